What follows belongs to an exercise in optimizing a design on an open flow for a short achievable clock period and few clock cycles; a production flow would make more cautious choices.
Only simulation tests tie the RTL to the original design; equivalence was not proved.
The runs stand in the order in which they began. Some may have run side by side, so a run need not build on the results above it, and the first need not be the original design.
Not every run is shown, and edits may drop behaviour that the tests do not exercise.
Power and IR drop assume default switching activity.

<file path="design.v">
module ALU(
    input [31:0] rs1,
    input [31:0] rs2,
    input [3:0]  ALUControl,
    output logic [31:0] rd
);
localparam ADD  = 4'b0000;
localparam SUB  = 4'b1000;
localparam SLL  = 4'b0001;
localparam SLT  = 4'b0010;
localparam SLTU = 4'b0011;
localparam XOR  = 4'b0100;
localparam SRL  = 4'b0101;
localparam SRA  = 4'b1101;
localparam OR   = 4'b0110;
localparam AND  = 4'b0111;
always_comb begin
    unique case (ALUControl) 
        ADD: begin
            rd = rs1 + rs2;
        end
        SUB: begin
            rd = rs1 - rs2;
        end
        SLL: begin
            rd = $unsigned(rs1) << rs2[4:0];
        end
        SLT: begin
            rd = $signed(rs1) < $signed(rs2) ? 1 : 0;
        end
        SLTU: begin
            rd = $unsigned(rs1) < $unsigned(rs2) ? 1 : 0;
        end
        XOR: begin
            rd = rs1 ^ rs2;
        end
        SRL: begin
            rd = $unsigned(rs1) >> rs2[4:0];
        end
        SRA: begin
            rd = $signed(rs1) >>> rs2[4:0];
        end
        OR: begin
            rd = rs1 | rs2;
        end
        AND: begin
            rd = rs1 & rs2;
        end
        default: begin
            rd = 32'b0;
        end
    endcase
end
endmodule
module ALU_Control_Unit(
    input [1:0] ALUOp,
    input [6:0] funct7,
    input [2:0] funct3,
    output logic [3:0] ALUControl
);
localparam ADD  = 4'b0000;
localparam SUB  = 4'b1000;
localparam SLL  = 4'b0001;
localparam SLT  = 4'b0010;
localparam SLTU = 4'b0011;
localparam XOR  = 4'b0100;
localparam SRL  = 4'b0101;
localparam SRA  = 4'b1101;
localparam OR   = 4'b0110;
localparam AND  = 4'b0111;
always_comb begin
    unique case (ALUOp) 
        2'b00: begin
            ALUControl = ADD;
        end
        2'b01: begin
            ALUControl = SUB;
        end
        2'b10: begin
            ALUControl = {funct7[5], funct3};
        end
        2'b11: begin
            if (funct3 == 3'b101) begin         
                ALUControl = {funct7[5], funct3};
            end
            else begin
                ALUControl = {1'b0, funct3};
            end
        end
        default: begin
            ALUControl = ADD;
        end
    endcase
end
endmodule
module Control_Unit(
    input  logic [6:0]  opcode,
    output logic [1:0]  ALUOp,       
    output logic [1:0]  ALUSrcA,     
    output logic        ALUSrcB,            
    output logic        Branch,
    output logic        Jal,
    output logic        Jalr,
    output logic        MemWrite,
    output logic        MemRead,
    output logic [1:0]  ResultSrc,    
    output logic        RegWrite,
    output logic        FALUEnable          
);
always_comb begin
    ALUOp = 2'b00;
    ALUSrcA = 2'b00;
    ALUSrcB = 1'b0;
    Branch = 1'b0;
    Jal = 1'b0;
    Jalr = 1'b0;
    MemWrite = 1'b0;
    MemRead = 1'b0;
    ResultSrc = 2'b00;
    RegWrite = 1'b0;
    FALUEnable = 1'b0;
    case (opcode)
        7'b0110011: begin
            ALUOp = 2'b10;
            RegWrite = 1'b1;
        end
        7'b0000011: begin
            ALUSrcB = 1'b1;
            MemRead = 1'b1;
            ResultSrc = 2'b01;
            RegWrite = 1'b1;
        end
        7'b0010011: begin
            ALUOp = 2'b11;
            ALUSrcB = 1'b1;
            RegWrite = 1'b1;
        end
        7'b1100111: begin
            ALUSrcB = 1'b1;
            Jalr = 1'b1;
            ResultSrc = 2'b10;
            RegWrite = 1'b1;
        end
        7'b0100011: begin
            ALUSrcB = 1'b1;
            MemWrite = 1'b1;
        end
        7'b1100011: begin
            ALUOp = 2'b01;
            Branch = 1'b1;
        end
        7'b0010111: begin
            ALUSrcA = 2'b01;
            ALUSrcB = 1'b1;
            RegWrite = 1'b1;
        end
        7'b0110111: begin
            ALUSrcA = 2'b10;
            ALUSrcB = 1'b1;
            RegWrite = 1'b1;
        end
        7'b1101111: begin
            Jal = 1'b1;
            ResultSrc = 2'b10;
            RegWrite = 1'b1;
        end
    endcase
end
endmodule
module EX_MEM_Reg(
    input clk,
    input rst,
    input [31:0] EX_pc4,
    input [31:0] EX_alu_result,
    input [31:0] EX_rs2_data,
    input [4:0]  EX_rd,
    input [2:0]  EX_funct3,
    input        EX_MemWrite,
    input        EX_MemRead,
    input        EX_RegWrite,
    input [1:0]  EX_ResultSrc,
    output logic [31:0] MEM_pc4,
    output logic [31:0] MEM_alu_result,
    output logic [31:0] MEM_rs2_data,
    output logic [4:0]  MEM_rd,
    output logic [2:0]  MEM_funct3,
    output logic        MEM_MemWrite,
    output logic        MEM_MemRead,
    output logic        MEM_RegWrite,
    output logic [1:0]  MEM_ResultSrc
);
always_ff @(posedge clk or posedge rst) begin
    if (rst) begin
        MEM_pc4         <= 32'b0;
        MEM_alu_result  <= 32'b0;
        MEM_rs2_data    <= 32'b0;
        MEM_rd          <= 5'b0;
        MEM_funct3      <= 3'b0;
        MEM_MemWrite    <= 1'b0;
        MEM_MemRead     <= 1'b0;
        MEM_RegWrite    <= 1'b0;
        MEM_ResultSrc   <= 2'b0;
    end
    else begin
        MEM_pc4         <= EX_pc4;
        MEM_alu_result  <= EX_alu_result;
        MEM_rs2_data    <= EX_rs2_data;
        MEM_rd          <= EX_rd;
        MEM_funct3      <= EX_funct3;
        MEM_MemWrite    <= EX_MemWrite;
        MEM_MemRead     <= EX_MemRead;
        MEM_RegWrite    <= EX_RegWrite;
        MEM_ResultSrc   <= EX_ResultSrc;
    end
end
endmodule
module Forwarding_Unit(
    input [4:0] EX_rs1,
    input [4:0] EX_rs2,
    input [4:0] MEM_rd,
    input       MEM_RegWrite,
    input [4:0] WB_rd,
    input       WB_RegWrite,
    output logic [1:0] ForwardA,
    output logic [1:0] ForwardB
);
always_comb begin
    ForwardA = 2'b00;
    if (MEM_RegWrite && (MEM_rd != 5'b0) && (MEM_rd == EX_rs1)) begin
        ForwardA = 2'b01;
    end
    else if (WB_RegWrite && (WB_rd != 5'b0) && (WB_rd == EX_rs1)) begin
        ForwardA = 2'b10;
    end 
end
always_comb begin
    ForwardB = 2'b00;
    if (MEM_RegWrite && (MEM_rd != 5'b0) && (MEM_rd == EX_rs2)) begin
        ForwardB = 2'b01;
    end
    else if (WB_RegWrite && (WB_rd != 5'b0) && (WB_rd == EX_rs2)) begin
        ForwardB = 2'b10;
    end 
end
endmodule
module Hazard_Detection_Unit(
    input [4:0] ID_rs1,
    input [4:0] ID_rs2,
    input [4:0] EX_rd,
    input       EX_MemRead,
    input ID_Branch,
    input ID_take_branch,
    input ID_Jal,
    input ID_Jalr,
    input ID_Branch_Stall,
    output logic Stall,
    output logic IF_ID_flush,
    output logic ID_EX_flush
);
logic load_use_hazard;
always_comb begin
    load_use_hazard = 1'b0;
    if (EX_MemRead) begin
        if ((EX_rd == ID_rs1) || (EX_rd == ID_rs2)) begin
            if (EX_rd != 5'b0) begin
                load_use_hazard = 1'b1;
            end
        end
    end
end
logic control_hazard;
logic branch_hazard;     
logic jump_hazard;       
always_comb begin
    branch_hazard = 1'b0;
    jump_hazard = 1'b0;
    if (ID_Branch && ID_take_branch) begin
        branch_hazard = 1'b1;
    end
    if (ID_Jal || ID_Jalr) begin
        jump_hazard = 1'b1;
    end
    control_hazard = (branch_hazard || jump_hazard) && !Stall;
end
assign Stall = ID_Branch_Stall || load_use_hazard;
always_comb begin
    IF_ID_flush = 1'b0;
    if (control_hazard) begin
        IF_ID_flush = 1'b1;
    end
end
always_comb begin
    ID_EX_flush = 1'b0;
    if (Stall) begin
        ID_EX_flush = 1'b1;
    end
    if (branch_hazard && control_hazard) begin
        ID_EX_flush = 1'b1;
    end
end
endmodule
module ID_EX_Reg(
    input clk,
    input rst,
    input flush,
    input [31:0] ID_PC,
    input [31:0] ID_pc4,
    input [31:0] ID_rs1_data,
    input [31:0] ID_rs2_data,
    input [31:0] ID_imm,
    input [4:0] ID_rs1,
    input [4:0] ID_rs2,
    input [4:0] ID_rd,
    input [2:0] ID_funct3,
    input [3:0] ID_ALUControl,
    input [1:0] ID_ALUSrcA,
    input       ID_ALUSrcB,
    input       ID_MemWrite,
    input       ID_MemRead,
    input       ID_RegWrite,
    input [1:0] ID_ResultSrc,
    output logic [31:0] EX_PC,
    output logic [31:0] EX_pc4,
    output logic [31:0] EX_rs1_data,
    output logic [31:0] EX_rs2_data,
    output logic [31:0] EX_imm,
    output logic [4:0] EX_rs1,
    output logic [4:0] EX_rs2,
    output logic [4:0] EX_rd,
    output logic [2:0] EX_funct3,
    output logic [3:0] EX_ALUControl,
    output logic [1:0] EX_ALUSrcA,
    output logic       EX_ALUSrcB,
    output logic       EX_MemWrite,
    output logic       EX_MemRead,
    output logic       EX_RegWrite,
    output logic [1:0] EX_ResultSrc
);
always_ff @(posedge clk or posedge rst) begin
    if (rst) begin
        EX_PC       <= 32'b0;
        EX_pc4      <= 32'b0;
        EX_rs1_data <= 32'b0;
        EX_rs2_data <= 32'b0;
        EX_imm      <= 32'b0;
        EX_rs1      <= 5'b0;
        EX_rs2      <= 5'b0;
        EX_rd       <= 5'b0;
        EX_funct3   <= 3'b0;
        EX_ALUControl <= 4'b0;
        EX_ALUSrcA  <= 2'b0;
        EX_ALUSrcB  <= 1'b0;
        EX_MemWrite <= 1'b0;
        EX_MemRead  <= 1'b0;
        EX_RegWrite <= 1'b0;
        EX_ResultSrc <= 2'b0;
    end
    else if (flush) begin
        EX_PC       <= 32'b0;
        EX_pc4      <= 32'b0;
        EX_rs1_data <= 32'b0;
        EX_rs2_data <= 32'b0;
        EX_imm      <= 32'b0;
        EX_rs1      <= 5'b0;
        EX_rs2      <= 5'b0;
        EX_rd       <= 5'b0;
        EX_funct3   <= 3'b0;
        EX_ALUControl <= 4'b0;
        EX_ALUSrcA  <= 2'b0;
        EX_ALUSrcB  <= 1'b0;
        EX_MemWrite <= 1'b0;
        EX_MemRead  <= 1'b0;
        EX_RegWrite <= 1'b0;
        EX_ResultSrc <= 2'b0;
    end
    else begin
        EX_PC       <= ID_PC;
        EX_pc4      <= ID_pc4;
        EX_rs1_data <= ID_rs1_data;
        EX_rs2_data <= ID_rs2_data;
        EX_imm      <= ID_imm;
        EX_rs1      <= ID_rs1;
        EX_rs2      <= ID_rs2;
        EX_rd       <= ID_rd;
        EX_funct3   <= ID_funct3;
        EX_ALUControl <= ID_ALUControl;
        EX_ALUSrcA  <= ID_ALUSrcA;
        EX_ALUSrcB  <= ID_ALUSrcB;
        EX_MemWrite <= ID_MemWrite;
        EX_MemRead  <= ID_MemRead;
        EX_RegWrite <= ID_RegWrite;
        EX_ResultSrc <= ID_ResultSrc;
    end
end
endmodule
module ID_Forwarding_Unit(
    input [4:0] ID_rs1,
    input [4:0] ID_rs2,
    input       ID_Branch,       
    input       ID_Jalr,
    input [4:0] EX_rd,
    input       EX_RegWrite,
    input       EX_MemRead,
    input [4:0] MEM_rd,
    input       MEM_RegWrite,
    input       MEM_MemRead,
    input [4:0] WB_rd,
    input       WB_RegWrite,
    output logic [1:0] ID_ForwardA,
    output logic [1:0] ID_ForwardB,
    output logic ID_Branch_Stall
);
logic need_forwarding;
assign need_forwarding = ID_Branch || ID_Jalr;
always_comb begin
    ID_ForwardA = 2'b00;
    if (need_forwarding) begin
        if (MEM_RegWrite && (MEM_rd != 5'b0) && (MEM_rd == ID_rs1)) begin
            ID_ForwardA = 2'b01;
        end
        else if (WB_RegWrite && (WB_rd != 5'b0) && (WB_rd == ID_rs1)) begin
            ID_ForwardA = 2'b10;
        end
    end
end
always_comb begin
    ID_ForwardB = 2'b00;
    if (need_forwarding) begin
        if (MEM_RegWrite && (MEM_rd != 5'b0) && (MEM_rd == ID_rs2)) begin
            ID_ForwardB = 2'b01;
        end
        else if (WB_RegWrite && (WB_rd != 5'b0) && (WB_rd == ID_rs2)) begin
            ID_ForwardB = 2'b10;
        end
    end
end
always_comb begin
    ID_Branch_Stall = 1'b0;
    if (need_forwarding) begin
        if (EX_RegWrite && (EX_rd != 5'b0)) begin
            if ((EX_rd == ID_rs1) || (EX_rd == ID_rs2)) begin
                ID_Branch_Stall = 1'b1;
            end
        end
        if (MEM_MemRead && MEM_RegWrite && (MEM_rd != 5'b0)) begin
            if ((MEM_rd == ID_rs1) || (MEM_rd == ID_rs2)) begin
                ID_Branch_Stall = 1'b1;
            end
        end
    end
end
endmodule
module IF_ID_Reg(
    input clk,
    input rst,
    input stall,
    input flush,
    input [31:0] IF_PC,
    input [31:0] IF_pc4,
    input [31:0] IF_instr,
    output logic [31:0] ID_PC,
    output logic [31:0] ID_pc4,
    output logic [31:0] ID_instr
);
always_ff @(posedge clk or posedge rst) begin
    if (rst) begin
        ID_PC       <= 32'b0;
        ID_pc4      <= 32'b0;
        ID_instr    <= 32'h00000013;  
    end
    else if (flush) begin
        ID_PC       <= 32'b0;
        ID_pc4      <= 32'b0;
        ID_instr    <= 32'h00000013;
    end
    else if (!stall) begin
        ID_PC       <= IF_PC;
        ID_pc4      <= IF_pc4;
        ID_instr    <= IF_instr;
    end
end
endmodule
module MEM_WB_Reg(
    input clk,
    input rst,
    input [31:0] MEM_pc4,
    input [31:0] MEM_alu_result,
    input [31:0] MEM_load_data,
    input [4:0]  MEM_rd,
    input        MEM_RegWrite,
    input [1:0]  MEM_ResultSrc,
    output logic [31:0] WB_pc4,
    output logic [31:0] WB_alu_result,
    output logic [31:0] WB_load_data,
    output logic [4:0]  WB_rd,
    output logic        WB_RegWrite,
    output logic [1:0]  WB_ResultSrc
);
always_ff @(posedge clk or posedge rst) begin
    if (rst) begin
        WB_pc4          <= 32'b0;
        WB_alu_result   <= 32'b0;
        WB_load_data    <= 32'b0;
        WB_rd           <= 5'b0;
        WB_RegWrite     <= 1'b0;
        WB_ResultSrc    <= 2'b0;
    end
    else begin
        WB_pc4          <= MEM_pc4;
        WB_alu_result   <= MEM_alu_result;
        WB_load_data    <= MEM_load_data;
        WB_rd           <= MEM_rd;
        WB_RegWrite     <= MEM_RegWrite;
        WB_ResultSrc    <= MEM_ResultSrc;
    end
end
endmodule
module branch_decision(
    input       Branch,
    input [2:0] funct3,
    input       eq,
    input       lt,
    input       ltu,
    output logic take_branch
);
localparam BEQ  = 3'b000;
localparam BNE  = 3'b001;
localparam BLT  = 3'b100;
localparam BGE  = 3'b101;
localparam BLTU = 3'b110;
localparam BGEU = 3'b111;
always_comb begin
    if (!Branch) begin
        take_branch = 1'b0;
    end
    else begin
        case (funct3)
            BEQ: begin
                take_branch = eq;
            end
            BNE: begin
                take_branch = ~eq;
            end
            BLT: begin
                take_branch = lt;
            end
            BGE: begin
                take_branch = ~lt;
            end
            BLTU: begin
                take_branch = ltu;
            end
            BGEU: begin
                take_branch = ~ltu;
            end
            default: begin
                take_branch = 1'b0;
            end
        endcase
    end
end
endmodule
module comparator(
    input [31:0] rs1,
    input [31:0] rs2,
    output logic eq,
    output logic lt,
    output logic ltu
);
assign eq = (rs1 == rs2);
assign lt = ($signed(rs1) < $signed(rs2));
assign ltu = (rs1 < rs2);
endmodule
module imm_gen(
    input  logic [31:0] instr,
    output logic [31:0] imm
);
logic [6:0] opcode;
assign opcode = instr[6:0];
always_comb begin
    case(opcode) 
        7'b0000011, 7'b0010011, 7'b1100111: begin
            imm = {{20{instr[31]}}, instr[31:20]};
        end
        7'b0100011: begin
            imm = {{20{instr[31]}}, instr[31:25], instr[11:7]};
        end
        7'b1100011: begin
            imm = {{19{instr[31]}}, instr[31], instr[7], instr[30:25], instr[11:8], 1'b0};
        end
        7'b0010111, 7'b0110111: begin
            imm = {instr[31:12], 12'b0};
        end
        7'b1101111: begin
            imm = {{11{instr[31]}}, instr[31], instr[19:12], instr[20], instr[30:21], 1'b0};
        end
        default: begin
            imm = 32'b0;
        end
    endcase
end
endmodule
module load_data(
    input        MemRead,
    input [31:0] dm_rdata,
    input [2:0]  funct3,
    input [31:0] alu_result,
    output logic [31:0] load_data_final
);
localparam LW  = 3'b010;
localparam LB  = 3'b000;
localparam LH  = 3'b001;
localparam LBU = 3'b100;
localparam LHU = 3'b101;
always_comb begin
    load_data_final = 32'b0;
    if (MemRead) begin
        load_data_final = dm_rdata;
        case (funct3)
            LW: begin
                load_data_final = dm_rdata;
            end
            LB: begin
                case (alu_result[1:0]) 
                    2'b00: load_data_final = {{24{dm_rdata[7]}}, dm_rdata[7:0]};
                    2'b01: load_data_final = {{24{dm_rdata[15]}}, dm_rdata[15:8]};
                    2'b10: load_data_final = {{24{dm_rdata[23]}}, dm_rdata[23:16]};
                    2'b11: load_data_final = {{24{dm_rdata[31]}}, dm_rdata[31:24]};
                endcase
            end
            LH: begin
                case (alu_result[1])
                    1'b0: load_data_final = {{16{dm_rdata[15]}}, dm_rdata[15:0]};
                    1'b1: load_data_final = {{16{dm_rdata[31]}}, dm_rdata[31:16]};
                endcase
            end
            LBU: begin
                case (alu_result[1:0])
                    2'b00: load_data_final = {24'b0, dm_rdata[7:0]};
                    2'b01: load_data_final = {24'b0, dm_rdata[15:8]};
                    2'b10: load_data_final = {24'b0, dm_rdata[23:16]};
                    2'b11: load_data_final = {24'b0, dm_rdata[31:24]};
                endcase
            end 
            LHU: begin
                case(alu_result[1])
                    1'b0: load_data_final = {16'b0, dm_rdata[15:0]};
                    1'b1: load_data_final = {16'b0, dm_rdata[31:16]};
                endcase
            end
        endcase
    end
end
endmodule
module pc_mux(
    input [1:0]  PCSel,
    input [31:0] pc4,
    input [31:0] pc_imm,
    input [31:0] ALU_Result,
    output logic [31:0] pc_next
);
always_comb begin
    case (PCSel)
        2'b00: begin
            pc_next = pc4;
        end
        2'b01: begin
            pc_next = pc_imm;
        end
        2'b10: begin
            pc_next = {ALU_Result[31:1], 1'b0};
        end
        default: begin
            pc_next = pc4;
        end
    endcase
end
endmodule
module pc_select(
    input Branch,
    input take_branch,
    input Jal,
    input Jalr,
    output logic [1:0] PCSel
);
always_comb begin
    if (Jalr) begin
        PCSel = 2'b10;
    end
    else if (Jal) begin
        PCSel = 2'b01;
    end
    else if (Branch && take_branch) begin
        PCSel = 2'b01;
    end
    else begin
        PCSel = 2'b00;
    end
end
endmodule
module regfile(
    input logic clk,
    input  logic [4:0]  rs1_addr,
    input  logic [4:0]  rs2_addr,
    output logic [31:0] rs1_data,
    output logic [31:0] rs2_data,
    input  logic        we,
    input  logic [4:0]  rd_addr,
    input  logic [31:0] rd_data
);
logic [31:0] regs [31:0];
assign rs1_data = (rs1_addr == 5'b0) ? 32'b0 :
                  (we && (rd_addr == rs1_addr)) ? rd_data : regs[rs1_addr];
assign rs2_data = (rs2_addr == 5'b0) ? 32'b0 :
                  (we && (rd_addr == rs2_addr)) ? rd_data : regs[rs2_addr];
always_ff @(posedge clk) begin
    if (we && (rd_addr != 5'b0)) begin
        regs[rd_addr] <= rd_data;
    end
end
endmodule
module store_data(
    input [2:0]  funct3,
    input        MemWrite,
    input [31:0] rs2_data,
    input [31:0] alu_result,
    output logic [3:0]  dm_web,
    output logic [31:0] dm_wdata
);
localparam SW = 3'b010;
localparam SB = 3'b000;
localparam SH = 3'b001;
always_comb begin
    dm_wdata = 32'b0;
    dm_web = 4'b1111;
    if (MemWrite) begin
        case(funct3)
            SB: begin
                dm_wdata = {4{rs2_data[7:0]}};
                case (alu_result[1:0]) 
                    2'b00: dm_web = 4'b1110;
                    2'b01: dm_web = 4'b1101;
                    2'b10: dm_web = 4'b1011;
                    2'b11: dm_web = 4'b0111;
                endcase
            end
            SH: begin
                dm_wdata = {2{rs2_data[15:0]}};
                case (alu_result[1:0]) 
                    2'b00: dm_web = 4'b1100;
                    2'b10: dm_web = 4'b0011;
                    default: dm_web = 4'b1111;
                endcase
            end
            SW: begin
                dm_wdata = rs2_data;
                dm_web = 4'b0;
            end
            default: begin
                dm_wdata = rs2_data;
                dm_web = 4'b1111;
            end
        endcase
    end
end
endmodule
module CPU(
    input logic clk,
    input logic rst,
    output logic [31:0] im_addr,
    input  logic [31:0] im_rdata,     
    output logic [31:0] dm_addr,
    output logic [31:0] dm_wdata,    
    output logic [3:0]  dm_web,       
    input  logic [31:0] dm_rdata      
);
logic [31:0] IF_PC;
logic [31:0] IF_pc4;
logic [31:0] IF_PC_next;
logic [31:0] IF_instr;
logic [31:0] ID_PC;
logic [31:0] ID_pc4;
logic [31:0] ID_instr;
logic IF_ID_stall;
logic IF_ID_flush;
logic [6:0] ID_opcode;
logic [4:0] ID_rd;
logic [2:0] ID_funct3;
logic [4:0] ID_rs1;
logic [4:0] ID_rs2;
logic [6:0] ID_funct7;
logic [31:0] ID_rs1_data;
logic [31:0] ID_rs2_data;
logic [31:0] ID_imm;
logic [1:0] ID_ALUOp;
logic [1:0] ID_ALUSrcA;
logic ID_ALUSrcB;
logic ID_Branch;
logic ID_Jal;
logic ID_Jalr;
logic ID_MemWrite;
logic ID_MemRead;
logic ID_RegWrite;
logic [1:0] ID_ResultSrc;
logic [3:0] ID_ALUControl;
logic [31:0] ID_pc_imm;
logic [31:0] ID_jalr_target;
logic ID_eq;
logic ID_lt;
logic ID_ltu;
logic ID_take_branch;
logic [1:0] ID_PCSel;
logic [1:0] ID_ForwardA;
logic [1:0] ID_ForwardB;
logic [31:0] ID_forward_rs1;
logic [31:0] ID_forward_rs2;
logic ID_Branch_Stall;
logic ID_EX_flush;
logic [31:0] EX_PC;
logic [31:0] EX_pc4;
logic [31:0] EX_rs1_data;
logic [31:0] EX_rs2_data;
logic [31:0] EX_imm;
logic [4:0] EX_rs1;
logic [4:0] EX_rs2;
logic [4:0] EX_rd;
logic [2:0] EX_funct3;
logic [3:0] EX_ALUControl;
logic [1:0] EX_ALUSrcA;
logic EX_ALUSrcB;
logic EX_MemWrite;
logic EX_MemRead;
logic EX_RegWrite;
logic [1:0] EX_ResultSrc;
logic [31:0] EX_alu_in1;
logic [31:0] EX_alu_in2;
logic [31:0] EX_alu_result;
logic [1:0] ForwardA;
logic [1:0] ForwardB;
logic [31:0] EX_forward_rs1;
logic [31:0] EX_forward_rs2;
logic [31:0] MEM_pc4;
logic [31:0] MEM_alu_result;
logic [31:0] MEM_rs2_data;
logic [4:0] MEM_rd;
logic [2:0] MEM_funct3;
logic MEM_MemWrite;
logic MEM_MemRead;
logic MEM_RegWrite;
logic [1:0] MEM_ResultSrc;
logic [31:0] MEM_load_data;
logic [31:0] MEM_fwd_data;
logic [31:0] WB_pc4;
logic [31:0] WB_alu_result;
logic [31:0] WB_load_data;
logic [4:0] WB_rd;
logic WB_RegWrite;
logic [1:0] WB_ResultSrc;
logic [31:0] WB_write_data;
assign im_addr = IF_PC;
assign IF_instr = im_rdata;
assign IF_pc4 = IF_PC + 32'd4;
pc_mux u_pc_mux(
    .PCSel(ID_PCSel),
    .pc4(IF_pc4),
    .pc_imm(ID_pc_imm),
    .ALU_Result(ID_jalr_target),
    .pc_next(IF_PC_next)
);
always_ff @(posedge clk or posedge rst) begin
    if (rst) begin
        IF_PC <= 32'b0;
    end
    else if (!IF_ID_stall) begin
        IF_PC <= IF_PC_next;
    end
end
Hazard_Detection_Unit u_hazard_detection(
    .ID_rs1(ID_rs1),
    .ID_rs2(ID_rs2),
    .EX_rd(EX_rd),
    .EX_MemRead(EX_MemRead),
    .ID_Branch(ID_Branch),
    .ID_take_branch(ID_take_branch),
    .ID_Jal(ID_Jal),
    .ID_Jalr(ID_Jalr),
    .ID_Branch_Stall(ID_Branch_Stall),
    .Stall(IF_ID_stall),
    .IF_ID_flush(IF_ID_flush),
    .ID_EX_flush(ID_EX_flush)
);
IF_ID_Reg u_IF_ID_Reg(
    .clk(clk),
    .rst(rst),
    .stall(IF_ID_stall),
    .flush(IF_ID_flush),
    .IF_PC(IF_PC),
    .IF_pc4(IF_pc4),
    .IF_instr(IF_instr),
    .ID_PC(ID_PC),
    .ID_pc4(ID_pc4),
    .ID_instr(ID_instr)
);
assign ID_opcode = ID_instr[6:0];
assign ID_rd = ID_instr[11:7];
assign ID_funct3 = ID_instr[14:12];
assign ID_rs1 = ID_instr[19:15];
assign ID_rs2 = ID_instr[24:20];
assign ID_funct7 = ID_instr[31:25];
regfile u_regfile(
    .clk(clk),
    .rs1_addr(ID_rs1),
    .rs2_addr(ID_rs2),
    .rs1_data(ID_rs1_data),
    .rs2_data(ID_rs2_data),
    .we(WB_RegWrite),
    .rd_addr(WB_rd),
    .rd_data(WB_write_data)
);
imm_gen u_imm(
    .instr(ID_instr),
    .imm(ID_imm)
);
assign ID_pc_imm = ID_PC + ID_imm;
assign ID_jalr_target = ID_forward_rs1 + ID_imm;
ID_Forwarding_Unit u_id_forwarding(
    .ID_rs1(ID_rs1),
    .ID_rs2(ID_rs2),
    .ID_Branch(ID_Branch),
    .ID_Jalr(ID_Jalr),
    .EX_rd(EX_rd),
    .EX_RegWrite(EX_RegWrite),
    .EX_MemRead(EX_MemRead),
    .MEM_rd(MEM_rd),
    .MEM_RegWrite(MEM_RegWrite),
    .MEM_MemRead(MEM_MemRead),
    .WB_rd(WB_rd),
    .WB_RegWrite(WB_RegWrite),
    .ID_ForwardA(ID_ForwardA),
    .ID_ForwardB(ID_ForwardB),
    .ID_Branch_Stall(ID_Branch_Stall)
);
always_comb begin
    case (ID_ForwardA)
        2'b00: ID_forward_rs1 = ID_rs1_data;
        2'b01: ID_forward_rs1 = MEM_fwd_data;
        2'b10: ID_forward_rs1 = WB_write_data;
        default: ID_forward_rs1 = ID_rs1_data;
    endcase
end
always_comb begin
    case (ID_ForwardB)
        2'b00: ID_forward_rs2 = ID_rs2_data;
        2'b01: ID_forward_rs2 = MEM_fwd_data;
        2'b10: ID_forward_rs2 = WB_write_data;
        default: ID_forward_rs2 = ID_rs2_data;
    endcase
end
Control_Unit u_ctrl(
    .opcode(ID_opcode),
    .ALUOp(ID_ALUOp),
    .ALUSrcA(ID_ALUSrcA),
    .ALUSrcB(ID_ALUSrcB),
    .Branch(ID_Branch),
    .Jal(ID_Jal),
    .Jalr(ID_Jalr),
    .MemWrite(ID_MemWrite),
    .MemRead(ID_MemRead),
    .ResultSrc(ID_ResultSrc),
    .RegWrite(ID_RegWrite),
    .FALUEnable()
);
ALU_Control_Unit u_aluctrl(
    .ALUOp(ID_ALUOp),
    .funct7(ID_funct7),
    .funct3(ID_funct3),
    .ALUControl(ID_ALUControl)
);
comparator u_com(
    .rs1(ID_forward_rs1),
    .rs2(ID_forward_rs2),
    .eq(ID_eq),
    .lt(ID_lt),
    .ltu(ID_ltu)
);
branch_decision u_br_dec(
    .Branch(ID_Branch),
    .funct3(ID_funct3),
    .eq(ID_eq),
    .lt(ID_lt),
    .ltu(ID_ltu),
    .take_branch(ID_take_branch)
);
pc_select u_pc_sel(
    .Branch(ID_Branch),
    .take_branch(ID_take_branch),
    .Jal(ID_Jal),
    .Jalr(ID_Jalr),
    .PCSel(ID_PCSel)
);
ID_EX_Reg u_ID_EX_Reg(
    .clk(clk),
    .rst(rst),
    .flush(ID_EX_flush),
    .ID_PC(ID_PC),
    .ID_pc4(ID_pc4),
    .ID_rs1_data(ID_rs1_data),
    .ID_rs2_data(ID_rs2_data),
    .ID_imm(ID_imm),
    .ID_rs1(ID_rs1),
    .ID_rs2(ID_rs2),
    .ID_rd(ID_rd),
    .ID_funct3(ID_funct3),
    .ID_ALUControl(ID_ALUControl),
    .ID_ALUSrcA(ID_ALUSrcA),
    .ID_ALUSrcB(ID_ALUSrcB),
    .ID_MemWrite(ID_MemWrite),
    .ID_MemRead(ID_MemRead),
    .ID_RegWrite(ID_RegWrite),
    .ID_ResultSrc(ID_ResultSrc),
    .EX_PC(EX_PC),
    .EX_pc4(EX_pc4),
    .EX_rs1_data(EX_rs1_data),
    .EX_rs2_data(EX_rs2_data),
    .EX_imm(EX_imm),
    .EX_rs1(EX_rs1),
    .EX_rs2(EX_rs2),
    .EX_rd(EX_rd),
    .EX_funct3(EX_funct3),
    .EX_ALUControl(EX_ALUControl),
    .EX_ALUSrcA(EX_ALUSrcA),
    .EX_ALUSrcB(EX_ALUSrcB),
    .EX_MemWrite(EX_MemWrite),
    .EX_MemRead(EX_MemRead),
    .EX_RegWrite(EX_RegWrite),
    .EX_ResultSrc(EX_ResultSrc)
);
Forwarding_Unit u_forwarding(
    .EX_rs1(EX_rs1),
    .EX_rs2(EX_rs2),
    .MEM_rd(MEM_rd),
    .MEM_RegWrite(MEM_RegWrite),
    .WB_rd(WB_rd),
    .WB_RegWrite(WB_RegWrite),
    .ForwardA(ForwardA),
    .ForwardB(ForwardB)
);
always_comb begin
    case (ForwardA)
        2'b00: EX_forward_rs1 = EX_rs1_data;
        2'b01: EX_forward_rs1 = MEM_fwd_data;
        2'b10: EX_forward_rs1 = WB_write_data;
        default: EX_forward_rs1 = EX_rs1_data;
    endcase
end
always_comb begin
    case (ForwardB)
        2'b00: EX_forward_rs2 = EX_rs2_data;
        2'b01: EX_forward_rs2 = MEM_fwd_data;
        2'b10: EX_forward_rs2 = WB_write_data;
        default: EX_forward_rs2 = EX_rs2_data;
    endcase
end
always_comb begin
    case (EX_ALUSrcA) 
        2'b00: EX_alu_in1 = EX_forward_rs1;
        2'b01: EX_alu_in1 = EX_PC;
        2'b10: EX_alu_in1 = 32'b0;
        default: EX_alu_in1 = EX_forward_rs1;
    endcase
end
assign EX_alu_in2 = (EX_ALUSrcB) ? EX_imm : EX_forward_rs2;
ALU u_alu(
    .rs1(EX_alu_in1),
    .rs2(EX_alu_in2),
    .ALUControl(EX_ALUControl),
    .rd(EX_alu_result)
);
EX_MEM_Reg u_EX_MEM_Reg(
    .clk(clk),
    .rst(rst),
    .EX_pc4(EX_pc4),
    .EX_alu_result(EX_alu_result),
    .EX_rs2_data(EX_forward_rs2),
    .EX_rd(EX_rd),
    .EX_funct3(EX_funct3),
    .EX_MemWrite(EX_MemWrite),
    .EX_MemRead(EX_MemRead),
    .EX_RegWrite(EX_RegWrite),
    .EX_ResultSrc(EX_ResultSrc),
    .MEM_pc4(MEM_pc4),
    .MEM_alu_result(MEM_alu_result),
    .MEM_rs2_data(MEM_rs2_data),
    .MEM_rd(MEM_rd),
    .MEM_funct3(MEM_funct3),
    .MEM_MemWrite(MEM_MemWrite),
    .MEM_MemRead(MEM_MemRead),
    .MEM_RegWrite(MEM_RegWrite),
    .MEM_ResultSrc(MEM_ResultSrc)
);
assign dm_addr = MEM_alu_result;
assign MEM_fwd_data = (MEM_ResultSrc == 2'b10) ? MEM_pc4 : MEM_alu_result;
store_data u_store_data(
    .funct3(MEM_funct3),
    .MemWrite(MEM_MemWrite),
    .rs2_data(MEM_rs2_data),
    .alu_result(MEM_alu_result),
    .dm_web(dm_web),
    .dm_wdata(dm_wdata)
);
load_data u_load_data(
    .MemRead(MEM_MemRead),
    .dm_rdata(dm_rdata),
    .funct3(MEM_funct3),
    .alu_result(MEM_alu_result),
    .load_data_final(MEM_load_data)
);
MEM_WB_Reg u_MEM_WB_Reg(
    .clk(clk),
    .rst(rst),
    .MEM_pc4(MEM_pc4),
    .MEM_alu_result(MEM_alu_result),
    .MEM_load_data(MEM_load_data),
    .MEM_rd(MEM_rd),
    .MEM_RegWrite(MEM_RegWrite),
    .MEM_ResultSrc(MEM_ResultSrc),
    .WB_pc4(WB_pc4),
    .WB_alu_result(WB_alu_result),
    .WB_load_data(WB_load_data),
    .WB_rd(WB_rd),
    .WB_RegWrite(WB_RegWrite),
    .WB_ResultSrc(WB_ResultSrc)
);
always_comb begin
    case (WB_ResultSrc)
        2'b00: WB_write_data = WB_alu_result;
        2'b01: WB_write_data = WB_load_data;
        2'b10: WB_write_data = WB_pc4;
        default: WB_write_data = 32'b0;
    endcase
end
endmodule
</file>
<file path="run.sh">
#!/bin/bash
# synth_recipe.tcl (not shown) runs the flow's synth.tcl, then flattens the netlist and writes it again
# the make line also repeats each setting of config.mk as NAME=value (left out here)
make -C /OpenROAD-flow-scripts/flow DESIGN_CONFIG=/design/flow/config.mk WORK_HOME=/design/flow/orfs CLKGATE_MAP_FILE= SYNTH_SCRIPT=/design/flow/synth_recipe.tcl finish
</file>
<file path="config.mk">
export PLATFORM = sky130hd
export DESIGN_NAME = CPU
export DESIGN_NICKNAME = CPU
export VERILOG_FILES = /design/flow/design.v
export SDC_FILE = /design/flow/constraint.sdc
export NUM_CORES = 4
export LEC_CHECK = 0
export CAP_MARGIN = 20
export CORE_MARGIN = 2
export CORE_UTILIZATION = 40
export PLACE_DENSITY = 0.6
export SLEW_MARGIN = 20
</file>
<file path="constraint.sdc">
create_clock -name core_clock -period 8.5 [get_ports {clk}]
set_input_delay 1.7000 -clock core_clock [delete_from_list [all_inputs] [get_ports {clk}]]
set_output_delay 1.7000 -clock core_clock [all_outputs]
set_load 0.01 [all_outputs]
</file>
==> out/qor.csv, run 1 <==
metric,value,unit
Hold Crit Class,reg -> reg,
WL final,324000,um
CP arrival,8.39,ns
initial antenna violation count,21,
Startpoint Class,flip-flop,
CTS Hold Bufs,0,
Worst Tran Pin Value,1.18,ns
hold_ws,0.346,ns
first-pass GRT wire length,454000,um
Critical Path RT,9.12,ns
Final Skew,0.0450,ns
Synth Instances,6318,
Yosys reg bits,1549,
clock buffer count from CTS,169,
DR vias/cell,6.53,
ys flop type,edfxtp_1,
Slew headroom,20.4,%
Clock transition at path regs,0.06,ns
die width,460,um
outcome,"complete, no violations",
Vias,60800,
CTS Root Cell,clkbuf_16,
syn avg cell area,13.2,um2
vias in the first global route,59400,
TritonRoute pass-1 iters,6,
full die area,0.211,mm2
I/O Pins,166,
sequential area share after synthesis,52.8,%
antenna-violating nets left,0,
Starting Density,40.2,%
DR WL/cell,34.8,um
dpl hpwl,220000,um
DRC,0,
H-Tree Depth,4,
total gr overflow,0,
unrepaired setup endpoints after global routing,no,
share of layout cells above drive strength 1,20.5,%
worst setup margin,0.728,ns
pre-CTS setup slack,1.20,ns
die height,460,um
r2r setup slk,0.73,ns
post_cts resized,0,
largest net degree at the start of global routing,140,
core area,0.207,mm2
final hold vios,0,
Slew Limit Fails,0,
Worst IR Drop VDD,0.000225,V
Mapped Area,0.0831,mm2
max_cap viols,0,
Finish-stage setup viols,0,
Yosys cell types,97,
Critical Path Fanout Max,20,
Starting DRT DRC Count,8002,
CP Capture Type,flip-flop,
asr flop ratio synth,33.9,%
cell row count,167,
number of I/O port buffers,165,
Setup CP Type,reg -> reg,
Layout area overhead,14.3,%
fin crit share,91.4,%
Clock Sinks,1549,
pwr dens,256,mW/mm2
Max Clk Rate,129,MHz
CTS tree,done,
Worst-Skew Late Latency,0.86,ns
Final Critical Period,7.77,ns
Post-synth EDFFs,1024,
GPL Wtd Cong,1.01,
Final nets,6729,
setup bufs post-CTS,0,
Leak,35.3,nW
Synth warnings,18,
worst-case clock buffer depth,3,
gr usage total,30.3,%
cells by family after synthesis:
kind of cell / synth area share (%)
compound gates: 11.1
xor+xnor: 1.64
fa+ha+maj: 3.02
buf+inv: 3.15
flops: 52.8
mux: 20.4
other cells: 0.00451
simple gates: 7.86
routing by layer:
metal,wire (um),GRT usage [%],vias up
met5,118,0,-
met4,17600,14.4,20
met3,35200,7.91,797
met2,143000,45.3,3743
met1,128000,41.1,31400
li1,-,-,24900
synthesized netlist by cell type (131+ instances only):
library cell | count | area (um2)
edfxtp_1 | 1024 | 30700
mux4_2 | 559 | 12600
dfrtp_1 | 522 | 13100
nand2_1 | 518 | 1940
nor2_1 | 365 | 1370
clkbuf_1 | 343 | 1290
mux2i_1 | 323 | 3230
o21ai_0 | 261 | 1310
a21oi_1 | 255 | 1280
ha_1 | 194 | 2430
inv_1 | 146 | 548
nor3_1 | 146 | 731
and3_1 | 131 | 820
cell type report:
| type | instances | area (um2) |
|---|---|---|
| flip-flops and latches | 1549 | 43900 |
| multi-input cells | 4158 | 37300 |
| clock inverters | 111 | 1370 |
| diodes | 6 | 15.0 |
| clock buffers | 203 | 4470 |
| repair buffers | 436 | 3950 |
| well taps | 2704 | 3380 |
| inverters | 151 | 574 |
| fillers | 18300 | 112000 |
where the power goes:
| part | leakage [nW] | switching (mW) | internal [mW] | total, mW |
|---|---|---|---|---|
| clock network | 2.81 | 3.26 | 4.49 | 7.75 |
| logic | 16.8 | 4.12 | 2.09 | 6.21 |
| registers | 15.7 | 0.939 | 9.46 | 10.4 |
registers in the layout, summed over array words and instances, names as in the netlist, 30 cells and up:
name	count
u_IF_ID_Reg.ID_pc4	30
u_MEM_WB_Reg.WB_load_data	32
u_EX_MEM_Reg.MEM_pc4	32
u_ID_EX_Reg.EX_imm	32
u_ID_EX_Reg.EX_rs1_data	32
u_IF_ID_Reg.ID_instr	32
u_EX_MEM_Reg.MEM_alu_result	32
u_MEM_WB_Reg.WB_pc4	32
u_ID_EX_Reg.EX_PC	32
u_EX_MEM_Reg.MEM_rs2_data	32
u_ID_EX_Reg.EX_pc4	30
u_regfile.regs	1024
u_MEM_WB_Reg.WB_alu_result	32
u_IF_ID_Reg.ID_PC	32
IF_PC	32
u_ID_EX_Reg.EX_rs2_data	32
metrics by stage:
step | area [um2] | total power, mW | utilization [%] | instances | TNS, ns
2_1_floorplan | 83200 | 13.4 | - | 6349 | -173.16
3_3_place_gp | 89200 | 16.5 | 43.1 | 8998 | 0
3_5_place_dp | 89200 | 16.5 | 43.1 | 8998 | 0
4_1_cts | 95000 | 24.2 | 45.9 | 9312 | 0
5_1_grt | 95000 | 25.0 | 45.9 | 9313 | 0
6_report | 95000 | 24.4 | 45.9 | 9318 | 0
cell usage in the layout (no fill, tap or decap), types with 67 or more instances in the layout:
cell type	count
clkdlybuf4s50_1	165
a21oi_1	255
and3_1	130
o211ai_1	102
mux4_2	559
clkbuf_16	171
a221oi_1	102
ha_1	193
mux2i_1	323
mux2_2	94
o31ai_1	77
o21ai_0	261
edfxtp_1	1024
nor2_1	333
nand2_1	515
buf_4	250
xnor2_1	93
nor3_1	146
dfrtp_1	510
o22ai_1	76
nand3_1	67
a21o_1	90
inv_1	144
final timing paths:
path                                        startpoint                              end  depth (start not counted)
worst max register to register   u_MEM_WB_Reg.WB_rd[3]  u_EX_MEM_Reg.MEM_alu_result[30]                         20
max in group asynchronous                          rst         u_IF_ID_Reg.ID_instr[18]                          4
min in group asynchronous                          rst          u_MEM_WB_Reg.WB_pc4[25]                          2
worst max-delay path             u_MEM_WB_Reg.WB_rd[3]  u_EX_MEM_Reg.MEM_alu_result[30]                         20
worst min-delay path            u_ID_EX_Reg.EX_pc4[31]         u_EX_MEM_Reg.MEM_pc4[31]                          0
worst min register to register  u_ID_EX_Reg.EX_pc4[31]         u_EX_MEM_Reg.MEM_pc4[31]                          0
worst max-delay path, stage by stage, from the launching register on:
cell and delay [ns]:
dfrtp_1 0.55, or3_4 0.51, o31ai_4 0.38, or4_1 0.87, nor3_1 0.11, o41ai_1 0.65, buf_4 0.33, ha_1 0.23
inv_1 0.07, fa_1 0.48, o21bai_1 0.16, a21oi_1 0.13, o21ai_0 0.44, a21oi_1 0.26, o21ai_0 0.43, a31oi_1 0.26
o31ai_1 0.57, a221oi_1 0.30, o21ai_0 0.33, mux2i_1 0.23, o2111ai_1 0.24
Testbench counts, summed over its fixed seeds: cycles 127,668.
==> run 2, diff against run 1 <==
==> design.v (replaced) <==
module CPU(
    input  logic        clk,
    input  logic        rst,
    output logic [31:0] im_addr,
    input  logic [31:0] im_rdata,
    output logic [31:0] dm_addr,
    output logic [31:0] dm_wdata,
    output logic [3:0]  dm_web,
    input  logic [31:0] dm_rdata
);
localparam int BI   = 5;             
localparam int BN   = 1 << BI;       
localparam int TL   = BI + 2;        
logic [31:0] pc;
logic [31:0] pc_next;
logic [31:0] if_pc4;
logic        if_hit;
logic [31:1] if_tgt;
logic [BN-1:0]   btb_v;
logic [31:TL]    btb_tag [BN];
logic [31:1]     btb_tgt [BN];
logic        id_valid;
logic [31:0] id_pc;
logic [31:0] id_instr;
logic        id_ptk;
logic [31:1] id_ptgt;
logic [6:0]  id_op;
logic [4:0]  id_rd, id_rs1, id_rs2;
logic [2:0]  id_f3;
logic        id_f7b5;
logic        id_lui, id_auipc, id_jal, id_jalr, id_br, id_load, id_store, id_opimm, id_oprr;
logic        id_ctrl;
logic        id_use1, id_use2;
logic        id_regwrite;
logic [31:0] id_imm;
logic [31:0] id_pc4;
logic [31:0] id_btgt;
logic [31:0] id_rs1v, id_rs2v;
logic        id_ret, id_call;
logic        stall;
logic        id_redir;
logic [31:0] id_rtgt;
logic        id_new_ptk;
logic [31:1] id_new_ptgt;
logic        id_new_match;
logic [31:0] ras [4];
logic [1:0]  ras_sp;
logic [2:0]  ras_cnt;
logic        ex_valid;
logic [31:0] ex_pc;
logic [31:0] ex_pc4;
logic [31:0] ex_btgt;
logic [31:0] ex_a, ex_b, ex_s;
logic        ex_fa_m, ex_fa_w, ex_fb_m, ex_fb_w, ex_fs_m, ex_fs_w;
logic [4:0]  ex_rd;
logic [2:0]  ex_f3;
logic        ex_jal, ex_jalr, ex_br, ex_load, ex_store, ex_regwrite;
logic        ex_ptk, ex_match;
logic [31:1] ex_ptgt;
logic        ex_r_sum, ex_r_slt, ex_r_sltu, ex_r_xor, ex_r_or, ex_r_and, ex_r_sll, ex_r_srl, ex_r_pc4;
logic        ex_sub, ex_sra;
logic [31:0] a, b, s;
logic [31:0] sum;
logic [31:0] ex_result;
logic        cond, ex_taken;
logic        ex_redir;
logic [31:0] ex_tgt;
logic [3:0]  ex_web;
logic [31:0] ex_wdata;
logic [31:0] mem_result;
logic [4:0]  mem_rd;
logic        mem_regwrite;
logic        mem_load;
logic [2:0]  mem_f3;
logic [3:0]  mem_web;
logic [31:0] mem_wdata;
logic        mem_bwe;
logic [31:0] mem_bpc;
logic [31:1] mem_btgt;
logic [31:0] mem_ld;
logic [31:0] mem_wbdata;
logic [31:0] wb_data;
logic [4:0]  wb_rd;
logic        wb_we;
logic [31:0] regs [32];
assign im_addr = pc;
assign if_pc4  = pc + 32'd4;
always_comb begin
    if_hit = btb_v[pc[TL-1:2]] && (btb_tag[pc[TL-1:2]] == pc[31:TL]);
    if_tgt = btb_tgt[pc[TL-1:2]];
end
always_comb begin
    if (ex_redir)       pc_next = ex_tgt;
    else if (stall)     pc_next = pc;
    else if (id_redir)  pc_next = id_rtgt;
    else if (if_hit)    pc_next = {if_tgt, 1'b0};
    else                pc_next = if_pc4;
end
always_ff @(posedge clk or posedge rst) begin
    if (rst) pc <= 32'b0;
    else     pc <= pc_next;
end
always_ff @(posedge clk or posedge rst) begin
    if (rst) btb_v <= '0;
    else if (mem_bwe) btb_v[mem_bpc[TL-1:2]] <= 1'b1;
end
always_ff @(posedge clk) begin
    if (mem_bwe) begin
        btb_tag[mem_bpc[TL-1:2]] <= mem_bpc[31:TL];
        btb_tgt[mem_bpc[TL-1:2]] <= mem_btgt;
    end
end
always_ff @(posedge clk or posedge rst) begin
    if (rst)                              id_valid <= 1'b0;
    else if (ex_redir || (id_redir && !stall)) id_valid <= 1'b0;
    else if (!stall)                      id_valid <= 1'b1;
end
always_ff @(posedge clk) begin
    if (!stall) begin
        id_pc    <= pc;
        id_instr <= im_rdata;
        id_ptk   <= if_hit;
        id_ptgt  <= if_tgt;
    end
end
assign id_op   = id_instr[6:0];
assign id_rd   = id_instr[11:7];
assign id_f3   = id_instr[14:12];
assign id_rs1  = id_instr[19:15];
assign id_rs2  = id_instr[24:20];
assign id_f7b5 = id_instr[30];
assign id_lui   = (id_op == 7'b0110111);
assign id_auipc = (id_op == 7'b0010111);
assign id_jal   = (id_op == 7'b1101111);
assign id_jalr  = (id_op == 7'b1100111);
assign id_br    = (id_op == 7'b1100011);
assign id_load  = (id_op == 7'b0000011);
assign id_store = (id_op == 7'b0100011);
assign id_opimm = (id_op == 7'b0010011);
assign id_oprr  = (id_op == 7'b0110011);
assign id_ctrl  = id_jal || id_jalr || id_br;
assign id_use1 = id_jalr || id_br || id_load || id_store || id_opimm || id_oprr;
assign id_use2 = id_br || id_store || id_oprr;
assign id_regwrite = (id_lui || id_auipc || id_jal || id_jalr || id_load || id_opimm || id_oprr)
                     && (id_rd != 5'b0);
always_comb begin
    case (1'b1)
        id_store:          id_imm = {{20{id_instr[31]}}, id_instr[31:25], id_instr[11:7]};
        id_br:             id_imm = {{19{id_instr[31]}}, id_instr[31], id_instr[7], id_instr[30:25], id_instr[11:8], 1'b0};
        id_lui, id_auipc:  id_imm = {id_instr[31:12], 12'b0};
        id_jal:            id_imm = {{11{id_instr[31]}}, id_instr[31], id_instr[19:12], id_instr[20], id_instr[30:21], 1'b0};
        default:           id_imm = {{20{id_instr[31]}}, id_instr[31:20]};
    endcase
end
assign id_pc4  = id_pc + 32'd4;
assign id_btgt = id_pc + id_imm;
assign id_rs1v = (id_rs1 == 5'b0) ? 32'b0 : (wb_we && (wb_rd == id_rs1)) ? wb_data : regs[id_rs1];
assign id_rs2v = (id_rs2 == 5'b0) ? 32'b0 : (wb_we && (wb_rd == id_rs2)) ? wb_data : regs[id_rs2];
always_ff @(posedge clk) begin
    if (wb_we) regs[wb_rd] <= wb_data;
end
assign stall = id_valid && ex_valid && ex_load && (ex_rd != 5'b0) &&
               ((id_use1 && (ex_rd == id_rs1)) || (id_use2 && (ex_rd == id_rs2)));
assign id_call = (id_jal || id_jalr) && (id_rd == 5'd1 || id_rd == 5'd5);
assign id_ret  = id_jalr && (id_rs1 == 5'd1 || id_rs1 == 5'd5) && !(id_rd == 5'd1 || id_rd == 5'd5);
always_comb begin
    id_redir     = 1'b0;
    id_rtgt      = id_btgt;
    id_new_ptk   = id_ptk;
    id_new_ptgt  = id_ptgt;
    id_new_match = (id_ptgt == id_btgt[31:1]);
    if (id_valid) begin
        if (!id_ctrl && id_ptk) begin
            id_redir   = 1'b1;
            id_rtgt    = id_pc4;
            id_new_ptk = 1'b0;
        end
        else if ((id_jal || (id_br && id_instr[31])) && !id_ptk) begin
            id_redir     = 1'b1;
            id_rtgt      = id_btgt;
            id_new_ptk   = 1'b1;
            id_new_match = 1'b1;
        end
        else if (id_ret && (ras_cnt != 3'd0) && (!id_ptk || (id_ptgt != ras[ras_sp][31:1]))) begin
            id_redir    = 1'b1;
            id_rtgt     = {ras[ras_sp][31:1], 1'b0};
            id_new_ptk  = 1'b1;
            id_new_ptgt = ras[ras_sp][31:1];
        end
    end
end
logic id_adv;
assign id_adv = id_valid && !stall && !ex_redir;
always_ff @(posedge clk or posedge rst) begin
    if (rst) begin
        ras_sp  <= 2'd0;
        ras_cnt <= 3'd0;
    end
    else if (id_adv) begin
        if (id_call && !id_ret) begin
            ras_sp  <= ras_sp + 2'd1;
            ras_cnt <= (ras_cnt == 3'd4) ? 3'd4 : ras_cnt + 3'd1;
        end
        else if (id_ret && !id_call) begin
            ras_sp  <= ras_sp - 2'd1;
            ras_cnt <= (ras_cnt == 3'd0) ? 3'd0 : ras_cnt - 3'd1;
        end
    end
end
always_ff @(posedge clk) begin
    if (id_adv && id_call) begin
        if (id_ret) ras[ras_sp] <= id_pc4;
        else        ras[ras_sp + 2'd1] <= id_pc4;
    end
end
logic fwd1_m, fwd1_w, fwd2_m, fwd2_w;
assign fwd1_m = ex_valid && ex_regwrite && (ex_rd == id_rs1);
assign fwd1_w = mem_regwrite && (mem_rd == id_rs1);
assign fwd2_m = ex_valid && ex_regwrite && (ex_rd == id_rs2);
assign fwd2_w = mem_regwrite && (mem_rd == id_rs2);
always_ff @(posedge clk or posedge rst) begin
    if (rst)                    ex_valid <= 1'b0;
    else if (ex_redir || stall) ex_valid <= 1'b0;
    else                        ex_valid <= id_valid;
end
always_ff @(posedge clk) begin
    ex_pc   <= id_pc;
    ex_pc4  <= id_pc4;
    ex_btgt <= id_btgt;
    ex_a    <= (id_lui) ? 32'b0 : (id_auipc || id_jal) ? id_pc : id_rs1v;
    ex_b    <= id_oprr ? id_rs2v : id_imm;
    ex_s    <= id_rs2v;
    ex_fa_m <= id_use1 && fwd1_m;
    ex_fa_w <= id_use1 && !fwd1_m && fwd1_w;
    ex_fb_m <= id_oprr && fwd2_m;
    ex_fb_w <= id_oprr && !fwd2_m && fwd2_w;
    ex_fs_m <= id_use2 && fwd2_m;
    ex_fs_w <= id_use2 && !fwd2_m && fwd2_w;
    ex_rd   <= id_rd;
    ex_f3   <= id_f3;
    ex_jal  <= id_jal;
    ex_jalr <= id_jalr;
    ex_br   <= id_br;
    ex_load <= id_load;
    ex_store <= id_store;
    ex_regwrite <= id_regwrite;
    ex_ptk   <= id_new_ptk;
    ex_ptgt  <= id_new_ptgt;
    ex_match <= id_new_match;
    ex_r_sum  <= (id_oprr && (id_f3 == 3'b000)) || (id_opimm && id_f3 == 3'b000) ||
                 id_lui || id_auipc || id_load || id_store || id_jalr || id_br;
    ex_sub    <= id_oprr && (id_f3 == 3'b000) && id_f7b5;
    ex_r_slt  <= (id_oprr || id_opimm) && (id_f3 == 3'b010) && !(id_oprr && id_f7b5);
    ex_r_sltu <= (id_oprr || id_opimm) && (id_f3 == 3'b011) && !(id_oprr && id_f7b5);
    ex_r_xor  <= (id_oprr || id_opimm) && (id_f3 == 3'b100) && !(id_oprr && id_f7b5);
    ex_r_or   <= (id_oprr || id_opimm) && (id_f3 == 3'b110) && !(id_oprr && id_f7b5);
    ex_r_and  <= (id_oprr || id_opimm) && (id_f3 == 3'b111) && !(id_oprr && id_f7b5);
    ex_r_sll  <= (id_oprr || id_opimm) && (id_f3 == 3'b001) && !(id_oprr && id_f7b5);
    ex_r_srl  <= (id_oprr || id_opimm) && (id_f3 == 3'b101);
    ex_sra    <= id_f7b5;
    ex_r_pc4  <= id_jal || id_jalr;
end
assign a = ex_fa_m ? mem_result : ex_fa_w ? wb_data : ex_a;
assign b = ex_fb_m ? mem_result : ex_fb_w ? wb_data : ex_b;
assign s = ex_fs_m ? mem_result : ex_fs_w ? wb_data : ex_s;
assign sum = ex_sub ? (a - b) : (a + b);
always_comb begin
    ex_result = 32'b0;
    if (ex_r_sum)  ex_result = ex_result | sum;
    if (ex_r_slt)  ex_result = ex_result | {31'b0, $signed(a) < $signed(b)};
    if (ex_r_sltu) ex_result = ex_result | {31'b0, a < b};
    if (ex_r_xor)  ex_result = ex_result | (a ^ b);
    if (ex_r_or)   ex_result = ex_result | (a | b);
    if (ex_r_and)  ex_result = ex_result | (a & b);
    if (ex_r_sll)  ex_result = ex_result | (a << b[4:0]);
    if (ex_r_srl)  ex_result = ex_result | 32'($signed({ex_sra & a[31], a}) >>> b[4:0]);
    if (ex_r_pc4)  ex_result = ex_pc4;
end
always_comb begin
    case (ex_f3)
        3'b000:  cond = (a == s);
        3'b001:  cond = (a != s);
        3'b100:  cond = ($signed(a) < $signed(s));
        3'b101:  cond = !($signed(a) < $signed(s));
        3'b110:  cond = (a < s);
        3'b111:  cond = !(a < s);
        default: cond = 1'b0;
    endcase
end
assign ex_taken = ex_jal || (ex_br && cond);
always_comb begin
    ex_redir = 1'b0;
    if (ex_valid) begin
        if (ex_jal || ex_br)
            ex_redir = (ex_taken != ex_ptk) || (ex_taken && !ex_match);
        else if (ex_jalr)
            ex_redir = !ex_ptk || (ex_ptgt != sum[31:1]);
    end
end
always_comb begin
    if (ex_jalr)       ex_tgt = {sum[31:1], 1'b0};
    else if (ex_taken) ex_tgt = ex_btgt;
    else               ex_tgt = ex_pc4;
end
always_comb begin
    ex_web   = 4'b1111;
    ex_wdata = s;
    case (ex_f3)
        3'b000: begin
            ex_wdata = {4{s[7:0]}};
            case (sum[1:0])
                2'b00: ex_web = 4'b1110;
                2'b01: ex_web = 4'b1101;
                2'b10: ex_web = 4'b1011;
                2'b11: ex_web = 4'b0111;
            endcase
        end
        3'b001: begin
            ex_wdata = {2{s[15:0]}};
            case (sum[1:0])
                2'b00: ex_web = 4'b1100;
                2'b10: ex_web = 4'b0011;
                default: ex_web = 4'b1111;
            endcase
        end
        3'b010: ex_web = 4'b0000;
        default: ex_web = 4'b1111;
    endcase
end
always_ff @(posedge clk or posedge rst) begin
    if (rst) begin
        mem_regwrite <= 1'b0;
        mem_web      <= 4'b1111;
        mem_bwe      <= 1'b0;
    end
    else begin
        mem_regwrite <= ex_valid && ex_regwrite;
        mem_web      <= (ex_valid && ex_store) ? ex_web : 4'b1111;
        mem_bwe      <= ex_valid && (ex_taken || ex_jalr);
    end
end
always_ff @(posedge clk) begin
    mem_result <= ex_result;
    mem_rd     <= ex_rd;
    mem_load   <= ex_load;
    mem_f3     <= ex_f3;
    mem_wdata  <= ex_wdata;
    mem_bpc    <= ex_pc;
    mem_btgt   <= ex_tgt[31:1];
end
assign dm_addr  = mem_result;
assign dm_wdata = mem_wdata;
assign dm_web   = mem_web;
always_comb begin
    case (mem_f3)
        3'b000: case (mem_result[1:0])
                    2'b00: mem_ld = {{24{dm_rdata[7]}},  dm_rdata[7:0]};
                    2'b01: mem_ld = {{24{dm_rdata[15]}}, dm_rdata[15:8]};
                    2'b10: mem_ld = {{24{dm_rdata[23]}}, dm_rdata[23:16]};
                    2'b11: mem_ld = {{24{dm_rdata[31]}}, dm_rdata[31:24]};
                endcase
        3'b001: mem_ld = mem_result[1] ? {{16{dm_rdata[31]}}, dm_rdata[31:16]}
                                       : {{16{dm_rdata[15]}}, dm_rdata[15:0]};
        3'b100: case (mem_result[1:0])
                    2'b00: mem_ld = {24'b0, dm_rdata[7:0]};
                    2'b01: mem_ld = {24'b0, dm_rdata[15:8]};
                    2'b10: mem_ld = {24'b0, dm_rdata[23:16]};
                    2'b11: mem_ld = {24'b0, dm_rdata[31:24]};
                endcase
        3'b101: mem_ld = mem_result[1] ? {16'b0, dm_rdata[31:16]} : {16'b0, dm_rdata[15:0]};
        default: mem_ld = dm_rdata;
    endcase
end
assign mem_wbdata = mem_load ? mem_ld : mem_result;
always_ff @(posedge clk or posedge rst) begin
    if (rst) wb_we <= 1'b0;
    else     wb_we <= mem_regwrite;
end
always_ff @(posedge clk) begin
    wb_data <= mem_wbdata;
    wb_rd   <= mem_rd;
end
endmodule
--- a/config.mk
+++ b/config.mk
@@ -5,8 +5,10 @@
 export SDC_FILE = /design/flow/constraint.sdc
 export NUM_CORES = 4
 export LEC_CHECK = 0
+export ABC_CLOCK_PERIOD_IN_PS = 3000
 export CAP_MARGIN = 20
 export CORE_MARGIN = 2
 export CORE_UTILIZATION = 40
 export PLACE_DENSITY = 0.6
+export SETUP_SLACK_MARGIN = 5
 export SLEW_MARGIN = 20
==> run 2 against run 1 <==
  * Routed wire length increased by 80%
  * Fmax is 45% higher
  * Global-route usage fell by 1.7 points
==> out/qor.csv, run 2 <==
metric,value,unit
hold_ws,0.328,ns
initial antenna violation count,46,
fin crit share,63.1,%
clock buffer count from CTS,368,
cell row count,229,
Yosys top cell area share,58.1,%
Synth Instances,9300,
Final Critical Period,5.36,ns
max_cap viols,0,
final core utilization,48.6,%
WL met2,270000,um
FF-to-FF path depth,21,
Final Skew,0.105,ns
Critical Path Fanout Max,17,
Final nets,10300,
largest reg by FF count,regs,
Critical Path RT,9.12,ns
Layout area overhead,20.6,%
die height,630,um
worst-case clock buffer depth,4,
gr usage total,28.6,%
Starting Density,40.3,%
Startpoint Class,flip-flop,
largest net degree at the start of global routing,85,
core area,0.390,mm2
DR vias/cell,6.38,
antenna-violating nets left,0,
full die area,0.397,mm2
vias in the first global route,96100,
"top cells by count, synth","3036 x edfxtp_1, 1172 x mux4_2, 547 x nand2_1",
Yosys cell types,108,
asr flop ratio synth,2.20,%
number of I/O port buffers,165,
first-pass GRT wire length,793000,um
Worst Tran Pin Value,1.20,ns
Worst IR Drop VDD,0.000259,V
Slew Limit Fails,0,
I/O Pins,166,
Synth warnings,1,
final instance area,0.189,mm2
syn avg cell area,16.9,um2
CTS Root Cell,clkbuf_16,
most frequent cells in the layout,"3036 x edfxtp_1, 1172 x mux4_2, 517 x nand2_1, 517 x buf_4, 439 x nor2_1",
met3 routed wirelength,58600,um
TritonRoute pass-1 iters,6,
Finish-stage setup viols,0,
dpl hpwl,355000,um
CTS tree,done,
metal1 wirelength,221000,um
DRC,0,
total gr overflow,0,
CP arrival,5.98,ns
Setup CP Type,reg -> reg,
worst setup margin,3.14,ns
Synth area leader,edfxtp_1,
pre-CTS setup slack,1.70,ns
outcome,"complete, no violations",
non-filler instance count after layout,15600,
pwr dens,292,mW/mm2
sequential area share after synthesis,64.9,%
Slew headroom,19.7,%
Starting DRT DRC Count,14200,
"commonest non-fill, non-tap cell in the layout",edfxtp_1,
most common cell in the synthesized netlist,edfxtp_1,
Clock transition at path regs,0.06,ns
setup_tns,0,ns
cell count of the worst hold path,0,
CP Capture Type,flip-flop,
WL final,583000,um
Tot Pwr,55.3,mW
Vias,99500,
main area contributors after synthesis,"edfxtp_1 58%, mux4_2 17%, dfxtp_1 5.6%",
DR WL/cell,37.4,um
share of layout cells above drive strength 1,33.5,%
Leak,63.5,nW
ys flop type,edfxtp_1,
Clock Sinks,3549,
unrepaired setup endpoints after global routing,yes,
max reg flops,1024,
Max Clk Rate,186,MHz
Mapped Area,0.157,mm2
Filler cells,32500,
top routing layer used,met5,
die width,630,um
Yosys reg bits,3549,
placed inst area,0.166,mm2
Post-Place Cells,14400,
GPL Wtd Cong,0.990,
final hold vios,0,
Hold Crit Class,reg -> reg,
Worst-Skew Late Latency,1.00,ns
H-Tree Depth,5,
Post-synth EDFFs,3036,
[run 2: cell types whose count changed after synthesis, moves of 71 or more]
cell      previous run  this run
mux4_2             559      1172
xnor2_1             93       170
a221oi_1           102        27
mux2i_1            323       394
dfxtp_1              0       435
and3_1             131        29
dfrtp_1            522        74
edfxtp_1          1024      3036
o31ai_1             92        21
buf_1               60       132
nor2_1             365       525
a21oi_1            255       361
[run 2: report_power, final]
group	leakage [nW]	internal (mW)	switching, mW	total (mW)
Sequential	32.7	21.0	2.03	23.0
Combinational	25.0	6.83	9.21	16.0
Clock	5.88	9.29	6.99	16.3
Total	63.5	37.1	18.2	55.3
[run 2: final timing paths]
kind	start	slack, ns	endpoint
setup / recovery	ex_fa_w	3.14	ras[0][27]
hold / removal	ex_pc[20]	0.33	mem_bpc[20]
setup reg to reg	ex_fa_w	3.14	ras[0][27]
hold reg to reg	ex_pc[20]	0.33	mem_bpc[20]
max in group asynchronous	rst	5.36	ras_sp[0]
min in group asynchronous	rst	1.51	btb_v[24]
[run 2: worst max-delay path, stage by stage (launching register included)]
cell      delay [ns]
dfxtp_4         0.40
buf_12          0.14
buf_16          0.13
buf_4           0.15
mux2i_1         0.12
o21a_1          0.22
ha_1            0.27
buf_4           0.28
inv_1           0.21
o21bai_2        0.24
a21oi_1         0.10
o21ai_0         0.32
a31oi_1         0.18
a211oi_1        0.40
nand4_1         0.20
nor4b_2         0.39
and4b_2         0.32
and3_4          0.23
a21oi_4         0.12
nor3_4          0.26
buf_6           0.18
buf_12          0.15
[run 2: logic make-up after synthesis]
kind of cell,Yosys count,synth area share (%)
adders and majority gates,175,1.41
and+or+nand+nor,1530,4.40
DFF,3549,64.9
xor gates and xnor gates,253,1.45
AOI/OAI and AO/OA,1340,5.55
muxes,1693,20.3
buffers and inverters,760,2.02
[run 2: final cells by class]
class,instances,area [um2],area share [%]
Antenna cell,23,57.6,0.0304
Clock buffer,477,9940,5.25
Clock inverter,208,2100,1.11
Inverter,176,718,0.380
Multi-Input combinational cell,5000,57000,30.1
Sequential cell,3549,102000,54.0
Tap cell,5197,6500,3.44
Timing Repair Buffer,969,10800,5.69
[run 2: repair_timing]
action                     in CTS  in global routing
setup endpoints to repair    1007                497
pin swaps                     168                119
buffers inserted              327                132
hold buffers                    0                  0
resized for setup            1105                290
gates cloned                   43                 12
[run 2: routing by layer]
| layer | track usage [%] | vias up |
|---|---|---|
| li1 | - | 39100 |
| met2 | 44.8 | 6459 |
| met1 | 38.4 | 52700 |
| met5 | 0 | - |
| met4 | 14.1 | 12 |
| met3 | 5.41 | 1262 |
Testbench counts for the RTL of run 2, summed over its fixed seeds: cycles 112,258.
==> run 3, diff against run 2 <==
--- a/design.v
+++ b/design.v
@@ -17,7 +17,7 @@
 logic        if_hit;
 logic [31:1] if_tgt;
 logic [BN-1:0]   btb_v;
-logic [31:TL]    btb_tag [BN];
+logic [31:TL-1]  btb_tag [BN];       
 logic [31:1]     btb_tgt [BN];
 logic        id_valid;
 logic [31:0] id_pc;
@@ -42,7 +42,6 @@
 logic [31:0] id_rtgt;
 logic        id_new_ptk;
 logic [31:1] id_new_ptgt;
-logic        id_new_match;
 logic [31:0] ras [4];
 logic [1:0]  ras_sp;
 logic [2:0]  ras_cnt;
@@ -51,14 +50,20 @@
 logic [31:0] ex_pc4;
 logic [31:0] ex_btgt;
 logic [31:0] ex_a, ex_b, ex_s;
-logic        ex_fa_m, ex_fa_w, ex_fb_m, ex_fb_w, ex_fs_m, ex_fs_w;
+logic        ex_fa_m, ex_fb_m, ex_fs_m;
 logic [4:0]  ex_rd;
 logic [2:0]  ex_f3;
 logic        ex_jal, ex_jalr, ex_br, ex_load, ex_store, ex_regwrite;
-logic        ex_ptk, ex_match;
+logic        ex_ptk;
+logic        ex_rt, ex_rn;           
+logic [5:0]  ex_cs;                  
+logic        ex_call, ex_ret;
+logic [31:0] ex_imm;
+logic        jalr_ok;
 logic [31:1] ex_ptgt;
 logic        ex_r_sum, ex_r_slt, ex_r_sltu, ex_r_xor, ex_r_or, ex_r_and, ex_r_sll, ex_r_srl, ex_r_pc4;
 logic        ex_sub, ex_sra;
+logic        ex_isadd;               
 logic [31:0] a, b, s;
 logic [31:0] sum;
 logic [31:0] ex_result;
@@ -86,15 +91,17 @@
 assign im_addr = pc;
 assign if_pc4  = pc + 32'd4;
 always_comb begin
-    if_hit = btb_v[pc[TL-1:2]] && (btb_tag[pc[TL-1:2]] == pc[31:TL]);
+    if_hit = btb_v[pc[TL-1:2]] && (btb_tag[pc[TL-1:2]] == {pc[31:TL], pc[1]});
     if_tgt = btb_tgt[pc[TL-1:2]];
 end
+logic [31:0] pc_norm;
 always_comb begin
+    if (stall)          pc_norm = pc;
+    else if (if_hit)    pc_norm = {if_tgt, 1'b0};
+    else                pc_norm = if_pc4;
     if (ex_redir)       pc_next = ex_tgt;
-    else if (stall)     pc_next = pc;
     else if (id_redir)  pc_next = id_rtgt;
-    else if (if_hit)    pc_next = {if_tgt, 1'b0};
-    else                pc_next = if_pc4;
+    else                pc_next = pc_norm;
 end
 always_ff @(posedge clk or posedge rst) begin
     if (rst) pc <= 32'b0;
@@ -106,13 +113,13 @@
 end
 always_ff @(posedge clk) begin
     if (mem_bwe) begin
-        btb_tag[mem_bpc[TL-1:2]] <= mem_bpc[31:TL];
+        btb_tag[mem_bpc[TL-1:2]] <= {mem_bpc[31:TL], mem_bpc[1]};
         btb_tgt[mem_bpc[TL-1:2]] <= mem_btgt;
     end
 end
 always_ff @(posedge clk or posedge rst) begin
     if (rst)                              id_valid <= 1'b0;
-    else if (ex_redir || (id_redir && !stall)) id_valid <= 1'b0;
+    else if (ex_redir || id_redir)             id_valid <= 1'b0;
     else if (!stall)                      id_valid <= 1'b1;
 end
 always_ff @(posedge clk) begin
@@ -154,70 +161,146 @@
 end
 assign id_pc4  = id_pc + 32'd4;
 assign id_btgt = id_pc + id_imm;
-assign id_rs1v = (id_rs1 == 5'b0) ? 32'b0 : (wb_we && (wb_rd == id_rs1)) ? wb_data : regs[id_rs1];
-assign id_rs2v = (id_rs2 == 5'b0) ? 32'b0 : (wb_we && (wb_rd == id_rs2)) ? wb_data : regs[id_rs2];
+logic [4:0]  rf_a1, rf_a2;
+logic [31:0] rf_v1, rf_v2;
+logic [31:0] id_r1, id_r2;
+assign rf_a1 = stall ? id_rs1 : im_rdata[19:15];
+assign rf_a2 = stall ? id_rs2 : im_rdata[24:20];
+assign rf_v1 = (rf_a1 == 5'b0) ? 32'b0 : (wb_we && (wb_rd == rf_a1)) ? wb_data : regs[rf_a1];
+assign rf_v2 = (rf_a2 == 5'b0) ? 32'b0 : (wb_we && (wb_rd == rf_a2)) ? wb_data : regs[rf_a2];
+always_ff @(posedge clk) begin
+    id_r1 <= rf_v1;
+    id_r2 <= rf_v2;
+end
 always_ff @(posedge clk) begin
     if (wb_we) regs[wb_rd] <= wb_data;
 end
-assign stall = id_valid && ex_valid && ex_load && (ex_rd != 5'b0) &&
-               ((id_use1 && (ex_rd == id_rs1)) || (id_use2 && (ex_rd == id_rs2)));
+logic ex_lnk;
+logic id_e1, id_e2, id_m1, id_m2, id_w1, id_w2;
+logic id_rdy1, id_rdy2;
+logic [31:0] id_p1, id_p2;           
+logic n_e1, n_m1, n_w1, n_e2, n_m2, n_w2;    
+assign n_e1 = id_valid && id_regwrite && (id_rd == im_rdata[19:15]);
+assign n_m1 = ex_valid && ex_regwrite && (ex_rd == im_rdata[19:15]);
+assign n_w1 = mem_regwrite && (mem_rd == im_rdata[19:15]);
+assign n_e2 = id_valid && id_regwrite && (id_rd == im_rdata[24:20]);
+assign n_m2 = ex_valid && ex_regwrite && (ex_rd == im_rdata[24:20]);
+assign n_w2 = mem_regwrite && (mem_rd == im_rdata[24:20]);
+assign ex_lnk = ex_jal || ex_jalr;
+logic id_x1, id_x2, id_r1s, id_r2s;    
+always_ff @(posedge clk) begin
+    if (stall) begin
+        id_e1 <= 1'b0; id_x1 <= 1'b0; id_m1 <= id_e1; id_w1 <= !id_e1 && id_m1; id_r1s <= !id_e1 && !id_m1;
+        id_e2 <= 1'b0; id_x2 <= 1'b0; id_m2 <= id_e2; id_w2 <= !id_e2 && id_m2; id_r2s <= !id_e2 && !id_m2;
+    end
+    else begin
+        id_e1  <= n_e1;
+        id_x1  <= n_e1 && (id_jal || id_jalr);
+        id_m1  <= !n_e1 && n_m1;
+        id_w1  <= !n_e1 && !n_m1 && n_w1;
+        id_r1s <= !(n_e1 && (id_jal || id_jalr)) && !(!n_e1 && n_m1) && !(!n_e1 && !n_m1 && n_w1);
+        id_e2  <= n_e2;
+        id_x2  <= n_e2 && (id_jal || id_jalr);
+        id_m2  <= !n_e2 && n_m2;
+        id_w2  <= !n_e2 && !n_m2 && n_w2;
+        id_r2s <= !(n_e2 && (id_jal || id_jalr)) && !(!n_e2 && n_m2) && !(!n_e2 && !n_m2 && n_w2);
+    end
+end
+assign id_rs1v = ({32{id_x1}} & ex_pc4) | ({32{id_m1}} & mem_result) | ({32{id_w1}} & wb_data) | ({32{id_r1s}} & id_r1);
+assign id_rs2v = ({32{id_x2}} & ex_pc4) | ({32{id_m2}} & mem_result) | ({32{id_w2}} & wb_data) | ({32{id_r2s}} & id_r2);
+assign id_p1   = ({32{id_x1}} & ex_pc4) | ({32{id_m1}} & mem_wbdata) | ({32{id_w1}} & wb_data) | ({32{id_r1s}} & id_r1);
+assign id_p2   = ({32{id_x2}} & ex_pc4) | ({32{id_m2}} & mem_wbdata) | ({32{id_w2}} & wb_data) | ({32{id_r2s}} & id_r2);
+assign id_rdy1 = !(id_e1 && !id_x1) && !(id_m1 && mem_load);
+assign id_rdy2 = !(id_e2 && !id_x2) && !(id_m2 && mem_load);
+logic        id_cond;
+logic [31:0] id_jt;
+logic        id_jok;
+logic [31:1] ijk, ijc;
+always_comb begin
+    case (id_f3)
+        3'b000:  id_cond = (id_rs1v == id_rs2v);
+        3'b001:  id_cond = (id_rs1v != id_rs2v);
+        3'b100:  id_cond = ($signed(id_rs1v) < $signed(id_rs2v));
+        3'b101:  id_cond = !($signed(id_rs1v) < $signed(id_rs2v));
+        3'b110:  id_cond = (id_rs1v < id_rs2v);
+        3'b111:  id_cond = !(id_rs1v < id_rs2v);
+        default: id_cond = 1'b0;
+    endcase
+    id_jt = id_rs1v + id_imm;
+    ijk = id_rs1v[31:1] ^ id_imm[31:1] ^ id_ptgt[31:1];
+    ijc[1] = id_rs1v[0] & id_imm[0];
+    for (int i = 2; i < 32; i++)
+        ijc[i] = (id_rs1v[i-1] & id_imm[i-1]) | (id_rs1v[i-1] & ijk[i-1]) | (id_imm[i-1] & ijk[i-1]);
+    id_jok = id_ptk && (ijk == ijc);
+end
+logic        fz1, fz2, fz_ok, fz_eq;
+logic [31:0] fz_z, fz_k, fz_c;
+always_comb begin
+    fz1 = id_e1 && ex_isadd && !id_e2 && id_rdy2;
+    fz2 = id_e2 && ex_isadd && !id_e1 && id_rdy1;
+    fz_ok = (id_f3[2:1] == 2'b00) && (fz1 || fz2);
+    fz_z = fz1 ? id_rs2v : id_rs1v;
+    fz_k = a ^ b ^ fz_z;
+    fz_c[0] = 1'b0;
+    for (int i = 1; i < 32; i++)
+        fz_c[i] = (a[i-1] & b[i-1]) | (a[i-1] & fz_k[i-1]) | (b[i-1] & fz_k[i-1]);
+    fz_eq = (fz_k == fz_c);
+end
+assign stall = id_valid && ex_load && ((id_use1 && id_e1) || (id_use2 && id_e2));
 assign id_call = (id_jal || id_jalr) && (id_rd == 5'd1 || id_rd == 5'd5);
 assign id_ret  = id_jalr && (id_rs1 == 5'd1 || id_rs1 == 5'd5) && !(id_rd == 5'd1 || id_rd == 5'd5);
+logic c_nc, c_jal, c_brr, c_brf, c_brb, c_jr, c_ret;
+logic [31:1] ras_top;
+assign ras_top = ras[ras_sp][31:1];
 always_comb begin
-    id_redir     = 1'b0;
-    id_rtgt      = id_btgt;
-    id_new_ptk   = id_ptk;
-    id_new_ptgt  = id_ptgt;
-    id_new_match = (id_ptgt == id_btgt[31:1]);
-    if (id_valid) begin
-        if (!id_ctrl && id_ptk) begin
-            id_redir   = 1'b1;
-            id_rtgt    = id_pc4;
-            id_new_ptk = 1'b0;
-        end
-        else if ((id_jal || (id_br && id_instr[31])) && !id_ptk) begin
-            id_redir     = 1'b1;
-            id_rtgt      = id_btgt;
-            id_new_ptk   = 1'b1;
-            id_new_match = 1'b1;
-        end
-        else if (id_ret && (ras_cnt != 3'd0) && (!id_ptk || (id_ptgt != ras[ras_sp][31:1]))) begin
-            id_redir    = 1'b1;
-            id_rtgt     = {ras[ras_sp][31:1], 1'b0};
-            id_new_ptk  = 1'b1;
-            id_new_ptgt = ras[ras_sp][31:1];
-        end
-    end
+    c_nc  = !id_ctrl && id_ptk;
+    c_jal = id_jal && !id_ptk;
+    c_brr = id_br && id_rdy1 && id_rdy2;
+    c_brf = id_br && !c_brr && fz_ok;
+    c_brb = id_br && !c_brr && !fz_ok && id_instr[31] && !id_ptk;
+    c_jr  = id_jalr && id_rdy1;
+    c_ret = id_jalr && !id_rdy1 && id_ret && (ras_cnt != 3'd0) && (!id_ptk || (id_ptgt != ras_top));
+    if (c_nc)           id_rtgt = id_pc4;
+    else if (id_br)     id_rtgt = id_ptk ? id_pc4 : id_btgt;
+    else if (c_jr)      id_rtgt = {id_jt[31:1], 1'b0};
+    else if (c_ret)     id_rtgt = {ras_top, 1'b0};
+    else                id_rtgt = id_btgt;
+    id_redir = id_valid && !stall &&
+               (c_nc || c_jal || c_brb || c_ret ||
+                (c_brr && (id_cond ^ id_ptk)) ||
+                (c_brf && (fz_eq ^ id_f3[0] ^ id_ptk)) ||
+                (c_jr && !id_jok));
+    if (c_nc)                            id_new_ptk = 1'b0;
+    else if (c_jal || c_brb || c_jr || c_ret) id_new_ptk = 1'b1;
+    else if (c_brr)                      id_new_ptk = id_cond;
+    else if (c_brf)                      id_new_ptk = fz_eq ^ id_f3[0];
+    else                                 id_new_ptk = id_ptk;
+    if (c_jr)           id_new_ptgt = id_jt[31:1];
+    else if (c_ret)     id_new_ptgt = ras_top;
+    else                id_new_ptgt = id_ptgt;
 end
-logic id_adv;
-assign id_adv = id_valid && !stall && !ex_redir;
 always_ff @(posedge clk or posedge rst) begin
     if (rst) begin
         ras_sp  <= 2'd0;
         ras_cnt <= 3'd0;
     end
-    else if (id_adv) begin
-        if (id_call && !id_ret) begin
+    else if (ex_valid) begin
+        if (ex_call && !ex_ret) begin
             ras_sp  <= ras_sp + 2'd1;
             ras_cnt <= (ras_cnt == 3'd4) ? 3'd4 : ras_cnt + 3'd1;
         end
-        else if (id_ret && !id_call) begin
+        else if (ex_ret && !ex_call) begin
             ras_sp  <= ras_sp - 2'd1;
             ras_cnt <= (ras_cnt == 3'd0) ? 3'd0 : ras_cnt - 3'd1;
         end
     end
 end
 always_ff @(posedge clk) begin
-    if (id_adv && id_call) begin
-        if (id_ret) ras[ras_sp] <= id_pc4;
-        else        ras[ras_sp + 2'd1] <= id_pc4;
+    if (ex_valid && ex_call) begin
+        if (ex_ret) ras[ras_sp] <= ex_pc4;
+        else        ras[ras_sp + 2'd1] <= ex_pc4;
     end
 end
-logic fwd1_m, fwd1_w, fwd2_m, fwd2_w;
-assign fwd1_m = ex_valid && ex_regwrite && (ex_rd == id_rs1);
-assign fwd1_w = mem_regwrite && (mem_rd == id_rs1);
-assign fwd2_m = ex_valid && ex_regwrite && (ex_rd == id_rs2);
-assign fwd2_w = mem_regwrite && (mem_rd == id_rs2);
 always_ff @(posedge clk or posedge rst) begin
     if (rst)                    ex_valid <= 1'b0;
     else if (ex_redir || stall) ex_valid <= 1'b0;
@@ -227,18 +310,18 @@
     ex_pc   <= id_pc;
     ex_pc4  <= id_pc4;
     ex_btgt <= id_btgt;
-    ex_a    <= (id_lui) ? 32'b0 : (id_auipc || id_jal) ? id_pc : id_rs1v;
-    ex_b    <= id_oprr ? id_rs2v : id_imm;
-    ex_s    <= id_rs2v;
-    ex_fa_m <= id_use1 && fwd1_m;
-    ex_fa_w <= id_use1 && !fwd1_m && fwd1_w;
-    ex_fb_m <= id_oprr && fwd2_m;
-    ex_fb_w <= id_oprr && !fwd2_m && fwd2_w;
-    ex_fs_m <= id_use2 && fwd2_m;
-    ex_fs_w <= id_use2 && !fwd2_m && fwd2_w;
+    ex_a    <= (id_lui) ? 32'b0 : (id_auipc || id_jal) ? id_pc : id_p1;
+    ex_b    <= id_oprr ? id_p2 : id_imm;
+    ex_s    <= id_p2;
+    ex_fa_m <= id_use1 && id_e1 && !ex_lnk;
+    ex_fb_m <= id_oprr && id_e2 && !ex_lnk;
+    ex_fs_m <= id_use2 && id_e2 && !ex_lnk;
     ex_rd   <= id_rd;
     ex_f3   <= id_f3;
     ex_jal  <= id_jal;
+    ex_call <= id_call;
+    ex_ret  <= id_ret;
+    ex_imm  <= id_imm;
     ex_jalr <= id_jalr;
     ex_br   <= id_br;
     ex_load <= id_load;
@@ -246,7 +329,9 @@
     ex_regwrite <= id_regwrite;
     ex_ptk   <= id_new_ptk;
     ex_ptgt  <= id_new_ptgt;
-    ex_match <= id_new_match;
+    ex_rt    <= id_br && !id_new_ptk;
+    ex_rn    <= id_br && id_new_ptk;
+    ex_cs    <= {id_f3 == 3'b111, id_f3 == 3'b110, id_f3 == 3'b101, id_f3 == 3'b100, id_f3 == 3'b001, id_f3 == 3'b000};
     ex_r_sum  <= (id_oprr && (id_f3 == 3'b000)) || (id_opimm && id_f3 == 3'b000) ||
                  id_lui || id_auipc || id_load || id_store || id_jalr || id_br;
     ex_sub    <= id_oprr && (id_f3 == 3'b000) && id_f7b5;
@@ -259,10 +344,11 @@
     ex_r_srl  <= (id_oprr || id_opimm) && (id_f3 == 3'b101);
     ex_sra    <= id_f7b5;
     ex_r_pc4  <= id_jal || id_jalr;
+    ex_isadd  <= (id_oprr && (id_f3 == 3'b000) && !id_f7b5) || (id_opimm && (id_f3 == 3'b000)) || id_lui || id_auipc;
 end
-assign a = ex_fa_m ? mem_result : ex_fa_w ? wb_data : ex_a;
-assign b = ex_fb_m ? mem_result : ex_fb_w ? wb_data : ex_b;
-assign s = ex_fs_m ? mem_result : ex_fs_w ? wb_data : ex_s;
+assign a = ex_fa_m ? mem_result : ex_a;
+assign b = ex_fb_m ? mem_result : ex_b;
+assign s = ex_fs_m ? mem_result : ex_s;
 assign sum = ex_sub ? (a - b) : (a + b);
 always_comb begin
     ex_result = 32'b0;
@@ -276,31 +362,27 @@
     if (ex_r_srl)  ex_result = ex_result | 32'($signed({ex_sra & a[31], a}) >>> b[4:0]);
     if (ex_r_pc4)  ex_result = ex_pc4;
 end
-always_comb begin
-    case (ex_f3)
-        3'b000:  cond = (a == s);
-        3'b001:  cond = (a != s);
-        3'b100:  cond = ($signed(a) < $signed(s));
-        3'b101:  cond = !($signed(a) < $signed(s));
-        3'b110:  cond = (a < s);
-        3'b111:  cond = !(a < s);
-        default: cond = 1'b0;
-    endcase
-end
+logic ex_eq, ex_lt, ex_ltu;
+assign ex_eq  = (a == s);
+assign ex_lt  = ($signed(a) < $signed(s));
+assign ex_ltu = (a < s);
+assign cond = (ex_cs[0] & ex_eq) | (ex_cs[1] & !ex_eq) | (ex_cs[2] & ex_lt) | (ex_cs[3] & !ex_lt) |
+              (ex_cs[4] & ex_ltu) | (ex_cs[5] & !ex_ltu);
 assign ex_taken = ex_jal || (ex_br && cond);
+assign ex_redir = ex_valid && ((cond ? ex_rt : ex_rn) || (ex_jalr && !(ex_ptk && jalr_ok)));
+logic [31:1] jk;
+logic [31:1] jc;
 always_comb begin
-    ex_redir = 1'b0;
-    if (ex_valid) begin
-        if (ex_jal || ex_br)
-            ex_redir = (ex_taken != ex_ptk) || (ex_taken && !ex_match);
-        else if (ex_jalr)
-            ex_redir = !ex_ptk || (ex_ptgt != sum[31:1]);
-    end
+    jk = a[31:1] ^ ex_imm[31:1] ^ ex_ptgt[31:1];
+    jc[1] = a[0] & ex_imm[0];
+    for (int i = 2; i < 32; i++)
+        jc[i] = (a[i-1] & ex_imm[i-1]) | (a[i-1] & jk[i-1]) | (ex_imm[i-1] & jk[i-1]);
+    jalr_ok = (jk == jc);
 end
 always_comb begin
     if (ex_jalr)       ex_tgt = {sum[31:1], 1'b0};
-    else if (ex_taken) ex_tgt = ex_btgt;
-    else               ex_tgt = ex_pc4;
+    else if (ex_ptk)   ex_tgt = ex_pc4;
+    else               ex_tgt = ex_btgt;
 end
 always_comb begin
     ex_web   = 4'b1111;
@@ -346,7 +428,7 @@
     mem_f3     <= ex_f3;
     mem_wdata  <= ex_wdata;
     mem_bpc    <= ex_pc;
-    mem_btgt   <= ex_tgt[31:1];
+    mem_btgt   <= ex_jalr ? sum[31:1] : ex_btgt[31:1];
 end
 assign dm_addr  = mem_result;
 assign dm_wdata = mem_wdata;
--- a/config.mk
+++ b/config.mk
@@ -5,7 +5,7 @@
 export SDC_FILE = /design/flow/constraint.sdc
 export NUM_CORES = 4
 export LEC_CHECK = 0
-export ABC_CLOCK_PERIOD_IN_PS = 3000
+export ABC_CLOCK_PERIOD_IN_PS = 1000
 export CAP_MARGIN = 20
 export CORE_MARGIN = 2
 export CORE_UTILIZATION = 40
==> run 3 against run 2 <==
  * Still clean on timing, DRC and antenna
  * Sequential cell count is 136 higher
  * Clock power is 7% higher
  * Highest routed layer unchanged
  * Fmax is 7.0% higher
  * Final cell count is 26% higher
  * Power is 12% higher
==> out/qor.csv, run 3 <==
metric,value,unit
cell count of the worst hold path,0,
final hold vios,0,
asr flop ratio synth,2.12,%
core area,0.421,mm2
antenna-violating nets left,0,
Setup CP Type,reg -> reg,
Critical Path RT,9.37,ns
"commonest non-fill, non-tap cell in the layout",edfxtp_1,
clock buffer count from CTS,386,
Max Clk Rate,199,MHz
number of I/O port buffers,165,
R2R Path Start,ex_pc4[28],
largest reg by FF count,regs,
first-pass GRT wire length,1000000,um
I/O Pins,166,
max_cap viols,0,
cell row count,238,
CTS tree,done,
outcome,"complete, no violations",
Post-synth EDFFs,3068,
worst setup margin,3.49,ns
fin crit share,59.0,%
initial antenna violation count,113,
internal cell power,40.1,mW
Clock Sinks,3685,
Clk pwr share,28.1,%
setup_tns,0,ns
Mapped Area,0.169,mm2
Slew headroom,14.9,%
max reg flops,1024,
DRC,0,
Startpoint Class,flip-flop,
most frequent cells in the layout,"3068 x edfxtp_1, 1327 x nand2_1, 814 x buf_4",
GPL Wtd Cong,1.07,
Synth area leader,edfxtp_1,
Final Critical Period,5.01,ns
Finish-stage setup viols,0,
CP Capture Type,flip-flop,
Flop pwr share,39.7,%
hold_ws,0.324,ns
Leak,77.0,nW
CTS Hold Bufs,0,
placed inst area,0.179,mm2
die width,654,um
switching share of power,35.5,%
Hold Crit Start,ex_pc[27],
"top cells by count, synth","3068 x edfxtp_1, 1423 x nand2_1, 624 x clkbuf_1",
total gr overflow,0,
Worst Hold End,mem_bpc[27],
main area contributors after synthesis,"edfxtp_1 54%, mux4_2 6.5%, dfxtp_1 6.4%",
Layout area overhead,28.6,%
Starting DRT DRC Count,22800,
Synth warnings,1,
pre-CTS setup slack,1.97,ns
Slew Limit Fails,0,
ys flop type,edfxtp_1,
Synth Instances,12500,
CP arrival,5.88,ns
syn avg cell area,13.6,um2
dpl hpwl,431000,um
Yosys cell types,101,
Reg2Reg Capture Point,pc[25],
TritonRoute pass-1 iters,9,
unrepaired setup endpoints after global routing,yes,
full die area,0.428,mm2
sequential area share after synthesis,62.0,%
Gate power share,32.2,%
Yosys top cell area share,54.5,%
Vias,130000,
pwr dens,286,mW/mm2
switching power,22.0,mW
Worst Tran Pin Value,1.26,ns
most common cell in the synthesized netlist,edfxtp_1,
DR vias/cell,6.61,
worst-case clock buffer depth,4,
vias in the first global route,120000,
Final nets,14100,
Starting Density,40.2,%
DR WL/cell,38.8,um
WL final,766000,um
share of layout cells above drive strength 1,31.5,%
CTS Root Cell,clkbuf_16,
Hold Crit Class,reg -> reg,
largest net degree at the start of global routing,88,
die height,654,um
Critical Path Fanout Max,8,
gr usage total,33.9,%
Worst-Skew Late Latency,1.04,ns
H-Tree Depth,5,
FF-to-FF path depth,21,
Clock transition at path regs,0.07,ns
Final Skew,0.174,ns
Filler cells,34500,
r2r setup slk,3.49,ns
Worst IR Drop VDD,0.000217,V
Yosys reg bits,3685,
final instance area,0.217,mm2
## run 3: cell types whose count changed in the layout (fill, tap and decap cells not counted), moves of 89 or more
cell / previous run / this run
a211oi_1: 62 / 249
a211oi_2: 12 / 191
a221oi_2: 4 / 96
a31oi_1: 32 / 304
and2_1: 19 / 379
and3_1: 26 / 150
buf_4: 517 / 814
buf_6: 105 / 258
dfxtp_1: 358 / 456
fa_1: 0 / 89
inv_1: 150 / 253
mux2i_1: 327 / 492
mux4_2: 1172 / 486
nand2_1: 517 / 1327
## run 3: critical path, cell delays in order (launching register included)
cell and delay (ns):
dfxtp_2 0.86, a222oi_1 0.25, buf_4 0.19, nand2_2 0.17, nor2_1 0.06, a21oi_1 0.20
fa_1 0.44, xnor2_1 0.19, nor3_1 0.20, nand4_1 0.20, nor4b_4 0.30, buf_6 0.17
xnor3_1 0.22, nor3_2 0.18, o31ai_4 0.08, buf_6 0.15, and2_4 0.19, buf_12 0.14
buf_12 0.14, a21oi_2 0.10, nand3_1 0.08, a221o_1 0.34
## run 3: cell families (layout without fill, tap and decap cells)
group | Yosys count | in the layout | synth area share [%]
compound gates | 2672 | 2672 | 11.0
xor+xnor | 306 | 306 | 1.59
fa+ha+maj | 330 | 330 | 2.86
buf+inv | 1151 | 2654 | 2.77
flops | 3685 | 3685 | 62.0
mux | 1275 | 1287 | 11.4
other cells | 0 | 80 | 0
simple gates | 3060 | 3072 | 8.42
## run 3: per-stage QoR
step / total power [mW] / utilization, % / cells
global route: 63.4 / 51.7 / 19700
floorplan: 32.7 / - / 12500
finish: 62.2 / 51.7 / 19700
CTS: 60.2 / 49.7 / 19300
global placement: 40.1 / 42.6 / 17800
detailed placement: 40.1 / 42.7 / 17800
## run 3: area by class of cell
type                    count  area (um2)  share of cell area, %
well taps                5640        7060                   3.24
diodes                     80         200                 0.0921
clock inverters           190        2190                   1.01
repair buffers           1622       19900                   9.14
multi-input cells        7667       70800                   32.6
flip-flops and latches   3685      105000                   48.4
clock buffers             524       10800                   4.94
repair inverters            1        8.76                0.00403
inverters                 317        1420                  0.653
## run 3: routing by layer
metal	vias to the layer above	track usage, %	share of wire [%]
li1	50900	-	-
met1	66000	44.9	36
met2	10800	49.0	42
met3	2649	9.35	14
met4	50	22.0	8.1
met5	-	0	0.048
## run 3: how the worst max path moves through the flow
stage	slack [ns]	startpoint	cells after the start	endpoint
after floorplan	3.79	ras_sp[0]	5	ras[1][10]
after global placement	2.04	ex_fa_m	16	pc[8]
after detailed placement	1.97	ex_fa_m	16	pc[8]
after CTS	3.67	id_x1	20	pc[16]
after global routing	3.37	id_instr[6]	22	pc[1]
final	3.49	ex_pc4[28]	21	pc[25]
## run 3: power by group through the flow
stage               sequential, mW  clock [mW]  combinational, mW
finish                        24.7        17.4               20.0
global route                  24.7        18.2               20.4
CTS                           24.5        17.5               18.2
detailed placement            25.1           0               15.0
global placement              25.2           0               14.9
floorplan                     23.5           0               9.15
## run 3: repair_timing
| item | CTS | global route |
|---|---|---|
| pin swaps | 424 | 486 |
| endpoints found under the setup margin | 735 | 413 |
| gates resized for setup | 1876 | 893 |
| gates cloned | 140 | 60 |
| setup buffers | 652 | 269 |
| hold endpoints to repair | 0 | 0 |
Testbench counts for the RTL of run 3, summed over its fixed seeds: cycles 108,823.
==> run 4, diff against run 3 <==
--- a/design.v
+++ b/design.v
@@ -1,3 +1,67 @@
+module ks_add32(
+    input  logic [31:0] x,
+    input  logic [31:0] y,
+    input  logic        cin,
+    output logic [31:0] s
+);
+logic [31:0] g0, p0, g1, p1, g2, p2, g3, p3, g4, p4, g5;
+always_comb begin
+    g0 = x & y;
+    p0 = x ^ y;
+    g0[0] = (x[0] & y[0]) | ((x[0] ^ y[0]) & cin);
+    for (int i = 0; i < 32; i++) begin
+        if (i >= 1) begin g1[i] = g0[i] | (p0[i] & g0[i-1]); p1[i] = p0[i] & p0[i-1]; end
+        else        begin g1[i] = g0[i]; p1[i] = p0[i]; end
+    end
+    for (int i = 0; i < 32; i++) begin
+        if (i >= 2) begin g2[i] = g1[i] | (p1[i] & g1[i-2]); p2[i] = p1[i] & p1[i-2]; end
+        else        begin g2[i] = g1[i]; p2[i] = p1[i]; end
+    end
+    for (int i = 0; i < 32; i++) begin
+        if (i >= 4) begin g3[i] = g2[i] | (p2[i] & g2[i-4]); p3[i] = p2[i] & p2[i-4]; end
+        else        begin g3[i] = g2[i]; p3[i] = p2[i]; end
+    end
+    for (int i = 0; i < 32; i++) begin
+        if (i >= 8) begin g4[i] = g3[i] | (p3[i] & g3[i-8]); p4[i] = p3[i] & p3[i-8]; end
+        else        begin g4[i] = g3[i]; p4[i] = p3[i]; end
+    end
+    for (int i = 0; i < 32; i++) begin
+        if (i >= 16) g5[i] = g4[i] | (p4[i] & g4[i-16]);
+        else         g5[i] = g4[i];
+    end
+    s[0] = p0[0] ^ cin;
+    for (int i = 1; i < 32; i++) s[i] = p0[i] ^ g5[i-1];
+end
+endmodule
+module cmp32(
+    input  logic [31:0] x,
+    input  logic [31:0] y,
+    output logic        eq,
+    output logic        ltu,
+    output logic        lt
+);
+logic [31:0] e0, l0;
+logic [15:0] e1, l1;
+logic [7:0]  e2, l2;
+logic [3:0]  e3, l3;
+logic [1:0]  e4, l4;
+logic        e5, l5;
+always_comb begin
+    e0 = ~(x ^ y);
+    l0 = ~x & y;
+    e0[31] = 1'b1;
+    l0[31] = 1'b0;
+    for (int i = 0; i < 16; i++) begin e1[i] = e0[2*i+1] & e0[2*i]; l1[i] = l0[2*i+1] | (e0[2*i+1] & l0[2*i]); end
+    for (int i = 0; i < 8; i++)  begin e2[i] = e1[2*i+1] & e1[2*i]; l2[i] = l1[2*i+1] | (e1[2*i+1] & l1[2*i]); end
+    for (int i = 0; i < 4; i++)  begin e3[i] = e2[2*i+1] & e2[2*i]; l3[i] = l2[2*i+1] | (e2[2*i+1] & l2[2*i]); end
+    for (int i = 0; i < 2; i++)  begin e4[i] = e3[2*i+1] & e3[2*i]; l4[i] = l3[2*i+1] | (e3[2*i+1] & l3[2*i]); end
+    e5 = e4[1] & e4[0];
+    l5 = l4[1] | (e4[1] & l4[0]);
+    eq  = e5 & (x[31] == y[31]);
+    ltu = (~x[31] & y[31]) | ((x[31] == y[31]) & l5);
+    lt  = (x[31] & ~y[31]) | ((x[31] == y[31]) & l5);
+end
+endmodule
 module CPU(
     input  logic        clk,
     input  logic        rst,
@@ -22,6 +86,8 @@
 logic        id_valid;
 logic [31:0] id_pc;
 logic [31:0] id_instr;
+logic [31:0] id_bjimm;
+logic [5:0]  id_cs;                  
 logic        id_ptk;
 logic [31:1] id_ptgt;
 logic [6:0]  id_op;
@@ -39,7 +105,6 @@
 logic        id_ret, id_call;
 logic        stall;
 logic        id_redir;
-logic [31:0] id_rtgt;
 logic        id_new_ptk;
 logic [31:1] id_new_ptgt;
 logic [31:0] ras [4];
@@ -51,6 +116,8 @@
 logic [31:0] ex_btgt;
 logic [31:0] ex_a, ex_b, ex_s;
 logic        ex_fa_m, ex_fb_m, ex_fs_m;
+logic        ex_fa_mn;               
+logic [31:0] ex_ax;                  
 logic [4:0]  ex_rd;
 logic [2:0]  ex_f3;
 logic        ex_jal, ex_jalr, ex_br, ex_load, ex_store, ex_regwrite;
@@ -60,7 +127,7 @@
 logic        ex_call, ex_ret;
 logic [31:0] ex_imm;
 logic        jalr_ok;
-logic [31:1] ex_ptgt;
+logic [31:0] ex_jd, ex_ju, ex_jv;      
 logic        ex_r_sum, ex_r_slt, ex_r_sltu, ex_r_xor, ex_r_or, ex_r_and, ex_r_sll, ex_r_srl, ex_r_pc4;
 logic        ex_sub, ex_sra;
 logic        ex_isadd;               
@@ -73,6 +140,7 @@
 logic [3:0]  ex_web;
 logic [31:0] ex_wdata;
 logic [31:0] mem_result;
+logic [31:0] mem_addr;
 logic [4:0]  mem_rd;
 logic        mem_regwrite;
 logic        mem_load;
@@ -90,17 +158,25 @@
 logic [31:0] regs [32];
 assign im_addr = pc;
 assign if_pc4  = pc + 32'd4;
-always_comb begin
-    if_hit = btb_v[pc[TL-1:2]] && (btb_tag[pc[TL-1:2]] == {pc[31:TL], pc[1]});
-    if_tgt = btb_tgt[pc[TL-1:2]];
+logic [31:0] pcn;
+logic [31:0] pcl;
+logic [BN-1:0] btb_m;
+always_ff @(posedge clk) pcn <= ~pc_next;
+assign pcl = ~pcn;
+always_comb begin
+    for (int i = 0; i < BN; i++)
+        btb_m[i] = btb_v[i] && (btb_tag[i] == {pcl[31:TL], pcl[1]});
+    if_hit = btb_m[pcl[TL-1:2]];
+    if_tgt = btb_tgt[pcl[TL-1:2]];
 end
 logic [31:0] pc_norm;
 always_comb begin
     if (stall)          pc_norm = pc;
+    else if (id_early)  pc_norm = id_etgt;
     else if (if_hit)    pc_norm = {if_tgt, 1'b0};
     else                pc_norm = if_pc4;
     if (ex_redir)       pc_next = ex_tgt;
-    else if (id_redir)  pc_next = id_rtgt;
+    else if (id_late)   pc_next = id_ltgt;
     else                pc_next = pc_norm;
 end
 always_ff @(posedge clk or posedge rst) begin
@@ -126,6 +202,10 @@
     if (!stall) begin
         id_pc    <= pc;
         id_instr <= im_rdata;
+        id_cs    <= {im_rdata[14:12] == 3'b111, im_rdata[14:12] == 3'b110, im_rdata[14:12] == 3'b101,
+                     im_rdata[14:12] == 3'b100, im_rdata[14:12] == 3'b001, im_rdata[14:12] == 3'b000};
+        id_bjimm <= im_rdata[3] ? {{11{im_rdata[31]}}, im_rdata[31], im_rdata[19:12], im_rdata[20], im_rdata[30:21], 1'b0}
+                                : {{19{im_rdata[31]}}, im_rdata[31], im_rdata[7], im_rdata[30:25], im_rdata[11:8], 1'b0};
         id_ptk   <= if_hit;
         id_ptgt  <= if_tgt;
     end
@@ -160,17 +240,19 @@
     endcase
 end
 assign id_pc4  = id_pc + 32'd4;
-assign id_btgt = id_pc + id_imm;
+ks_add32 u_id_btgt(.x(id_pc), .y(id_bjimm), .cin(1'b0), .s(id_btgt));
 logic [4:0]  rf_a1, rf_a2;
 logic [31:0] rf_v1, rf_v2;
 logic [31:0] id_r1, id_r2;
-assign rf_a1 = stall ? id_rs1 : im_rdata[19:15];
-assign rf_a2 = stall ? id_rs2 : im_rdata[24:20];
+assign rf_a1 = im_rdata[19:15];
+assign rf_a2 = im_rdata[24:20];
 assign rf_v1 = (rf_a1 == 5'b0) ? 32'b0 : (wb_we && (wb_rd == rf_a1)) ? wb_data : regs[rf_a1];
 assign rf_v2 = (rf_a2 == 5'b0) ? 32'b0 : (wb_we && (wb_rd == rf_a2)) ? wb_data : regs[rf_a2];
 always_ff @(posedge clk) begin
-    id_r1 <= rf_v1;
-    id_r2 <= rf_v2;
+    if (!stall)      id_r1 <= rf_v1;
+    else if (id_w1)  id_r1 <= wb_data;
+    if (!stall)      id_r2 <= rf_v2;
+    else if (id_w2)  id_r2 <= wb_data;
 end
 always_ff @(posedge clk) begin
     if (wb_we) regs[wb_rd] <= wb_data;
@@ -188,10 +270,13 @@
 assign n_w2 = mem_regwrite && (mem_rd == im_rdata[24:20]);
 assign ex_lnk = ex_jal || ex_jalr;
 logic id_x1, id_x2, id_r1s, id_r2s;    
+logic id_nx1, id_nm1, id_nw1, id_nr1, id_nx2, id_nm2, id_nw2, id_nr2;    
 always_ff @(posedge clk) begin
     if (stall) begin
         id_e1 <= 1'b0; id_x1 <= 1'b0; id_m1 <= id_e1; id_w1 <= !id_e1 && id_m1; id_r1s <= !id_e1 && !id_m1;
+        id_nx1 <= 1'b1; id_nm1 <= !id_e1; id_nw1 <= !(!id_e1 && id_m1); id_nr1 <= !(!id_e1 && !id_m1);
         id_e2 <= 1'b0; id_x2 <= 1'b0; id_m2 <= id_e2; id_w2 <= !id_e2 && id_m2; id_r2s <= !id_e2 && !id_m2;
+        id_nx2 <= 1'b1; id_nm2 <= !id_e2; id_nw2 <= !(!id_e2 && id_m2); id_nr2 <= !(!id_e2 && !id_m2);
     end
     else begin
         id_e1  <= n_e1;
@@ -199,57 +284,49 @@
         id_m1  <= !n_e1 && n_m1;
         id_w1  <= !n_e1 && !n_m1 && n_w1;
         id_r1s <= !(n_e1 && (id_jal || id_jalr)) && !(!n_e1 && n_m1) && !(!n_e1 && !n_m1 && n_w1);
+        id_nx1 <= !(n_e1 && (id_jal || id_jalr));
+        id_nm1 <= !(!n_e1 && n_m1);
+        id_nw1 <= !(!n_e1 && !n_m1 && n_w1);
+        id_nr1 <= (n_e1 && (id_jal || id_jalr)) || (!n_e1 && n_m1) || (!n_e1 && !n_m1 && n_w1);
         id_e2  <= n_e2;
         id_x2  <= n_e2 && (id_jal || id_jalr);
         id_m2  <= !n_e2 && n_m2;
         id_w2  <= !n_e2 && !n_m2 && n_w2;
         id_r2s <= !(n_e2 && (id_jal || id_jalr)) && !(!n_e2 && n_m2) && !(!n_e2 && !n_m2 && n_w2);
+        id_nx2 <= !(n_e2 && (id_jal || id_jalr));
+        id_nm2 <= !(!n_e2 && n_m2);
+        id_nw2 <= !(!n_e2 && !n_m2 && n_w2);
+        id_nr2 <= (n_e2 && (id_jal || id_jalr)) || (!n_e2 && n_m2) || (!n_e2 && !n_m2 && n_w2);
     end
 end
 assign id_rs1v = ({32{id_x1}} & ex_pc4) | ({32{id_m1}} & mem_result) | ({32{id_w1}} & wb_data) | ({32{id_r1s}} & id_r1);
 assign id_rs2v = ({32{id_x2}} & ex_pc4) | ({32{id_m2}} & mem_result) | ({32{id_w2}} & wb_data) | ({32{id_r2s}} & id_r2);
-assign id_p1   = ({32{id_x1}} & ex_pc4) | ({32{id_m1}} & mem_wbdata) | ({32{id_w1}} & wb_data) | ({32{id_r1s}} & id_r1);
-assign id_p2   = ({32{id_x2}} & ex_pc4) | ({32{id_m2}} & mem_wbdata) | ({32{id_w2}} & wb_data) | ({32{id_r2s}} & id_r2);
+assign id_p1   = ({32{!id_nx1}} & ex_pc4) | ({32{!id_nm1}} & mem_wbdata) | ({32{!id_nw1}} & wb_data) | ({32{!id_nr1}} & id_r1);
+assign id_p2   = ({32{!id_nx2}} & ex_pc4) | ({32{!id_nm2}} & mem_wbdata) | ({32{!id_nw2}} & wb_data) | ({32{!id_nr2}} & id_r2);
 assign id_rdy1 = !(id_e1 && !id_x1) && !(id_m1 && mem_load);
 assign id_rdy2 = !(id_e2 && !id_x2) && !(id_m2 && mem_load);
 logic        id_cond;
-logic [31:0] id_jt;
-logic        id_jok;
-logic [31:1] ijk, ijc;
-always_comb begin
-    case (id_f3)
-        3'b000:  id_cond = (id_rs1v == id_rs2v);
-        3'b001:  id_cond = (id_rs1v != id_rs2v);
-        3'b100:  id_cond = ($signed(id_rs1v) < $signed(id_rs2v));
-        3'b101:  id_cond = !($signed(id_rs1v) < $signed(id_rs2v));
-        3'b110:  id_cond = (id_rs1v < id_rs2v);
-        3'b111:  id_cond = !(id_rs1v < id_rs2v);
-        default: id_cond = 1'b0;
-    endcase
-    id_jt = id_rs1v + id_imm;
-    ijk = id_rs1v[31:1] ^ id_imm[31:1] ^ id_ptgt[31:1];
-    ijc[1] = id_rs1v[0] & id_imm[0];
-    for (int i = 2; i < 32; i++)
-        ijc[i] = (id_rs1v[i-1] & id_imm[i-1]) | (id_rs1v[i-1] & ijk[i-1]) | (id_imm[i-1] & ijk[i-1]);
-    id_jok = id_ptk && (ijk == ijc);
+logic id_eq, id_lt, id_ltu;
+cmp32 u_id_cmp(.x(id_rs1v), .y(id_rs2v), .eq(id_eq), .ltu(id_ltu), .lt(id_lt));
+always_comb begin
+    id_cond = (id_cs[0] & id_eq) | (id_cs[1] & !id_eq) | (id_cs[2] & id_lt) | (id_cs[3] & !id_lt) |
+              (id_cs[4] & id_ltu) | (id_cs[5] & !id_ltu);
 end
-logic        fz1, fz2, fz_ok, fz_eq;
-logic [31:0] fz_z, fz_k, fz_c;
+logic        fz_ok, fz_eq;
+logic [31:0] fz_x, fz_c;
 always_comb begin
-    fz1 = id_e1 && ex_isadd && !id_e2 && id_rdy2;
-    fz2 = id_e2 && ex_isadd && !id_e1 && id_rdy1;
-    fz_ok = (id_f3[2:1] == 2'b00) && (fz1 || fz2);
-    fz_z = fz1 ? id_rs2v : id_rs1v;
-    fz_k = a ^ b ^ fz_z;
-    fz_c[0] = 1'b0;
-    for (int i = 1; i < 32; i++)
-        fz_c[i] = (a[i-1] & b[i-1]) | (a[i-1] & fz_k[i-1]) | (b[i-1] & fz_k[i-1]);
-    fz_eq = (fz_k == fz_c);
+    fz_ok = (id_f3[2:1] == 2'b00) && ex_isadd &&
+            ((id_e1 && (id_rs2 == 5'd0)) || (id_e2 && (id_rs1 == 5'd0)));
+    fz_x = a ^ b;
+    fz_c = {a[30:0] | b[30:0], 1'b0};
+    fz_eq = (fz_x == fz_c);
 end
 assign stall = id_valid && ex_load && ((id_use1 && id_e1) || (id_use2 && id_e2));
 assign id_call = (id_jal || id_jalr) && (id_rd == 5'd1 || id_rd == 5'd5);
 assign id_ret  = id_jalr && (id_rs1 == 5'd1 || id_rs1 == 5'd5) && !(id_rd == 5'd1 || id_rd == 5'd5);
-logic c_nc, c_jal, c_brr, c_brf, c_brb, c_jr, c_ret;
+logic c_nc, c_jal, c_brr, c_brf, c_brb, c_ret;
+logic id_early, id_late;
+logic [31:0] id_etgt, id_ltgt;
 logic [31:1] ras_top;
 assign ras_top = ras[ras_sp][31:1];
 always_comb begin
@@ -258,25 +335,21 @@
     c_brr = id_br && id_rdy1 && id_rdy2;
     c_brf = id_br && !c_brr && fz_ok;
     c_brb = id_br && !c_brr && !fz_ok && id_instr[31] && !id_ptk;
-    c_jr  = id_jalr && id_rdy1;
-    c_ret = id_jalr && !id_rdy1 && id_ret && (ras_cnt != 3'd0) && (!id_ptk || (id_ptgt != ras_top));
-    if (c_nc)           id_rtgt = id_pc4;
-    else if (id_br)     id_rtgt = id_ptk ? id_pc4 : id_btgt;
-    else if (c_jr)      id_rtgt = {id_jt[31:1], 1'b0};
-    else if (c_ret)     id_rtgt = {ras_top, 1'b0};
-    else                id_rtgt = id_btgt;
-    id_redir = id_valid && !stall &&
-               (c_nc || c_jal || c_brb || c_ret ||
-                (c_brr && (id_cond ^ id_ptk)) ||
-                (c_brf && (fz_eq ^ id_f3[0] ^ id_ptk)) ||
-                (c_jr && !id_jok));
+    c_ret = id_ret && (ras_cnt != 3'd0) && (!id_ptk || (id_ptgt != ras_top));
+    if (c_nc)           id_etgt = id_pc4;
+    else if (c_ret)     id_etgt = {ras_top, 1'b0};
+    else                id_etgt = id_btgt;
+    id_ltgt = id_ptk ? id_pc4 : id_btgt;
+    id_early = id_valid && !stall && (c_nc || c_jal || c_brb || c_ret);
+    id_late  = id_valid && !stall &&
+               ((c_brr && (id_cond ^ id_ptk)) || (c_brf && (fz_eq ^ id_f3[0] ^ id_ptk)));
+    id_redir = id_early || id_late;
     if (c_nc)                            id_new_ptk = 1'b0;
-    else if (c_jal || c_brb || c_jr || c_ret) id_new_ptk = 1'b1;
+    else if (c_jal || c_brb || c_ret)    id_new_ptk = 1'b1;
     else if (c_brr)                      id_new_ptk = id_cond;
     else if (c_brf)                      id_new_ptk = fz_eq ^ id_f3[0];
     else                                 id_new_ptk = id_ptk;
-    if (c_jr)           id_new_ptgt = id_jt[31:1];
-    else if (c_ret)     id_new_ptgt = ras_top;
+    if (c_ret)          id_new_ptgt = ras_top;
     else                id_new_ptgt = id_ptgt;
 end
 always_ff @(posedge clk or posedge rst) begin
@@ -314,6 +387,8 @@
     ex_b    <= id_oprr ? id_p2 : id_imm;
     ex_s    <= id_p2;
     ex_fa_m <= id_use1 && id_e1 && !ex_lnk;
+    ex_fa_mn <= !(id_use1 && id_e1 && !ex_lnk);
+    ex_ax   <= ((id_lui) ? 32'b0 : (id_auipc || id_jal) ? id_pc : id_p1) ^ {32{id_oprr && id_f3 == 3'b000 && id_f7b5}};
     ex_fb_m <= id_oprr && id_e2 && !ex_lnk;
     ex_fs_m <= id_use2 && id_e2 && !ex_lnk;
     ex_rd   <= id_rd;
@@ -322,13 +397,15 @@
     ex_call <= id_call;
     ex_ret  <= id_ret;
     ex_imm  <= id_imm;
+    ex_jd   <= id_imm ^ {id_new_ptgt, 1'b0};
+    ex_ju   <= id_imm & ~{id_new_ptgt, 1'b0};
+    ex_jv   <= id_imm | ~{id_new_ptgt, 1'b0};
     ex_jalr <= id_jalr;
     ex_br   <= id_br;
     ex_load <= id_load;
     ex_store <= id_store;
     ex_regwrite <= id_regwrite;
     ex_ptk   <= id_new_ptk;
-    ex_ptgt  <= id_new_ptgt;
     ex_rt    <= id_br && !id_new_ptk;
     ex_rn    <= id_br && id_new_ptk;
     ex_cs    <= {id_f3 == 3'b111, id_f3 == 3'b110, id_f3 == 3'b101, id_f3 == 3'b100, id_f3 == 3'b001, id_f3 == 3'b000};
@@ -349,12 +426,17 @@
 assign a = ex_fa_m ? mem_result : ex_a;
 assign b = ex_fb_m ? mem_result : ex_b;
 assign s = ex_fs_m ? mem_result : ex_s;
-assign sum = ex_sub ? (a - b) : (a + b);
+logic [31:0] a_add, b_add;
+assign a_add = ex_fa_mn ? ex_ax : (mem_result ^ {32{ex_sub}});
+assign b_add = ex_fb_m ? mem_result : ex_b;
+ks_add32 u_ex_add(.x(a_add), .y(b_add), .cin(1'b0), .s(sum));
+logic slt_eq, slt_ltu, slt_lt;
+cmp32 u_slt_cmp(.x(a), .y(b), .eq(slt_eq), .ltu(slt_ltu), .lt(slt_lt));
 always_comb begin
     ex_result = 32'b0;
-    if (ex_r_sum)  ex_result = ex_result | sum;
-    if (ex_r_slt)  ex_result = ex_result | {31'b0, $signed(a) < $signed(b)};
-    if (ex_r_sltu) ex_result = ex_result | {31'b0, a < b};
+    if (ex_r_sum)  ex_result = ex_result | (sum ^ {32{ex_sub}});    
+    if (ex_r_slt)  ex_result = ex_result | {31'b0, slt_lt};
+    if (ex_r_sltu) ex_result = ex_result | {31'b0, slt_ltu};
     if (ex_r_xor)  ex_result = ex_result | (a ^ b);
     if (ex_r_or)   ex_result = ex_result | (a | b);
     if (ex_r_and)  ex_result = ex_result | (a & b);
@@ -363,9 +445,7 @@
     if (ex_r_pc4)  ex_result = ex_pc4;
 end
 logic ex_eq, ex_lt, ex_ltu;
-assign ex_eq  = (a == s);
-assign ex_lt  = ($signed(a) < $signed(s));
-assign ex_ltu = (a < s);
+cmp32 u_br_cmp(.x(a), .y(s), .eq(ex_eq), .ltu(ex_ltu), .lt(ex_lt));
 assign cond = (ex_cs[0] & ex_eq) | (ex_cs[1] & !ex_eq) | (ex_cs[2] & ex_lt) | (ex_cs[3] & !ex_lt) |
               (ex_cs[4] & ex_ltu) | (ex_cs[5] & !ex_ltu);
 assign ex_taken = ex_jal || (ex_br && cond);
@@ -373,10 +453,10 @@
 logic [31:1] jk;
 logic [31:1] jc;
 always_comb begin
-    jk = a[31:1] ^ ex_imm[31:1] ^ ex_ptgt[31:1];
+    jk = a[31:1] ^ ex_jd[31:1];
     jc[1] = a[0] & ex_imm[0];
     for (int i = 2; i < 32; i++)
-        jc[i] = (a[i-1] & ex_imm[i-1]) | (a[i-1] & jk[i-1]) | (ex_imm[i-1] & jk[i-1]);
+        jc[i] = a[i-1] ? ex_jv[i-1] : ex_ju[i-1];
     jalr_ok = (jk == jc);
 end
 always_comb begin
@@ -423,6 +503,7 @@
 end
 always_ff @(posedge clk) begin
     mem_result <= ex_result;
+    mem_addr   <= sum;
     mem_rd     <= ex_rd;
     mem_load   <= ex_load;
     mem_f3     <= ex_f3;
@@ -430,26 +511,26 @@
     mem_bpc    <= ex_pc;
     mem_btgt   <= ex_jalr ? sum[31:1] : ex_btgt[31:1];
 end
-assign dm_addr  = mem_result;
+assign dm_addr  = mem_addr;
 assign dm_wdata = mem_wdata;
 assign dm_web   = mem_web;
 always_comb begin
     case (mem_f3)
-        3'b000: case (mem_result[1:0])
+        3'b000: case (mem_addr[1:0])
                     2'b00: mem_ld = {{24{dm_rdata[7]}},  dm_rdata[7:0]};
                     2'b01: mem_ld = {{24{dm_rdata[15]}}, dm_rdata[15:8]};
                     2'b10: mem_ld = {{24{dm_rdata[23]}}, dm_rdata[23:16]};
                     2'b11: mem_ld = {{24{dm_rdata[31]}}, dm_rdata[31:24]};
                 endcase
-        3'b001: mem_ld = mem_result[1] ? {{16{dm_rdata[31]}}, dm_rdata[31:16]}
+        3'b001: mem_ld = mem_addr[1] ? {{16{dm_rdata[31]}}, dm_rdata[31:16]}
                                        : {{16{dm_rdata[15]}}, dm_rdata[15:0]};
-        3'b100: case (mem_result[1:0])
+        3'b100: case (mem_addr[1:0])
                     2'b00: mem_ld = {24'b0, dm_rdata[7:0]};
                     2'b01: mem_ld = {24'b0, dm_rdata[15:8]};
                     2'b10: mem_ld = {24'b0, dm_rdata[23:16]};
                     2'b11: mem_ld = {24'b0, dm_rdata[31:24]};
                 endcase
-        3'b101: mem_ld = mem_result[1] ? {16'b0, dm_rdata[31:16]} : {16'b0, dm_rdata[15:0]};
+        3'b101: mem_ld = mem_addr[1] ? {16'b0, dm_rdata[31:16]} : {16'b0, dm_rdata[15:0]};
         default: mem_ld = dm_rdata;
     endcase
 end
==> run 4 against run 3 <==
  * Routed wire length is 13% lower
  * Design area is 4.2% lower
  * Die area is 1.8% higher
  * First-iteration DRC count is 25% lower
  * Critical endpoint is now pc[27]
  * Worst hold slack worse by 0.047 ns
  * Critical path type unchanged
  * Clock skew is 0.066 ns lower
  * Fmax is 16% higher
  * Sequential power is 3% higher
  * Register-to-register slack better by 0.70 ns
  * Power is 2.3% higher
  * Count of clock-buffer cells in the layout is 24 higher
==> out/qor.csv, run 4 <==
metric,value,unit
Setup CP Type,reg -> reg,
antenna-violating nets left,0,
Layout area overhead,21.0,%
"critical path, cell by cell","buf_4, a22o_1, a221oi_2, ha_1, nand3_2, nor4_4, buf_4, a221oi_4, a21oi_2, o31a_1, nand3b_1, buf_12, or3_4, a41o_4, buf_6, nor2_4, buf_12, buf_4, o21ai_2, a31o_2",
asr flop ratio synth,2.03,%
final core utilization,48.7,%
crit-path most repeated cell,buf_4,
internal cell power,40.8,mW
syn avg cell area,15.5,um2
storage element area,0.109,mm2
max reg flops,1024,
Final Critical Period,4.31,ns
r2r setup slk,4.19,ns
WL final,664000,um
Slew Limit Fails,0,
pwr dens,305,mW/mm2
DR vias/cell,6.27,
cell count of the worst hold path,0,
main area contributors after synthesis,"edfxtp_1 55%, mux4_2 13%, dfxtp_1 7.1%",
vias in the first global route,109000,
gr usage total,29.6,%
Yosys top cell area share,54.9,%
first-pass GRT wire length,898000,um
Starting Density,40.2,%
DR WL/cell,37.0,um
most frequent cells in the layout,"3151 x edfxtp_1, 979 x mux4_2, 977 x xnor2_1",
Worst Tran Pin Value,1.31,ns
Finish-stage setup viols,0,
CP Capture Type,flip-flop,
max_cap viols,0,
worst-case clock buffer depth,4,
GPL Wtd Cong,1.03,
switching power,22.8,mW
Clock transition at path regs,0.06,ns
Clock Sinks,3836,
share of layout cells above drive strength 1,30.7,%
Flop pwr share,40.2,%
total gr overflow,0,
sequential area share after synthesis,63.1,%
largest family of logic cells by synthesized area,multiplexers,
Worst-Skew Late Latency,1.03,ns
Crit path max-delay family,compound AO/OA/AOI/OAI gates,
Synth Instances,11100,
Worst path max stage delay,0.41,ns
Synth warnings,3,
adder-cell area share of the yosys netlist,2.18,%
Worst Path Buf+Inv,6,
TritonRoute pass-1 iters,7,
Hold Crit Class,reg -> reg,
Worst path slowest cell,dfxtp_4,
DRC,0,
cell row count,240,
number of I/O port buffers,165,
simple logic cell fraction of the synthesized area,4.84,%
post-synthesis mux area share,15.2,%
outcome,"complete, no violations",
Slew headroom,12.6,%
CTS tree,done,
Critical Path Fanout Max,7,
area occupied by multi-input gates,0.0658,mm2
initial antenna violation count,48,
Leak,70.3,nW
largest net degree at the start of global routing,131,
"top cells by count, synth","3151 x edfxtp_1, 1029 x xnor2_1, 979 x mux4_2",
die height,660,um
Max Clk Rate,232,MHz
ys flop type,edfxtp_1,
most common cell in the synthesized netlist,edfxtp_1,
Final Skew,0.108,ns
Crit. path cell count,20,
dpl hpwl,410000,um
Critical Path RT,9.34,ns
complex-gate fraction of the synthesized area,5.96,%
Post-synth EDFFs,3151,
Gate power share,32.3,%
CTS Hold Bufs,0,
Startpoint Class,flip-flop,
core area,0.428,mm2
Final nets,12300,
FF-to-FF path depth,20,
switching share of power,35.8,%
Post-Place Cells,16600,
"commonest non-fill, non-tap cell in the layout",edfxtp_1,
XOR/XNOR share of the synthesized area,6.06,%
Synth area leader,edfxtp_1,
setup_tns,0,ns
H-Tree Depth,5,
CP arrival,5.15,ns
clock buffer count from CTS,400,
Vias,113000,
Mapped Area,0.172,mm2
Yosys reg bits,3836,
non-filler instance count after layout,18000,
unrepaired setup endpoints after global routing,yes,
final hold vios,0,
Yosys cell types,101,
largest reg by FF count,regs,
Clk pwr share,27.6,%
Filler cells,35700,
I/O Pins,166,
Starting DRT DRC Count,17100,
fin crit share,50.7,%
Worst IR Drop VDD,0.000300,V
die width,660,um
full die area,0.436,mm2
CTS Root Cell,clkbuf_16,
-- run 4: cell count changes in the layout (fill, tap and decap cells not counted), sizes merged, moves of 95 or more --
cell	delta
mux2i	-296
mux4	+482
and3	-149
xnor2	+830
and2	-385
mux2	-101
nand2	-862
a221oi	-106
inv	+95
buf	-475
a211oi	-366
a31oi	-295
nor4	+170
o32ai	-123
-- run 4: final cells by class --
class	instances	area share [%]
timing repair inverter	3	0.0126
sequential	3836	52.4
multi-input combinational	6197	31.6
timing repair buffer	1079	5.56
clock buffer	548	5.36
inverter	383	0.736
antenna	31	0.0372
clock inverter	195	0.879
tap	5687	3.42
-- run 4: path summary, 6_finish.rpt --
path                       startpoint     endpoint
min in group asynchronous         rst        pc[7]
max reg2reg                     id_x1       pc[27]
max in group asynchronous         rst        pc[2]
min                         ex_pc[22]  mem_bpc[22]
min reg2reg                 ex_pc[22]  mem_bpc[22]
max                             id_x1       pc[27]
-- run 4: power by group through the flow --
| stage | Sequential [mW] | Combinational, mW | Clock, mW |
|---|---|---|---|
| after detailed placement | 26.1 | 17.1 | 0 |
| after CTS | 25.4 | 19.2 | 17.7 |
| after floorplan | 24.7 | 9.74 | 0 |
| after global routing | 25.6 | 21.0 | 18.4 |
| after global placement | 26.1 | 17.0 | 0 |
| final | 25.5 | 20.5 | 17.5 |
-- run 4: per-layer routing --
layer | GRT usage, % | part of all wire [%] | vias up | wire length, um
li1 | - | - | 44800 | -
met1 | 39.9 | 38 | 58500 | 252000
met2 | 44.7 | 44 | 7575 | 294000
met3 | 6.02 | 11 | 1698 | 70800
met4 | 16.9 | 7.0 | 14 | 46700
met5 | 0.0887 | 0.013 | - | 89
-- run 4: logic make-up (layout without fill, tap and decap cells) --
kind of cell             count (synthesis)  count (layout)
AO/OA/AOI/OAI                         1563            1565
XOR/XNOR                              1189            1189
adder cells (fa/ha/maj)                299             299
buffers and inverters                 1054            2208
flip-flops                            3836            3836
multiplexers                          1372            1372
other                                    0              31
AND/OR/NAND/NOR                       1766            1772
-- run 4: timing repair --
item / CTS / global route
pin swaps: 180 / 202
cloned: 38 / 9
gates resized for setup: 1270 / 524
setup buffers: 353 / 150
setup endpoints to repair: 695 / 712
hold endpoints to repair: 0 / 0
-- run 4: per-stage QoR --
stage                     setup slack [ns]  hold WS, ns  total power, mW  area [um2]
final                                 4.19        0.278             63.6      208000
after global routing                  4.15        0.291             64.9      208000
after CTS                             4.31        0.295             62.3      204000
after detailed placement              2.81        0.312             43.3      183000
after global placement                1.38        0.311             43.1      182000
after floorplan                       3.90        0.310             34.5      174000
Testbench counts for the RTL of run 4, summed over its fixed seeds: cycles 108,884.
==> run 5, diff against run 4 <==
--- a/design.v
+++ b/design.v
@@ -141,6 +141,7 @@
 logic [31:0] ex_wdata;
 logic [31:0] mem_result;
 logic [31:0] mem_addr;
+logic [31:0] mem_resn;                
 logic [4:0]  mem_rd;
 logic        mem_regwrite;
 logic        mem_load;
@@ -170,13 +171,29 @@
     if_tgt = btb_tgt[pcl[TL-1:2]];
 end
 logic [31:0] pc_norm;
+logic        xr_pend, ir_pend;
+logic [31:0] xr_tgt, ir_tgt;
+always_ff @(posedge clk or posedge rst) begin
+    if (rst) begin
+        xr_pend <= 1'b0;
+        ir_pend <= 1'b0;
+    end
+    else begin
+        xr_pend <= ex_redir;
+        ir_pend <= id_late;        
+    end
+end
+always_ff @(posedge clk) begin
+    xr_tgt <= ex_tgt;
+    ir_tgt <= id_ptk ? id_pc4 : id_btgt;
+end
 always_comb begin
     if (stall)          pc_norm = pc;
     else if (id_early)  pc_norm = id_etgt;
     else if (if_hit)    pc_norm = {if_tgt, 1'b0};
     else                pc_norm = if_pc4;
-    if (ex_redir)       pc_next = ex_tgt;
-    else if (id_late)   pc_next = id_ltgt;
+    if (xr_pend)        pc_next = xr_tgt;
+    else if (ir_pend)   pc_next = ir_tgt;
     else                pc_next = pc_norm;
 end
 always_ff @(posedge clk or posedge rst) begin
@@ -195,7 +212,7 @@
 end
 always_ff @(posedge clk or posedge rst) begin
     if (rst)                              id_valid <= 1'b0;
-    else if (ex_redir || id_redir)             id_valid <= 1'b0;
+    else if (ex_redir || id_redir || xr_pend || ir_pend) id_valid <= 1'b0;
     else if (!stall)                      id_valid <= 1'b1;
 end
 always_ff @(posedge clk) begin
@@ -326,7 +343,8 @@
 assign id_ret  = id_jalr && (id_rs1 == 5'd1 || id_rs1 == 5'd5) && !(id_rd == 5'd1 || id_rd == 5'd5);
 logic c_nc, c_jal, c_brr, c_brf, c_brb, c_ret;
 logic id_early, id_late;
-logic [31:0] id_etgt, id_ltgt;
+logic id_res, id_out;                 
+logic [31:0] id_etgt;
 logic [31:1] ras_top;
 assign ras_top = ras[ras_sp][31:1];
 always_comb begin
@@ -339,15 +357,14 @@
     if (c_nc)           id_etgt = id_pc4;
     else if (c_ret)     id_etgt = {ras_top, 1'b0};
     else                id_etgt = id_btgt;
-    id_ltgt = id_ptk ? id_pc4 : id_btgt;
     id_early = id_valid && !stall && (c_nc || c_jal || c_brb || c_ret);
-    id_late  = id_valid && !stall &&
-               ((c_brr && (id_cond ^ id_ptk)) || (c_brf && (fz_eq ^ id_f3[0] ^ id_ptk)));
+    id_res   = id_valid && !stall && (c_brr || c_brf);
+    id_out   = c_brr ? id_cond : (fz_eq ^ id_f3[0]);
+    id_late  = id_res && (id_out ^ id_ptk);
     id_redir = id_early || id_late;
     if (c_nc)                            id_new_ptk = 1'b0;
     else if (c_jal || c_brb || c_ret)    id_new_ptk = 1'b1;
-    else if (c_brr)                      id_new_ptk = id_cond;
-    else if (c_brf)                      id_new_ptk = fz_eq ^ id_f3[0];
+    else if (c_brr || c_brf)             id_new_ptk = id_out;
     else                                 id_new_ptk = id_ptk;
     if (c_ret)          id_new_ptgt = ras_top;
     else                id_new_ptgt = id_ptgt;
@@ -427,7 +444,7 @@
 assign b = ex_fb_m ? mem_result : ex_b;
 assign s = ex_fs_m ? mem_result : ex_s;
 logic [31:0] a_add, b_add;
-assign a_add = ex_fa_mn ? ex_ax : (mem_result ^ {32{ex_sub}});
+assign a_add = ex_fa_mn ? ex_ax : ex_sub ? mem_resn : mem_result;
 assign b_add = ex_fb_m ? mem_result : ex_b;
 ks_add32 u_ex_add(.x(a_add), .y(b_add), .cin(1'b0), .s(sum));
 logic slt_eq, slt_ltu, slt_lt;
@@ -449,7 +466,11 @@
 assign cond = (ex_cs[0] & ex_eq) | (ex_cs[1] & !ex_eq) | (ex_cs[2] & ex_lt) | (ex_cs[3] & !ex_lt) |
               (ex_cs[4] & ex_ltu) | (ex_cs[5] & !ex_ltu);
 assign ex_taken = ex_jal || (ex_br && cond);
-assign ex_redir = ex_valid && ((cond ? ex_rt : ex_rn) || (ex_jalr && !(ex_ptk && jalr_ok)));
+logic ex_out, ex_r1, ex_r0;
+assign ex_out   = ex_jalr ? !jalr_ok : cond;
+assign ex_r1    = ex_valid && (ex_rt || ex_jalr);
+assign ex_r0    = ex_valid && (ex_rn || (ex_jalr && !ex_ptk));
+assign ex_redir = ex_out ? ex_r1 : ex_r0;
 logic [31:1] jk;
 logic [31:1] jc;
 always_comb begin
@@ -503,6 +524,7 @@
 end
 always_ff @(posedge clk) begin
     mem_result <= ex_result;
+    mem_resn   <= ~ex_result;
     mem_addr   <= sum;
     mem_rd     <= ex_rd;
     mem_load   <= ex_load;
==> run 5 against run 4 <==
  * Still clean on timing, DRC and antenna
  * Final cell count is 0.67% higher
  * Global-route usage is 0.18 points higher
  * Area after synthesis rose by 1.6%
  * Sequential cell count up 97
  * Power increased by 3.2%
  * Highest routed layer unchanged
==> out/qor.csv, run 5 <==
metric,value,unit
Finish-stage setup viols,0,
full die area,0.442,mm2
Clock transition at path regs,0.06,ns
first-pass GRT wire length,916000,um
Slew Limit Fails,0,
Slew headroom,20.4,%
Post-synth EDFFs,3151,
max reg flops,1024,
Hold Crit Start,ex_pc[17],
Yosys top cell area share,54.1,%
Setup CP Type,reg -> reg,
antenna-violating nets left,0,
share of layout cells above drive strength 1,28.3,%
CP arrival,4.65,ns
Clock Sinks,3933,
"commonest non-fill, non-tap cell in the layout",edfxtp_1,
asr flop ratio synth,2.03,%
worst-case clock buffer depth,4,
fin crit share,44.7,%
Worst IR Drop VDD,0.000265,V
worst setup margin,4.70,ns
Synth warnings,3,
Critical Path RT,9.35,ns
Synth area leader,edfxtp_1,
Hold Crit Class,reg -> reg,
core area,0.435,mm2
cell row count,242,
total gr overflow,0,
Yosys cell types,104,
Synth Instances,11200,
Final nets,12300,
sequential area share after synthesis,63.3,%
hold_ws,0.277,ns
initial antenna violation count,50,
Vias,113000,
Starting Density,40.2,%
unrepaired setup endpoints after global routing,yes,
syn avg cell area,15.7,um2
Final Critical Period,3.80,ns
dpl hpwl,415000,um
CP Capture Type,flip-flop,
pwr dens,314,mW/mm2
Leak,71.4,nW
Startpoint Class,flip-flop,
FF-to-FF path depth,16,
WL final,675000,um
Reg2Reg Capture Point,mem_result[24],
Worst Tran Pin Value,1.19,ns
max_cap viols,0,
Max Clk Rate,263,MHz
Mapped Area,0.175,mm2
r2r setup slk,4.70,ns
Critical Path Fanout Max,5,
R2R Path Start,ex_fb_m,
TritonRoute pass-1 iters,10,
pre-CTS setup slack,2.93,ns
number of I/O port buffers,165,
setup_tns,0,ns
I/O Pins,166,
GPL Wtd Cong,1.01,
outcome,"complete, no violations",
"top cells by count, synth","3151 x edfxtp_1, 979 x mux4_2, 912 x xnor2_1",
most common cell in the synthesized netlist,edfxtp_1,
DR WL/cell,37.3,um
vias in the first global route,110000,
DR vias/cell,6.25,
cell count of the worst hold path,0,
DRC,0,
most frequent cells in the layout,"3151 x edfxtp_1, 979 x mux4_2, 858 x xnor2_1",
CTS tree,done,
final hold vios,0,
gr usage total,29.8,%
Layout area overhead,19.6,%
die height,665,um
Starting DRT DRC Count,16500,
ys flop type,edfxtp_1,
Worst Hold End,mem_bpc[17],
main area contributors after synthesis,"edfxtp_1 54%, mux4_2 13%, dfxtp_1 8.0%",
Final Skew,0.103,ns
Worst-Skew Late Latency,1.04,ns
die width,665,um
Yosys reg bits,3933,
largest net degree at the start of global routing,108,
CTS Root Cell,clkbuf_16,
largest reg by FF count,regs,
H-Tree Depth,5,
clock buffer count from CTS,411,
CTS Hold Bufs,0,
run 5: changes by cell type after synthesis, moves of 39 or more:
cell,previous run,this run
a21oi_1,384,294
buf_2,101,50
nand4_1,81,122
xor2_1,159,269
mux2i_1,261,373
xnor2_1,1029,912
dfxtp_1,607,702
o21ai_0,366,439
clkbuf_1,382,343
run 5: routing by layer:
layer | GRT usage (%) | part of all wire [%]
met1 | 40.4 | 39
met2 | 45.6 | 45
met3 | 5.83 | 10
met4 | 15.4 | 6.5
met5 | 0 | 0.0087
run 5: cell type report:
| class | instances | area (um2) |
|---|---|---|
| fill | 36700 | 226000 |
| sequential | 3933 | 111000 |
| multi-input combinational | 6199 | 64600 |
| clock buffer | 547 | 11300 |
| timing repair buffer | 1015 | 11100 |
| tap | 5734 | 7170 |
| clock inverter | 218 | 2130 |
| inverter | 407 | 1650 |
| antenna | 24 | 60.1 |
| timing repair inverter | 3 | 33.8 |
run 5: worst max path at each step:
stage,from,endpoint,depth (start not counted)
3_3_place_gp,ex_fb_m,mem_result[12],14
4_1_cts,ex_fb_m,mem_resn[20],14
3_5_place_dp,ex_fb_m,mem_result[23],13
5_1_grt,ex_fb_m,mem_result[24],16
2_1_floorplan,ras_sp[0],ras[1][10],5
6_report,ex_fb_m,mem_result[24],16
run 5: timing repair:
action,4_1_cts,5_1_grt
gates cloned,50,3
setup buffers,327,101
pin swaps,190,161
gates resized for setup,1232,317
endpoints found under the setup margin,1033,440
run 5: where the power goes:
part	switching, mW	total (mW)	internal (mW)
Sequential	2.47	26.3	23.8
Combinational	13.0	21.2	8.11
Clock	7.85	18.2	10.3
Total	23.4	65.6	42.2
run 5: stage by stage:
stage	utilization [%]	cell area, um2	power, mW	instances
finish	48.1	209000	65.6	18100
CTS	47.5	207000	64.6	18000
global placement	42.4	184000	43.8	16800
floorplan	-	176000	35.5	11200
detailed placement	42.5	185000	43.9	16800
global route	48.1	209000	67.0	18100
run 5: cell families after synthesis:
kind of cell	Yosys count	synth area share (%)
adder cells (fa/ha/maj)	299	2.15
AO/OA/AOI/OAI	1475	5.61
buffers and inverters	1043	2.73
XOR/XNOR	1181	5.92
AND/OR/NAND/NOR	1782	4.92
flip-flops	3933	63.3
multiplexers	1453	15.4
run 5: worst max-delay path, stage by stage (launching register included):
cell and delay [ns]:
dfxtp_4 0.40, buf_12 0.15, mux2i_4 0.33, buf_12 0.17, inv_16 0.04, ha_4 0.16
fa_2 0.41, a21oi_4 0.18, o221ai_4 0.15, o2111ai_4 0.32, a21oi_4 0.12, o41ai_4 0.35
buf_4 0.19, xnor2_2 0.09, xor2_1 0.18, a221o_1 0.32, o21a_1 0.13
Testbench counts for the RTL of run 5, summed over its fixed seeds: cycles 114,600.
==> run 6, diff against run 5 <==
--- a/config.mk
+++ b/config.mk
@@ -8,7 +8,7 @@
 export ABC_CLOCK_PERIOD_IN_PS = 1000
 export CAP_MARGIN = 20
 export CORE_MARGIN = 2
-export CORE_UTILIZATION = 40
-export PLACE_DENSITY = 0.6
+export CORE_UTILIZATION = 55
+export PLACE_DENSITY = 0.75
 export SETUP_SLACK_MARGIN = 5
 export SLEW_MARGIN = 20
==> run 6 against run 5 <==
  * First-iteration DRC count rose by 33%
  * Area after synthesis unchanged
  * Routed wire length shrank 1.9%
  * Highest routed layer unchanged
  * Register-to-register slack got worse by 0.06 ns
  * Count of clock-buffer cells in the layout fell by 29
  * Fmax shrank 1.5%
  * Sequential share of layout area up 0.11 points
  * Global-route usage rose by 9.8 points
  * Critical path depth up 2
  * Synthesized cell count unchanged
  * Worst hold slack better by 0.027 ns
==> out/qor.csv, run 6 <==
metric,value,unit
initial antenna violation count,40,
Worst path slowest cell,dfxtp_4,
setup_tns,0,ns
Mapped Area,0.175,mm2
"critical path, cell by cell","buf_12, buf_4, buf_8, mux2i_4, inv_2, ha_4, buf_4, a211o_1, a21oi_2, and3_4, o31a_1, buf_6, o21ai_4, o41ai_4, buf_4, xor2_4, nand2_1, o21ai_1",
clock buffer count from CTS,394,
Layout area overhead,19.3,%
Worst Path Buf+Inv,7,
placed inst area,0.182,mm2
Worst IR Drop VDD,0.000300,V
CP arrival,4.76,ns
dpl hpwl,384000,um
Crit. path cell count,18,
R2R Path Start,ex_fb_m,
cell row count,207,
"top cells by count, synth","3151 x edfxtp_1, 979 x mux4_2, 912 x xnor2_1",
final instance area,0.209,mm2
Worst path max stage delay,0.41,ns
max_cap viols,0,
Yosys reg bits,3933,
outcome,"complete, no violations",
die height,568,um
Hold Crit Class,reg -> reg,
final hold vios,0,
Clock transition at path regs,0.06,ns
H-Tree Depth,5,
I/O Pins,166,
asr flop ratio synth,2.03,%
antenna-violating nets left,0,
Worst-Skew Late Latency,1.00,ns
vias in the first global route,113000,
r2r setup slk,4.64,ns
core area,0.317,mm2
first-pass GRT wire length,889000,um
Starting DRT DRC Count,21900,
DR vias/cell,7.06,
WL final,662000,um
"commonest non-fill, non-tap cell in the layout",edfxtp_1,
Filler cells,20900,
CTS Hold Bufs,0,
area occupied by multi-input gates,0.0651,mm2
Starting Density,55.1,%
die width,568,um
Setup crit end,xr_tgt[31],
TritonRoute pass-1 iters,10,
Synth area leader,edfxtp_1,
Critical Path Fanout Max,5,
Critical Path RT,9.40,ns
pwr dens,316,mW/mm2
share of layout cells above drive strength 1,29.3,%
worst-case clock buffer depth,4,
Slew headroom,11.2,%
CP Capture Type,flip-flop,
most common cell in the synthesized netlist,edfxtp_1,
Finish-stage setup viols,0,
ys flop type,edfxtp_1,
Reg2Reg Capture Point,xr_tgt[31],
Final Critical Period,3.86,ns
Slew Limit Fails,0,
Setup CP Type,reg -> reg,
largest net degree at the start of global routing,109,
number of I/O port buffers,165,
sequential area share after synthesis,63.3,%
Vias,117000,
syn avg cell area,15.7,um2
Yosys cell types,104,
fin crit share,45.4,%
Synth Instances,11200,
most frequent cells in the layout,"3151 x edfxtp_1, 979 x mux4_2, 846 x xnor2_1",
gr usage total,39.6,%
largest reg by FF count,regs,
GPL Wtd Cong,1.06,
Synth warnings,3,
max reg flops,1024,
FF-to-FF path depth,18,
main area contributors after synthesis,"edfxtp_1 54%, mux4_2 13%, dfxtp_1 8.0%",
DRC,0,
storage element area,0.111,mm2
unrepaired setup endpoints after global routing,yes,
crit-path most repeated cell,buf_4,
Leak,72.3,nW
Final Skew,0.0763,ns
Max Clk Rate,259,MHz
Final nets,12500,
critical path startpoint,ex_fb_m,
total gr overflow,0,
Startpoint Class,flip-flop,
CTS Root Cell,clkbuf_16,
Yosys top cell area share,54.1,%
Clock Sinks,3933,
Post-synth EDFFs,3151,
Crit path max-delay family,compound AO/OA/AOI/OAI gates,
full die area,0.322,mm2
CTS tree,done,
DR WL/cell,39.8,um
Worst Tran Pin Value,1.33,ns
## run 6: cell counts after synthesis
Identical to the previous run, type by type.
## run 6: what timing repair did
item | in CTS | in global routing
cloned | 49 | 32
pin swaps | 139 | 220
buffers inserted | 323 | 278
endpoints found under the setup margin | 748 | 502
gates resized for setup | 1053 | 539
## run 6: how the worst min path moves through the flow
stage | depth (start not counted) | endpoint | start
4_1_cts | 0 | mem_bpc[11] | ex_pc[11]
2_1_floorplan | 0 | mem_bpc[10] | ex_pc[10]
6_report | 0 | mem_bpc[11] | ex_pc[11]
5_1_grt | 0 | mem_bpc[20] | ex_pc[20]
3_3_place_gp | 0 | mem_bpc[22] | ex_pc[22]
3_5_place_dp | 0 | mem_bpc[30] | ex_pc[30]
## run 6: report_power, final
part	switching (mW)	internal [mW]	leakage [nW]
clock network	7.66	9.83	6.24
logic	13.5	8.72	30.3
registers	2.51	23.8	35.8
total	23.6	42.4	72.3
## run 6: layer usage
layer	part of all wire, %	GRT usage, %
met3	14	11.2
met2	44	58.8
met5	0.017	0
met1	34	51.7
met4	8.1	24.6
## run 6: cells by family (layout without fill, tap and decap cells)
kind of cell | after synthesis | count (layout) | synth area share [%]
AOI/OAI and AO/OA | 1475 | 1476 | 5.61
adders and majority gates | 299 | 299 | 2.15
and+or+nand+nor | 1782 | 1790 | 4.92
xor gates and xnor gates | 1181 | 1181 | 5.92
muxes | 1453 | 1453 | 15.4
other | 0 | 28 | 0
buffers and inverters | 1043 | 2305 | 2.73
DFF | 3933 | 3933 | 63.3
## run 6: area by class of cell
| cell class | instances | area share, % |
|---|---|---|
| diodes | 28 | 0.0336 |
| clock buffers | 518 | 5.14 |
| clock inverters | 210 | 0.968 |
| inverters | 407 | 0.773 |
| multi-input cells | 6199 | 31.2 |
| flip-flops and latches | 3933 | 53.2 |
| well taps | 4180 | 2.51 |
| repair buffers | 1168 | 6.16 |
| repair inverters | 2 | 0.0120 |
## run 6: stage by stage
stage / cells / util (%) / hold slack (ns) / power, mW / setup WS [ns]
3_5_place_dp: 15200 / 57.4 / 0.312 / 43.3 / 3.17
4_1_cts: 16300 / 64.0 / 0.317 / 62.9 / 4.74
3_3_place_gp: 15200 / 57.4 / 0.310 / 43.0 / 2.46
6_report: 16600 / 65.7 / 0.304 / 66.0 / 4.64
5_1_grt: 16600 / 65.7 / 0.323 / 66.8 / 4.60
2_1_floorplan: 11200 / - / 0.310 / 35.5 / 4.09
==> run 7, diff against run 6 <==
--- a/design.v
+++ b/design.v
@@ -128,8 +128,9 @@
 logic [31:0] ex_imm;
 logic        jalr_ok;
 logic [31:0] ex_jd, ex_ju, ex_jv;      
-logic        ex_r_sum, ex_r_slt, ex_r_sltu, ex_r_xor, ex_r_or, ex_r_and, ex_r_sll, ex_r_srl, ex_r_pc4;
+logic        ex_r_slt, ex_r_sltu, ex_r_xor, ex_r_or, ex_r_and, ex_r_sll, ex_r_srl, ex_r_pc4;
 logic        ex_sub, ex_sra;
+logic        ex_r_add;               
 logic        ex_isadd;               
 logic [31:0] a, b, s;
 logic [31:0] sum;
@@ -426,9 +427,10 @@
     ex_rt    <= id_br && !id_new_ptk;
     ex_rn    <= id_br && id_new_ptk;
     ex_cs    <= {id_f3 == 3'b111, id_f3 == 3'b110, id_f3 == 3'b101, id_f3 == 3'b100, id_f3 == 3'b001, id_f3 == 3'b000};
-    ex_r_sum  <= (id_oprr && (id_f3 == 3'b000)) || (id_opimm && id_f3 == 3'b000) ||
-                 id_lui || id_auipc || id_load || id_store || id_jalr || id_br;
     ex_sub    <= id_oprr && (id_f3 == 3'b000) && id_f7b5;
+    ex_r_add  <= ((id_oprr && (id_f3 == 3'b000)) || (id_opimm && id_f3 == 3'b000) ||
+                  id_lui || id_auipc || id_load || id_store || id_jalr || id_br) &&
+                 !(id_oprr && (id_f3 == 3'b000) && id_f7b5);
     ex_r_slt  <= (id_oprr || id_opimm) && (id_f3 == 3'b010) && !(id_oprr && id_f7b5);
     ex_r_sltu <= (id_oprr || id_opimm) && (id_f3 == 3'b011) && !(id_oprr && id_f7b5);
     ex_r_xor  <= (id_oprr || id_opimm) && (id_f3 == 3'b100) && !(id_oprr && id_f7b5);
@@ -451,7 +453,8 @@
 cmp32 u_slt_cmp(.x(a), .y(b), .eq(slt_eq), .ltu(slt_ltu), .lt(slt_lt));
 always_comb begin
     ex_result = 32'b0;
-    if (ex_r_sum)  ex_result = ex_result | (sum ^ {32{ex_sub}});    
+    if (ex_r_add)  ex_result = ex_result | sum;
+    if (ex_sub)    ex_result = ex_result | ~sum;                     
     if (ex_r_slt)  ex_result = ex_result | {31'b0, slt_lt};
     if (ex_r_sltu) ex_result = ex_result | {31'b0, slt_ltu};
     if (ex_r_xor)  ex_result = ex_result | (a ^ b);
--- a/config.mk
+++ b/config.mk
@@ -8,7 +8,7 @@
 export ABC_CLOCK_PERIOD_IN_PS = 1000
 export CAP_MARGIN = 20
 export CORE_MARGIN = 2
-export CORE_UTILIZATION = 55
-export PLACE_DENSITY = 0.75
+export CORE_UTILIZATION = 40
+export PLACE_DENSITY = 0.6
 export SETUP_SLACK_MARGIN = 5
 export SLEW_MARGIN = 20
==> run 7 against run 6 <==
  * Still clean on timing, DRC and antenna
  * Die area is 37% higher
  * Clock power is 2% higher
  * Global-route usage is 10 points lower
  * Area after synthesis is 0.23% lower
  * Synthesized cell count is 0.28% higher
  * Register-to-register slack worse by 0.11 ns
  * Fmax is 2.9% lower
  * Critical endpoint is now mem_result[31]
  * Largest cell class unchanged
  * Largest power group unchanged
==> out/qor.csv, run 7 <==
metric,value,unit
outcome,"complete, no violations",
Starting DRT DRC Count,17000,
vias in the first global route,110000,
critical path startpoint,ex_fb_m,
max_cap viols,0,
share of layout cells above drive strength 1,28.8,%
"critical path, cell by cell","buf_12, buf_12, mux2i_4, inv_2, ha_4, a21oi_4, o21ai_1, a221oi_4, o311ai_4, a221o_2, a2111oi_4, buf_4, o21a_1, a311o_1, mux2i_1, a22oi_1",
"top cells by count, synth","3151 x edfxtp_1, 972 x xnor2_1, 968 x mux4_2",
Post-Place Cells,16800,
fin crit share,46.7,%
Clk pwr share,27.4,%
Critical Path Fanout Max,8,
first-pass GRT wire length,908000,um
Synth Instances,11200,
full die area,0.441,mm2
dpl hpwl,414000,um
Final Skew,0.132,ns
initial antenna violation count,41,
GPL Wtd Cong,1.01,
switching power,23.3,mW
asr flop ratio synth,2.03,%
Worst Path Buf+Inv,4,
R2R Path Start,ex_fb_m,
Yosys top cell area share,54.2,%
final instance area,0.210,mm2
switching share of power,35.7,%
final core utilization,48.3,%
Max Clk Rate,252,MHz
final hold vios,0,
Startpoint Class,flip-flop,
placed inst area,0.184,mm2
Filler cells,36300,
worst setup margin,4.53,ns
Yosys cell types,107,
Synth area leader,edfxtp_1,
hold_ws,0.326,ns
largest net degree at the start of global routing,106,
Worst Tran Pin Value,1.19,ns
FF-to-FF path depth,16,
ys flop type,edfxtp_1,
gr usage total,29.4,%
CP arrival,4.78,ns
DR WL/cell,37.0,um
Final nets,12400,
CTS Root Cell,clkbuf_16,
sequential area share after synthesis,63.4,%
Tot Pwr,65.2,mW
crit-path most repeated cell,buf_12,
die width,664,um
non-filler instance count after layout,18100,
Slew Limit Fails,0,
"commonest non-fill, non-tap cell in the layout",edfxtp_1,
pre-CTS setup slack,2.84,ns
Worst-Skew Late Latency,1.01,ns
Worst path slowest cell,a221o_2,
setup_tns,0,ns
r2r setup slk,4.53,ns
WL final,669000,um
Crit path max-delay family,compound AO/OA/AOI/OAI gates,
Clock Sinks,3933,
Finish-stage setup viols,0,
Mapped Area,0.174,mm2
Clock transition at path regs,0.06,ns
Reg2Reg Capture Point,mem_result[31],
Leak,71.2,nW
Worst IR Drop VDD,0.000318,V
antenna-violating nets left,0,
Flop pwr share,40.1,%
Critical Path RT,9.31,ns
Yosys reg bits,3933,
clock buffer count from CTS,408,
H-Tree Depth,5,
worst-case clock buffer depth,4,
total gr overflow,0,
Worst path max stage delay,0.46,ns
Synth warnings,3,
cell row count,242,
CTS tree,done,
internal cell power,42.0,mW
syn avg cell area,15.6,um2
number of I/O port buffers,165,
max reg flops,1024,
Hold Crit Class,reg -> reg,
most common cell in the synthesized netlist,edfxtp_1,
Vias,113000,
most frequent cells in the layout,"3151 x edfxtp_1, 968 x mux4_2, 944 x xnor2_1",
Post-synth EDFFs,3151,
Slew headroom,18.1,%
CP Capture Type,flip-flop,
die height,664,um
main area contributors after synthesis,"edfxtp_1 54%, mux4_2 12%, dfxtp_1 8.1%",
Setup crit end,mem_result[31],
Setup CP Type,reg -> reg,
unrepaired setup endpoints after global routing,yes,
Crit. path cell count,16,
DRC,0,
Gate power share,32.5,%
largest reg by FF count,regs,
core area,0.435,mm2
TritonRoute pass-1 iters,13,
Starting Density,40.2,%
DR vias/cell,6.23,
CTS Hold Bufs,0,
pwr dens,311,mW/mm2
Final Critical Period,3.97,ns
Layout area overhead,20.2,%
I/O Pins,166,
-- run 7: changes by cell type in the layout (fill, tap and decap cells not counted), moves of 32 or more --
| cell | delta |
|---|---|
| o211ai_1 | +44 |
| nor4_2 | -37 |
| ha_4 | +36 |
| nor4_1 | +61 |
| inv_1 | -76 |
| inv_2 | +65 |
| xnor2_2 | -32 |
| xnor2_1 | +98 |
| a222oi_1 | +33 |
| nand2_1 | +66 |
| ha_1 | -62 |
| buf_4 | -136 |
| xor2_1 | -113 |
| nand4_1 | -33 |
-- run 7: cells by family (layout without fill, tap and decap cells) --
logic type	after synthesis	in the layout	share of synthesized area (%)
other	0	21	0
AOI/OAI and AO/OA	1530	1536	6.00
buffers and inverters	1043	2160	2.51
muxes	1441	1441	15.3
DFF	3933	3933	63.4
xor gates and xnor gates	1135	1135	5.71
and+or+nand+nor	1816	1823	4.91
adders and majority gates	299	299	2.15
-- run 7: layout make-up --
class / instances / area (um2) / area share, %
antenna: 21 / 52.6 / 0.0251
clock buffer: 508 / 11100 / 5.28
clock inverter: 239 / 2150 / 1.03
inverter: 400 / 1600 / 0.761
multi-input combinational: 6234 / 65400 / 31.2
sequential: 3933 / 111000 / 52.9
tap: 5734 / 7170 / 3.42
timing repair buffer: 1011 / 11200 / 5.34
timing repair inverter: 2 / 17.5 / 0.00835
-- run 7: how the worst min path moves through the flow --
stage	slack, ns	end	cells past startpoint	start
5_1_grt	0.33	mem_bpc[23]	0	ex_pc[23]
3_5_place_dp	0.31	mem_bpc[16]	0	ex_pc[16]
6_report	0.33	mem_bpc[9]	0	ex_pc[9]
4_1_cts	0.33	mem_bpc[9]	0	ex_pc[9]
2_1_floorplan	0.31	mem_bpc[10]	0	ex_pc[10]
3_3_place_gp	0.31	mem_bpc[30]	0	ex_pc[30]
-- run 7: layer usage --
| metal | track usage (%) | part of all wire, % | wire length [um] | vias up |
|---|---|---|---|---|
| met4 | 14.5 | 6.0 | 40200 | 2 |
| met1 | 39.8 | 39 | 258000 | 59100 |
| met2 | 45.8 | 46 | 305000 | 6948 |
| met5 | 0 | 0.0028 | 19 | - |
| met3 | 5.43 | 9.9 | 66400 | 1442 |
| li1 | - | - | - | 45200 |
-- run 7: power groups by stage --
stage | combinational [mW] | sequential [mW] | clock [mW]
after detailed placement | 17.2 | 26.7 | 0
final | 21.2 | 26.1 | 17.9
after global routing | 21.8 | 26.1 | 18.8
after global placement | 17.1 | 26.7 | 0
after floorplan | 9.82 | 25.5 | 0
after CTS | 20.0 | 26.0 | 18.0
-- run 7: repair_timing --
item | in CTS | in global routing
setup endpoints to repair | 796 | 414
pin swaps | 183 | 215
gates resized for setup | 1225 | 578
gates cloned | 47 | 7
buffers inserted | 316 | 122
Testbench counts for the RTL of run 7, summed over its fixed seeds: cycles 114,600.

==> what the ideal ports hide <==
No port has a modelled driver above. Below, the same layouts with a new extraction and two added sets of constraints. Step 1 sets driving cells, clkbuf_16 on the clock port and buf_2 on the other inputs (assumed; they add their load-dependent delay and slew). Step 2 times the ports against the registers' clock, not the clock port: input delays grow and output delays shrink by t, the midpoint of the rising clock arrivals with the driver on. a / b / c = ideal / step 1 / step 2; a / b = the first two.
run | t, ns | setup WS [ns] | hold WS [ns]
run 1 | 0.918 | 0.728 / 0.728 / 0.728 | 0.346 / 0.346 / 0.346
run 2 | 1.048 | 3.138 / 3.138 / 3.138 | 0.328 / 0.328 / 0.328
run 3 | 1.064 | 3.487 / 3.487 / 3.140 | 0.324 / 0.324 / 0.324
run 4 | 1.107 | 4.188 / 4.188 / 3.836 | 0.278 / 0.278 / 0.278
run 5 | 1.091 | 4.700 / 4.700 / 3.960 | 0.277 / 0.277 / 0.277
run 6 | 1.053 | 4.643 / 4.643 / 3.938 | 0.304 / 0.304 / 0.304
run 7 | 1.054 | 4.529 / 4.529 / 3.932 | 0.326 / 0.326 / 0.326
After both steps every run listed still meets setup and hold. For run 5, which loses most, drivers alone change the setup slack by 0.000 ns; drivers and shift together by -0.740 ns.
